Source: an optimization exercise on an open RTL-to-GDS flow (aim: small area). Production flows keep margins and buffers that such runs may drop. Function was checked by simulation only, so behaviour that the tests miss may differ from the original. The runs stand in the order in which they began. Some may have run side by side, so a run need not build on the results above it, and the first need not be the original design. Not every run is shown, and edits may drop behaviour that the tests do not exercise. No activity file was given, so power comes from the tool's default toggle rates.

==> flow/design.v <==
module dff (q, d, wen, clk, rst);
    output         q;  
    input          d;  
    input 	   wen;  
    input          clk;  
    input          rst;  
    reg            state;
    assign q = state;
    always @(posedge clk) begin
      state <= rst ? 0 : (wen ? d : state);
    end
endmodule
module pipeline_reg #(parameter WIDTH = 16)(
    input clk,
    input rst_n,
    input [WIDTH-1:0] d,
    input clr,
    input wren,
    output [WIDTH-1:0] q
);
   dff ff [WIDTH-1:0](
      .q(q),
      .d(clr ? {WIDTH{1'b0}} : d),   
      .wen(wren),                   
      .clk(clk),                    
      .rst(~rst_n)                   
   );
endmodule
module pc_reg (
    input clk,                
    input rst_n,              
	input wen,
    input [15:0] pc_next,     
    output [15:0] pc      
);
	dff iDFF0(.d(pc_next[0]), .q(pc[0]), .wen(wen), .clk(clk), .rst(rst_n));
	dff iDFF1(.d(pc_next[1]), .q(pc[1]), .wen(wen), .clk(clk), .rst(rst_n));
	dff iDFF2(.d(pc_next[2]), .q(pc[2]), .wen(wen), .clk(clk), .rst(rst_n));
	dff iDFF3(.d(pc_next[3]), .q(pc[3]), .wen(wen), .clk(clk), .rst(rst_n));
	dff iDFF4(.d(pc_next[4]), .q(pc[4]), .wen(wen), .clk(clk), .rst(rst_n));
	dff iDFF5(.d(pc_next[5]), .q(pc[5]), .wen(wen), .clk(clk), .rst(rst_n));
	dff iDFF6(.d(pc_next[6]), .q(pc[6]), .wen(wen), .clk(clk), .rst(rst_n));
	dff iDFF7(.d(pc_next[7]), .q(pc[7]), .wen(wen), .clk(clk), .rst(rst_n));
	dff iDFF8(.d(pc_next[8]), .q(pc[8]), .wen(wen), .clk(clk), .rst(rst_n));
	dff iDFF9(.d(pc_next[9]), .q(pc[9]), .wen(wen), .clk(clk), .rst(rst_n));
	dff iDFF10(.d(pc_next[10]), .q(pc[10]), .wen(wen), .clk(clk), .rst(rst_n));
	dff iDFF11(.d(pc_next[11]), .q(pc[11]), .wen(wen), .clk(clk), .rst(rst_n));
	dff iDFF12(.d(pc_next[12]), .q(pc[12]), .wen(wen), .clk(clk), .rst(rst_n));
	dff iDFF13(.d(pc_next[13]), .q(pc[13]), .wen(wen), .clk(clk), .rst(rst_n));
	dff iDFF14(.d(pc_next[14]), .q(pc[14]), .wen(wen), .clk(clk), .rst(rst_n));
	dff iDFF15(.d(pc_next[15]), .q(pc[15]), .wen(wen), .clk(clk), .rst(rst_n));
endmodule
module full_adder_1bit(A, B, Cin, Sum, Cout);
	input A, B;			 
	input Cin;			 
	output Sum, Cout;		 
	wire A_xor_B;
	wire Cout_in0, Cout_in1;
	xor iXOR0(A_xor_B, A, B);
	xor iXOR1(Sum, A_xor_B, Cin);
	and iAND0(Cout_in0, A_xor_B, Cin);
	and iAND1(Cout_in1, A, B);
	or iOR0(Cout, Cout_in0, Cout_in1);
endmodule
module CLA(
	input [3:0] A,
	input [3:0] B,
	input Cin,
	output Cout,
	output [3:0] Sum,
	output Gg,
	output Pg);
	wire [3:0] carry;
	wire [3:0] g;
	wire [3:0] p;
	assign g[0] = A[0] & B[0];
	assign g[1] = A[1] & B[1];
	assign g[2] = A[2] & B[2];
	assign g[3] = A[3] & B[3];
	assign p[0] = A[0] | B[0];
	assign p[1] = A[1] | B[1];
	assign p[2] = A[2] | B[2];
	assign p[3] = A[3] | B[3];
	assign Pg = p[3] & p[2] & p[1] & p[0];
	assign Gg = g[3] | (p[3] & g[2]) | (p[3] & p[2] & g[1]) | (p[3] & p[2] & p[1] & g[0]);
	assign carry[0] = Cin;
	assign carry[1] = g[0] | (p[0] & carry[0]);
	assign carry[2] = g[1] | (p[1] & carry[1]);
	assign carry[3] = g[2] | (p[2] & carry[2]);
	assign Cout = g[3] | (p[3] & carry[3]);
	full_adder_1bit iFA0(.A(A[0]), .B(B[0]), .Cin(carry[0]), .Sum(Sum[0]), .Cout());
	full_adder_1bit iFA1(.A(A[1]), .B(B[1]), .Cin(carry[1]), .Sum(Sum[1]), .Cout());
	full_adder_1bit iFA2(.A(A[2]), .B(B[2]), .Cin(carry[2]), .Sum(Sum[2]), .Cout());
	full_adder_1bit iFA3(.A(A[3]), .B(B[3]), .Cin(carry[3]), .Sum(Sum[3]), .Cout());
endmodule
module CLA_5bit(
    input  [4:0] A,
    input  [4:0] B,
    input        Cin,
    output [4:0] Sum,
    output       Cout
);
    wire [3:0] sum_lower;
    wire       carry_lower;
    CLA cla4_inst(
        .A(A[3:0]),
        .B(B[3:0]),
        .Cin(Cin),
        .Cout(carry_lower),
        .Sum(sum_lower),
        .Gg(),  
        .Pg()   
    );
    wire carry_upper;
    full_adder_1bit fa_upper(
        .A(A[4]),
        .B(B[4]),
        .Cin(carry_lower),
        .Sum(Sum[4]),
        .Cout(carry_upper)
    );
    assign Sum[3:0] = sum_lower;
    assign Cout     = carry_upper;
endmodule
module CLA_6bit(
    input  [5:0] A,
    input  [5:0] B,
    input        Cin,
    output [5:0] Sum,
    output       Cout
);
    wire [3:0] sum_lower;
    wire       carry_lower;
    CLA cla4_inst(
        .A(A[3:0]),
        .B(B[3:0]),
        .Cin(Cin),
        .Cout(carry_lower),
        .Sum(sum_lower),
        .Gg(),  
        .Pg()   
    );
    wire sum_bit4, carry_bit4;
    full_adder_1bit fa4(
        .A(A[4]),
        .B(B[4]),
        .Cin(carry_lower),
        .Sum(sum_bit4),
        .Cout(carry_bit4)
    );
    wire sum_bit5, carry_bit5;
    full_adder_1bit fa5(
        .A(A[5]),
        .B(B[5]),
        .Cin(carry_bit4),
        .Sum(sum_bit5),
        .Cout(carry_bit5)
    );
    assign Sum = {sum_bit5, sum_bit4, sum_lower};
    assign Cout = carry_bit5;
endmodule
module CLA_7bit(
    input  [6:0] A,
    input  [6:0] B,
    input        Cin,
    output [6:0] Sum,
    output       Cout
);
    wire [3:0] sum_lower;
    wire       carry_lower;
    CLA cla4_inst(
        .A(A[3:0]),
        .B(B[3:0]),
        .Cin(Cin),
        .Cout(carry_lower),
        .Sum(sum_lower),
        .Gg(),
        .Pg()
    );
    wire sum_bit4, carry_bit4;
    full_adder_1bit fa4(
        .A(A[4]),
        .B(B[4]),
        .Cin(carry_lower),
        .Sum(sum_bit4),
        .Cout(carry_bit4)
    );
    wire sum_bit5, carry_bit5;
    full_adder_1bit fa5(
        .A(A[5]),
        .B(B[5]),
        .Cin(carry_bit4),
        .Sum(sum_bit5),
        .Cout(carry_bit5)
    );
    wire sum_bit6, carry_bit6;
    full_adder_1bit fa6(
        .A(A[6]),
        .B(B[6]),
        .Cin(carry_bit5),
        .Sum(sum_bit6),
        .Cout(carry_bit6)
    );
    assign Sum = {sum_bit6, sum_bit5, sum_bit4, sum_lower};
    assign Cout = carry_bit6;
endmodule
module adder(
	input [15:0] A,
	input [15:0] B,
	input Sub,
	output [15:0] Sum,
	output Ovfl);
	wire [15:0] B_in;		 
	wire [4:0] C;			 
	wire [15:0] Unsat_Sum;		 
	wire [3:0] Pg;			 
	wire [3:0] Gg;			 
	assign B_in = Sub ? (~B) : B;
	assign C[0] = Sub;
	assign C[1] = Gg[0] | (Pg[0] & C[0]);
	assign C[2] = Gg[1] | (Pg[1] & C[1]);
	assign C[3] = Gg[2] | (Pg[2] & C[2]);
	assign C[4] = Gg[3] | (Pg[3] & C[3]);
	CLA iCLA0(.A(A[3:0]), .B(B_in[3:0]), .Cin(C[0]), .Cout(), .Sum(Unsat_Sum[3:0]), .Gg(Gg[0]), .Pg(Pg[0]));
	CLA iCLA1(.A(A[7:4]), .B(B_in[7:4]), .Cin(C[1]), .Cout(), .Sum(Unsat_Sum[7:4]), .Gg(Gg[1]), .Pg(Pg[1]));
	CLA iCLA2(.A(A[11:8]), .B(B_in[11:8]), .Cin(C[2]), .Cout(), .Sum(Unsat_Sum[11:8]), .Gg(Gg[2]), .Pg(Pg[2]));
	CLA iCLA3(.A(A[15:12]), .B(B_in[15:12]), .Cin(C[3]), .Cout(), .Sum(Unsat_Sum[15:12]), .Gg(Gg[3]), .Pg(Pg[3]));
	assign Ovfl = (~A[15] & ~B_in[15] & Unsat_Sum[15]) | (A[15] & B_in[15] & ~Unsat_Sum[15]);
	assign Sum = Ovfl ? 
             ((~A[15] & ~B_in[15]) ? 16'h7FFF : 
             ((A[15] & B_in[15]) ? 16'h8000 : Unsat_Sum)) 
             : Unsat_Sum;
endmodule
module adder_16bit(
	input [15:0] A,
	input [15:0] B,
	input Sub,
	output [15:0] Sum
);
	wire [15:0] B_in;		 
	wire [4:0] C;			 
	wire [3:0] Pg;			 
	wire [3:0] Gg;			 
	assign B_in = Sub ? (~B) : B;
	assign C[0] = Sub;
	assign C[1] = Gg[0] | (Pg[0] & C[0]);
	assign C[2] = Gg[1] | (Pg[1] & C[1]);
	assign C[3] = Gg[2] | (Pg[2] & C[2]);
	assign C[4] = Gg[3] | (Pg[3] & C[3]);
	CLA iCLA0(.A(A[3:0]), .B(B_in[3:0]), .Cin(C[0]), .Cout(), .Sum(Sum[3:0]), .Gg(Gg[0]), .Pg(Pg[0]));
	CLA iCLA1(.A(A[7:4]), .B(B_in[7:4]), .Cin(C[1]), .Cout(), .Sum(Sum[7:4]), .Gg(Gg[1]), .Pg(Pg[1]));
	CLA iCLA2(.A(A[11:8]), .B(B_in[11:8]), .Cin(C[2]), .Cout(), .Sum(Sum[11:8]), .Gg(Gg[2]), .Pg(Pg[2]));
	CLA iCLA3(.A(A[15:12]), .B(B_in[15:12]), .Cin(C[3]), .Cout(), .Sum(Sum[15:12]), .Gg(Gg[3]), .Pg(Pg[3]));
endmodule
module addsub_4bit (Sum, Ovfl, A, B, sub);
	input [3:0] A, B;  
	input sub;  
	output [3:0] Sum;  
	output Ovfl;  
	wire Cin_bit0;
	wire Cout_bit0, Cout_bit1, Cout_bit2, Cout_bit3;
	wire [3:0] B_operand;
	assign Cin_bit0 = sub ? 1 : 0;
	assign B_operand = sub ? ~B : B;
	full_adder_1bit FA0(.A(A[0]), .B(B_operand[0]), .Cin(Cin_bit0), .Sum(Sum[0]), .Cout(Cout_bit0));
	full_adder_1bit FA1(.A(A[1]), .B(B_operand[1]), .Cin(Cout_bit0), .Sum(Sum[1]), .Cout(Cout_bit1));
	full_adder_1bit FA2(.A(A[2]), .B(B_operand[2]), .Cin(Cout_bit1), .Sum(Sum[2]), .Cout(Cout_bit2));
	full_adder_1bit FA3(.A(A[3]), .B(B_operand[3]), .Cin(Cout_bit2), .Sum(Sum[3]), .Cout(Cout_bit3));
	assign Ovfl = (~A[3] & ~B_operand[3] & Sum[3]) | (A[3] & B_operand[3] & ~Sum[3]);
endmodule
module PADDSB (Sum, A, B);
	input [15:0] A, B;  
	output [15:0] Sum;  
	wire Ovfl0, Ovfl1, Ovfl2, Ovfl3;
	wire sub;
	assign sub = 0;
	wire [15:0] result;
	addsub_4bit iAS0(.A(A[3:0]), .B(B[3:0]), .Sum(result[3:0]), .Ovfl(Ovfl0), .sub(sub));
	addsub_4bit iAS1(.A(A[7:4]), .B(B[7:4]), .Sum(result[7:4]), .Ovfl(Ovfl1), .sub(sub));
	addsub_4bit iAS2(.A(A[11:8]), .B(B[11:8]), .Sum(result[11:8]), .Ovfl(Ovfl2), .sub(sub));
	addsub_4bit iAS3(.A(A[15:12]), .B(B[15:12]), .Sum(result[15:12]), .Ovfl(Ovfl3), .sub(sub));
	assign Sum[3:0] = Ovfl0 ? ((A[3] == B[3]) ? (A[3] ? 4'b1000 : 4'b0111) : result[3:0]) : result[3:0];
	assign Sum[7:4] = Ovfl1 ? ((A[7] == B[7]) ? (A[7] ? 4'b1000 : 4'b0111) : result[7:4]) : result[7:4];
	assign Sum[11:8] = Ovfl2 ? ((A[11] == B[11]) ? (A[11] ? 4'b1000 : 4'b0111) : result[11:8]) : result[11:8];
	assign Sum[15:12] = Ovfl3 ? ((A[15] == B[15]) ? (A[15] ? 4'b1000 : 4'b0111) : result[15:12]) : result[15:12];
endmodule
module RED(
    input  [15:0] A,
    input  [15:0] B,
    output [15:0] R
);
    wire signed [4:0] a0, a1, a2, a3;
    wire signed [4:0] b0, b1, b2, b3;
    assign a0 = {A[3],   A[3:0]};
    assign a1 = {A[7],   A[7:4]};
    assign a2 = {A[11],  A[11:8]};
    assign a3 = {A[15],  A[15:12]};
    assign b0 = {B[3],   B[3:0]};
    assign b1 = {B[7],   B[7:4]};
    assign b2 = {B[11],  B[11:8]};
    assign b3 = {B[15],  B[15:12]};
    wire [4:0] sum0, sum1, sum2, sum3;
    CLA_5bit cla5_0(.A(a0), .B(b0), .Cin(1'b0), .Sum(sum0), .Cout());
    CLA_5bit cla5_1(.A(a1), .B(b1), .Cin(1'b0), .Sum(sum1), .Cout());
    CLA_5bit cla5_2(.A(a2), .B(b2), .Cin(1'b0), .Sum(sum2), .Cout());
    CLA_5bit cla5_3(.A(a3), .B(b3), .Cin(1'b0), .Sum(sum3), .Cout());
    wire signed [5:0] s0, s1, s2, s3;
    assign s0 = {sum0[4], sum0};
    assign s1 = {sum1[4], sum1};
    assign s2 = {sum2[4], sum2};
    assign s3 = {sum3[4], sum3};
    wire [5:0] partial0, partial1;
    CLA_6bit cla6_0(.A(s0), .B(s1), .Cin(1'b0), .Sum(partial0), .Cout());
    CLA_6bit cla6_1(.A(s2), .B(s3), .Cin(1'b0), .Sum(partial1), .Cout());
    wire signed [6:0] p0, p1;
    assign p0 = {partial0[5], partial0};
    assign p1 = {partial1[5], partial1};
    wire [6:0] final_sum;
    CLA_7bit cla7_0(.A(p0), .B(p1), .Cin(1'b0), .Sum(final_sum), .Cout());
    assign R = {{9{final_sum[6]}}, final_sum};
endmodule
module Shifter (Shift_Out, Shift_In, Shift_Val, Mode);
	input [15:0] Shift_In;  
	input [3:0] Shift_Val;  
	input Mode;  
	output [15:0] Shift_Out;  
	wire [15:0] SRA_Stage1, SRA_Stage2, SRA_Stage3, SRA_Stage4;
	wire [15:0] SLL_Stage1, SLL_Stage2, SLL_Stage3, SLL_Stage4;
	wire [15:0] Stage1_Result, Stage2_Result, Stage3_Result; 
	assign SRA_Stage1 = Shift_Val[0] ? {Shift_In[15], Shift_In[15:1]} : Shift_In;
	assign SLL_Stage1 = Shift_Val[0] ? {Shift_In[14:0], 1'b0} : Shift_In;
	assign Stage1_Result = Mode ? SRA_Stage1 : SLL_Stage1;
	assign SRA_Stage2 = Shift_Val[1] ? {{2{Stage1_Result[15]}}, Stage1_Result[15:2]} : Stage1_Result;
	assign SLL_Stage2 = Shift_Val[1] ? {Stage1_Result[13:0], 2'b00} : Stage1_Result;
	assign Stage2_Result = Mode ? SRA_Stage2 : SLL_Stage2;
	assign SRA_Stage3 = Shift_Val[2] ? {{4{Stage2_Result[15]}}, Stage2_Result[15:4]} : Stage2_Result;
	assign SLL_Stage3 = Shift_Val[2] ? {Stage2_Result[11:0], 4'b0000} : Stage2_Result;
	assign Stage3_Result = Mode ? SRA_Stage3 : SLL_Stage3;
	assign SRA_Stage4 = Shift_Val[3] ? {{8{Stage3_Result[15]}}, Stage3_Result[15:8]} : Stage3_Result;
	assign SLL_Stage4 = Shift_Val[3] ? {Stage3_Result[7:0], 8'b00000000} : Stage3_Result;
	assign Shift_Out = Mode ? SRA_Stage4 : SLL_Stage4;
endmodule
module rotate_right(ROR_In, ROR_Val, ROR_Out);
	input [15:0] ROR_In;
	input [3:0] ROR_Val;
	output [15:0] ROR_Out;
	wire [15:0] ror_stage1, ror_stage2, ror_stage3;
	assign ror_stage1 = ROR_Val[0] ? {ROR_In[0], ROR_In[15:1]} : ROR_In;
	assign ror_stage2 = ROR_Val[1] ? {ror_stage1[1:0], ror_stage1[15:2]} : ror_stage1;
	assign ror_stage3 = ROR_Val[2] ? {ror_stage2[3:0], ror_stage2[15:4]} : ror_stage2;
	assign ROR_Out = ROR_Val[3] ? {ror_stage3[7:0], ror_stage3[15:8]} : ror_stage3;
endmodule
module alu(
	input [15:0] a,
	input [15:0] b,
	input [3:0] op,
	output [15:0] result,
	output [2:0] flags
	);
	wire sub;
	wire shift_mode;
	wire [15:0] sum;
	wire [15:0] xor_result;
	wire [15:0] red_result;
	wire [15:0] shift_result;
	wire [15:0] ror_result;
	wire [15:0] paddsb_result;
	wire [15:0] add_sub, xor_red, adder_xorred, shift_rorpaddsb;
	wire [15:0] level3_mux1, level3_mux2;
	wire [15:0] llb_result, lhb_result, lb_result;
	wire [15:0] addr_result;
	wire V, Z_flag_op;
	assign sub = op[0];
	adder iadd_sub(.A(a), .B(b), .Sub(sub), .Sum(sum), .Ovfl(V));
	adder iLWSW(.A({a & 16'hFFFE}), .B(b), .Sub(1'b0), .Sum(addr_result), .Ovfl());
	assign xor_result = a ^ b;
	RED iRED(.A(a), .B(b), .R(red_result));
	assign shift_mode = op[0];
	Shifter iShift(.Shift_In(a), .Shift_Val(b[3:0]), .Shift_Out(shift_result), .Mode(shift_mode));
	rotate_right iROR(.ROR_In(a), .ROR_Val(b[3:0]), .ROR_Out(ror_result));
	PADDSB ipaddsb(.A(a), .B(b), .Sum(paddsb_result));
	assign flags[0] = V & (op == 4'b0000 | op == 4'b0001);
	assign Z_flag_op = ((op == 4'b0000) | (op == 4'b0001) | (op == 4'b0010) | (op == 4'b0100) | (op == 4'b0101) | (op == 4'b0110));
	assign flags[1] = (result == 16'h0000) & (Z_flag_op);
	assign flags[2] = (sum[15] == 1'b1) & (op == 4'b0000 | op == 4'b0001);
	assign llb_result = {a[15:8], b[7:0]};
	assign lhb_result = {b[7:0], a[7:0]};
	assign lb_result = op[0] ? lhb_result : llb_result;
	reg [15:0] final_result;
	always @* begin
		case(op)
			4'b0000: final_result = sum;                
			4'b0001: final_result = sum;                
			4'b0010: final_result = xor_result;         
			4'b0011: final_result = red_result;         
			4'b0100: final_result = shift_result;       
			4'b0101: final_result = shift_result;       
			4'b0110: final_result = ror_result;         
			4'b0111: final_result = paddsb_result;      
			4'b1000: final_result = addr_result;        
			4'b1001: final_result = addr_result;        
			4'b1010: final_result = llb_result;         
			4'b1011: final_result = lhb_result;         
			4'b1110: final_result = a;				    
			default: final_result = 16'h0000;           
		endcase
	end
	assign result = final_result;
endmodule
module BitCell( input clk, input rst, input D, input WriteEnable, input ReadEnable1, input
	ReadEnable2, output Bitline1, output Bitline2);
	wire Q_Out;
	dff iDFF0 (.clk(clk), .rst(rst), .d(D), .wen(WriteEnable), .q(Q_Out));
	assign Bitline1 = (ReadEnable1) ? Q_Out : 1'b0;
	assign Bitline2 = (ReadEnable2) ? Q_Out : 1'b0;
endmodule
module Register( input clk, input rst, input [15:0] D, input WriteReg, input ReadEnable1, input
	ReadEnable2, output [15:0] Bitline1, output [15:0] Bitline2);
	BitCell iBC0(.clk(clk), .rst(rst), .D(D[0]), .WriteEnable(WriteReg), .ReadEnable1(ReadEnable1), .ReadEnable2(ReadEnable2), .Bitline1(Bitline1[0]), .Bitline2(Bitline2[0]));
	BitCell iBC1(.clk(clk), .rst(rst), .D(D[1]), .WriteEnable(WriteReg), .ReadEnable1(ReadEnable1), .ReadEnable2(ReadEnable2), .Bitline1(Bitline1[1]), .Bitline2(Bitline2[1]));
	BitCell iBC2(.clk(clk), .rst(rst), .D(D[2]), .WriteEnable(WriteReg), .ReadEnable1(ReadEnable1), .ReadEnable2(ReadEnable2), .Bitline1(Bitline1[2]), .Bitline2(Bitline2[2]));
	BitCell iBC3(.clk(clk), .rst(rst), .D(D[3]), .WriteEnable(WriteReg), .ReadEnable1(ReadEnable1), .ReadEnable2(ReadEnable2), .Bitline1(Bitline1[3]), .Bitline2(Bitline2[3]));
	BitCell iBC4(.clk(clk), .rst(rst), .D(D[4]), .WriteEnable(WriteReg), .ReadEnable1(ReadEnable1), .ReadEnable2(ReadEnable2), .Bitline1(Bitline1[4]), .Bitline2(Bitline2[4]));
	BitCell iBC5(.clk(clk), .rst(rst), .D(D[5]), .WriteEnable(WriteReg), .ReadEnable1(ReadEnable1), .ReadEnable2(ReadEnable2), .Bitline1(Bitline1[5]), .Bitline2(Bitline2[5]));
	BitCell iBC6(.clk(clk), .rst(rst), .D(D[6]), .WriteEnable(WriteReg), .ReadEnable1(ReadEnable1), .ReadEnable2(ReadEnable2), .Bitline1(Bitline1[6]), .Bitline2(Bitline2[6]));
	BitCell iBC7(.clk(clk), .rst(rst), .D(D[7]), .WriteEnable(WriteReg), .ReadEnable1(ReadEnable1), .ReadEnable2(ReadEnable2), .Bitline1(Bitline1[7]), .Bitline2(Bitline2[7]));
	BitCell iBC8(.clk(clk), .rst(rst), .D(D[8]), .WriteEnable(WriteReg), .ReadEnable1(ReadEnable1), .ReadEnable2(ReadEnable2), .Bitline1(Bitline1[8]), .Bitline2(Bitline2[8]));
	BitCell iBC9(.clk(clk), .rst(rst), .D(D[9]), .WriteEnable(WriteReg), .ReadEnable1(ReadEnable1), .ReadEnable2(ReadEnable2), .Bitline1(Bitline1[9]), .Bitline2(Bitline2[9]));
	BitCell iBC10(.clk(clk), .rst(rst), .D(D[10]), .WriteEnable(WriteReg), .ReadEnable1(ReadEnable1), .ReadEnable2(ReadEnable2), .Bitline1(Bitline1[10]), .Bitline2(Bitline2[10]));
	BitCell iBC11(.clk(clk), .rst(rst), .D(D[11]), .WriteEnable(WriteReg), .ReadEnable1(ReadEnable1), .ReadEnable2(ReadEnable2), .Bitline1(Bitline1[11]), .Bitline2(Bitline2[11]));
	BitCell iBC12(.clk(clk), .rst(rst), .D(D[12]), .WriteEnable(WriteReg), .ReadEnable1(ReadEnable1), .ReadEnable2(ReadEnable2), .Bitline1(Bitline1[12]), .Bitline2(Bitline2[12]));
	BitCell iBC13(.clk(clk), .rst(rst), .D(D[13]), .WriteEnable(WriteReg), .ReadEnable1(ReadEnable1), .ReadEnable2(ReadEnable2), .Bitline1(Bitline1[13]), .Bitline2(Bitline2[13]));
	BitCell iBC14(.clk(clk), .rst(rst), .D(D[14]), .WriteEnable(WriteReg), .ReadEnable1(ReadEnable1), .ReadEnable2(ReadEnable2), .Bitline1(Bitline1[14]), .Bitline2(Bitline2[14]));
	BitCell iBC15(.clk(clk), .rst(rst), .D(D[15]), .WriteEnable(WriteReg), .ReadEnable1(ReadEnable1), .ReadEnable2(ReadEnable2), .Bitline1(Bitline1[15]), .Bitline2(Bitline2[15]));
endmodule	
module ReadDecoder_4_16(input [3:0] RegId, output [15:0] Wordline);
	assign Wordline[0] = (RegId == 4'b0000) ? 1 : 0;
	assign Wordline[1] = (RegId == 4'b0001) ? 1 : 0;
	assign Wordline[2] = (RegId == 4'b0010) ? 1 : 0;
	assign Wordline[3] = (RegId == 4'b0011) ? 1 : 0;
	assign Wordline[4] = (RegId == 4'b0100) ? 1 : 0;
	assign Wordline[5] = (RegId == 4'b0101) ? 1 : 0;
	assign Wordline[6] = (RegId == 4'b0110) ? 1 : 0;
	assign Wordline[7] = (RegId == 4'b0111) ? 1 : 0;
	assign Wordline[8] = (RegId == 4'b1000) ? 1 : 0;
	assign Wordline[9] = (RegId == 4'b1001) ? 1 : 0;
	assign Wordline[10] = (RegId == 4'b1010) ? 1 : 0;
	assign Wordline[11] = (RegId == 4'b1011) ? 1 : 0;
	assign Wordline[12] = (RegId == 4'b1100) ? 1 : 0;
	assign Wordline[13] = (RegId == 4'b1101) ? 1 : 0;
	assign Wordline[14] = (RegId == 4'b1110) ? 1 : 0;
	assign Wordline[15] = (RegId == 4'b1111) ? 1 : 0;
endmodule
module WriteDecoder_4_16(input [3:0] RegId, input WriteReg, output [15:0] Wordline);
	assign Wordline[0] = 1'b0;
	assign Wordline[1] = ((RegId == 4'b0001) & WriteReg) ? 1 : 0;
	assign Wordline[2] = ((RegId == 4'b0010) & WriteReg) ? 1 : 0;
	assign Wordline[3] = ((RegId == 4'b0011) & WriteReg) ? 1 : 0;
	assign Wordline[4] = ((RegId == 4'b0100) & WriteReg) ? 1 : 0;
	assign Wordline[5] = ((RegId == 4'b0101) & WriteReg) ? 1 : 0;
	assign Wordline[6] = ((RegId == 4'b0110) & WriteReg) ? 1 : 0;
	assign Wordline[7] = ((RegId == 4'b0111) & WriteReg) ? 1 : 0;
	assign Wordline[8] = ((RegId == 4'b1000) & WriteReg) ? 1 : 0;
	assign Wordline[9] = ((RegId == 4'b1001) & WriteReg) ? 1 : 0;
	assign Wordline[10] = ((RegId == 4'b1010) & WriteReg) ? 1 : 0;
	assign Wordline[11] = ((RegId == 4'b1011) & WriteReg) ? 1 : 0;
	assign Wordline[12] = ((RegId == 4'b1100) & WriteReg) ? 1 : 0;
	assign Wordline[13] = ((RegId == 4'b1101) & WriteReg) ? 1 : 0;
	assign Wordline[14] = ((RegId == 4'b1110) & WriteReg) ? 1 : 0;
	assign Wordline[15] = ((RegId == 4'b1111) & WriteReg) ? 1 : 0;
endmodule
module RegisterFile(input clk, input rst, input [3:0] SrcReg1, input [3:0] SrcReg2, input [3:0]
	DstReg, input WriteReg, input [15:0] DstData, output [15:0] SrcData1, output [15:0] SrcData2);
	wire [15:0] SrcReg1_Sel, SrcReg2_Sel;
	wire [15:0] WriteEn;
	wire [15:0] Data_Out1, Data_Out2;
	wire [15:0] Rd1 [0:15];
	wire [15:0] Rd2 [0:15];
	ReadDecoder_4_16 iRD0 (.RegId(SrcReg1), .Wordline(SrcReg1_Sel));
	ReadDecoder_4_16 iRD1 (.RegId(SrcReg2), .Wordline(SrcReg2_Sel));
	WriteDecoder_4_16 iWD0 (.RegId(DstReg), .WriteReg(WriteReg), .Wordline(WriteEn));
	Register iReg0(.clk(clk), .rst(rst), .D(DstData), .WriteReg(WriteEn[0]), .ReadEnable1(SrcReg1_Sel[0]), .ReadEnable2(SrcReg2_Sel[0]), .Bitline1(Rd1[0]), .Bitline2(Rd2[0]));
	Register iReg1(.clk(clk), .rst(rst), .D(DstData), .WriteReg(WriteEn[1]), .ReadEnable1(SrcReg1_Sel[1]), .ReadEnable2(SrcReg2_Sel[1]), .Bitline1(Rd1[1]), .Bitline2(Rd2[1]));
	Register iReg2(.clk(clk), .rst(rst), .D(DstData), .WriteReg(WriteEn[2]), .ReadEnable1(SrcReg1_Sel[2]), .ReadEnable2(SrcReg2_Sel[2]), .Bitline1(Rd1[2]), .Bitline2(Rd2[2]));
	Register iReg3(.clk(clk), .rst(rst), .D(DstData), .WriteReg(WriteEn[3]), .ReadEnable1(SrcReg1_Sel[3]), .ReadEnable2(SrcReg2_Sel[3]), .Bitline1(Rd1[3]), .Bitline2(Rd2[3]));
	Register iReg4(.clk(clk), .rst(rst), .D(DstData), .WriteReg(WriteEn[4]), .ReadEnable1(SrcReg1_Sel[4]), .ReadEnable2(SrcReg2_Sel[4]), .Bitline1(Rd1[4]), .Bitline2(Rd2[4]));
	Register iReg5(.clk(clk), .rst(rst), .D(DstData), .WriteReg(WriteEn[5]), .ReadEnable1(SrcReg1_Sel[5]), .ReadEnable2(SrcReg2_Sel[5]), .Bitline1(Rd1[5]), .Bitline2(Rd2[5]));
	Register iReg6(.clk(clk), .rst(rst), .D(DstData), .WriteReg(WriteEn[6]), .ReadEnable1(SrcReg1_Sel[6]), .ReadEnable2(SrcReg2_Sel[6]), .Bitline1(Rd1[6]), .Bitline2(Rd2[6]));
	Register iReg7(.clk(clk), .rst(rst), .D(DstData), .WriteReg(WriteEn[7]), .ReadEnable1(SrcReg1_Sel[7]), .ReadEnable2(SrcReg2_Sel[7]), .Bitline1(Rd1[7]), .Bitline2(Rd2[7]));
	Register iReg8(.clk(clk), .rst(rst), .D(DstData), .WriteReg(WriteEn[8]), .ReadEnable1(SrcReg1_Sel[8]), .ReadEnable2(SrcReg2_Sel[8]), .Bitline1(Rd1[8]), .Bitline2(Rd2[8]));
	Register iReg9(.clk(clk), .rst(rst), .D(DstData), .WriteReg(WriteEn[9]), .ReadEnable1(SrcReg1_Sel[9]), .ReadEnable2(SrcReg2_Sel[9]), .Bitline1(Rd1[9]), .Bitline2(Rd2[9]));
	Register iReg10(.clk(clk), .rst(rst), .D(DstData), .WriteReg(WriteEn[10]), .ReadEnable1(SrcReg1_Sel[10]), .ReadEnable2(SrcReg2_Sel[10]), .Bitline1(Rd1[10]), .Bitline2(Rd2[10]));
	Register iReg11(.clk(clk), .rst(rst), .D(DstData), .WriteReg(WriteEn[11]), .ReadEnable1(SrcReg1_Sel[11]), .ReadEnable2(SrcReg2_Sel[11]), .Bitline1(Rd1[11]), .Bitline2(Rd2[11]));
	Register iReg12(.clk(clk), .rst(rst), .D(DstData), .WriteReg(WriteEn[12]), .ReadEnable1(SrcReg1_Sel[12]), .ReadEnable2(SrcReg2_Sel[12]), .Bitline1(Rd1[12]), .Bitline2(Rd2[12]));
	Register iReg13(.clk(clk), .rst(rst), .D(DstData), .WriteReg(WriteEn[13]), .ReadEnable1(SrcReg1_Sel[13]), .ReadEnable2(SrcReg2_Sel[13]), .Bitline1(Rd1[13]), .Bitline2(Rd2[13]));
	Register iReg14(.clk(clk), .rst(rst), .D(DstData), .WriteReg(WriteEn[14]), .ReadEnable1(SrcReg1_Sel[14]), .ReadEnable2(SrcReg2_Sel[14]), .Bitline1(Rd1[14]), .Bitline2(Rd2[14]));
	Register iReg15(.clk(clk), .rst(rst), .D(DstData), .WriteReg(WriteEn[15]), .ReadEnable1(SrcReg1_Sel[15]), .ReadEnable2(SrcReg2_Sel[15]), .Bitline1(Rd1[15]), .Bitline2(Rd2[15]));
	assign Data_Out1 = Rd1[0] | Rd1[1] | Rd1[2] | Rd1[3] | Rd1[4] | Rd1[5] | Rd1[6] | Rd1[7] |
	                   Rd1[8] | Rd1[9] | Rd1[10] | Rd1[11] | Rd1[12] | Rd1[13] | Rd1[14] | Rd1[15];
	assign Data_Out2 = Rd2[0] | Rd2[1] | Rd2[2] | Rd2[3] | Rd2[4] | Rd2[5] | Rd2[6] | Rd2[7] |
	                   Rd2[8] | Rd2[9] | Rd2[10] | Rd2[11] | Rd2[12] | Rd2[13] | Rd2[14] | Rd2[15];
	assign SrcData1 = (WriteReg && (SrcReg1 == DstReg)) ? DstData : Data_Out1;
	assign SrcData2 = (WriteReg && (SrcReg2 == DstReg)) ? DstData : Data_Out2;
endmodule
module control (
    input [15:0] instruction,
    output RR1Mux,
    output RR2Mux,
    output [1:0] ImmMux,
    output ALUSrcMux,
    output MemtoRegMux,
    output PCSMux,
    output HaltMux,
    output BranchRegMux,
    output BranchMux,
    output RegWrite,
    output MemWrite,
    output MemRead,
    output Flag_Enable,
    output [3:0] ALUop
);
    wire [3:0] op;
    assign op = instruction[15:12];
    assign ALUop = op;
    assign MemWrite = (op == 4'b1001);  
    assign MemRead = (op == 4'b1000);
    assign RR1Mux = (op[3] & ~op[2] & op[1]);
    assign RR2Mux = MemWrite;
    assign ImmMux[1] = op[3] & ~op[2] & op[1];  
    assign ImmMux[0] = op[3] & ~op[2] & ~op[1];  
    assign ALUSrcMux = (~op[3] & op[2] & ~(op[1] & op[0])) |  
                   (op[3] & (~op[2] | ~op[1]));          
    assign MemtoRegMux = MemRead;
    assign PCSMux = (op == 4'b1110);
    assign HaltMux = (op == 4'b1111); 
    assign BranchMux = (op == 4'b1100);
    assign BranchRegMux = (op == 4'b1101);
    assign RegWrite = ~op[3] |                 
                     (op == 4'b1000) |         
                     (op == 4'b1010) |         
                     (op == 4'b1011) |         
                     (op == 4'b1110);          
    assign Flag_Enable = ((op == 4'b0000) | 
        (op == 4'b0001) | (op == 4'b0010) | (op == 4'b0100) | (op == 4'b0101) | (op == 4'b0110));
endmodule
module branch_unit(
    input         clk,               
    input         rst_n,             
    input         Flag_Enable_D,     
    input  [2:0]  branch_condition,  
    input  [15:0] a,                 
    input  [15:0] b,                 
    input  [3:0]  op,                
    output        branch_taken       
);
    wire sub;
    wire [15:0] sum;
    wire overflow;
    wire computed_V, computed_Z, computed_N;
    wire Z_flag_op;
    wire N, Z, V;
    assign sub = op[0];
    adder iadd_sub(
        .A(a),
        .B(b),
        .Sub(sub),
        .Sum(sum),
        .Ovfl(overflow)
    );
    assign computed_V = overflow & ((op == 4'b0000) | (op == 4'b0001));
    assign Z_flag_op = (op == 4'b0000) | (op == 4'b0001) |
                       (op == 4'b0010) | (op == 4'b0100) |
                       (op == 4'b0101) | (op == 4'b0110);
    assign computed_Z = (sum == 16'h0000) & Z_flag_op;
    assign computed_N = (sum[15] == 1'b1) & ((op == 4'b0000) | (op == 4'b0001));
    dff idff0(.d(computed_N), .q(N), .wen(Flag_Enable_D), .clk(clk), .rst(~rst_n));  
    dff idff1(.d(computed_Z), .q(Z), .wen(Flag_Enable_D), .clk(clk), .rst(~rst_n));  
    dff idff2(.d(computed_V), .q(V), .wen(Flag_Enable_D), .clk(clk), .rst(~rst_n));  
    reg Branch;
    always @(*) begin
        case (branch_condition)
            3'b000: Branch = ~Z;           
            3'b001: Branch = Z;            
            3'b010: Branch = ~Z & ~N;      
            3'b011: Branch = N;            
            3'b100: Branch = Z | (~Z & ~N);  
            3'b101: Branch = N | Z;        
            3'b110: Branch = V;            
            3'b111: Branch = 1'b1;         
            default: Branch = 1'b0;
        endcase
    end
    assign branch_taken = Branch;
endmodule
module hazard_forward(
    input         ALUSrcMux,
    input         reg_wr_enX,       
    input         reg_wr_enM,       
    input         reg_wr_enW,       
    input  [3:0]  write_regX,       
    input  [3:0]  write_regM,       
    input  [3:0]  write_regW,       
    input  [3:0]  rr1_reg_D,        
    input  [3:0]  rr2_reg_D,        
    input  [3:0]  rr1_reg_X,        
    input  [3:0]  rr2_reg_X,        
    input MemWriteD,
    input         mem_to_regX,      
    input         mem_to_regM,      
    output        stallFD,          
    output [1:0]  forwardD,         
    output [1:0]  forward_A_selX,   
    output [1:0]  forward_B_selX,    
    output forward_M_selM
);
    assign forwardD =
          (reg_wr_enX & (rr1_reg_D == write_regX)) ? 2'b01 :
          (reg_wr_enM & (rr1_reg_D == write_regM)) ? 2'b10 :
          (reg_wr_enW & (rr1_reg_D == write_regW)) ? 2'b11 : 2'b00;
    wire fwdA_ex_mem, fwdB_ex_mem;
    assign fwdA_ex_mem = reg_wr_enM & (write_regM != 4'b0000) & (write_regM == rr1_reg_X);
    assign fwdB_ex_mem = reg_wr_enM & (write_regM != 4'b0000) & (write_regM == rr2_reg_X);  
    wire fwdA_mem_wb, fwdB_mem_wb;
    assign fwdA_mem_wb = reg_wr_enW & (write_regW != 4'b0000) & (write_regW == rr1_reg_X);
    assign fwdB_mem_wb = reg_wr_enW & (write_regW != 4'b0000) & (write_regW == rr2_reg_X);  
    assign forward_A_selX = fwdA_ex_mem ? 2'b01 : (fwdA_mem_wb ? 2'b10 : 2'b00);
    assign forward_B_selX = fwdB_ex_mem ? 2'b01 : (fwdB_mem_wb ? 2'b10 : 2'b00);
    wire fwd_mem_to_mem;
    assign fwd_mem_to_mem = (write_regM != 4'b0000) & (write_regM == write_regW);
    assign forward_M_selM = fwd_mem_to_mem;
    wire load_hazard;
    assign load_hazard = mem_to_regX & (write_regX != 4'b0000) &
                     ((write_regX == rr1_reg_D) |
                       ( (write_regX == rr2_reg_D) & (~MemWriteD) ) );
    assign stallFD = load_hazard;
endmodule
module fetch(
    input clk,                     
    input rst_n,                   
    input stall,                   
    input flush,                   
    input [15:0] branch_target,    
    input [15:0] instruction,      
    output [15:0] pc,              
    output [31:0] F_out    
);
    wire [15:0] pc_next;           
    wire [15:0] pc_plus_2;         
    wire halt_PC;
    wire pc_en;
    assign pc_en = ~(stall);
    assign pc_next = (halt_PC & !flush)? pc :      
                 flush ? branch_target :         
                 pc_plus_2;                       
    pc_reg PC(
        .clk(clk),
        .rst_n(~rst_n),
        .wen(pc_en),
        .pc_next(pc_next),
        .pc(pc)
    );
    adder_16bit pc_incrementer(
        .A(pc),
        .B(16'h0002),
        .Sub(1'b0),
        .Sum(pc_plus_2)
    );
    assign halt_PC = &instruction[15:12];
    assign F_out = {pc_plus_2, instruction};
endmodule
module decode (
    input clk,
    input rst_n,
    input [31:0] D_in,
    input [15:0] write_data_W,
    input [3:0] wr_reg_W,
    input RegWrite_W,
    input [15:0] branch_fwrd,
    input [1:0] forwardD,
    output flush,
    output [15:0] branch_target,
    output [70:0] D_out
);
    wire [15:0] pc_plus_2_F;
    wire [15:0] instruction_F;
    wire [3:0] rr1_reg_D;                
    wire [3:0] rr2_reg_D;                
    wire [3:0] wr_reg_D;                 
    wire [15:0] rr1_data_D;              
    wire [15:0] rr2_data_D;              
    wire [15:0] imm_value_D;             
    wire RR1Mux_D;                       
    wire RR2Mux_D;                       
    wire [1:0] ImmMux_D;                 
    wire ALUSrcMux_D;                    
    wire MemtoRegMux_D;                  
    wire PCSMux_D;                       
    wire HaltMux_D;                      
    wire BranchRegMux_D;                 
    wire BranchMux_D;                    
    wire RegWrite_D;                     
    wire MemWrite_D;                     
    wire MemRead_D;                      
    wire Flag_Enable_D;                  
    wire [3:0] ALUop_D;                  
    assign pc_plus_2_F = D_in[31:16];     
    assign instruction_F = D_in[15:0];    
    control ctrl_unit(
        .instruction(instruction_F),
        .RR1Mux(RR1Mux_D),
        .RR2Mux(RR2Mux_D),
        .ImmMux(ImmMux_D),
        .ALUSrcMux(ALUSrcMux_D),
        .MemtoRegMux(MemtoRegMux_D),
        .PCSMux(PCSMux_D),
        .HaltMux(HaltMux_D),  
        .BranchRegMux(BranchRegMux_D),
        .BranchMux(BranchMux_D),
        .RegWrite(RegWrite_D),
        .MemWrite(MemWrite_D),
        .MemRead(MemRead_D),
        .Flag_Enable(Flag_Enable_D),
        .ALUop(ALUop_D)
    );
    assign rr1_reg_D = RR1Mux_D ? instruction_F[11:8] : instruction_F[7:4];     
    assign rr2_reg_D = (MemWrite_D | MemRead_D) ? instruction_F[11:8] : instruction_F[3:0];  
    assign wr_reg_D = instruction_F[11:8];  
    RegisterFile RF(
        .clk(clk),
        .rst(~rst_n),                   
        .SrcReg1(rr1_reg_D),
        .SrcReg2(rr2_reg_D),
        .DstReg(wr_reg_W),           
        .WriteReg(RegWrite_W),       
        .DstData(write_data_W),      
        .SrcData1(rr1_data_D), 
        .SrcData2(rr2_data_D)
    );
    assign imm_value_D = (ImmMux_D == 2'b00) ? {{12{1'b0}}, instruction_F[3:0]} :              
                       (ImmMux_D == 2'b01) ? {{11{instruction_F[3]}}, instruction_F[3:0], 1'b0} :  
                       {{8{1'b0}}, instruction_F[7:0]};                                      
    wire branch_taken;
    branch_unit branch_inst(
        .clk(clk),
        .rst_n(rst_n),
        .Flag_Enable_D(Flag_Enable_D),
        .branch_condition(instruction_F[11:9]),
        .a(rr1_data_D),         
        .b(rr2_data_D),         
        .op(ALUop_D),
        .branch_taken(branch_taken)
    );
    wire [15:0] extended_imm;
    wire [15:0] branch_imm;
    assign extended_imm = {{6{instruction_F[8]}}, instruction_F[8:0], 1'b0};  
    adder_16bit branch_adder(
        .A(pc_plus_2_F),
        .B(extended_imm),
        .Sub(1'b0),
        .Sum(branch_imm)
    );
    assign D_out = {
        PCSMux_D ? pc_plus_2_F : rr1_data_D,      
        rr2_data_D,      
        imm_value_D,     
        rr1_reg_D,       
        rr2_reg_D,       
        wr_reg_D,        
        ALUop_D,         
        ALUSrcMux_D,     
        MemtoRegMux_D,   
        RegWrite_D,      
        MemWrite_D,      
        MemRead_D,       
        Flag_Enable_D,   
        HaltMux_D        
    };
    assign flush = (branch_taken && (BranchMux_D || BranchRegMux_D));
    wire internal_data_select;
    assign internal_data_select = (forwardD == 2'b00);
    assign branch_target = internal_data_select ? ((flush) ? (BranchMux_D ? branch_imm : rr1_data_D) : 16'h0000) : branch_fwrd;
endmodule
module execute(
    input clk,
    input rst_n,
    input [70:0] X_in,
    input [1:0] fwdMuxSel_A,
    input [1:0] fwdMuxSel_B,
    input [15:0] fwd_dataMux_A,
    input [15:0] fwd_dataMux_B,
    output [48:0] X_out       
);
    wire [3:0] wr_reg_X;         
    wire [3:0] rr2_reg_X;        
    wire [3:0] rr1_reg_X;        
    wire [15:0] imm_value_X;     
    wire [15:0] rr2_data_X;      
    wire [15:0] rr1_data_X;      
    wire HaltMux_X;              
    wire Flag_Enable_X;          
    wire MemRead_X;              
    wire MemWrite_X;             
    wire RegWrite_X;             
    wire MemtoRegMux_X;          
    wire ALUSrcMux_X;            
    wire [3:0] ALUop_X;          
    assign {
        rr1_data_X,       
        rr2_data_X,       
        imm_value_X,      
        rr1_reg_X,        
        rr2_reg_X,        
        wr_reg_X,         
        ALUop_X,          
        ALUSrcMux_X,      
        MemtoRegMux_X,    
        RegWrite_X,       
        MemWrite_X,       
        MemRead_X,        
        Flag_Enable_X,    
        HaltMux_X         
    } = X_in;
    wire [15:0] alu_input_a;
    wire [15:0] alu_input_b;
    wire internal_a, internal_b;
    assign internal_a = (fwdMuxSel_A == 2'b00) || (fwdMuxSel_A == 2'b11);
    assign internal_b = (fwdMuxSel_B == 2'b00) || (fwdMuxSel_B == 2'b11);
    assign alu_input_a = internal_a ? rr1_data_X : fwd_dataMux_A;
    assign alu_input_b = ALUSrcMux_X ? imm_value_X : (internal_b ? rr2_data_X : fwd_dataMux_B);
    wire [15:0] alu_result_X;
    wire [2:0] flags;
    alu ALU(
        .a(alu_input_a),
        .b(alu_input_b),
        .op(ALUop_X),             
        .result(alu_result_X),
        .flags(flags)             
    );
    assign X_out = {
    rr1_reg_X,            
    rr2_reg_X,            
    alu_result_X,       
    rr2_data_X,       
    wr_reg_X,         
    MemWrite_X,       
    MemtoRegMux_X,    
    RegWrite_X,       
    HaltMux_X,        
    MemRead_X         
};
endmodule
module memory(
    input clk,
    input rst_n,
    input [48:0] M_in,
    input fwdMuxSel_M,
    input [15:0] fwdDataWB,
    output [38:0] M_out,
    output [15:0] mem_addr,
    output [15:0] mem_wdata,
    output mem_we,
    output mem_re,
    input [15:0] mem_rdata
);
    wire [3:0] wr_reg_M;         
    wire [15:0] alu_result_M;
    wire [15:0] rr2_data_M, MemDataIn;      
    wire [3:0] rr1_reg_M, rr2_reg_M;  
    wire MemRead_M;              
    wire MemWrite_M;             
    wire RegWrite_M;             
    wire MemtoRegMux_M;          
    wire HaltMux_M;              
assign {
    rr1_reg_M,            
    rr2_reg_M,            
    alu_result_M,       
    rr2_data_M,       
    wr_reg_M,         
    MemWrite_M,       
    MemtoRegMux_M,    
    RegWrite_M,       
    HaltMux_M,        
    MemRead_M         
} = M_in;
    assign MemDataIn = fwdMuxSel_M ? fwdDataWB : rr2_data_M;
    wire [15:0] mem_data_out;
    assign mem_addr = alu_result_M;          
    assign mem_wdata = MemDataIn;            
    assign mem_we = MemWrite_M;              
    assign mem_re = MemRead_M;               
    assign mem_data_out = mem_rdata;         
    assign M_out = {
        alu_result_M,        
        mem_data_out,      
        wr_reg_M,          
        HaltMux_M,         
        RegWrite_M,        
        MemtoRegMux_M      
    };
endmodule
module writeback(
    input [38:0] W_in,
    output HaltMux_W,    
    output RegWrite_W,  
    output [15:0] write_data_W,
    output [3:0] wr_reg_W
);
    wire [15:0] alu_result;
    wire [15:0] mem_data_out;
    wire MemtoRegMux_W;
    assign {
        alu_result,        
        mem_data_out,      
        wr_reg_W,          
        HaltMux_W,         
        RegWrite_W,        
        MemtoRegMux_W      
    } = W_in;
    assign write_data_W = MemtoRegMux_W ? mem_data_out : alu_result;
endmodule
module cpu(
    input clk,
    input rst_n,
    output hlt,
    output [15:0] pc,
    input [15:0] imem_data,
    output [15:0] dmem_addr,
    output [15:0] dmem_wdata,
    output dmem_we,
    output dmem_re,
    input [15:0] dmem_rdata
);
    wire flush;
    wire stallFD;       
    wire fwdMuxSel_M;   
    wire [15:0] branch_target;
    wire [15:0] write_data_W;
    wire [3:0] wr_reg_W;
    wire RegWrite_W;
    wire [31:0] FD_pipe_in, FD_pipe_out;
    wire [70:0] DX_pipe_in, DX_pipe_out;
    wire [48:0] XM_pipe_in, XM_pipe_out;
    wire [38:0] MW_pipe_in, MW_pipe_out;
    wire [1:0] fwdMuxSel_A, fwdMuxSel_B;
    wire [1:0] forwardD;
    wire forward_M_selM;
     hazard_forward hazard (
         .ALUSrcMux(DX_pipe_in[6]),
         .reg_wr_enX(XM_pipe_in[4]),        
         .reg_wr_enM(MW_pipe_in[1]),        
         .reg_wr_enW(RegWrite_W),      
         .write_regX(XM_pipe_in[8:5]),      
         .write_regM(MW_pipe_in[6:3]),      
         .write_regW(wr_reg_W),        
         .rr1_reg_D(DX_pipe_in[22:19]),        
         .rr2_reg_D(DX_pipe_in[18:15]),        
         .MemWriteD(DX_pipe_in[3]),
         .rr1_reg_X(XM_pipe_in[48:45]),        
         .rr2_reg_X(XM_pipe_in[44:41]),        
         .mem_to_regX(XM_pipe_in[3]),
         .mem_to_regM(MW_pipe_in[0]),
         .stallFD(stallFD),              
         .forwardD(forwardD),            
         .forward_A_selX(fwdMuxSel_A),   
         .forward_B_selX(fwdMuxSel_B),    
         .forward_M_selM(fwdMuxSel_M)
    );
    fetch fetch(
        .clk(clk),
        .rst_n(rst_n),
        .stall(stallFD),                
        .flush(flush),                   
        .branch_target(branch_target),   
        .pc(pc),                         
        .instruction(imem_data),         
        .F_out(FD_pipe_in)             
    );
    pipeline_reg #(.WIDTH(32)) ID_pipeline(
        .clk(clk),
        .rst_n(rst_n),
        .d(FD_pipe_in),
        .clr(flush),         
        .wren(~stallFD),     
        .q(FD_pipe_out)
    );
    wire [15:0] branch_fwrd, alu_result_X, alu_result_M;
    assign alu_result_X = XM_pipe_in[40:25];
    assign alu_result_M = MW_pipe_in[38:23];
    assign branch_fwrd =
                     forwardD == 2'b11 ? write_data_W :  
                     forwardD == 2'b01 ? alu_result_X :  
                     forwardD == 2'b10 ? alu_result_M :  
                     16'h0000;                           
    decode decode(
    .clk(clk),
    .rst_n(rst_n),
    .D_in(FD_pipe_out),
    .flush(flush),           
    .branch_target(branch_target),
    .D_out(DX_pipe_in),
    .write_data_W(write_data_W),
    .wr_reg_W(wr_reg_W),
    .RegWrite_W(RegWrite_W),
    .forwardD(forwardD),      
    .branch_fwrd(branch_fwrd)    
    );  
    pipeline_reg #(.WIDTH(71)) DX_pipeline(
        .clk(clk),
        .rst_n(rst_n),
        .d(DX_pipe_in),
        .clr(1'b0),        
        .wren(1'b1),       
        .q(DX_pipe_out)
    );
    wire [15:0] fwd_dataMux_A, fwd_dataMux_B;
    assign fwd_dataMux_A = 
                fwdMuxSel_A == 2'b10 ? write_data_W :  
                fwdMuxSel_A == 2'b01 ? alu_result_M :   
                16'h0000;
    assign fwd_dataMux_B = 
                fwdMuxSel_B == 2'b10 ? write_data_W :  
                fwdMuxSel_B == 2'b01 ? alu_result_M :   
                16'h0000;
    execute execute(
        .clk(clk),
        .rst_n(rst_n),
        .X_in(DX_pipe_out),
        .X_out(XM_pipe_in),
        .fwdMuxSel_A(fwdMuxSel_A),
        .fwdMuxSel_B(fwdMuxSel_B),
        .fwd_dataMux_A(fwd_dataMux_A),
        .fwd_dataMux_B(fwd_dataMux_B)
    );
    pipeline_reg #(.WIDTH(49)) XM_pipeline(
        .clk(clk),
        .rst_n(rst_n),
        .d(XM_pipe_in),
        .clr(1'b0),     
        .wren(1'b1),    
        .q(XM_pipe_out)
    );
    memory memory(
        .clk(clk),
        .rst_n(rst_n),
        .M_in(XM_pipe_out),
        .M_out(MW_pipe_in),
        .fwdDataWB(write_data_W),
        .fwdMuxSel_M(fwdMuxSel_M),
        .mem_addr(dmem_addr),
        .mem_wdata(dmem_wdata),
        .mem_we(dmem_we),
        .mem_re(dmem_re),
        .mem_rdata(dmem_rdata)
    );
    pipeline_reg #(.WIDTH(39)) MW_pipeline(
        .clk(clk),
        .rst_n(rst_n),
        .d(MW_pipe_in),
        .clr(1'b0),       
        .wren(1'b1),     
        .q(MW_pipe_out)
    );
    writeback writeback(
        .W_in(MW_pipe_out),
        .HaltMux_W(hlt),    
        .write_data_W(write_data_W),
        .wr_reg_W(wr_reg_W),
        .RegWrite_W(RegWrite_W)
    );
endmodule
==> flow/run.sh <==
#!/bin/bash
# synth_recipe.tcl (not shown) runs the flow's synth.tcl, then flattens the netlist and writes it again
# the make line also repeats each setting of config.mk as NAME=value (left out here)
make -C /OpenROAD-flow-scripts/flow DESIGN_CONFIG=/design/flow/config.mk WORK_HOME=/design/flow/orfs CLKGATE_MAP_FILE= SYNTH_SCRIPT=/design/flow/synth_recipe.tcl finish
==> flow/config.mk <==
export PLATFORM = sky130hd
export DESIGN_NAME = cpu
export DESIGN_NICKNAME = cpu
export VERILOG_FILES = /design/flow/design.v
export SDC_FILE = /design/flow/constraint.sdc
export NUM_CORES = 4
export LEC_CHECK = 0
export CAP_MARGIN = 20
export CORE_MARGIN = 2
export CORE_UTILIZATION = 40
export SLEW_MARGIN = 20
==> flow/constraint.sdc <==
create_clock -name core_clock -period 9.0 [get_ports {clk}]
set_input_delay 1.8000 -clock core_clock [delete_from_list [all_inputs] [get_ports {clk}]]
set_output_delay 1.8000 -clock core_clock [all_outputs]
set_load 0.01 [all_outputs]
==> results of run 1 <==
[kinds of logic (layout without fill, tap and decap cells)]
kind of cell / after synthesis / in the layout / synth area share, %
buffers and inverters: 491 / 484 / 7.44
AND/OR/NAND/NOR: 1090 / 1090 / 17.5
XOR/XNOR: 87 / 87 / 2.71
adder cells (fa/ha/maj): 199 / 199 / 11.0
flip-flops: 432 / 432 / 30.8
multiplexers: 110 / 110 / 4.13
AO/OA/AOI/OAI: 1065 / 1065 / 26.3
other: 0 / 1 / 0
[per-layer routing]
| layer | global-route usage, % | routed length (um) | vias to the layer above |
|---|---|---|---|
| met5 | 0.270 | 0 | - |
| met4 | 15.1 | 6460 | 0 |
| met3 | 6.16 | 12900 | 401 |
| met2 | 49.1 | 51700 | 1820 |
| met1 | 45.6 | 50600 | 13211 |
| li1 | - | - | 12333 |
[timing repair]
action                     CTS  global route
setup buffers                0             0
hold buffers                 0             0
setup endpoints to repair    0             2
resized for setup            0             1
[where the power goes]
part	internal, uW	switching (uW)
logic	288	580
clock network	1180	855
registers	1950	70.1
total	3420	1510
[area by class of cell]
cell class | instances | share of cell area, %
Sequential cell | 432 | 27.3
Antenna cell | 1 | 0.00791
Inverter | 166 | 2.04
Multi-Input combinational cell | 2551 | 55.6
Timing Repair Buffer | 237 | 6.26
Clock inverter | 23 | 0.972
Tap cell | 940 | 3.72
Clock buffer | 58 | 4.03
[per-stage QoR]
stage / hold slack [ns] / setup slack [ns] / util [%]
floorplan: 0.412 / 1.63 / -
global placement: 0.427 / 0.899 / 43.0
detailed placement: 0.437 / 0.807 / 43.1
CTS: 0.451 / 0.763 / 45.3
global route: 0.481 / 0.0448 / 45.4
finish: 0.444 / 0.574 / 45.4
[registers in the layout, indices dropped and copies added (netlist names), 32 cells and up]
signal	count
XM_pipeline.ff.state	40
ID_pipeline.ff.state	32
DX_pipeline.ff.state	62
MW_pipeline.ff.state	39
[how the worst min path moves through the flow]
stage | from | end | slack, ns | cells after the start
after global placement | XM_pipeline.ff[1].state$_SDFF_PN0_ | MW_pipeline.ff[2].state$_SDFF_PN0_ | 0.43 | 1
final | XM_pipeline.ff[1].state$_SDFF_PN0_ | MW_pipeline.ff[2].state$_SDFF_PN0_ | 0.44 | 1
after CTS | XM_pipeline.ff[1].state$_SDFF_PN0_ | MW_pipeline.ff[2].state$_SDFF_PN0_ | 0.45 | 1
after global routing | XM_pipeline.ff[1].state$_SDFF_PN0_ | MW_pipeline.ff[2].state$_SDFF_PN0_ | 0.48 | 1
after floorplan | XM_pipeline.ff[1].state$_SDFF_PN0_ | MW_pipeline.ff[2].state$_SDFF_PN0_ | 0.41 | 1
after detailed placement | XM_pipeline.ff[1].state$_SDFF_PN0_ | MW_pipeline.ff[2].state$_SDFF_PN0_ | 0.44 | 1
[layout by cell type (no fill, tap or decap), drive strengths merged, types with 7 or more instances in the layout]
| cell | n |
|---|---|
| nor2 | 497 |
| dfxtp | 432 |
| a211oi | 257 |
| nand2 | 211 |
| o21ai | 186 |
| a21oi | 182 |
| inv | 166 |
| a22oi | 162 |
| buf | 154 |
| ha | 116 |
| nand3 | 103 |
| mux2i | 88 |
| and2 | 84 |
| clkdlybuf4s50 | 83 |
| fa | 82 |
| xnor2 | 62 |
| clkbuf | 58 |
| and3 | 37 |
| nor3 | 36 |
| o211ai | 30 |
| a221oi | 29 |
| nor2b | 28 |
| a222oi | 27 |
| nor4 | 26 |
| xor2 | 25 |
| nand4 | 24 |
| a22o | 23 |
| a31oi | 21 |
| o31ai | 21 |
| o2111ai | 20 |
| mux2 | 20 |
| o21bai | 17 |
| nand2b | 14 |
| clkinv | 12 |
| a32oi | 10 |
| or3 | 9 |
| o22ai | 8 |
| a2111oi | 8 |
| o221ai | 7 |
==> impl_metrics.ini, run 1 <==
[status]
status = finished clean

[placed_design]
placed_area_um2 = 30000
port_buffers = 84
place.gp.congestion = 1.02
dp_hpwl_um = 86000
placedCellCount = 4325

[detailed_routing]
vias = 27765
routedWlPerCell_um = 27.6
drtIter0Drc = 4067
routed_wl_um = 122000
dr.pass1.iters = 7
ant_nets = 0
drc = 0
vias_per_cell = 6.30

[clock_network]
numCtsBuffers = 45
cts_max_path_buffers = 3
cts_root_buf = clkbuf_16
clock_latency_ns = 0.61
h-tree-depth = 2
cts_tree = yes
clk_transition_reported_paths_ns = 0.07
cts.sinks = 432

[run]
max_cap_violations = 0

[final_layout]
multi_input_area_um2 = 17600
stdcell_area_um2 = 31700
drive_above_1_share_pct = 10.0
finalNetCount = 3665
seq_area_um2 = 8650
area_delta_synth_final_pct = 12.7
fillers = 6953
fin_cells = 4408

[synthesis]
yosys.area.top_type = dfxtp_1
yosysSeqAreaShare_pct = 30.8
yosysMostFrequentCell = nor2_1
syn_inst = 3474
synth_ff_type = dfxtp_1
synth.top_cell.area_share_pct = 30.8
synth_edf_count = 0
post_synth_most_frequent_cells = nor2_1, dfxtp_1, a211oi_1, clkbuf_1, nand2_1
netlist_area_um2 = 28100
synth_seq_cells = 432
yosys-top-cells-area = dfxtp_1, a211oi_1, nor2_1
netlist-cell-type-count = 89
yosys_warnings = 4
avgSynthCellArea_um2 = 8.08
synthArstFlopShare_pct = 0

[critical_path]
cp-end-kind = flip-flop
worstSetupPathDepth = 24
crit_family = adder cells
cp.arrival_ns = 8.91
r2r_setup_slack_ns = 0.57
crit_fanout = 22
rr_startpoint = MW_pipeline.ff[4].state$_SDFF_PN0_
worstPathCellList = xor2_1 -> nor2_1 -> nand2_1 -> a21oi_1 -> o21ai_0 -> o21ai_0 -> inv_1 -> ha_1 -> fa_1 -> fa_1 -> inv_1 -> fa_1 -> fa_1 -> fa_1 -> fa_1 -> inv_1 -> fa_1 -> nor2_1 -> a2111oi_0 -> o21ai_0 -> a221oi_1 -> o21ai_0 -> nor4_1 -> nor2_1
crit_buf_inv = 3
setup.worst_path.start = MW_pipeline.ff[4].state$_SDFF_PN0_
endpoint = fetch.PC.iDFF15.state$_SDFFE_PN0P_
required_ns = 9.49
slowest_delay_ns = 0.73
crit_path_top_delay_cell = dfxtp_1
crit_path_frequent_cell = fa_1
critical_path_class = reg -> reg
startpoint_type = flip-flop
r2r-end = fetch.PC.iDFF15.state$_SDFFE_PN0P_
worst-r2r-cell-count = 24

[global_routing]
grt_usage_pct = 32.8
gr-total-overflow = 0
grt_max_degree = 129
antenna_found_initial = 4
grt_pass1_vias = 25568
grt_first_pass_wirelength_um = 176000

[die]
coreArea_um2 = 69800
dieWidth_um = 269
die_area_um2 = 72300
start_util_pct = 40.2
ios = 85
die_height_um = 269
fp-row-count = 97

[power]
peakVddDrop_mv = 0.136
total_power_uw = 4920
pwr_density_cell_nw_per_um2 = 156
cellLeakagePower_uw = 0.0117

[timing]
worst_pin_slew_ns = 1.14
relSlewSlack_pct = 23.2
fin_skew_ns = 0.0279
period_needed_ns = 8.43
fin_setup_tns_ns = 0
fin_crit_sh_pct = 93.6
rsz0062_at_grt = false
fmax_mhz = 119
setup_viol = 0
hold_viol = 0
slew_viol_final = 0

[worst_hold_path]
hp-class = reg -> reg
==> inputs of run 2 (changes only) <==
==> flow/design.v (replaced) <==
module cpu(
    input clk,
    input rst_n,
    output hlt,
    output [15:0] pc,
    input [15:0] imem_data,
    output [15:0] dmem_addr,
    output [15:0] dmem_wdata,
    output dmem_we,
    output dmem_re,
    input [15:0] dmem_rdata
);
    wire rst = ~rst_n;
    reg  [15:0] pc_q;                  
    reg  [15:0] fd_i;                  
    reg  [15:0] dx_a, dx_b, dx_i;      
    reg         fl_n, fl_z, fl_v;      
    reg  [15:0] xm_alu, xm_b;          
    reg  [3:0]  xm_wr;
    reg         xm_sw, xm_lw, xm_rw, xm_hlt;
    reg  [15:0] mw_wd;                 
    reg  [3:0]  mw_wr;
    reg         mw_rw, mw_hlt;
    assign pc  = pc_q;
    assign hlt = mw_hlt;
    wire [15:0] rf_wd = mw_wd & {16{rst_n}};
    wire [15:0] rf_q [0:15];
    assign rf_q[0] = 16'h0000;
    genvar g;
    generate
        for (g = 1; g < 16; g = g + 1) begin : R
            reg [15:0] q;
            wire we = rst | (mw_rw & (mw_wr == g));
            always @(posedge clk)
                if (we) q <= rf_wd;
            assign rf_q[g] = q;
        end
    endgenerate
    wire [3:0] op_d  = fd_i[15:12];
    wire       d_lb  = op_d[3] & ~op_d[2] & op_d[1];        
    wire       d_mem = op_d[3] & ~op_d[2] & ~op_d[1];       
    wire       d_sw  = d_mem & op_d[0];
    wire [3:0] rr1_d = d_lb  ? fd_i[11:8] : fd_i[7:4];
    wire [3:0] rr2_d = d_mem ? fd_i[11:8] : fd_i[3:0];
    wire byp1 = mw_rw & (rr1_d == mw_wr);
    wire byp2 = mw_rw & (rr2_d == mw_wr);
    reg [15:0] rd1, rd2;
    integer k;
    always @* begin
        rd1 = {16{byp1}} & mw_wd;
        rd2 = {16{byp2}} & mw_wd;
        for (k = 1; k < 16; k = k + 1) begin
            rd1 = rd1 | ({16{~byp1 & (rr1_d == k)}} & rf_q[k]);
            rd2 = rd2 | ({16{~byp2 & (rr2_d == k)}} & rf_q[k]);
        end
    end
    wire        f_sub = op_d[0];
    wire [15:0] f_b   = f_sub ? ~rd2 : rd2;
    wire [15:0] f_s;
    wire [16:0] f_c;
    assign f_c[0] = f_sub;
    generate
        for (g = 0; g < 16; g = g + 1) begin : FA
            assign f_s[g]   = rd1[g] ^ f_b[g] ^ f_c[g];
            assign f_c[g+1] = (rd1[g] & f_b[g]) | (f_c[g] & (rd1[g] ^ f_b[g]));
        end
    endgenerate
    wire f_ovf  = (rd1[15] == f_b[15]) & (f_s[15] != rd1[15]);
    wire f_as   = ~op_d[3] & ~op_d[2] & ~op_d[1];           
    wire f_en   = ~op_d[3] & ~(op_d[1] & op_d[0]);
    wire f_n    = f_as & (f_ovf ? rd1[15] : f_s[15]);
    wire f_z    = ~f_ovf & ~|f_s;
    wire f_v    = f_as & f_ovf;
    reg taken;
    always @* begin
        case (fd_i[11:9])
            3'b000: taken = ~fl_z;
            3'b001: taken = fl_z;
            3'b010: taken = ~fl_z & ~fl_n;
            3'b011: taken = fl_n;
            3'b100: taken = fl_z | ~fl_n;
            3'b101: taken = fl_n | fl_z;
            3'b110: taken = fl_v;
            default: taken = 1'b1;
        endcase
    end
    wire flush = taken & op_d[3] & op_d[2] & ~op_d[1];      
    wire [3:0] op_x  = dx_i[15:12];
    wire       x_lb  = op_x[3] & ~op_x[2] & op_x[1];
    wire       x_mem = op_x[3] & ~op_x[2] & ~op_x[1];
    wire       x_sw  = x_mem & op_x[0];
    wire       x_lw  = x_mem & ~op_x[0];
    wire [3:0] wr_x  = dx_i[11:8];
    wire [3:0] rr1_x = x_lb  ? dx_i[11:8] : dx_i[7:4];
    wire [3:0] rr2_x = x_mem ? dx_i[11:8] : dx_i[3:0];
    wire       x_rw  = ~op_x[3] | x_lw | x_lb | (op_x == 4'b1110);
    wire m_fw  = xm_rw & (xm_wr != 4'd0);
    wire w_fw  = mw_rw & (mw_wr != 4'd0);
    wire fam   = m_fw & (xm_wr == rr1_x);
    wire faw   = w_fw & (mw_wr == rr1_x) & ~fam;
    wire fbm   = m_fw & (xm_wr == rr2_x);
    wire fbw   = w_fw & (mw_wr == rr2_x) & ~fbm;
    wire [15:0] a  = ({16{fam}} & xm_alu) | ({16{faw}} & mw_wd) | ({16{~fam & ~faw}} & dx_a);
    wire [15:0] br = ({16{fbm}} & xm_alu) | ({16{fbw}} & mw_wd) | ({16{~fbm & ~fbw}} & dx_b);
    wire        x_sub  = (op_x == 4'b0001);
    wire        x_nib  = ~op_x[3] & op_x[1] & op_x[0];      
    wire [15:0] ad_a   = {a[15:1], a[0] & ~op_x[3]};
    wire [15:0] ad_b0  = op_x[3] ? {{11{dx_i[3]}}, dx_i[3:0], 1'b0} : br;
    wire [15:0] ad_b   = x_sub ? ~ad_b0 : ad_b0;
    wire [15:0] ad_p   = ad_a ^ ad_b;
    wire [15:0] ad_s;
    wire [16:0] ad_c;
    wire [3:0]  nib_co;
    assign ad_c[0] = x_sub;
    generate
        for (g = 0; g < 16; g = g + 1) begin : AD
            wire co = (ad_a[g] & ad_b[g]) | (ad_c[g] & ad_p[g]);
            assign ad_s[g] = ad_p[g] ^ ad_c[g];
            if (g % 4 == 3) begin : NB
                assign nib_co[g/4] = co;
                assign ad_c[g+1] = co & ~x_nib;
            end else begin : NN
                assign ad_c[g+1] = co;
            end
        end
    endgenerate
    wire        ad_ovf = (ad_a[15] == ad_b[15]) & (ad_s[15] != ad_a[15]);
    wire [15:0] r_add  = ad_ovf ? {ad_a[15], {15{~ad_a[15]}}} : ad_s;
    wire [15:0] r_pad;
    wire [4:0]  nsum [0:3];
    generate
        for (g = 0; g < 4; g = g + 1) begin : PD
            wire ov = (ad_a[4*g+3] == ad_b[4*g+3]) & (ad_s[4*g+3] != ad_a[4*g+3]);
            assign r_pad[4*g+3:4*g] = ov ? {ad_a[4*g+3], {3{~ad_a[4*g+3]}}} : ad_s[4*g+3:4*g];
            assign nsum[g] = {ad_p[4*g+3] ^ nib_co[g], ad_s[4*g+3:4*g]};
        end
    endgenerate
    wire [5:0]  red0 = {nsum[0][4], nsum[0]} + {nsum[1][4], nsum[1]};
    wire [5:0]  red1 = {nsum[2][4], nsum[2]} + {nsum[3][4], nsum[3]};
    wire [6:0]  red  = {red0[5], red0} + {red1[5], red1};
    wire [15:0] r_red = {{9{red[6]}}, red};
    wire [3:0]  sh_n   = dx_i[3:0];
    wire        x_sll  = (op_x == 4'b0100);
    wire        x_sra  = (op_x == 4'b0101);
    wire [3:0]  rot_n  = x_sll ? (4'd0 - sh_n) : sh_n;
    wire [15:0] rot1   = rot_n[0] ? {a[0],      a[15:1]}     : a;
    wire [15:0] rot2   = rot_n[1] ? {rot1[1:0], rot1[15:2]}  : rot1;
    wire [15:0] rot4   = rot_n[2] ? {rot2[3:0], rot2[15:4]}  : rot2;
    wire [15:0] rot8   = rot_n[3] ? {rot4[7:0], rot4[15:8]}  : rot4;
    wire [15:0] therm;                        
    wire [15:0] r_sh;
    generate
        for (g = 0; g < 16; g = g + 1) begin : SH
            assign therm[g] = (sh_n <= g);
            wire keep = x_sll ? therm[g] : (x_sra ? therm[15-g] : 1'b1);
            assign r_sh[g] = keep ? rot8[g] : (x_sra & a[15]);
        end
    endgenerate
    wire s_add = (~op_x[3] & ~op_x[2] & ~op_x[1]) | x_mem;
    wire s_xor = (op_x == 4'b0010);
    wire s_red = (op_x == 4'b0011);
    wire s_sh  = ~op_x[3] & op_x[2] & ~(op_x[1] & op_x[0]);
    wire s_pad = (op_x == 4'b0111);
    wire s_llb = (op_x == 4'b1010);
    wire s_lhb = (op_x == 4'b1011);
    wire s_pcs = (op_x == 4'b1110);
    wire [15:0] alu_x =
          ({16{s_add}} & r_add)
        | ({16{s_xor}} & (a ^ br))
        | ({16{s_red}} & r_red)
        | ({16{s_sh}}  & r_sh)
        | ({16{s_pad}} & r_pad)
        | ({16{s_llb}} & {a[15:8], dx_i[7:0]})
        | ({16{s_lhb}} & {dx_i[7:0], a[7:0]})
        | ({16{s_pcs}} & a);
    wire stall = x_lw & (wr_x != 4'd0) &
                 ((wr_x == rr1_d) | ((wr_x == rr2_d) & ~d_sw));
    wire fdx = x_sw  & (fd_i[7:4] == wr_x);
    wire fdm = xm_rw & (fd_i[7:4] == xm_wr);
    wire fdw = mw_rw & (fd_i[7:4] == mw_wr);
    wire [15:0] b_tgt  = pc_q + {{6{fd_i[8]}}, fd_i[8:0], 1'b0};
    wire [15:0] tgt    = fdx ? alu_x : fdm ? xm_alu : fdw ? mw_wd :
                         (op_d[0] ? rd1 : b_tgt);
    wire        halt_f = &imem_data[15:12];
    wire [15:0] pc_p2  = {pc_q[15:1] + 15'd1, pc_q[0]};
    wire [15:0] pc_nx  = flush ? tgt : (halt_f ? pc_q : pc_p2);
    assign dmem_addr  = xm_alu;
    assign dmem_we    = xm_sw;
    assign dmem_re    = xm_lw;
    assign dmem_wdata = ((xm_wr != 4'd0) & (xm_wr == mw_wr)) ? mw_wd : xm_b;
    always @(posedge clk) begin
        if (rst) begin
            pc_q <= 16'h0000;
            fd_i <= 16'h0000;
        end else if (~stall) begin
            pc_q <= pc_nx;
            fd_i <= flush ? 16'h0000 : imem_data;
        end
    end
    always @(posedge clk) begin
        if (rst) begin
            fl_n <= 1'b0; fl_z <= 1'b0; fl_v <= 1'b0;
        end else if (f_en) begin
            fl_n <= f_n; fl_z <= f_z; fl_v <= f_v;
        end
    end
    always @(posedge clk) begin
        if (rst) begin
            dx_a <= 16'h0000; dx_b <= 16'h0000;
            dx_i <= 16'hC000;    
            xm_alu <= 16'h0000; xm_b <= 16'h0000; xm_wr <= 4'd0;
            xm_sw <= 1'b0; xm_lw <= 1'b0; xm_rw <= 1'b0; xm_hlt <= 1'b0;
            mw_wd <= 16'h0000; mw_wr <= 4'd0; mw_rw <= 1'b0; mw_hlt <= 1'b0;
        end else begin
            dx_a <= (op_d == 4'b1110) ? pc_q : rd1;
            dx_b <= rd2;
            dx_i <= fd_i;
            xm_alu <= alu_x; xm_b <= dx_b; xm_wr <= wr_x;
            xm_sw <= x_sw; xm_lw <= x_lw; xm_rw <= x_rw; xm_hlt <= (op_x == 4'b1111);
            mw_wd <= xm_lw ? dmem_rdata : xm_alu;
            mw_wr <= xm_wr; mw_rw <= xm_rw; mw_hlt <= xm_hlt;
        end
    end
endmodule
--- a/flow/config.mk
+++ b/flow/config.mk
@@ -5,7 +5,8 @@
 export SDC_FILE = /design/flow/constraint.sdc
 export NUM_CORES = 4
 export LEC_CHECK = 0
+export ABC_AREA = 1
 export CAP_MARGIN = 20
 export CORE_MARGIN = 2
-export CORE_UTILIZATION = 40
+export CORE_UTILIZATION = 60
 export SLEW_MARGIN = 20
==> run 2 against run 1 <==
  * The layout now fails its checks (negative setup slack)
  * Clock skew increased by 0.0096 ns
  * Global-route usage grew 20 points
  * Sequential power rose by 8%
  * Maximum frequency fell by 9.1%
  * Largest power group is now combinational cells
  * Clock power fell by 7%
  * Count of clock-buffer cells in the layout shrank 3
  * Non-clock buffer count up 176
  * Register-to-register slack got worse by 0.84 ns
  * Sequential cell count decreased by 47
  * Final area down 7.7%
==> impl_metrics.ini, run 2 <==
[critical_path]
crit_path_top_delay_cell = fa_1
r2r_setup_slack_ns = -0.27
cp.arrival_ns = 9.74
required_ns = 9.47
rr_startpoint = dx_i[15]$_SDFF_PN1_
crit_path_frequent_cell = fa_2
r2r-end = pc_q[13]$_SDFFE_PN0P_
startpoint_type = flip-flop
worst-r2r-cell-count = 49
critical_path_class = reg -> reg
cp-end-kind = flip-flop
crit_fanout = 8
slowest_delay_ns = 0.53
setup.worst_path.start = dx_i[15]$_SDFF_PN1_

[global_routing]
grt_pass1_vias = 24950
antenna_found_initial = 5
grt_usage_pct = 52.5
grt_max_degree = 84
gr-total-overflow = 0
grt_first_pass_wirelength_um = 157000

[detailed_routing]
routed_wl_um = 109000
routedWlPerCell_um = 27.9
dr.pass1.iters = 9
vias = 26374
drc = 0
vias_per_cell = 6.74
ant_nets = 0
drtIter0Drc = 4683

[timing]
hold_viol = 0
fin_setup_tns_ns = -3.48
fin_crit_sh_pct = 103
fin_skew_ns = 0.0375
fin_ws_ns = -0.266
rsz0062_at_grt = true
relSlewSlack_pct = 20.1
setup_viol = 23
period_needed_ns = 9.27
worst_pin_slew_ns = 1.20
fmax_mhz = 108
slew_viol_final = 0

[synthesis]
synth_ff_type = edfxtp_1
synthArstFlopShare_pct = 0
avgSynthCellArea_um2 = 7.82
yosys_warnings = 1
yosys-top-cells-area = edfxtp_1, dfxtp_1, nand2_1
post_synth_most_frequent_cells = nand2_1, inv_1, nand3_1, nor2_1, edfxtp_1
yosysSeqAreaShare_pct = 42.8
synth_seq_cells = 385
yosysMostFrequentCell = nand2_1
netlist-cell-type-count = 53
synth.top_cell.area_share_pct = 30.5
syn_inst = 3019
netlist_area_um2 = 23600
synth_edf_count = 240
yosys.area.top_type = edfxtp_1

[final_layout]
largest_register_ffs = 240
multi_input_area_um2 = 11900
finalNetCount = 3464
area_delta_synth_final_pct = 23.8
layout_common_cells = nand2_1, inv_1, buf_4
fin_cells = 3912
drive_above_1_share_pct = 18.3
regMostFlops = R.q
seq_area_um2 = 10100
fillers = 2877
final_common_cell = nand2_1

[placed_design]
place.gp.congestion = 1.17
port_buffers = 84
placedCellCount = 3802
dp_hpwl_um = 78300

[clock_network]
holdBufCountCts = 0
cts.sinks = 385
cts_tree = yes
h-tree-depth = 2
cts_root_buf = clkbuf_16
clk_transition_reported_paths_ns = 0.07
cts_max_path_buffers = 3
clock_latency_ns = 0.61
numCtsBuffers = 42

[power]
peakVddDrop_mv = 0.224
pwr_density_cell_nw_per_um2 = 216
seqPwrFrac_pct = 34.5
power.share.clock_pct = 29.9
pwr-share-comb_pct = 35.6
p_sw_uw = 2320
intPower_uw = 3990
cellLeakagePower_uw = 0.0126
p_sw_share_pct = 36.8

[run]
max_cap_violations = 0

[worst_hold_path]
hp-start = dx_b[15]$_SDFF_PN0_
hp-class = reg -> reg
holdPathEnd = xm_b[15]$_SDFF_PN0_
whs_path_depth = 2

[die]
start_util_pct = 60.9
ios = 85
die_height_um = 202
coreArea_um2 = 38700
dieWidth_um = 202
die_area_um2 = 41000
fp-row-count = 72

[status]
status = finished with violations
check.faults = negative setup slack
## run 2: changes by cell type after synthesis, sizes merged, moves of 229 or more
cell,previous run,this run
dfxtp,432,145
a211oi,257,28
nand2,211,607
inv,162,444
edfxtp,0,240
nor2,497,255
## run 2: worst max path at each step
stage | to | cells past startpoint
final | pc_q[13]$_SDFFE_PN0P_ | 49
after detailed placement | pc_q[13]$_SDFFE_PN0P_ | 53
after global placement | pc_q[13]$_SDFFE_PN0P_ | 53
after global routing | pc_q[8]$_SDFFE_PN0P_ | 54
after CTS | pc_q[12]$_SDFFE_PN0P_ | 54
after floorplan | pc_q[8]$_SDFFE_PN0P_ | 56
## run 2: repair_timing
| item | 4_1_cts | 5_1_grt |
|---|---|---|
| setup buffers | 22 | 8 |
| setup endpoints to repair | 25 | 27 |
| gates cloned | 3 | 0 |
| pin swaps | 43 | 60 |
| resized for setup | 59 | 73 |
## run 2: critical path, delay by kind of cell (launching register included)
kind	cells	cell delay, ns
fa+ha+maj	17	5.32
simple gates	20	2.35
buf+inv	9	0.81
flops	1	0.38
compound gates	3	0.28
## run 2: logic make-up (layout without fill, tap and decap cells)
family | Yosys count | in the layout | share of synthesized area, %
xor+xnor | 62 | 62 | 2.30
compound gates | 668 | 668 | 16.8
other cells | 0 | 3 | 0
buf+inv | 570 | 940 | 9.50
fa+ha+maj | 71 | 71 | 5.16
flops | 385 | 385 | 42.8
simple gates | 1263 | 1265 | 23.4
## run 2: cell type report
type                            instances  share of cell area [%]
Clock inverter                         21                    1.12
Inverter                              451                    5.84
Clock buffer                           55                    3.94
Sequential cell                       385                    34.7
Timing Repair Buffer                  413                    11.6
Tap cell                              518                    2.22
Antenna cell                            3                  0.0257
Multi-Input combinational cell       2066                    40.6
## run 2: stage by stage
step / hold WS [ns] / cell area [um^2] / total power [uW] / utilization [%] / setup slack, ns
final: 0.419 / 29200 / 6320 / 75.4 / -0.266
after global routing: 0.432 / 29200 / 6490 / 75.4 / -0.608
after CTS: 0.426 / 28900 / 6060 / 74.6 / -0.117
after detailed placement: 0.421 / 27100 / 4110 / 69.9 / -0.471
after global placement: 0.413 / 27000 / 4040 / 69.8 / -0.327
after floorplan: 0.390 / 23800 / 3260 / - / 0.0191
## run 2: metal layers
| metal | wire [um] | part of all wire [%] | up-vias | GRT usage, % |
|---|---|---|---|---|
| met2 | 44200 | 40 | 2627 | 76.3 |
| met3 | 18200 | 17 | 849 | 20.5 |
| met4 | 12100 | 11 | 4 | 41.9 |
| met5 | 26 | 0.024 | - | 0 |
| li1 | - | - | 10983 | - |
| met1 | 34700 | 32 | 11911 | 61.8 |
## run 2: power by group through the flow
stage	sequential, uW	clock [uW]	combinational, uW
after detailed placement	2190	0	1910
after global placement	2190	0	1850
after floorplan	2140	0	1120
after CTS	2160	1870	2030
after global routing	2180	1930	2370
final	2180	1890	2250
==> inputs of run 3 (changes only) <==
==> flow/design.v (replaced) <==
module cpu(
    input clk,
    input rst_n,
    output hlt,
    output [15:0] pc,
    input [15:0] imem_data,
    output [15:0] dmem_addr,
    output [15:0] dmem_wdata,
    output dmem_we,
    output dmem_re,
    input [15:0] dmem_rdata
);
    wire rst = ~rst_n;
    genvar g;
    reg  [15:0] pc_q;                  
    reg  [15:0] fd_i;                  
    reg  [15:0] dx_a, dx_b, dx_i;      
    reg         dx_bub;                
    reg         dx_fam, dx_faw;        
    reg         dx_fbm, dx_fbw;        
    reg         fl_n, fl_z, fl_v;      
    reg  [15:0] xm_alu, xm_b;          
    reg  [3:0]  xm_wr;
    reg         xm_sw, xm_lw, xm_rw, xm_hlt;
    reg  [15:0] mw_wd;                 
    reg  [3:0]  mw_wr;
    reg         mw_rw, mw_hlt;
    assign pc  = pc_q;
    assign hlt = mw_hlt;
    wire [15:0] rf_wd;
    wire [15:0] rf_q [0:15];
    assign rf_q[0] = mw_wd;            
    wire [15:1] rf_we;
    wdec u_wdec(.wr(mw_wr), .rw(mw_rw), .rst(rst), .we(rf_we));
    generate
        for (g = 0; g < 16; g = g + 1) begin : WD
            g_and2 u(.a(mw_wd[g]), .b(rst_n), .y(rf_wd[g]));
        end
        for (g = 1; g < 16; g = g + 1) begin : R
            reg [15:0] q;
            always @(posedge clk)
                if (rf_we[g]) q <= rf_wd;
            assign rf_q[g] = q;
        end
    endgenerate
    wire [3:0] op_d  = fd_i[15:12];
    wire       d_lb  = op_d[3] & ~op_d[2] & op_d[1];        
    wire       d_mem = op_d[3] & ~op_d[2] & ~op_d[1];       
    wire       d_sw  = d_mem & op_d[0];
    wire       d_pcs = (op_d == 4'b1110);
    wire [3:0] rr1_d = d_lb  ? fd_i[11:8] : fd_i[7:4];
    wire [3:0] rr2_d = d_mem ? fd_i[11:8] : fd_i[3:0];
    wire [3:0] op_x  = dx_i[15:12];
    wire [3:0] wr_x  = dx_i[11:8];
    wire       x_lb  = op_x[3] & ~op_x[2] & op_x[1];
    wire       x_mem = op_x[3] & ~op_x[2] & ~op_x[1];
    wire       x_sw  = ~dx_bub & x_mem & op_x[0];
    wire       x_lw  = ~dx_bub & x_mem & ~op_x[0];
    wire       x_rw  = ~dx_bub & (~op_x[3] | (x_mem & ~op_x[0]) | x_lb | (op_x == 4'b1110));
    wire       x_hlt = ~dx_bub & (op_x == 4'b1111);
    wire       x_nz  = (wr_x != 4'd0);
    wire       m_fw  = xm_rw & (xm_wr != 4'd0);
    wire e1x, e2x, e1m, e2m, e1w, e2w;
    eq4 u_e1x(.a(rr1_d), .b(wr_x),  .y(e1x));
    eq4 u_e2x(.a(rr2_d), .b(wr_x),  .y(e2x));
    eq4 u_e1m(.a(rr1_d), .b(xm_wr), .y(e1m));
    eq4 u_e2m(.a(rr2_d), .b(xm_wr), .y(e2m));
    eq4 u_e1w(.a(rr1_d), .b(mw_wr), .y(e1w));
    eq4 u_e2w(.a(rr2_d), .b(mw_wr), .y(e2w));
    wire byp1 = mw_rw & e1w;
    wire byp2 = mw_rw & e2w;
    wire [16:0] s1, s2;
    rdsel u_s1(.rr(rr1_d), .byp(byp1), .pcs(d_pcs), .sel(s1));
    rdsel u_s2(.rr(rr2_d), .byp(byp2), .pcs(1'b0),  .sel(s2));
    wire [15:0] rd1, rd2;              
    generate
        for (g = 0; g < 16; g = g + 1) begin : B
            wire [16:0] col;
            genvar h;
            for (h = 0; h < 16; h = h + 1) begin : C
                assign col[h] = rf_q[h][g];
            end
            assign col[16] = pc_q[g];
            ao17 u_r1(.s(s1), .d(col), .y(rd1[g]));
            ao16 u_r2(.s(s2[15:0]), .d(col[15:0]), .y(rd2[g]));
        end
    endgenerate
    wire f_n, f_z, f_v;
    flagcalc u_fl(.a(rd1), .b(rd2), .sub(op_d[0]), .n(f_n), .z(f_z), .v(f_v));
    wire f_as = ~op_d[3] & ~op_d[2] & ~op_d[1];             
    wire f_en = ~op_d[3] & ~(op_d[1] & op_d[0]);
    reg taken;
    always @* begin
        case (fd_i[11:9])
            3'b000: taken = ~fl_z;
            3'b001: taken = fl_z;
            3'b010: taken = ~fl_z & ~fl_n;
            3'b011: taken = fl_n;
            3'b100: taken = fl_z | ~fl_n;
            3'b101: taken = fl_n | fl_z;
            3'b110: taken = fl_v;
            default: taken = 1'b1;
        endcase
    end
    wire flush = taken & op_d[3] & op_d[2] & ~op_d[1];      
    wire stall = x_lw & x_nz & (e1x | (e2x & ~d_sw));
    wire [15:0] alu_x;
    alu u_alu(.op(op_x), .imm(dx_i[7:0]), .dx_a(dx_a), .dx_b(dx_b),
              .m_val(xm_alu), .w_val(mw_wd),
              .fam(dx_fam), .faw(dx_faw), .fbm(dx_fbm), .fbw(dx_fbw),
              .y(alu_x));
    wire fdx = x_sw & e1x;
    wire fdm = xm_rw & e1m;
    wire go  = rst_n & ~stall;
    wire halt_f = &imem_data[15:12];
    wire sel_x  = go & flush & fdx;
    wire sel_m  = go & flush & ~fdx & fdm;
    wire sel_r  = go & flush & ~fdx & ~fdm & (byp1 | op_d[0]);
    wire sel_ad = go & (flush ? (~fdx & ~fdm & ~byp1 & ~op_d[0]) : ~halt_f);
    wire sel_pc = rst_n & (stall | (~flush & halt_f));
    wire [15:0] pc_add;
    pcadd u_pca(.pc(pc_q), .off(fd_i[8:0]), .br(flush), .y(pc_add));
    wire [15:0] pc_nx;
    generate
        for (g = 0; g < 16; g = g + 1) begin : P
            ao5 u_p(.s({sel_pc, sel_ad, sel_r, sel_m, sel_x}),
                    .d({pc_q[g], pc_add[g], rd1[g], xm_alu[g], alu_x[g]}),
                    .y(pc_nx[g]));
        end
    endgenerate
    wire sfw_eq;
    eq4 u_sfw(.a(xm_wr), .b(mw_wr), .y(sfw_eq));
    wire sfw = sfw_eq & (xm_wr != 4'd0);       
    wire [15:0] wd_nx, fd_nx;
    wire fd_hold = rst_n & stall;
    wire fd_take = go & ~flush;
    generate
        for (g = 0; g < 16; g = g + 1) begin : MX
            g_mux2 u_sd(.a0(xm_b[g]), .a1(mw_wd[g]), .s(sfw), .y(dmem_wdata[g]));
            g_mux2 u_wd(.a0(xm_alu[g]), .a1(dmem_rdata[g]), .s(xm_lw), .y(wd_nx[g]));
            g_ao22 u_fd(.a(fd_i[g]), .b(fd_hold), .c(imem_data[g]), .d(fd_take), .y(fd_nx[g]));
        end
    endgenerate
    assign dmem_addr = xm_alu;
    assign dmem_we   = xm_sw;
    assign dmem_re   = xm_lw;
    always @(posedge clk) begin
        pc_q <= pc_nx;
        fd_i <= fd_nx;
    end
    always @(posedge clk) begin
        if (rst) begin
            fl_n <= 1'b0; fl_z <= 1'b0; fl_v <= 1'b0;
        end else if (f_en) begin
            fl_n <= f_as & f_n; fl_z <= f_z; fl_v <= f_as & f_v;
        end
    end
    always @(posedge clk) begin
        dx_a   <= rd1;
        dx_b   <= rd2;
        dx_i   <= fd_i;
        dx_fam <= e1x & x_rw & x_nz;
        dx_faw <= e1m & m_fw;
        dx_fbm <= e2x & x_rw & x_nz;
        dx_fbw <= e2m & m_fw;
        xm_alu <= alu_x;
        xm_b   <= dx_b;
        mw_wd  <= wd_nx;
    end
    always @(posedge clk) begin
        dx_bub <= rst;
        if (rst) begin
            xm_wr <= 4'd0;
            xm_sw <= 1'b0; xm_lw <= 1'b0; xm_rw <= 1'b0; xm_hlt <= 1'b0;
            mw_wr <= 4'd0; mw_rw <= 1'b0; mw_hlt <= 1'b0;
        end else begin
            xm_wr <= dx_bub ? 4'd0 : wr_x;
            xm_sw <= x_sw; xm_lw <= x_lw; xm_rw <= x_rw; xm_hlt <= x_hlt;
            mw_wr <= xm_wr; mw_rw <= xm_rw; mw_hlt <= xm_hlt;
        end
    end
endmodule
module wdec(input [3:0] wr, input rw, input rst, output [15:1] we);
    genvar g;
    generate
        for (g = 1; g < 16; g = g + 1) begin : W
            assign we[g] = rst | (rw & (wr == g));
        end
    endgenerate
endmodule
module eq4(input [3:0] a, input [3:0] b, output y);
    assign y = (a == b);
endmodule
module rdsel(input [3:0] rr, input byp, input pcs, output [16:0] sel);
    wire en = ~pcs & ~byp;
    genvar g;
    generate
        for (g = 1; g < 16; g = g + 1) begin : S
            assign sel[g] = en & (rr == g);
        end
    endgenerate
    assign sel[0]  = ~pcs & byp;
    assign sel[16] = pcs;
endmodule
module ao17(input [16:0] s, input [16:0] d, output y);
    wire [5:0] n;
    g_aoi222 u0(.a(s[0]),  .b(d[0]),  .c(s[1]),  .d(d[1]),  .e(s[2]),  .f(d[2]),  .y(n[0]));
    g_aoi222 u1(.a(s[3]),  .b(d[3]),  .c(s[4]),  .d(d[4]),  .e(s[5]),  .f(d[5]),  .y(n[1]));
    g_aoi222 u2(.a(s[6]),  .b(d[6]),  .c(s[7]),  .d(d[7]),  .e(s[8]),  .f(d[8]),  .y(n[2]));
    g_aoi222 u3(.a(s[9]),  .b(d[9]),  .c(s[10]), .d(d[10]), .e(s[11]), .f(d[11]), .y(n[3]));
    g_aoi222 u4(.a(s[12]), .b(d[12]), .c(s[13]), .d(d[13]), .e(s[14]), .f(d[14]), .y(n[4]));
    g_aoi22  u5(.a(s[15]), .b(d[15]), .c(s[16]), .d(d[16]), .y(n[5]));
    wire m;
    g_and3  u6(.a(n[0]), .b(n[1]), .c(n[2]), .y(m));
    g_nand4 u7(.a(m), .b(n[3]), .c(n[4]), .d(n[5]), .y(y));
endmodule
module ao16(input [15:0] s, input [15:0] d, output y);
    wire [5:0] n;
    g_aoi222 u0(.a(s[0]),  .b(d[0]),  .c(s[1]),  .d(d[1]),  .e(s[2]),  .f(d[2]),  .y(n[0]));
    g_aoi222 u1(.a(s[3]),  .b(d[3]),  .c(s[4]),  .d(d[4]),  .e(s[5]),  .f(d[5]),  .y(n[1]));
    g_aoi222 u2(.a(s[6]),  .b(d[6]),  .c(s[7]),  .d(d[7]),  .e(s[8]),  .f(d[8]),  .y(n[2]));
    g_aoi222 u3(.a(s[9]),  .b(d[9]),  .c(s[10]), .d(d[10]), .e(s[11]), .f(d[11]), .y(n[3]));
    g_aoi222 u4(.a(s[12]), .b(d[12]), .c(s[13]), .d(d[13]), .e(s[14]), .f(d[14]), .y(n[4]));
    g_nand2  u5(.a(s[15]), .b(d[15]), .y(n[5]));
    wire m;
    g_and3  u6(.a(n[0]), .b(n[1]), .c(n[2]), .y(m));
    g_nand4 u7(.a(m), .b(n[3]), .c(n[4]), .d(n[5]), .y(y));
endmodule
module ao5(input [4:0] s, input [4:0] d, output y);
    wire n0, n1;
    g_aoi222 u0(.a(s[0]), .b(d[0]), .c(s[1]), .d(d[1]), .e(s[2]), .f(d[2]), .y(n0));
    g_aoi22  u1(.a(s[3]), .b(d[3]), .c(s[4]), .d(d[4]), .y(n1));
    g_nand2  u2(.a(n0), .b(n1), .y(y));
endmodule
module ao3(input [2:0] s, input [2:0] d, output y);
    wire n;
    g_aoi222 u0(.a(s[0]), .b(d[0]), .c(s[1]), .d(d[1]), .e(s[2]), .f(d[2]), .y(n));
    g_inv    u1(.a(n), .y(y));
endmodule
module nadd16(input [15:0] a, input [15:0] b, input cin, input kill,
              output [15:0] bs, output [3:0] nco, output [15:0] s);
    genvar g;
    wire [16:0] rc;
    generate
        for (g = 0; g < 16; g = g + 1) begin : F
            wire ci = (g == 0) ? cin : ((g % 4 == 0) ? 1'b0 : rc[g]);
            g_fa u(.a(a[g]), .b(b[g]), .c(ci), .s(bs[g]), .co(rc[g+1]));
        end
    endgenerate
    assign nco = {rc[16], rc[12], rc[8], rc[4]};
    wire [3:0] allp;                   
    wire [3:1] c;                      
    generate
        for (g = 1; g < 4; g = g + 1) begin : N
            wire p01, p012;
            g_and2 u0(.a(bs[4*g]),   .b(bs[4*g+1]), .y(p01));
            g_and2 u1(.a(p01),       .b(bs[4*g+2]), .y(p012));
            g_and2 u2(.a(p012),      .b(bs[4*g+3]), .y(allp[g]));
            wire cj;
            if (g == 1) begin : C1
                assign cj = nco[0];
            end else begin : CN
                g_ao21 u3(.a(allp[g-1]), .b(c[g-1]), .c(nco[g-1]), .y(cj));
            end
            g_andn u4(.a(cj), .b(kill), .y(c[g]));
            wire t1, t2, t3;
            g_and2 u5(.a(c[g]), .b(bs[4*g]),   .y(t1));
            g_and2 u6(.a(c[g]), .b(p01),       .y(t2));
            g_and2 u7(.a(c[g]), .b(p012),      .y(t3));
            g_xor2 x0(.a(bs[4*g]),   .b(c[g]), .y(s[4*g]));
            g_xor2 x1(.a(bs[4*g+1]), .b(t1),   .y(s[4*g+1]));
            g_xor2 x2(.a(bs[4*g+2]), .b(t2),   .y(s[4*g+2]));
            g_xor2 x3(.a(bs[4*g+3]), .b(t3),   .y(s[4*g+3]));
        end
    endgenerate
    assign allp[0] = 1'b0;
    assign s[3:0] = bs[3:0];
endmodule
module flagcalc(input [15:0] a, input [15:0] b, input sub, output n, output z, output v);
    wire [15:0] bb, bs, s;
    wire [3:0]  nco;
    genvar g;
    generate
        for (g = 0; g < 16; g = g + 1) begin : X
            g_xor2 u(.a(b[g]), .b(sub), .y(bb[g]));
        end
    endgenerate
    nadd16 u_add(.a(a), .b(bb), .cin(sub), .kill(1'b0), .bs(bs), .nco(nco), .s(s));
    wire ovf = (a[15] == bb[15]) & (s[15] != a[15]);
    assign n = ovf ? a[15] : s[15];
    assign z = ~ovf & ~|s;
    assign v = ovf;
endmodule
module pcadd(input [15:0] pc, input [8:0] off, input br, output [15:0] y);
    wire [15:1] ad;
    assign ad[1] = br ? off[0] : 1'b1;
    genvar g;
    generate
        for (g = 2; g < 16; g = g + 1) begin : A
            assign ad[g] = br & off[(g < 10) ? g - 1 : 8];
        end
    endgenerate
    wire [16:1] c;
    assign c[1] = 1'b0;
    generate
        for (g = 1; g < 16; g = g + 1) begin : F
            g_fa u(.a(pc[g]), .b(ad[g]), .c(c[g]), .s(y[g]), .co(c[g+1]));
        end
    endgenerate
    assign y[0] = pc[0];
endmodule
module alu(
    input  [3:0]  op,
    input  [7:0]  imm,             
    input  [15:0] dx_a, dx_b, m_val, w_val,
    input         fam, faw, fbm, fbw,
    output [15:0] y
);
    wire x_lb  = op[3] & ~op[2] & op[1];
    wire x_mem = op[3] & ~op[2] & ~op[1];
    wire isrc  = (~op[3] & op[2] & ~(op[1] & op[0])) | (op[3] & ~(op[2] & op[1]));
    wire sub   = (op == 4'b0001);
    wire nib   = ~op[3] & op[1] & op[0];                     
    wire sa_m = fam, sa_w = ~fam & faw, sa_r = ~fam & ~faw;
    wire sb_m = ~isrc & fbm, sb_w = ~isrc & ~fbm & fbw, sb_r = ~isrc & ~fbm & ~fbw;
    wire [15:0] ib = x_lb  ? {8'h00, imm} :
                     x_mem ? {{11{imm[3]}}, imm[3:0], 1'b0} : {12'h000, imm[3:0]};
    wire [15:0] ibs = ib & {16{isrc}};
    wire [15:0] a, aa, b, p;
    genvar g;
    generate
        for (g = 0; g < 16; g = g + 1) begin : BIT
            ao3 u_a(.s({sa_r, sa_w, sa_m}), .d({dx_a[g], w_val[g], m_val[g]}), .y(a[g]));
            opb u_b(.s({sb_r, sb_w, sb_m}), .d({dx_b[g], w_val[g], m_val[g]}), .i(ibs[g]), .inv(sub), .y(b[g]));
            g_xor2 u_p(.a(aa[g]), .b(b[g]), .y(p[g]));
        end
    endgenerate
    assign aa = {a[15:1], a[0] & ~op[3]};              
    wire [15:0] bs, s;
    wire [3:0]  nco;
    nadd16 u_add(.a(aa), .b(b), .cin(sub), .kill(nib), .bs(bs), .nco(nco), .s(s));
    wire [4:0] x0 = {p[3]  ^ nco[0], bs[3:0]};
    wire [4:0] x1 = {p[7]  ^ nco[1], bs[7:4]};
    wire [4:0] x2 = {p[11] ^ nco[2], bs[11:8]};
    wire [4:0] x3 = {p[15] ^ nco[3], bs[15:12]};
    wire [5:0] u, v;
    wire [6:0] red;
    sadd5 u_u(.a(x0), .b(x1), .y(u));
    sadd5 u_v(.a(x2), .b(x3), .y(v));
    sadd6 u_r(.a(u), .b(v), .y(red));
    wire [3:0]  sh_n = imm[3:0];
    wire        sll  = (op == 4'b0100);
    wire [3:0]  rn   = sll ? (4'd0 - sh_n) : sh_n;
    wire [15:0] rot;
    rotr u_rot(.a(a), .n(rn), .y(rot));
    wire [3:0]  a3 = {aa[15], aa[11], aa[7], aa[3]};
    wire [3:0]  b3 = {b[15], b[11], b[7], b[3]};
    wire [3:0]  s3 = {s[15], s[11], s[7], s[3]};
    wire [15:0] thr;
    wire [3:0]  gs;
    wire [7:0]  cn;
    wire        c_sll, c_sra, c_ror, c_fill, s_xor, s_red, sa_lo, sa_hi, s_llb, s_lhb;
    aluctl u_ctl(.op(op), .n(sh_n), .a3(a3), .b3(b3), .s3(s3), .red6(red[6]),
                 .thr(thr), .gs(gs), .cn(cn),
                 .sll(c_sll), .sra(c_sra), .ror(c_ror), .fill(c_fill),
                 .s_xor(s_xor), .s_red(s_red), .sa_lo(sa_lo), .sa_hi(sa_hi),
                 .s_llb(s_llb), .s_lhb(s_lhb));
    generate
        for (g = 0; g < 16; g = g + 1) begin : RS
            wire kk, nk;
            shmask u_m(.tl(thr[g]), .tr(thr[15-g]), .sll(c_sll), .sra(c_sra), .ror(c_ror),
                       .fill(c_fill), .c(cn[2*(g/4) + ((g % 4 == 3) ? 1 : 0)]), .kk(kk), .nk(nk));
            if (g < 7) begin : LO
                rbit6 u_r(.s(s[g]), .gs(gs[g/4]), .p(p[g]), .sx(s_xor), .rot(rot[g]), .kk(kk),
                          .r(red[g]), .sr(s_red), .a(a[g]), .sa(sa_lo), .b(b[g]), .sb(s_llb),
                          .nk(nk), .y(y[g]));
            end else if (g < 8) begin : L7
                rbit5 u_r(.s(s[g]), .gs(gs[g/4]), .p(p[g]), .sx(s_xor), .rot(rot[g]), .kk(kk),
                          .a(a[g]), .sa(sa_lo), .b(b[g]), .sb(s_llb), .nk(nk), .y(y[g]));
            end else begin : HI
                rbit5 u_r(.s(s[g]), .gs(gs[g/4]), .p(p[g]), .sx(s_xor), .rot(rot[g]), .kk(kk),
                          .a(a[g]), .sa(sa_hi), .b(b[g-8]), .sb(s_lhb), .nk(nk), .y(y[g]));
            end
        end
    endgenerate
endmodule
module opb(input [2:0] s, input [2:0] d, input i, input inv, output y);
    wire o = (s[0] & d[0]) | (s[1] & d[1]) | (s[2] & d[2]) | i;
    assign y = o ^ inv;
endmodule
module shmask(input tl, input tr, input sll, input sra, input ror, input fill,
              input c, output kk, output nk);
    assign kk = ror | (sll & tl) | (sra & tr);
    assign nk = ~(c | (fill & ~tr));
endmodule
module rbit6(input s, gs, p, sx, rot, kk, r, sr, a, sa, b, sb, nk, output y);
    wire n0, n1;
    g_aoi222 u0(.a(s), .b(gs), .c(p), .d(sx), .e(rot), .f(kk), .y(n0));
    g_aoi222 u1(.a(r), .b(sr), .c(a), .d(sa), .e(b), .f(sb), .y(n1));
    g_nand3  u2(.a(n0), .b(n1), .c(nk), .y(y));
endmodule
module rbit5(input s, gs, p, sx, rot, kk, a, sa, b, sb, nk, output y);
    wire n0, n1;
    g_aoi222 u0(.a(s), .b(gs), .c(p), .d(sx), .e(rot), .f(kk), .y(n0));
    g_aoi22  u1(.a(a), .b(sa), .c(b), .d(sb), .y(n1));
    g_nand3  u2(.a(n0), .b(n1), .c(nk), .y(y));
endmodule
module sadd5(input [4:0] a, input [4:0] b, output [5:0] y);
    wire [5:0] c;
    g_ha u0(.a(a[0]), .b(b[0]), .s(y[0]), .co(c[1]));
    g_fa u1(.a(a[1]), .b(b[1]), .c(c[1]), .s(y[1]), .co(c[2]));
    g_fa u2(.a(a[2]), .b(b[2]), .c(c[2]), .s(y[2]), .co(c[3]));
    g_fa u3(.a(a[3]), .b(b[3]), .c(c[3]), .s(y[3]), .co(c[4]));
    g_fa u4(.a(a[4]), .b(b[4]), .c(c[4]), .s(y[4]), .co(c[5]));
    assign y[5] = a[4] ^ b[4] ^ c[5];
endmodule
module sadd6(input [5:0] a, input [5:0] b, output [6:0] y);
    wire [6:0] c;
    g_ha u0(.a(a[0]), .b(b[0]), .s(y[0]), .co(c[1]));
    g_fa u1(.a(a[1]), .b(b[1]), .c(c[1]), .s(y[1]), .co(c[2]));
    g_fa u2(.a(a[2]), .b(b[2]), .c(c[2]), .s(y[2]), .co(c[3]));
    g_fa u3(.a(a[3]), .b(b[3]), .c(c[3]), .s(y[3]), .co(c[4]));
    g_fa u4(.a(a[4]), .b(b[4]), .c(c[4]), .s(y[4]), .co(c[5]));
    g_fa u5(.a(a[5]), .b(b[5]), .c(c[5]), .s(y[5]), .co(c[6]));
    assign y[6] = a[5] ^ b[5] ^ c[6];
endmodule
module rotr(input [15:0] a, input [3:0] n, output [15:0] y);
    wire [15:0] r1, r2, r4, r8;
    genvar g;
    generate
        for (g = 0; g < 16; g = g + 1) begin : M
            g_mux2i m1(.a0(a[g]),  .a1(a[(g+1)%16]),  .s(n[0]), .y(r1[g]));
            g_mux2i m2(.a0(r1[g]), .a1(r1[(g+2)%16]), .s(n[1]), .y(r2[g]));
            g_mux2i m4(.a0(r2[g]), .a1(r2[(g+4)%16]), .s(n[2]), .y(r4[g]));
            g_mux2i m8(.a0(r4[g]), .a1(r4[(g+8)%16]), .s(n[3]), .y(r8[g]));
        end
    endgenerate
    assign y = r8;
endmodule
module aluctl(
    input [3:0] op, input [3:0] n,
    input [3:0] a3, input [3:0] b3, input [3:0] s3,    
    input red6,
    output [15:0] thr, output [3:0] gs, output [7:0] cn,
    output sll, output sra, output ror, output fill,
    output s_xor, output s_red, output sa_lo, output sa_hi, output s_llb, output s_lhb
);
    wire x_mem = op[3] & ~op[2] & ~op[1];
    wire s_add = (~op[3] & ~op[2] & ~op[1]) | x_mem;
    wire s_pad = (op == 4'b0111);
    wire s_pcs = (op == 4'b1110);
    assign sll   = (op == 4'b0100);
    assign sra   = (op == 4'b0101);
    assign ror   = (op == 4'b0110);
    assign fill  = sra & a3[3];
    assign s_xor = (op == 4'b0010);
    assign s_red = (op == 4'b0011);
    assign s_llb = (op == 4'b1010);
    assign s_lhb = (op == 4'b1011);
    assign sa_lo = s_pcs | s_lhb;
    assign sa_hi = s_pcs | s_llb;
    genvar g;
    generate
        for (g = 0; g < 16; g = g + 1) begin : T
            assign thr[g] = (n <= g);
        end
    endgenerate
    wire [3:0] ov;
    generate
        for (g = 0; g < 4; g = g + 1) begin : O
            assign ov[g] = (a3[g] == b3[g]) & (s3[g] != a3[g]);
            assign gs[g] = (s_add & ~ov[3]) | (s_pad & ~ov[g]);
            wire sat_add = s_add & ov[3];
            wire sat_pad = s_pad & ov[g];
            wire rs = s_red & red6;
            assign cn[2*g]   = (sat_add & ~a3[3]) | (sat_pad & ~a3[g]) | ((g >= 2) ? rs : 1'b0);
            assign cn[2*g+1] = (sat_add & ((g == 3) ? a3[3] : ~a3[3])) | (sat_pad & a3[g]) |
                               ((g >= 1) ? rs : 1'b0);
        end
    endgenerate
endmodule
module g_aoi222(input a, b, c, d, e, f, output y);
    assign y = ~((a & b) | (c & d) | (e & f));
endmodule
module g_aoi22(input a, b, c, d, output y);
    assign y = ~((a & b) | (c & d));
endmodule
module g_ao22(input a, b, c, d, output y);
    assign y = (a & b) | (c & d);
endmodule
module g_ao21(input a, b, c, output y);
    assign y = (a & b) | c;
endmodule
module g_nand2(input a, b, output y);
    assign y = ~(a & b);
endmodule
module g_and2(input a, b, output y);
    assign y = a & b;
endmodule
module g_andn(input a, b, output y);
    assign y = a & ~b;
endmodule
module g_and3(input a, b, c, output y);
    assign y = a & b & c;
endmodule
module g_nand3(input a, b, c, output y);
    assign y = ~(a & b & c);
endmodule
module g_nand4(input a, b, c, d, output y);
    assign y = ~(a & b & c & d);
endmodule
module g_inv(input a, output y);
    assign y = ~a;
endmodule
module g_xor2(input a, b, output y);
    assign y = a ^ b;
endmodule
module g_mux2(input a0, a1, s, output y);
    assign y = s ? a1 : a0;
endmodule
module g_mux2i(input a0, a1, s, output y);
    assign y = ~(s ? a1 : a0);
endmodule
module g_fa(input a, b, c, output s, co);
    assign s  = a ^ b ^ c;
    assign co = (a & b) | (c & (a ^ b));
endmodule
module g_ha(input a, b, output s, co);
    assign s  = a ^ b;
    assign co = a & b;
endmodule
--- a/flow/config.mk
+++ b/flow/config.mk
@@ -5,8 +5,8 @@
 export SDC_FILE = /design/flow/constraint.sdc
 export NUM_CORES = 4
 export LEC_CHECK = 0
-export ABC_AREA = 1
 export CAP_MARGIN = 20
 export CORE_MARGIN = 2
 export CORE_UTILIZATION = 60
 export SLEW_MARGIN = 20
+export SYNTH_HIERARCHICAL = 1
==> run 3 against run 2 <==
  * Final area decreased by 19%
  * Critical path type unchanged
  * The run now finishes clean
  * Setup slack improved by 1.4 ns
  * Area after synthesis down 14%
  * Non-clock buffer count decreased by 257
==> impl_metrics.ini, run 3 <==
[final_layout]
drive_above_1_share_pct = 16.4
area_delta_synth_final_pct = 16.1
fin_cells = 2203
fillers = 2329
regMostFlops = R.q
final_common_cell = edfxtp_1
largest_register_ffs = 240
layout_common_cells = edfxtp_1, a222oi_1, dfxtp_1
finalNetCount = 1818

[placed_design]
placedCellCount = 2123
port_buffers = 84
pre_cts_ws_ns = 1.31
dp_hpwl_um = 47700
place.gp.congestion = 1.01

[detailed_routing]
vias_per_cell = 7.27
drc = 0
routedWlPerCell_um = 29.9
ant_nets = 0
drtIter0Drc = 2550
dr.pass1.iters = 14
vias = 16026
routed_wl_um = 65900

[global_routing]
grt_first_pass_wirelength_um = 97800
grt_max_degree = 30
grt_usage_pct = 37.2
antenna_found_initial = 0
grt_pass1_vias = 15780
gr-total-overflow = 0

[critical_path]
rr_startpoint = dx_i[14]$_DFF_P_
crit_fanout = 21
setup.worst_path.start = dx_i[14]$_DFF_P_
cp.arrival_ns = 8.31
worstPathCellList = nor2b_4 -> nor4_2 -> a22oi_1 -> nand2_1 -> xor2_1 -> fa_1 -> fa_1 -> fa_1 -> fa_1 -> fa_1 -> fa_1 -> fa_1 -> fa_1 -> xor3_1 -> a22oi_2 -> nand2_1 -> a21oi_1 -> nand3_1 -> a222oi_1 -> nand2_1
critical_path_class = reg -> reg
crit_path_top_delay_cell = nor4_2
crit_path_frequent_cell = fa_1
crit_family = adder cells
slowest_delay_ns = 0.94
cp-end-kind = flip-flop
crit_buf_inv = 0
required_ns = 9.45
startpoint_type = flip-flop

[clock_network]
cts_max_path_buffers = 3
numCtsBuffers = 43
cts.sinks = 390
cts_tree = yes
cts_resized = 0
cts_root_buf = clkbuf_16
h-tree-depth = 2
post_cts_buffers = 0
clk_transition_reported_paths_ns = 0.06
holdBufCountCts = 0
clock_latency_ns = 0.58

[die]
die_area_um2 = 35300
dieWidth_um = 188
die_height_um = 188
start_util_pct = 60.7
ios = 85
coreArea_um2 = 33400
fp-row-count = 67

[synthesis]
syn_inst = 1547
yosys_warnings = 7
avgSynthCellArea_um2 = 13.1
netlist_area_um2 = 20300

[timing]
fin_skew_ns = 0.0249
fin_setup_tns_ns = 0
fin_ws_ns = 1.15
worst_pin_slew_ns = 1.12
period_needed_ns = 7.85
relSlewSlack_pct = 24.9
setup_viol = 0
slew_viol_final = 0
rsz0062_at_grt = false
fmax_mhz = 127
fin_crit_sh_pct = 87.3
hold_viol = 0

[run]
max_cap_violations = 0

[power]
cellLeakagePower_uw = 0.00917
pwr_density_cell_nw_per_um2 = 283
peakVddDrop_mv = 0.263

[worst_hold_path]
hp-start = dx_b[15]$_DFF_P_
hp-class = reg -> reg

[status]
status = finished clean
[run 3: cell count changes in the layout (fill, tap and decap cells not counted), sizes merged, moves of 63 or more]
cell / change
and2: +75
buf: -258
o22ai: -119
mux2i: +66
nand3: -279
nand2: -531
a222oi: +215
a21oi: -128
o21ai: -215
a22oi: +63
nor2: -207
inv: -398
[run 3: stage by stage]
stage                     util, %  power [uW]  hold slack (ns)  area, um^2
after detailed placement     66.1        4760            0.350       22100
after global routing         70.5        6890            0.368       23600
after floorplan                 -        3910            0.331       20300
after CTS                    70.5        6590            0.355       23600
after global placement       66.0        4730            0.337       22100
final                        70.5        6670            0.352       23600
[run 3: area by class of cell]
| cell class | instances | area [um^2] | share of cell area [%] |
|---|---|---|---|
| flip-flops and latches | 390 | 10200 | 43.3 |
| multi-input cells | 1087 | 9790 | 41.5 |
| repair buffers | 156 | 1380 | 5.86 |
| clock buffers | 48 | 1110 | 4.73 |
| well taps | 448 | 561 | 2.38 |
| clock inverters | 31 | 360 | 1.53 |
| inverters | 42 | 160 | 0.679 |
| diodes | 1 | 2.50 | 0.0106 |
[run 3: path summary, 6_finish.rpt]
path / endpoint / slack, ns / depth (start not counted)
setup / recovery: pc_q[8]$_DFF_P_ / 1.15 / 20
setup reg to reg: pc_q[8]$_DFF_P_ / 1.15 / 20
hold / removal: xm_b[15]$_DFF_P_ / 0.35 / 0
hold reg to reg: xm_b[15]$_DFF_P_ / 0.35 / 0
[run 3: report_power, final]
part	total [uW]	switching [uW]	internal [uW]
sequential	2630	340	2290
clock	1840	741	1100
combinational	2200	1260	941
total	6670	2340	4330
[run 3: metal layers]
metal / share of wire, % / track usage, % / up-vias
li1: - / - / 6737
met3: 10 / 6.12 / 229
met1: 38 / 49.1 / 7901
met2: 47 / 59.8 / 1159
met5: 0 / 0 / -
met4: 5.2 / 18.6 / 0
==> inputs of run 4 (changes only) <==
--- a/flow/config.mk
+++ b/flow/config.mk
@@ -8,5 +8,7 @@
 export CAP_MARGIN = 20
 export CORE_MARGIN = 2
 export CORE_UTILIZATION = 60
+export CTS_CLUSTER_DIAMETER = 100
+export CTS_CLUSTER_SIZE = 25
 export SLEW_MARGIN = 20
 export SYNTH_HIERARCHICAL = 1
==> run 4 against run 3 <==
  * Wire length is 1.5% lower
  * Sequential power is essentially flat
  * Final cell count down 2.2%
  * Critical path type unchanged
  * Largest power group unchanged
==> impl_metrics.ini, run 4 <==
[status]
status = finished clean

[timing]
hold_viol = 0
period_needed_ns = 7.91
slew_viol_final = 0
rsz0062_at_grt = false
fin_crit_sh_pct = 87.9
worst_pin_slew_ns = 1.17
fin_setup_tns_ns = 0
fin_skew_ns = 0.0350
setup_viol = 0
fmax_mhz = 126
relSlewSlack_pct = 21.6

[clock_network]
cts_resized = 0
h-tree-depth = 1
holdBufCountCts = 0
cts_max_path_buffers = 3
cts.sinks = 390
cts_root_buf = clkbuf_16
clk_transition_reported_paths_ns = 0.10
clock_latency_ns = 0.54
numCtsBuffers = 19
post_cts_buffers = 0
cts_tree = yes

[critical_path]
cp-end-kind = flip-flop
startpoint_type = flip-flop
crit_fanout = 21
r2r_setup_slack_ns = 1.09
required_ns = 9.42
critical_path_class = reg -> reg
cp.arrival_ns = 8.33

[final_layout]
area_delta_synth_final_pct = 11.5
regMostFlops = R.q
drive_above_1_share_pct = 14.1
seq_area_um2 = 10200
largest_register_ffs = 240
antenna_cells = 0
final_common_cell = edfxtp_1
layout_common_cells = edfxtp_1, a222oi_1, dfxtp_1
finalNetCount = 1794
fillers = 2423
multi_input_area_um2 = 9790

[synthesis]
avgSynthCellArea_um2 = 13.1
netlist_area_um2 = 20300
yosys_warnings = 7
syn_inst = 1547

[global_routing]
grt_first_pass_wirelength_um = 96000
grt_pass1_vias = 15461
grt_usage_pct = 36.2
antenna_found_initial = 0
gr-total-overflow = 0
grt_max_degree = 30

[detailed_routing]
vias_per_cell = 7.31
drc = 0
ant_nets = 0
vias = 15760
dr.pass1.iters = 10
routed_wl_um = 64900
routedWlPerCell_um = 30.1
drtIter0Drc = 2505

[placed_design]
place.gp.congestion = 1.01
dp_hpwl_um = 47700
port_buffers = 84

[power]
pwr_density_cell_nw_per_um2 = 255
cellLeakagePower_uw = 0.00870
peakVddDrop_mv = 0.258
total_power_uw = 5770

[die]
ios = 85
die_height_um = 188
dieWidth_um = 188
coreArea_um2 = 33400
fp-row-count = 67
die_area_um2 = 35300
start_util_pct = 60.7

[worst_hold_path]
hp-class = reg -> reg

[run]
max_cap_violations = 0
## run 4: layout make-up
class	instances	share of cell area, %
clock inverter	3	0.0995
tap	448	2.48
sequential	390	45.1
inverter	42	0.708
timing repair buffer	156	6.10
clock buffer	29	2.27
multi-input combinational	1087	43.2
## run 4: worst paths after layout
check / from / end / cells after the start
worst max-delay path: dx_i[14]$_DFF_P_ / pc_q[8]$_DFF_P_ / 20
worst min-delay path: dx_b[15]$_DFF_P_ / xm_b[15]$_DFF_P_ / 0
worst max register to register: dx_i[14]$_DFF_P_ / pc_q[8]$_DFF_P_ / 20
worst min register to register: dx_b[15]$_DFF_P_ / xm_b[15]$_DFF_P_ / 0
## run 4: critical path: stages, from the launching register on
cell      delay, ns
dfxtp_1        0.92
nor2b_4        0.14
nor4_2         0.98
a22oi_1        0.21
nand2_1        0.12
xor2_1         0.61
fa_1           0.32
fa_1           0.49
fa_1           0.45
fa_1           0.47
fa_1           0.46
fa_1           0.39
fa_1           0.38
fa_1           0.38
xor3_1         0.27
a22oi_2        0.26
nand2_1        0.13
a21oi_1        0.13
nand3_1        0.13
a222oi_1       0.42
nand2_1        0.09
## run 4: power by group
| group | internal (uW) | total [uW] | switching [uW] |
|---|---|---|---|
| logic | 939 | 2180 | 1240 |
| clock network | 403 | 960 | 557 |
| registers | 2290 | 2620 | 337 |
| total | 3630 | 5770 | 2140 |
## run 4: metal layers
layer | part of all wire, % | global-route usage (%)
met5 | 0 | 0
met4 | 4.2 | 14.1
met3 | 9.6 | 5.35
met2 | 48 | 59.7
met1 | 38 | 48.7
## run 4: per-stage QoR
| stage | worst slack [ns] | hold slack (ns) | cells | utilization, % | area (um^2) |
|---|---|---|---|---|---|
| floorplan | 0.518 | 0.331 | 1557 | - | 20300 |
| global placement | 1.50 | 0.337 | 2122 | 66.0 | 22100 |
| detailed placement | 1.31 | 0.350 | 2123 | 66.1 | 22100 |
| CTS | 1.24 | 0.337 | 2155 | 67.7 | 22600 |
| global route | 0.749 | 0.364 | 2155 | 67.7 | 22600 |
| finish | 1.09 | 0.345 | 2155 | 67.7 | 22600 |
==> inputs of run 5 (changes only) <==
==> flow/flow/run.sh (new file) <==
#!/bin/bash
# Layout flow: the standard ORFS flow (standard.sh), with the port
# buffers made of the smallest buffer cell and the clock tree built with
# larger sink clusters and without dummy loads.
set -euo pipefail
export BUFFER_PORTS_ARGS="-buffer_cell sky130_fd_sc_hd__buf_1"
export CTS_ARGS="-sink_clustering_enable -repair_clock_nets -sink_clustering_size 25 -sink_clustering_max_diameter 100 -dont_use_dummy_load"
bash standard.sh > orfs_make.log 2>&1
==> flow/standard.sh (new file) <==
#!/bin/bash
# synth_recipe.tcl (not shown) runs the flow's synth.tcl, then flattens the netlist and writes it again
# the make line also repeats each setting of config.mk as NAME=value (left out here)
make -C /OpenROAD-flow-scripts/flow DESIGN_CONFIG=/design/flow/config.mk WORK_HOME=/design/flow/orfs CLKGATE_MAP_FILE= SYNTH_SCRIPT=/design/flow/synth_recipe.tcl "${@:-finish}"
--- a/flow/config.mk
+++ b/flow/config.mk
@@ -8,7 +8,5 @@
 export CAP_MARGIN = 20
 export CORE_MARGIN = 2
 export CORE_UTILIZATION = 60
-export CTS_CLUSTER_DIAMETER = 100
-export CTS_CLUSTER_SIZE = 25
 export SLEW_MARGIN = 20
 export SYNTH_HIERARCHICAL = 1
removed: flow/run.sh
==> run 5 against run 4 <==
  * Still clean
  * Maximum frequency increased by 2.0%
  * Synthesized cell count stayed put
  * Setup slack better by 0.15 ns
  * Critical path depth stayed put
  * First-iteration DRC count rose by 6.7%
  * Clock power is 2.2% lower
  * Count of clock-buffer cells in the layout down 9
  * Die area stayed put
  * Hold slack improved by 0.027 ns
==> impl_metrics.ini, run 5 <==
[status]
status = finished clean

[timing]
period_needed_ns = 7.76
hold_viol = 0
slew_viol_final = 0
fin_crit_sh_pct = 86.2
fin_skew_ns = 0.0943
worst_pin_slew_ns = 1.11
rsz0062_at_grt = false
fmax_mhz = 129
relSlewSlack_pct = 25.5
setup_viol = 0
fin_setup_tns_ns = 0

[clock_network]
cts.sinks = 390
post_cts_buffers = 0
cts_root_buf = clkbuf_16
clock_latency_ns = 0.56
cts_resized = 0
clk_transition_reported_paths_ns = 0.10
cts_tree = yes
holdBufCountCts = 0
cts_max_path_buffers = 3
h-tree-depth = 1
numCtsBuffers = 20

[final_layout]
final_common_cell = edfxtp_1
antenna_cells = 0
drive_above_1_share_pct = 13.7
largest_register_ffs = 240
area_delta_synth_final_pct = 8.62
finalNetCount = 1789
regMostFlops = R.q
stdcell_area_um2 = 22100
layout_common_cells = edfxtp_1, a222oi_1, dfxtp_1
final_core_util_pct = 65.9

[power]
peakVddDrop_mv = 0.235
p_sw_share_pct = 37.5
pwr-share-comb_pct = 37.4
p_sw_uw = 2130
seqPwrFrac_pct = 46.1
pwr_density_cell_nw_per_um2 = 258
cellLeakagePower_uw = 0.00845
power.share.clock_pct = 16.5
intPower_uw = 3560

[synthesis]
avgSynthCellArea_um2 = 13.1
yosys_warnings = 7
netlist_area_um2 = 20300
syn_inst = 1547

[placed_design]
port_buffers = 84
placed_area_um2 = 21500
dp_hpwl_um = 47900
place.gp.congestion = 0.982

[die]
die_area_um2 = 35300
die_height_um = 188
dieWidth_um = 188
start_util_pct = 60.7
fp-row-count = 67
coreArea_um2 = 33400
ios = 85

[run]
max_cap_violations = 0

[critical_path]
cp.arrival_ns = 8.19
critical_path_class = reg -> reg
r2r_setup_slack_ns = 1.24
startpoint_type = flip-flop
cp-end-kind = flip-flop
crit_fanout = 21
required_ns = 9.43

[global_routing]
gr-total-overflow = 0
grt_first_pass_wirelength_um = 96000
grt_usage_pct = 36.3
grt_max_degree = 30
grt_pass1_vias = 15019
antenna_found_initial = 0

[detailed_routing]
routedWlPerCell_um = 30.3
drtIter0Drc = 2672
drc = 0
routed_wl_um = 64700
vias = 15530
ant_nets = 0
dr.pass1.iters = 10
vias_per_cell = 7.27

[worst_hold_path]
hp-class = reg -> reg
[run 5: cell count changes in the layout (fill, tap and decap cells not counted), sizes merged]
cell	previous run	this run
buf	72	150
clkbuf	29	20
clkdlybuf4s50	84	0
clkinvlp	1	0
inv	44	42
[run 5: per-stage QoR]
stage / setup slack [ns] / total power (uW) / instances / hold WS (ns)
2_1_floorplan: 0.518 / 3910 / 1557 / 0.331
3_3_place_gp: 1.52 / 4710 / 2116 / 0.353
3_5_place_dp: 1.33 / 4700 / 2116 / 0.358
4_1_cts: 1.32 / 5620 / 2136 / 0.375
5_1_grt: 0.884 / 5910 / 2137 / 0.379
6_report: 1.24 / 5690 / 2137 / 0.372
[run 5: cell type report]
cell class | instances | area (um^2)
multi-input cells | 1087 | 9810
inverters | 42 | 160
clock buffers | 20 | 500
fillers | 2484 | 11400
well taps | 448 | 561
flip-flops and latches | 390 | 10200
repair buffers | 150 | 811
[run 5: power groups by stage]
| stage | clock network [uW] | registers [uW] | logic (uW) |
|---|---|---|---|
| 2_1_floorplan | 0 | 2510 | 1410 |
| 3_3_place_gp | 0 | 2630 | 2080 |
| 3_5_place_dp | 0 | 2640 | 2050 |
| 4_1_cts | 943 | 2600 | 2080 |
| 5_1_grt | 995 | 2650 | 2270 |
| 6_report | 939 | 2620 | 2130 |
[run 5: metal layers]
metal,global-route usage [%],wire [um],vias to the layer above
met5,0,0,-
met4,14.6,2860,0
met3,5.48,6570,176
met2,58.5,30000,1112
met1,49.8,25300,7606
li1,-,-,6636
[run 5: final timing paths]
path,start,end,cells past startpoint
worst max-delay path,dx_i[14]$_DFF_P_,pc_q[7]$_DFF_P_,20
worst min-delay path,dx_b[10]$_DFF_P_,xm_b[10]$_DFF_P_,0
worst max register to register,dx_i[14]$_DFF_P_,pc_q[7]$_DFF_P_,20
worst min register to register,dx_b[10]$_DFF_P_,xm_b[10]$_DFF_P_,0
[run 5: worst max-delay path, cell delays in order, from the launching register on]
cell	delay, ns
dfxtp_1	0.92
nor2b_4	0.15
nor4b_2	0.87
a22oi_1	0.17
nand2_1	0.13
xor2_1	0.62
fa_1	0.32
fa_1	0.47
fa_1	0.43
fa_1	0.39
fa_1	0.40
fa_1	0.48
fa_1	0.46
fa_1	0.40
xor3_1	0.26
a22oi_2	0.23
o31ai_1	0.12
a21oi_1	0.16
nand3_1	0.22
a222oi_1	0.37
nand2_1	0.08
==> inputs of run 6 (changes only) <==
--- a/flow/design.v
+++ b/flow/design.v
@@ -277,18 +277,35 @@
     assign s[3:0] = bs[3:0];
 endmodule
 module flagcalc(input [15:0] a, input [15:0] b, input sub, output n, output z, output v);
-    wire [15:0] bb, bs, s;
-    wire [3:0]  nco;
+    wire [15:0] bb, bs;
+    wire [16:0] rc;
     genvar g;
     generate
-        for (g = 0; g < 16; g = g + 1) begin : X
-            g_xor2 u(.a(b[g]), .b(sub), .y(bb[g]));
+        for (g = 0; g < 16; g = g + 1) begin : F
+            g_xor2 u_x(.a(b[g]), .b(sub), .y(bb[g]));
+            wire ci = (g == 0) ? sub : ((g % 4 == 0) ? 1'b0 : rc[g]);
+            g_fa u(.a(a[g]), .b(bb[g]), .c(ci), .s(bs[g]), .co(rc[g+1]));
         end
     endgenerate
-    nadd16 u_add(.a(a), .b(bb), .cin(sub), .kill(1'b0), .bs(bs), .nco(nco), .s(s));
-    wire ovf = (a[15] == bb[15]) & (s[15] != a[15]);
-    assign n = ovf ? a[15] : s[15];
-    assign z = ~ovf & ~|s;
+    wire [3:0] allp, allz, nz;
+    wire [3:1] c;
+    generate
+        for (g = 0; g < 4; g = g + 1) begin : N
+            assign allp[g] = &bs[4*g+3:4*g];
+            assign allz[g] = ~|bs[4*g+3:4*g];
+        end
+    endgenerate
+    assign c[1] = rc[4];
+    assign c[2] = rc[8]  | (allp[1] & c[1]);
+    assign c[3] = rc[12] | (allp[2] & c[2]);
+    assign nz[0] = allz[0];
+    assign nz[1] = c[1] ? allp[1] : allz[1];
+    assign nz[2] = c[2] ? allp[2] : allz[2];
+    assign nz[3] = c[3] ? allp[3] : allz[3];
+    wire s15 = bs[15] ^ (c[3] & bs[12] & bs[13] & bs[14]);
+    wire ovf = (a[15] == bb[15]) & (s15 != a[15]);
+    assign n = ovf ? a[15] : s15;
+    assign z = ~ovf & (&nz);
     assign v = ovf;
 endmodule
 module pcadd(input [15:0] pc, input [8:0] off, input br, output [15:0] y);
==> run 6 against run 5 <==
  * Maximum frequency grew 1.8%
  * Largest cell class unchanged
  * Power is 0.64% lower
  * Die area is 0.85% lower
  * Highest routed layer unchanged
  * Register-to-register slack improved by 0.14 ns
  * Sequential power about the same
==> impl_metrics.ini, run 6 <==
[synthesis]
netlist_area_um2 = 20100
avgSynthCellArea_um2 = 13.2
yosys_warnings = 7
syn_inst = 1522

[status]
status = finished clean

[global_routing]
grt_first_pass_wirelength_um = 95200
antenna_found_initial = 0
grt_pass1_vias = 14639
grt_max_degree = 30
grt_usage_pct = 36.6
gr-total-overflow = 0

[critical_path]
startpoint_type = flip-flop
worst-r2r-cell-count = 22
crit_path_frequent_cell = fa_1
slowest_delay_ns = 0.49
rr_startpoint = fd_i[9]$_DFF_P_
r2r-end = pc_q[15]$_DFF_P_
crit_path_top_delay_cell = dfxtp_1
r2r_setup_slack_ns = 1.38
crit_fanout = 12
setup.worst_path.start = fd_i[9]$_DFF_P_
critical_path_class = reg -> reg
required_ns = 9.46
endpoint = pc_q[15]$_DFF_P_
worstPathCellList = nor4bb_1 -> and4bb_1 -> nand3_4 -> inv_4 -> nand2b_1 -> fa_1 -> fa_1 -> fa_1 -> fa_1 -> fa_1 -> fa_1 -> fa_1 -> fa_1 -> fa_1 -> fa_1 -> fa_1 -> fa_1 -> fa_1 -> fa_1 -> fa_1 -> a22oi_2 -> nand2_1
cp-end-kind = flip-flop
cp.arrival_ns = 8.08

[final_layout]
drive_above_1_share_pct = 14.5
final_core_util_pct = 65.9
area_delta_synth_final_pct = 9.02
final_common_cell = edfxtp_1
regMostFlops = R.q
layout_common_cells = edfxtp_1, a222oi_1, dfxtp_1
stdcell_area_um2 = 21900
fillers = 2553
largest_register_ffs = 240
finalNetCount = 1773
fin_cells = 2121
antenna_cells = 0

[timing]
relSlewSlack_pct = 25.4
fin_crit_sh_pct = 84.7
hold_viol = 0
worst_pin_slew_ns = 1.12
fmax_mhz = 131
setup_viol = 0
fin_setup_tns_ns = 0
period_needed_ns = 7.62
fin_skew_ns = 0.118
timing.hold.ws_ns = 0.356
rsz0062_at_grt = false
slew_viol_final = 0

[power]
p_sw_uw = 2110
power.share.clock_pct = 16.6
p_sw_share_pct = 37.3
pwr_density_cell_nw_per_um2 = 258
intPower_uw = 3540
seqPwrFrac_pct = 46.1
pwr-share-comb_pct = 37.3
peakVddDrop_mv = 0.229
cellLeakagePower_uw = 0.00836

[die]
dieWidth_um = 187
die_height_um = 187
coreArea_um2 = 33300
ios = 85
start_util_pct = 60.5
fp-row-count = 67
die_area_um2 = 35000

[clock_network]
clock_latency_ns = 0.57
holdBufCountCts = 0
numCtsBuffers = 20
cts_resized = 0
h-tree-depth = 1
cts_tree = yes
cts_root_buf = clkbuf_16
cts_max_path_buffers = 3
post_cts_buffers = 0
clk_transition_reported_paths_ns = 0.10
cts.sinks = 390

[placed_design]
placedCellCount = 2101
dp_hpwl_um = 47000
port_buffers = 84
place.gp.congestion = 0.981
placed_area_um2 = 21400

[worst_hold_path]
hp-class = reg -> reg

[detailed_routing]
routed_wl_um = 65200
routedWlPerCell_um = 30.7
drtIter0Drc = 3377
ant_nets = 0
drc = 0
dr.pass1.iters = 14
vias_per_cell = 7.33
vias = 15541

[run]
max_cap_violations = 0
## run 6: stage by stage
stage | power [uW] | setup slack, ns
floorplan | 3880 | 0.518
global placement | 4630 | 1.47
detailed placement | 4660 | 1.35
CTS | 5580 | 1.40
global route | 5880 | 1.15
finish | 5650 | 1.38
## run 6: area by class of cell
cell class	count	area [um^2]	share of cell area [%]
inverter	43	164	0.747
multi-input combinational	1063	9640	43.9
sequential	390	10200	46.5
timing repair buffer	157	863	3.94
clock buffer	20	500	2.28
tap	448	561	2.56
## run 6: how the worst min path moves through the flow
| stage | start | endpoint | slack, ns | cells after the start |
|---|---|---|---|---|
| floorplan | dx_b[0]$_DFF_P_ | xm_b[0]$_DFF_P_ | 0.33 | 0 |
| global placement | dx_b[15]$_DFF_P_ | xm_b[15]$_DFF_P_ | 0.34 | 0 |
| detailed placement | dx_b[15]$_DFF_P_ | xm_b[15]$_DFF_P_ | 0.34 | 0 |
| CTS | dx_b[15]$_DFF_P_ | xm_b[15]$_DFF_P_ | 0.36 | 0 |
| global route | dx_b[12]$_DFF_P_ | xm_b[12]$_DFF_P_ | 0.37 | 0 |
| finish | dx_b[15]$_DFF_P_ | xm_b[15]$_DFF_P_ | 0.36 | 0 |
## run 6: power by group through the flow
stage | Combinational (uW) | Clock, uW | Sequential (uW)
5_1_grt | 2250 | 1000 | 2630
3_5_place_dp | 2020 | 0 | 2630
4_1_cts | 2050 | 938 | 2590
6_report | 2110 | 937 | 2610
3_3_place_gp | 2010 | 0 | 2620
2_1_floorplan | 1370 | 0 | 2510
## run 6: worst max-delay path, delay by kind of cell (launching register included)
family,cells,cell delay (ns)
AOI/OAI and AO/OA,1,0.16
adders and majority gates,15,6.08
buffers and inverters,1,0.14
DFF,1,0.49
and+or+nand+nor,5,0.69
## run 6: metal layers
layer | track usage [%] | vias to the layer above | routed length [um] | share of wire, %
met5 | 0 | - | 0 | 0
met4 | 10.9 | 0 | 2170 | 3.3
met3 | 6.15 | 131 | 8500 | 13
met2 | 55.4 | 1170 | 28800 | 44
met1 | 54.3 | 7642 | 25700 | 39
li1 | - | 6598 | - | -
==> inputs of run 7 (changes only) <==
==> flow/flow/run.sh (replaced) <==
#!/bin/bash
# Layout flow: the standard ORFS flow (standard.sh) in two parts.
#  1. standard synthesis, unchanged;
#  2. every combinational cell that synthesis sized above drive strength 1
#     is set back to drive strength 1 (flow/downsize.tcl); placement and
#     timing repair size cells up again where the layout needs it;
#  3. the rest of the standard flow, with the port buffers made of the
#     smallest buffer cell and the clock tree built with larger sink
#     clusters and without dummy loads.
# Each tool's output goes to a log file of its own in this folder (and ORFS
# keeps its per-step logs under orfs/logs).
set -euo pipefail
export BUFFER_PORTS_ARGS="-buffer_cell sky130_fd_sc_hd__buf_1"
export CTS_ARGS="-sink_clustering_enable -repair_clock_nets -sink_clustering_size 25 -sink_clustering_max_diameter 100 -dont_use_dummy_load"
bash standard.sh synth > synth_make.log 2>&1
RESULTS_DIR="$PWD/orfs/results/$FLOW_PLATFORM/cpu/base" \
    openroad -no_init -exit flow/downsize.tcl > downsize.log 2>&1
bash standard.sh > layout_make.log 2>&1
==> flow/flow/downsize.tcl (new file) <==
# Set every combinational cell that synthesis gave a drive strength above 1
# back to drive strength 1; placement and timing repair size up where needed.
read_db $::env(RESULTS_DIR)/1_synth.odb
set db [ord::get_db]
set block [[$db getChip] getBlock]
set n 0
foreach inst [$block getInsts] {
  set name [[$inst getMaster] getName]
  if {![regexp {^(sky130_fd_sc_hd__[a-z0-9]+)_([0-9]+)$} $name -> base drive]} { continue }
  if {$drive == 1} { continue }
  if {[regexp {__(df|edf|sdf|dl|sdl|conb|clk|tap|fill|decap|diode|lpflow)} $base]} { continue }
  set m [$db findMaster ${base}_1]
  if {$m == "NULL"} { continue }
  $inst swapMaster $m
  incr n
}
puts "downsize: $n instances set to drive strength 1"
write_db $::env(RESULTS_DIR)/1_synth.odb
==> run 7 against run 6 <==
  * Final area decreased by 3.2%
  * Combinational power increased by 4%
  * Critical path type unchanged
  * Power increased by 0.92%
  * Maximum frequency shrank 3.3%
  * Still clean on timing, DRC and antenna
  * Sequential share of layout area increased by 1.5 points
  * Global-route usage is 0.97 points higher
  * Highest routed layer unchanged
==> impl_metrics.ini, run 7 <==
[synthesis]
avgSynthCellArea_um2 = 12.7
netlist_area_um2 = 19400
yosys_warnings = 7
syn_inst = 1522

[final_layout]
finalNetCount = 1765
regMostFlops = R.q
drive_above_1_share_pct = 6.73
fillers = 2386
final_core_util_pct = 66.9
area_delta_synth_final_pct = 9.46
largest_register_ffs = 240
layout_common_cells = edfxtp_1, a222oi_1, dfxtp_1
final_common_cell = edfxtp_1

[detailed_routing]
routed_wl_um = 63800
vias_per_cell = 7.57
vias = 15662
drtIter0Drc = 2753
routedWlPerCell_um = 30.8
drc = 0
ant_nets = 0
dr.pass1.iters = 10

[timing]
hold_viol = 0
fin_skew_ns = 0.0470
rsz0062_at_grt = false
fin_setup_tns_ns = 0
slew_viol_final = 0
period_needed_ns = 7.88
relSlewSlack_pct = 26.0
fmax_mhz = 127
setup_viol = 0
fin_crit_sh_pct = 87.6
worst_pin_slew_ns = 1.11

[clock_network]
cts_root_buf = clkbuf_16
cts_resized = 0
h-tree-depth = 1
clk_transition_reported_paths_ns = 0.10
post_cts_buffers = 0
clock_latency_ns = 0.55
cts_tree = yes
cts.sinks = 390
holdBufCountCts = 0
numCtsBuffers = 19
cts_max_path_buffers = 3

[power]
cellLeakagePower_uw = 0.00818
peakVddDrop_mv = 0.410
pwr_density_cell_nw_per_um2 = 269

[critical_path]
endpoint = pc_q[15]$_DFF_P_
worst-r2r-cell-count = 22
cp.arrival_ns = 8.32
startpoint_type = flip-flop
required_ns = 9.44
r2r_setup_slack_ns = 1.12
crit_fanout = 12
r2r-end = pc_q[15]$_DFF_P_
setup.worst_path.start = fd_i[9]$_DFF_P_
rr_startpoint = fd_i[9]$_DFF_P_
cp-end-kind = flip-flop
critical_path_class = reg -> reg

[die]
die_height_um = 184
fp-row-count = 65
dieWidth_um = 184
start_util_pct = 61.2
coreArea_um2 = 31700
ios = 85
die_area_um2 = 33800

[global_routing]
grt_pass1_vias = 15209
grt_max_degree = 30
grt_usage_pct = 37.5
antenna_found_initial = 1
grt_first_pass_wirelength_um = 94100
gr-total-overflow = 0

[run]
max_cap_violations = 0

[status]
status = finished clean

[placed_design]
dp_hpwl_um = 46200
port_buffers = 84
place.gp.congestion = 0.988

[worst_hold_path]
hp-class = reg -> reg
[run 7: worst max-delay path: stages, from the launching register on]
cell and delay [ns]:
dfxtp_1 0.50, nor4bb_1 0.09, and4bb_1 0.30, nand3_1 0.20, inv_1 0.34, nand2b_1 0.13
fa_1 0.42, fa_1 0.39, fa_1 0.40, fa_1 0.40, fa_1 0.39, fa_1 0.42
fa_1 0.43, fa_1 0.39, fa_1 0.39, fa_1 0.38, fa_1 0.39, fa_1 0.40
fa_1 0.39, fa_1 0.38, fa_1 0.44, a22oi_1 0.17, nand2_1 0.06
[run 7: worst min path at each step]
stage,slack (ns),depth (start not counted),startpoint,endpoint
after floorplan,0.33,0,dx_b[0]$_DFF_P_,xm_b[0]$_DFF_P_
after global placement,0.34,0,dx_b[15]$_DFF_P_,xm_b[15]$_DFF_P_
after detailed placement,0.35,0,dx_b[15]$_DFF_P_,xm_b[15]$_DFF_P_
after CTS,0.36,0,dx_b[3]$_DFF_P_,xm_b[3]$_DFF_P_
after global routing,0.37,0,dx_b[3]$_DFF_P_,xm_b[3]$_DFF_P_
final,0.37,0,dx_b[3]$_DFF_P_,xm_b[3]$_DFF_P_
[run 7: power breakdown]
group          internal [uW]  leakage [uW]  switching, uW  total, uW
combinational            833       0.00425           1360       2190
sequential              2290       0.00370            317       2600
clock                    380      0.000234            532        912
[run 7: final cells by class]
class	instances	area [um^2]	share of cell area [%]
Tap cell	402	503	2.37
Sequential cell	390	10200	48.1
Timing Repair Buffer	150	811	3.82
Antenna cell	1	2.50	0.0118
Clock buffer	19	475	2.24
Inverter	43	161	0.760
Multi-Input combinational cell	1063	9070	42.7
[run 7: per-layer routing]
metal	up-vias	track usage, %	share of wire, %
li1	6587	-	-
met4	0	17.1	4.5
met2	1240	60.9	47
met5	-	0	0
met1	7652	49.2	36
met3	183	7.25	12
[run 7: metrics by stage]
step / setup slack [ns] / power, uW / instances / hold WS, ns / area (um^2)
after floorplan: 0.575 / 3770 / 1530 / 0.331 / 19400
after global placement: 1.25 / 4720 / 2048 / 0.339 / 20700
after detailed placement: 1.23 / 4760 / 2048 / 0.348 / 20700
after CTS: 1.22 / 5660 / 2067 / 0.364 / 21200
after global routing: 0.810 / 5890 / 2067 / 0.370 / 21200
final: 1.12 / 5700 / 2068 / 0.365 / 21200
==> inputs of run 8 (changes only) <==
--- a/flow/design.v
+++ b/flow/design.v
@@ -27,19 +27,15 @@
     reg         mw_rw, mw_hlt;
     assign pc  = pc_q;
     assign hlt = mw_hlt;
-    wire [15:0] rf_wd;
     wire [15:0] rf_q [0:15];
     assign rf_q[0] = mw_wd;            
     wire [15:1] rf_we;
-    wdec u_wdec(.wr(mw_wr), .rw(mw_rw), .rst(rst), .we(rf_we));
+    wdec u_wdec(.wr(mw_wr), .rw(mw_rw), .rst(dx_bub), .we(rf_we));
     generate
-        for (g = 0; g < 16; g = g + 1) begin : WD
-            g_and2 u(.a(mw_wd[g]), .b(rst_n), .y(rf_wd[g]));
-        end
         for (g = 1; g < 16; g = g + 1) begin : R
             reg [15:0] q;
             always @(posedge clk)
-                if (rf_we[g]) q <= rf_wd;
+                if (rf_we[g]) q <= mw_wd;
             assign rf_q[g] = q;
         end
     endgenerate
@@ -133,11 +129,13 @@
     wire sfw = sfw_eq & (xm_wr != 4'd0);       
     wire [15:0] wd_nx, fd_nx;
     wire fd_hold = rst_n & stall;
+    wire wd_ld = rst_n & xm_lw;                
+    wire wd_al = rst_n & ~xm_lw;               
     wire fd_take = go & ~flush;
     generate
         for (g = 0; g < 16; g = g + 1) begin : MX
             g_mux2 u_sd(.a0(xm_b[g]), .a1(mw_wd[g]), .s(sfw), .y(dmem_wdata[g]));
-            g_mux2 u_wd(.a0(xm_alu[g]), .a1(dmem_rdata[g]), .s(xm_lw), .y(wd_nx[g]));
+            g_ao22 u_wd(.a(xm_alu[g]), .b(wd_al), .c(dmem_rdata[g]), .d(wd_ld), .y(wd_nx[g]));
             g_ao22 u_fd(.a(fd_i[g]), .b(fd_hold), .c(imem_data[g]), .d(fd_take), .y(fd_nx[g]));
         end
     endgenerate
@@ -149,9 +147,7 @@
         fd_i <= fd_nx;
     end
     always @(posedge clk) begin
-        if (rst) begin
-            fl_n <= 1'b0; fl_z <= 1'b0; fl_v <= 1'b0;
-        end else if (f_en) begin
+        if (f_en) begin
             fl_n <= f_as & f_n; fl_z <= f_z; fl_v <= f_as & f_v;
         end
     end
@@ -169,14 +165,15 @@
     end
     always @(posedge clk) begin
         dx_bub <= rst;
+        xm_wr  <= dx_bub ? 4'd0 : wr_x;
+        mw_wr  <= xm_wr;
+        mw_rw  <= xm_rw;
         if (rst) begin
-            xm_wr <= 4'd0;
             xm_sw <= 1'b0; xm_lw <= 1'b0; xm_rw <= 1'b0; xm_hlt <= 1'b0;
-            mw_wr <= 4'd0; mw_rw <= 1'b0; mw_hlt <= 1'b0;
+            mw_hlt <= 1'b0;
         end else begin
-            xm_wr <= dx_bub ? 4'd0 : wr_x;
             xm_sw <= x_sw; xm_lw <= x_lw; xm_rw <= x_rw; xm_hlt <= x_hlt;
-            mw_wr <= xm_wr; mw_rw <= xm_rw; mw_hlt <= xm_hlt;
+            mw_hlt <= xm_hlt;
         end
     end
 endmodule
@@ -342,13 +339,13 @@
     wire sb_m = ~isrc & fbm, sb_w = ~isrc & ~fbm & fbw, sb_r = ~isrc & ~fbm & ~fbw;
     wire [15:0] ib = x_lb  ? {8'h00, imm} :
                      x_mem ? {{11{imm[3]}}, imm[3:0], 1'b0} : {12'h000, imm[3:0]};
-    wire [15:0] ibs = ib & {16{isrc}};
+    wire [15:0] nibs = ~(ib & {16{isrc}});
     wire [15:0] a, aa, b, p;
     genvar g;
     generate
         for (g = 0; g < 16; g = g + 1) begin : BIT
             ao3 u_a(.s({sa_r, sa_w, sa_m}), .d({dx_a[g], w_val[g], m_val[g]}), .y(a[g]));
-            opb u_b(.s({sb_r, sb_w, sb_m}), .d({dx_b[g], w_val[g], m_val[g]}), .i(ibs[g]), .inv(sub), .y(b[g]));
+            opb u_b(.s({sb_r, sb_w, sb_m}), .d({dx_b[g], w_val[g], m_val[g]}), .ni(nibs[g]), .inv(sub), .y(b[g]));
             g_xor2 u_p(.a(aa[g]), .b(b[g]), .y(p[g]));
         end
     endgenerate
@@ -401,9 +398,11 @@
         end
     endgenerate
 endmodule
-module opb(input [2:0] s, input [2:0] d, input i, input inv, output y);
-    wire o = (s[0] & d[0]) | (s[1] & d[1]) | (s[2] & d[2]) | i;
-    assign y = o ^ inv;
+module opb(input [2:0] s, input [2:0] d, input ni, input inv, output y);
+    wire n, o;
+    g_aoi222 u0(.a(s[0]), .b(d[0]), .c(s[1]), .d(d[1]), .e(s[2]), .f(d[2]), .y(n));
+    g_nand2  u1(.a(n), .b(ni), .y(o));
+    g_xor2   u2(.a(o), .b(inv), .y(y));
 endmodule
 module shmask(input tl, input tr, input sll, input sra, input ror, input fill,
               input c, output kk, output nk);
==> run 8 against run 7 <==
  * Still clean on timing, DRC and antenna
  * First-iteration DRC count is 1.2% lower
  * Die area is 1.1% lower
  * Utilization is 0.17 points lower
  * Non-clock buffer count is 6 higher
  * Largest power group unchanged
==> impl_metrics.ini, run 8 <==
[status]
status = finished clean

[critical_path]
worst-r2r-cell-count = 23
crit_fanout = 10
r2r_setup_slack_ns = 0.74
cp.arrival_ns = 8.68
required_ns = 9.42
critical_path_class = reg -> reg
cp-end-kind = flip-flop
r2r-end = pc_q[15]$_DFF_P_
setup.worst_path.start = fd_i[11]$_DFF_P_
startpoint_type = flip-flop
endpoint = pc_q[15]$_DFF_P_
rr_startpoint = fd_i[11]$_DFF_P_

[die]
die_height_um = 183
ios = 85
die_area_um2 = 33400
start_util_pct = 60.8
coreArea_um2 = 31600
dieWidth_um = 183
fp-row-count = 65

[clock_network]
cts_resized = 0
holdBufCountCts = 0
cts_tree = yes
numCtsBuffers = 19
clk_transition_reported_paths_ns = 0.10
h-tree-depth = 1
post_cts_buffers = 0
cts_max_path_buffers = 3
cts_root_buf = clkbuf_16
clock_latency_ns = 0.53
cts.sinks = 390

[power]
pwr_density_cell_nw_per_um2 = 262
intPower_uw = 3470
p_sw_uw = 2060
power.share.clock_pct = 16.5
cellLeakagePower_uw = 0.00814
seqPwrFrac_pct = 46.9
pwr-share-comb_pct = 36.6
peakVddDrop_mv = 0.243
p_sw_share_pct = 37.2

[timing]
worst_pin_slew_ns = 1.16
relSlewSlack_pct = 22.3
fin_crit_sh_pct = 91.8
fin_setup_tns_ns = 0
rsz0062_at_grt = false
period_needed_ns = 8.26
slew_viol_final = 0
fmax_mhz = 121
fin_ws_ns = 0.735
setup_viol = 0
fin_skew_ns = 0.0289
timing.hold.ws_ns = 0.370
hold_viol = 0

[global_routing]
grt_first_pass_wirelength_um = 91300
gr-total-overflow = 0
grt_pass1_vias = 14560
antenna_found_initial = 0
grt_max_degree = 26
grt_usage_pct = 36.5

[worst_hold_path]
hp-class = reg -> reg

[final_layout]
fillers = 2363
final_common_cell = edfxtp_1
finalNetCount = 1736
largest_register_ffs = 240
seq_area_um2 = 10200
antenna_cells = 0
area_delta_synth_final_pct = 9.80
regMostFlops = R.q
layout_common_cells = edfxtp_1, a222oi_1, dfxtp_1
multi_input_area_um2 = 8830
drive_above_1_share_pct = 7.03

[detailed_routing]
vias_per_cell = 7.53
ant_nets = 0
drtIter0Drc = 2721
dr.pass1.iters = 9
routed_wl_um = 61700
routedWlPerCell_um = 30.3
drc = 0
vias = 15338

[placed_design]
port_buffers = 84
dp_hpwl_um = 45000
pre_cts_ws_ns = 0.829
place.gp.congestion = 1.04

[synthesis]
syn_inst = 1486
avgSynthCellArea_um2 = 12.9
netlist_area_um2 = 19200
yosys_warnings = 7

[run]
max_cap_violations = 0
-- run 8: power groups by stage --
stage | sequential [uW] | clock (uW) | combinational, uW
2_1_floorplan | 2520 | 0 | 1230
3_3_place_gp | 2590 | 0 | 1950
3_5_place_dp | 2610 | 0 | 1960
4_1_cts | 2570 | 908 | 1980
5_1_grt | 2620 | 971 | 2140
6_report | 2590 | 911 | 2020
-- run 8: how the worst min path moves through the flow --
stage               cells past startpoint                to              from  slack (ns)
floorplan                               0   xm_b[0]$_DFF_P_   dx_b[0]$_DFF_P_        0.33
detailed placement                      0  xm_b[11]$_DFF_P_  dx_b[11]$_DFF_P_        0.35
CTS                                     0  xm_b[11]$_DFF_P_  dx_b[11]$_DFF_P_        0.37
global route                            0  xm_b[11]$_DFF_P_  dx_b[11]$_DFF_P_        0.37
global placement                        0   xm_b[1]$_DFF_P_   dx_b[1]$_DFF_P_        0.34
finish                                  0   xm_b[6]$_DFF_P_   dx_b[6]$_DFF_P_        0.37
-- run 8: through the flow --
| stage | power (uW) | utilization (%) | cell area, um^2 | std cells |
|---|---|---|---|---|
| finish | 5520 | 66.8 | 21100 | 2038 |
| global route | 5730 | 66.8 | 21100 | 2038 |
| CTS | 5460 | 66.7 | 21000 | 2038 |
| detailed placement | 4570 | 65.2 | 20600 | 2019 |
| global placement | 4540 | 65.2 | 20600 | 2019 |
| floorplan | 3750 | - | 19200 | 1494 |
-- run 8: per-layer routing --
| metal | wire (um) | vias to the layer above | global-route usage [%] |
|---|---|---|---|
| met1 | 23100 | 7463 | 49.2 |
| met2 | 29500 | 1178 | 60.2 |
| met3 | 5960 | 195 | 4.23 |
| met5 | 0 | - | 0 |
| li1 | - | 6502 | - |
| met4 | 3130 | 0 | 16.0 |
-- run 8: final cells by class --
class                      instances  area share [%]
multi-input combinational       1027            41.9
timing repair buffer             156            4.06
inverter                          44           0.784
tap                              402            2.39
clock buffer                      19            2.26
sequential                       390            48.6
-- run 8: worst max-delay path, stage by stage (launching register included) --
cell	delay, ns
dfxtp_1	0.50
nor2b_1	0.08
a311oi_1	0.25
a22oi_1	0.13
or3_1	0.50
inv_1	0.24
nand2b_1	0.11
fa_1	0.43
fa_1	0.39
fa_1	0.39
fa_1	0.39
fa_1	0.39
fa_1	0.39
fa_1	0.48
fa_1	0.42
fa_1	0.41
fa_1	0.41
fa_1	0.39
fa_1	0.39
fa_1	0.38
fa_1	0.39
fa_1	0.43
a22oi_1	0.19
nand2_1	0.07
==> inputs of run 9 (changes only) <==
--- a/flow/design.v
+++ b/flow/design.v
@@ -43,7 +43,8 @@
     wire       d_lb  = op_d[3] & ~op_d[2] & op_d[1];        
     wire       d_mem = op_d[3] & ~op_d[2] & ~op_d[1];       
     wire       d_sw  = d_mem & op_d[0];
-    wire       d_pcs = (op_d == 4'b1110);
+    wire       d_pcs;                                    
+    g_and2 u_pcs(.a(op_d[3] & op_d[2]), .b(op_d[1] & ~op_d[0]), .y(d_pcs));
     wire [3:0] rr1_d = d_lb  ? fd_i[11:8] : fd_i[7:4];
     wire [3:0] rr2_d = d_mem ? fd_i[11:8] : fd_i[3:0];
     wire [3:0] op_x  = dx_i[15:12];
@@ -98,7 +99,8 @@
             default: taken = 1'b1;
         endcase
     end
-    wire flush = taken & op_d[3] & op_d[2] & ~op_d[1];      
+    wire flush;                                              
+    g_and2 u_fl2(.a(taken), .b(op_d[3] & op_d[2] & ~op_d[1]), .y(flush));
     wire stall = x_lw & x_nz & (e1x | (e2x & ~d_sw));
     wire [15:0] alu_x;
     alu u_alu(.op(op_x), .imm(dx_i[7:0]), .dx_a(dx_a), .dx_b(dx_b),
@@ -109,11 +111,13 @@
     wire fdm = xm_rw & e1m;
     wire go  = rst_n & ~stall;
     wire halt_f = &imem_data[15:12];
-    wire sel_x  = go & flush & fdx;
-    wire sel_m  = go & flush & ~fdx & fdm;
-    wire sel_r  = go & flush & ~fdx & ~fdm & (byp1 | op_d[0]);
-    wire sel_ad = go & (flush ? (~fdx & ~fdm & ~byp1 & ~op_d[0]) : ~halt_f);
-    wire sel_pc = rst_n & (stall | (~flush & halt_f));
+    wire gf = go & flush;
+    wire sel_x, sel_m, sel_r, sel_ad, sel_pc;
+    g_and2 u_sx(.a(gf), .b(fdx), .y(sel_x));
+    g_and2 u_sm(.a(gf), .b(~fdx & fdm), .y(sel_m));
+    g_and2 u_sr(.a(gf), .b(~fdx & ~fdm & (byp1 | op_d[0])), .y(sel_r));
+    g_and2 u_sa(.a(go), .b(flush ? (~fdx & ~fdm & ~byp1 & ~op_d[0]) : ~halt_f), .y(sel_ad));
+    g_and2 u_sp(.a(rst_n), .b(stall | (~flush & halt_f)), .y(sel_pc));
     wire [15:0] pc_add;
     pcadd u_pca(.pc(pc_q), .off(fd_i[8:0]), .br(flush), .y(pc_add));
     wire [15:0] pc_nx;
@@ -126,12 +130,14 @@
     endgenerate
     wire sfw_eq;
     eq4 u_sfw(.a(xm_wr), .b(mw_wr), .y(sfw_eq));
-    wire sfw = sfw_eq & (xm_wr != 4'd0);       
+    wire sfw;                                  
+    g_and2 u_sfw2(.a(sfw_eq), .b(xm_wr != 4'd0), .y(sfw));
     wire [15:0] wd_nx, fd_nx;
-    wire fd_hold = rst_n & stall;
-    wire wd_ld = rst_n & xm_lw;                
-    wire wd_al = rst_n & ~xm_lw;               
-    wire fd_take = go & ~flush;
+    wire fd_hold, fd_take, wd_ld, wd_al;
+    g_and2 u_fh(.a(rst_n), .b(stall),   .y(fd_hold));
+    g_and2 u_ft(.a(go),    .b(~flush),  .y(fd_take));
+    g_and2 u_wl(.a(rst_n), .b(xm_lw),   .y(wd_ld));     
+    g_and2 u_wa(.a(rst_n), .b(~xm_lw),  .y(wd_al));     
     generate
         for (g = 0; g < 16; g = g + 1) begin : MX
             g_mux2 u_sd(.a0(xm_b[g]), .a1(mw_wd[g]), .s(sfw), .y(dmem_wdata[g]));
@@ -178,10 +184,15 @@
     end
 endmodule
 module wdec(input [3:0] wr, input rw, input rst, output [15:1] we);
+    wire [3:0] hi, lo;
     genvar g;
     generate
+        for (g = 0; g < 4; g = g + 1) begin : D
+            assign hi[g] = rw & (wr[3:2] == g);
+            assign lo[g] = (wr[1:0] == g);
+        end
         for (g = 1; g < 16; g = g + 1) begin : W
-            assign we[g] = rst | (rw & (wr == g));
+            g_ao21 u(.a(hi[g/4]), .b(lo[g%4]), .c(rst), .y(we[g]));
         end
     endgenerate
 endmodule
@@ -190,13 +201,18 @@
 endmodule
 module rdsel(input [3:0] rr, input byp, input pcs, output [16:0] sel);
     wire en = ~pcs & ~byp;
+    wire [3:0] hi, lo;
     genvar g;
     generate
+        for (g = 0; g < 4; g = g + 1) begin : D
+            assign hi[g] = en & (rr[3:2] == g);
+            assign lo[g] = (rr[1:0] == g);
+        end
         for (g = 1; g < 16; g = g + 1) begin : S
-            assign sel[g] = en & (rr == g);
+            g_and2 u(.a(hi[g/4]), .b(lo[g%4]), .y(sel[g]));
         end
     endgenerate
-    assign sel[0]  = ~pcs & byp;
+    g_and2 u0(.a(byp), .b(~pcs), .y(sel[0]));
     assign sel[16] = pcs;
 endmodule
 module ao17(input [16:0] s, input [16:0] d, output y);
@@ -333,10 +349,16 @@
     wire x_lb  = op[3] & ~op[2] & op[1];
     wire x_mem = op[3] & ~op[2] & ~op[1];
     wire isrc  = (~op[3] & op[2] & ~(op[1] & op[0])) | (op[3] & ~(op[2] & op[1]));
-    wire sub   = (op == 4'b0001);
+    wire sub;
+    g_and2 u_sub(.a(~op[3] & ~op[2] & ~op[1]), .b(op[0]), .y(sub));
     wire nib   = ~op[3] & op[1] & op[0];                     
-    wire sa_m = fam, sa_w = ~fam & faw, sa_r = ~fam & ~faw;
-    wire sb_m = ~isrc & fbm, sb_w = ~isrc & ~fbm & fbw, sb_r = ~isrc & ~fbm & ~fbw;
+    wire sa_m = fam, sa_w, sa_r;
+    g_and2 u_saw(.a(~fam), .b(faw),  .y(sa_w));
+    g_and2 u_sar(.a(~fam), .b(~faw), .y(sa_r));
+    wire sb_m, sb_w, sb_r;
+    g_and2 u_sbm(.a(~isrc), .b(fbm), .y(sb_m));
+    g_and2 u_sbw(.a(~isrc & ~fbm), .b(fbw),  .y(sb_w));
+    g_and2 u_sbr(.a(~isrc & ~fbm), .b(~fbw), .y(sb_r));
     wire [15:0] ib = x_lb  ? {8'h00, imm} :
                      x_mem ? {{11{imm[3]}}, imm[3:0], 1'b0} : {12'h000, imm[3:0]};
     wire [15:0] nibs = ~(ib & {16{isrc}});
@@ -364,7 +386,12 @@
     sadd6 u_r(.a(u), .b(v), .y(red));
     wire [3:0]  sh_n = imm[3:0];
     wire        sll  = (op == 4'b0100);
-    wire [3:0]  rn   = sll ? (4'd0 - sh_n) : sh_n;
+    wire [3:0]  ng   = 4'd0 - sh_n;
+    wire [3:0]  rn;
+    assign rn[0] = sh_n[0];
+    g_mux2 u_rn1(.a0(sh_n[1]), .a1(ng[1]), .s(sll), .y(rn[1]));
+    g_mux2 u_rn2(.a0(sh_n[2]), .a1(ng[2]), .s(sll), .y(rn[2]));
+    g_mux2 u_rn3(.a0(sh_n[3]), .a1(ng[3]), .s(sll), .y(rn[3]));
     wire [15:0] rot;
     rotr u_rot(.a(a), .n(rn), .y(rot));
     wire [3:0]  a3 = {aa[15], aa[11], aa[7], aa[3]};
@@ -465,16 +492,19 @@
     wire s_add = (~op[3] & ~op[2] & ~op[1]) | x_mem;
     wire s_pad = (op == 4'b0111);
     wire s_pcs = (op == 4'b1110);
-    assign sll   = (op == 4'b0100);
-    assign sra   = (op == 4'b0101);
-    assign ror   = (op == 4'b0110);
-    assign fill  = sra & a3[3];
-    assign s_xor = (op == 4'b0010);
-    assign s_red = (op == 4'b0011);
-    assign s_llb = (op == 4'b1010);
-    assign s_lhb = (op == 4'b1011);
-    assign sa_lo = s_pcs | s_lhb;
-    assign sa_hi = s_pcs | s_llb;
+    wire s_rd  = (op == 4'b0011);
+    wire [3:0] oh = {op[3] & op[2], op[3] & ~op[2], ~op[3] & op[2], ~op[3] & ~op[2]};
+    wire [3:0] ol = {op[1] & op[0], op[1] & ~op[0], ~op[1] & op[0], ~op[1] & ~op[0]};
+    g_and2 u_sll(.a(oh[1]), .b(ol[0]), .y(sll));
+    g_and2 u_sra(.a(oh[1]), .b(ol[1]), .y(sra));
+    g_and2 u_ror(.a(oh[1]), .b(ol[2]), .y(ror));
+    g_and2 u_fil(.a(op == 4'b0101), .b(a3[3]), .y(fill));
+    g_and2 u_xor(.a(oh[0]), .b(ol[2]), .y(s_xor));
+    g_and2 u_red(.a(oh[0]), .b(ol[3]), .y(s_red));
+    g_and2 u_llb(.a(oh[2]), .b(ol[2]), .y(s_llb));
+    g_and2 u_lhb(.a(oh[2]), .b(ol[3]), .y(s_lhb));
+    g_or2  u_slo(.a(s_pcs), .b(op == 4'b1011), .y(sa_lo));
+    g_or2  u_shi(.a(s_pcs), .b(op == 4'b1010), .y(sa_hi));
     genvar g;
     generate
         for (g = 0; g < 16; g = g + 1) begin : T
@@ -488,7 +518,7 @@
             assign gs[g] = (s_add & ~ov[3]) | (s_pad & ~ov[g]);
             wire sat_add = s_add & ov[3];
             wire sat_pad = s_pad & ov[g];
-            wire rs = s_red & red6;
+            wire rs = s_rd & red6;
             assign cn[2*g]   = (sat_add & ~a3[3]) | (sat_pad & ~a3[g]) | ((g >= 2) ? rs : 1'b0);
             assign cn[2*g+1] = (sat_add & ((g == 3) ? a3[3] : ~a3[3])) | (sat_pad & a3[g]) |
                                ((g >= 1) ? rs : 1'b0);
@@ -545,3 +575,6 @@
     assign s  = a ^ b;
     assign co = a & b;
 endmodule
+module g_or2(input a, b, output y);
+    assign y = a | b;
+endmodule
==> flow/flow/run.sh (replaced) <==
#!/bin/bash
# Layout flow: the standard ORFS flow (standard.sh) in two parts.
#  1. standard synthesis, unchanged;
#  2. every combinational cell that synthesis sized above drive strength 1
#     is set back to drive strength 1 (flow/downsize.tcl); placement and
#     timing repair size cells up again where the layout needs it;
#  3. the rest of the standard flow, with
#     - the port buffers made of the smallest buffer cell,
#     - timing-driven global placement that keeps none of its trial
#       buffering (GPL_KEEP_OVERFLOW 0); the resizer step after placement
#       repairs what needs it,
#     - the clock tree built with larger sink clusters and no dummy loads.
# Each tool's output goes to a log file of its own in this folder (and ORFS
# keeps its per-step logs under orfs/logs).
set -euo pipefail
export BUFFER_PORTS_ARGS="-buffer_cell sky130_fd_sc_hd__buf_1"
export GPL_KEEP_OVERFLOW=0
export CTS_ARGS="-sink_clustering_enable -repair_clock_nets -sink_clustering_size 25 -sink_clustering_max_diameter 100 -dont_use_dummy_load"
bash standard.sh synth > synth_make.log 2>&1
RESULTS_DIR="$PWD/orfs/results/$FLOW_PLATFORM/cpu/base" \
    openroad -no_init -exit flow/downsize.tcl > downsize.log 2>&1
bash standard.sh > layout_make.log 2>&1
==> run 9 against run 8 <==
  * Global-route usage up 0.33 points
  * Still clean
  * Sequential cell count unchanged
  * Critical endpoint is now pc_q[5]$_DFF_P_
  * Wire length up 1.7%
  * Count of clock-buffer cells in the layout up 1
  * First-iteration DRC count up 9.0%
  * Non-clock buffer count down 72
  * Critical path depth up 2
==> impl_metrics.ini, run 9 <==
[status]
status = finished clean

[critical_path]
cp-end-kind = flip-flop
crit_buf_inv = 0
required_ns = 9.40
critical_path_class = reg -> reg
crit_path_top_delay_cell = dfxtp_1
slowest_delay_ns = 0.74
crit_fanout = 17
crit_family = simple AND/OR/NAND/NOR gates
cp.arrival_ns = 8.67
startpoint_type = flip-flop

[clock_network]
cts_resized = 0
h-tree-depth = 1
clock_latency_ns = 0.57
holdBufCountCts = 0
cts.sinks = 390
cts_tree = yes
cts_root_buf = clkbuf_16
post_cts_buffers = 0
cts_max_path_buffers = 3
numCtsBuffers = 20
clk_transition_reported_paths_ns = 0.11

[final_layout]
final_common_cell = edfxtp_1
final_core_util_pct = 65.1
largest_register_ffs = 240
regMostFlops = R.q
fin_cells = 1983
fillers = 2428
layout_common_cells = edfxtp_1, a222oi_1, dfxtp_1
finalNetCount = 1681
seq_area_um2 = 10200
antenna_cells = 0
drive_above_1_share_pct = 1.39
multi_input_area_um2 = 8860
area_delta_synth_final_pct = 6.42

[global_routing]
grt_max_degree = 26
grt_first_pass_wirelength_um = 92500
antenna_found_initial = 0
grt_pass1_vias = 14682
grt_usage_pct = 36.8
gr-total-overflow = 0

[timing]
relSlewSlack_pct = 18.0
period_needed_ns = 8.27
setup_viol = 0
fin_setup_tns_ns = 0
fin_skew_ns = 0.101
rsz0062_at_grt = false
hold_viol = 0
slew_viol_final = 0
fmax_mhz = 121
worst_pin_slew_ns = 1.23
fin_crit_sh_pct = 91.9
timing.hold.ws_ns = 0.368

[synthesis]
syn_inst = 1498
netlist_area_um2 = 19400
avgSynthCellArea_um2 = 12.9
yosys_warnings = 7

[power]
peakVddDrop_mv = 0.221
pwr_density_cell_nw_per_um2 = 264
cellLeakagePower_uw = 0.00794

[detailed_routing]
vias = 15353
routedWlPerCell_um = 31.6
ant_nets = 0
routed_wl_um = 62700
drtIter0Drc = 2967
drc = 0
vias_per_cell = 7.74
dr.pass1.iters = 14

[placed_design]
port_buffers = 84
dp_hpwl_um = 44100
place.gp.congestion = 1.05
placedCellCount = 1963

[die]
dieWidth_um = 184
start_util_pct = 61.2
die_height_um = 184
fp-row-count = 65
die_area_um2 = 33700
ios = 85
coreArea_um2 = 31600

[worst_hold_path]
hp-class = reg -> reg

[run]
max_cap_violations = 0
## run 9: cell types whose count changed in the layout (fill, tap and decap cells not counted), sizes merged, moves of 4 or more
cell,before,now
and2b,2,8
a22oi,47,42
inv,44,49
nor3,14,7
buf,156,84
and2,44,105
nand2b,13,3
a21oi,24,28
nor2,50,24
a21o,4,18
o21ai,22,13
o31ai,12,7
nand2,74,69
## run 9: layer usage
layer	vias up	part of all wire, %	routed length (um)	track usage (%)
met1	7630	37	23400	49.3
li1	6376	-	-	-
met2	1168	47	29700	60.6
met3	179	11	6720	4.71
met4	0	4.6	2880	16.1
met5	-	0	0	0
## run 9: metrics by stage
step | setup WS [ns] | total power, uW | area [um^2]
finish | 0.730 | 5440 | 20600
global route | 0.338 | 5650 | 20600
CTS | 0.959 | 5380 | 20600
detailed placement | 0.940 | 4460 | 20100
global placement | 1.06 | 4430 | 20100
floorplan | 1.62 | 3730 | 19400
## run 9: worst paths after layout
kind / start / to / slack, ns / cells past startpoint
worst max-delay path: dx_i[15]$_DFF_P_ / pc_q[5]$_DFF_P_ / 0.73 / 25
worst min-delay path: dx_b[15]$_DFF_P_ / xm_b[15]$_DFF_P_ / 0.37 / 0
worst min register to register: dx_b[15]$_DFF_P_ / xm_b[15]$_DFF_P_ / 0.37 / 0
worst max register to register: dx_i[15]$_DFF_P_ / pc_q[5]$_DFF_P_ / 0.73 / 25
## run 9: cell type report
class                      instances  area share [%]
multi-input combinational       1038            43.0
sequential                       390            49.7
tap                              402            2.44
clock buffer                      20            2.43
inverter                          49           0.893
timing repair buffer              84            1.53
## run 9: worst reg2reg max path, stage by stage, from the launching register on
cell and delay (ns):
dfxtp_1 0.74, nor2b_1 0.51, a21oi_1 0.10, nor2b_1 0.17, and2_1 0.36, a222oi_1 0.41, nand2_1 0.12, xor2_1 0.25
fa_1 0.54, fa_1 0.40, fa_1 0.41, fa_1 0.58, and2_1 0.15, a21o_1 0.13, nor2b_1 0.33, a21o_1 0.16
nor2b_1 0.28, and2_1 0.20, xor2_1 0.30, or3b_1 0.43, nand3_1 0.20, o31ai_1 0.18, a222oi_1 0.45, nand3_1 0.28
a222oi_1 0.39, nand2_1 0.09
## run 9: power by group
| part | switching (uW) | internal, uW |
|---|---|---|
| Combinational | 1110 | 765 |
| Sequential | 340 | 2280 |
| Clock | 548 | 398 |
==> inputs of run 10 (changes only) <==
--- a/flow/design.v
+++ b/flow/design.v
@@ -65,10 +65,12 @@
     eq4 u_e1w(.a(rr1_d), .b(mw_wr), .y(e1w));
     eq4 u_e2w(.a(rr2_d), .b(mw_wr), .y(e2w));
     wire byp1 = mw_rw & e1w;
-    wire byp2 = mw_rw & e2w;
+    wire byp2;                                  
+    g_and2 u_byp2(.a(mw_rw), .b(e2w), .y(byp2));
     wire [16:0] s1, s2;
     rdsel u_s1(.rr(rr1_d), .byp(byp1), .pcs(d_pcs), .sel(s1));
-    rdsel u_s2(.rr(rr2_d), .byp(byp2), .pcs(1'b0),  .sel(s2));
+    rdsel2 u_s2(.rr(rr2_d), .byp(byp2), .sel(s2[15:0]));
+    assign s2[16] = 1'b0;
     wire [15:0] rd1, rd2;              
     generate
         for (g = 0; g < 16; g = g + 1) begin : B
@@ -215,6 +217,21 @@
     g_and2 u0(.a(byp), .b(~pcs), .y(sel[0]));
     assign sel[16] = pcs;
 endmodule
+module rdsel2(input [3:0] rr, input byp, output [15:0] sel);
+    wire en = ~byp;
+    wire [3:0] hi, lo;
+    genvar g;
+    generate
+        for (g = 0; g < 4; g = g + 1) begin : D
+            assign hi[g] = en & (rr[3:2] == g);
+            assign lo[g] = (rr[1:0] == g);
+        end
+        for (g = 1; g < 16; g = g + 1) begin : S
+            g_and2 u(.a(hi[g/4]), .b(lo[g%4]), .y(sel[g]));
+        end
+    endgenerate
+    assign sel[0] = byp;
+endmodule
 module ao17(input [16:0] s, input [16:0] d, output y);
     wire [5:0] n;
     g_aoi222 u0(.a(s[0]),  .b(d[0]),  .c(s[1]),  .d(d[1]),  .e(s[2]),  .f(d[2]),  .y(n[0]));
@@ -256,8 +273,11 @@
     wire [16:0] rc;
     generate
         for (g = 0; g < 16; g = g + 1) begin : F
-            wire ci = (g == 0) ? cin : ((g % 4 == 0) ? 1'b0 : rc[g]);
-            g_fa u(.a(a[g]), .b(b[g]), .c(ci), .s(bs[g]), .co(rc[g+1]));
+            if (g % 4 == 0 && g > 0) begin : H
+                g_ha u(.a(a[g]), .b(b[g]), .s(bs[g]), .co(rc[g+1]));
+            end else begin : A
+                g_fa u(.a(a[g]), .b(b[g]), .c((g == 0) ? cin : rc[g]), .s(bs[g]), .co(rc[g+1]));
+            end
         end
     endgenerate
     assign nco = {rc[16], rc[12], rc[8], rc[4]};
@@ -296,8 +316,11 @@
     generate
         for (g = 0; g < 16; g = g + 1) begin : F
             g_xor2 u_x(.a(b[g]), .b(sub), .y(bb[g]));
-            wire ci = (g == 0) ? sub : ((g % 4 == 0) ? 1'b0 : rc[g]);
-            g_fa u(.a(a[g]), .b(bb[g]), .c(ci), .s(bs[g]), .co(rc[g+1]));
+            if (g % 4 == 0 && g > 0) begin : H
+                g_ha u(.a(a[g]), .b(bb[g]), .s(bs[g]), .co(rc[g+1]));
+            end else begin : A
+                g_fa u(.a(a[g]), .b(bb[g]), .c((g == 0) ? sub : rc[g]), .s(bs[g]), .co(rc[g+1]));
+            end
         end
     endgenerate
     wire [3:0] allp, allz, nz;
@@ -330,10 +353,10 @@
             assign ad[g] = br & off[(g < 10) ? g - 1 : 8];
         end
     endgenerate
-    wire [16:1] c;
-    assign c[1] = 1'b0;
+    wire [16:2] c;
+    g_ha u1(.a(pc[1]), .b(ad[1]), .s(y[1]), .co(c[2]));
     generate
-        for (g = 1; g < 16; g = g + 1) begin : F
+        for (g = 2; g < 16; g = g + 1) begin : F
             g_fa u(.a(pc[g]), .b(ad[g]), .c(c[g]), .s(y[g]), .co(c[g+1]));
         end
     endgenerate
@@ -352,7 +375,8 @@
     wire sub;
     g_and2 u_sub(.a(~op[3] & ~op[2] & ~op[1]), .b(op[0]), .y(sub));
     wire nib   = ~op[3] & op[1] & op[0];                     
-    wire sa_m = fam, sa_w, sa_r;
+    wire sa_m = fam;
+    wire sa_w, sa_r;
     g_and2 u_saw(.a(~fam), .b(faw),  .y(sa_w));
     g_and2 u_sar(.a(~fam), .b(~faw), .y(sa_r));
     wire sb_m, sb_w, sb_r;
@@ -399,18 +423,18 @@
     wire [3:0]  s3 = {s[15], s[11], s[7], s[3]};
     wire [15:0] thr;
     wire [3:0]  gs;
-    wire [7:0]  cn;
-    wire        c_sll, c_sra, c_ror, c_fill, s_xor, s_red, sa_lo, sa_hi, s_llb, s_lhb;
+    wire [7:0]  ncn;
+    wire        c_sll, c_sra, c_ror, c_nfill, s_xor, s_red, sa_lo, sa_hi, s_llb, s_lhb;
     aluctl u_ctl(.op(op), .n(sh_n), .a3(a3), .b3(b3), .s3(s3), .red6(red[6]),
-                 .thr(thr), .gs(gs), .cn(cn),
-                 .sll(c_sll), .sra(c_sra), .ror(c_ror), .fill(c_fill),
+                 .thr(thr), .gs(gs), .ncn(ncn),
+                 .sll(c_sll), .sra(c_sra), .ror(c_ror), .nfill(c_nfill),
                  .s_xor(s_xor), .s_red(s_red), .sa_lo(sa_lo), .sa_hi(sa_hi),
                  .s_llb(s_llb), .s_lhb(s_lhb));
     generate
         for (g = 0; g < 16; g = g + 1) begin : RS
             wire kk, nk;
             shmask u_m(.tl(thr[g]), .tr(thr[15-g]), .sll(c_sll), .sra(c_sra), .ror(c_ror),
-                       .fill(c_fill), .c(cn[2*(g/4) + ((g % 4 == 3) ? 1 : 0)]), .kk(kk), .nk(nk));
+                       .nfill(c_nfill), .nc(ncn[2*(g/4) + ((g % 4 == 3) ? 1 : 0)]), .kk(kk), .nk(nk));
             if (g < 7) begin : LO
                 rbit6 u_r(.s(s[g]), .gs(gs[g/4]), .p(p[g]), .sx(s_xor), .rot(rot[g]), .kk(kk),
                           .r(red[g]), .sr(s_red), .a(a[g]), .sa(sa_lo), .b(b[g]), .sb(s_llb),
@@ -431,10 +455,10 @@
     g_nand2  u1(.a(n), .b(ni), .y(o));
     g_xor2   u2(.a(o), .b(inv), .y(y));
 endmodule
-module shmask(input tl, input tr, input sll, input sra, input ror, input fill,
-              input c, output kk, output nk);
+module shmask(input tl, input tr, input sll, input sra, input ror, input nfill,
+              input nc, output kk, output nk);
     assign kk = ror | (sll & tl) | (sra & tr);
-    assign nk = ~(c | (fill & ~tr));
+    assign nk = nc & (nfill | tr);
 endmodule
 module rbit6(input s, gs, p, sx, rot, kk, r, sr, a, sa, b, sb, nk, output y);
     wire n0, n1;
@@ -484,8 +508,8 @@
     input [3:0] op, input [3:0] n,
     input [3:0] a3, input [3:0] b3, input [3:0] s3,    
     input red6,
-    output [15:0] thr, output [3:0] gs, output [7:0] cn,
-    output sll, output sra, output ror, output fill,
+    output [15:0] thr, output [3:0] gs, output [7:0] ncn,
+    output sll, output sra, output ror, output nfill,
     output s_xor, output s_red, output sa_lo, output sa_hi, output s_llb, output s_lhb
 );
     wire x_mem = op[3] & ~op[2] & ~op[1];
@@ -498,7 +522,7 @@
     g_and2 u_sll(.a(oh[1]), .b(ol[0]), .y(sll));
     g_and2 u_sra(.a(oh[1]), .b(ol[1]), .y(sra));
     g_and2 u_ror(.a(oh[1]), .b(ol[2]), .y(ror));
-    g_and2 u_fil(.a(op == 4'b0101), .b(a3[3]), .y(fill));
+    assign nfill = ~((op == 4'b0101) & a3[3]);
     g_and2 u_xor(.a(oh[0]), .b(ol[2]), .y(s_xor));
     g_and2 u_red(.a(oh[0]), .b(ol[3]), .y(s_red));
     g_and2 u_llb(.a(oh[2]), .b(ol[2]), .y(s_llb));
@@ -519,9 +543,9 @@
             wire sat_add = s_add & ov[3];
             wire sat_pad = s_pad & ov[g];
             wire rs = s_rd & red6;
-            assign cn[2*g]   = (sat_add & ~a3[3]) | (sat_pad & ~a3[g]) | ((g >= 2) ? rs : 1'b0);
-            assign cn[2*g+1] = (sat_add & ((g == 3) ? a3[3] : ~a3[3])) | (sat_pad & a3[g]) |
-                               ((g >= 1) ? rs : 1'b0);
+            assign ncn[2*g]   = ~((sat_add & ~a3[3]) | (sat_pad & ~a3[g]) | ((g >= 2) ? rs : 1'b0));
+            assign ncn[2*g+1] = ~((sat_add & ((g == 3) ? a3[3] : ~a3[3])) | (sat_pad & a3[g]) |
+                                ((g >= 1) ? rs : 1'b0));
         end
     endgenerate
 endmodule
==> run 10 against run 9 <==
  * Final area fell by 0.72%
  * First-iteration DRC count rose by 12%
  * Maximum frequency fell by 2.7%
  * Still clean on timing, DRC and antenna
  * Clock skew fell by 0.023 ns
  * Hold slack improved by 0.0044 ns
  * Critical path type unchanged
  * Register-to-register slack got worse by 0.23 ns
  * Highest routed layer unchanged
  * Power rose by 3.7%
  * Global-route usage rose by 1.4 points
  * Sequential share of layout area rose by 0.36 points
  * Sequential power rose by 2%
==> impl_metrics.ini, run 10 <==
[status]
status = finished clean

[timing]
fin_crit_sh_pct = 94.4
slew_viol_final = 0
hold_viol = 0
fin_setup_tns_ns = 0
setup_viol = 0
period_needed_ns = 8.50
fmax_mhz = 118
fin_skew_ns = 0.0787
rsz0062_at_grt = false
worst_pin_slew_ns = 1.08
relSlewSlack_pct = 27.8

[final_layout]
fillers = 2369
final_common_cell = edfxtp_1
largest_register_ffs = 240
stdcell_area_um2 = 20500
layout_common_cells = edfxtp_1, a222oi_1, dfxtp_1
fin_cells = 1948
drive_above_1_share_pct = 1.49
finalNetCount = 1645
area_delta_synth_final_pct = 6.22
regMostFlops = R.q

[die]
die_height_um = 183
start_util_pct = 61.0
ios = 85
coreArea_um2 = 31600
dieWidth_um = 183
die_area_um2 = 33500
fp-row-count = 65

[detailed_routing]
dr.pass1.iters = 14
drc = 0
drtIter0Drc = 3327
routedWlPerCell_um = 33.8
vias_per_cell = 7.86
routed_wl_um = 65800
ant_nets = 0
vias = 15312

[placed_design]
dp_hpwl_um = 46400
place.gp.congestion = 1.14
placedCellCount = 1927
placed_area_um2 = 20000
port_buffers = 84

[worst_hold_path]
hp-class = reg -> reg

[clock_network]
holdBufCountCts = 0
post_cts_buffers = 0
numCtsBuffers = 20
cts.sinks = 390
cts_tree = yes
clock_latency_ns = 0.55
cts_resized = 0
cts_root_buf = clkbuf_16
clk_transition_reported_paths_ns = 0.10
cts_max_path_buffers = 3
h-tree-depth = 1

[synthesis]
avgSynthCellArea_um2 = 13.1
yosys_warnings = 7
netlist_area_um2 = 19300
syn_inst = 1475

[critical_path]
required_ns = 9.21
worstPathCellList = nor3b_1 -> mux2_1 -> xor2_1 -> nor4_1 -> and2_1 -> nor3b_1 -> and2_1 -> a222oi_1 -> and3_1 -> nand4_1 -> xor2_1 -> fa_1 -> fa_1 -> fa_1 -> fa_1 -> or4_1 -> nor2_1 -> o211ai_1 -> a2111oi_1
slowest_delay_ns = 0.94
critical_path_class = reg -> reg
cp-end-kind = flip-flop
cp.arrival_ns = 8.71
crit_fanout = 20
crit_path_top_delay_cell = a2111oi_1
crit_path_frequent_cell = fa_1
startpoint_type = flip-flop

[run]
max_cap_violations = 0

[global_routing]
antenna_found_initial = 1
grt_max_degree = 26
gr-total-overflow = 0
grt_usage_pct = 38.2
grt_pass1_vias = 14117
grt_first_pass_wirelength_um = 93700

[power]
pwr_density_cell_nw_per_um2 = 276
peakVddDrop_mv = 0.224
cellLeakagePower_uw = 0.00776
run 10: routing by layer:
metal / vias up / wire length (um) / GRT usage [%]
li1: 6324 / - / -
met1: 7478 / 23800 / 50.8
met2: 1280 / 30200 / 61.4
met3: 230 / 7470 / 5.74
met4: 0 / 4410 / 19.7
met5: - / 0 / 0
run 10: critical path, delay by kind of cell, from the launching register on:
| kind | cells | cell delay (ns) |
|---|---|---|
| compound gates | 3 | 1.54 |
| xor+xnor | 2 | 0.41 |
| fa+ha+maj | 4 | 1.70 |
| flops | 1 | 0.45 |
| mux | 1 | 0.55 |
| simple gates | 9 | 3.48 |
run 10: stage by stage:
step	util, %	setup WS, ns	total power (uW)	hold slack (ns)
after floorplan	-	1.87	3840	0.330
after global routing	64.8	0.381	5830	0.375
after global placement	63.2	0.897	4640	0.357
after detailed placement	63.2	0.867	4650	0.358
after CTS	64.8	0.772	5570	0.373
final	64.8	0.500	5640	0.372
run 10: area by class of cell:
cell class              instances  area, um^2  share of cell area, %
flip-flops and latches        390       10200                   50.1
clock buffers                  20         500                   2.45
inverters                      32         120                  0.587
diodes                          1        2.50                 0.0122
repair buffers                 84         315                   1.54
multi-input cells            1019        8770                   42.9
well taps                     402         503                   2.46
run 10: report_power, final:
part | internal, uW | switching [uW] | total [uW]
clock network | 398 | 539 | 938
logic | 830 | 1220 | 2050
registers | 2290 | 366 | 2660
total | 3520 | 2120 | 5640
run 10: worst paths after layout:
check,startpoint,to,slack (ns),cells past startpoint
setup / recovery,fd_i[15]$_DFF_P_,fl_z$_DFFE_PP_,0.50,19
hold reg to reg,dx_b[9]$_DFF_P_,xm_b[9]$_DFF_P_,0.37,0
setup reg to reg,fd_i[15]$_DFF_P_,fl_z$_DFFE_PP_,0.50,19
hold / removal,dx_b[9]$_DFF_P_,xm_b[9]$_DFF_P_,0.37,0
==> inputs of run 11 (changes only) <==
--- a/flow/design.v
+++ b/flow/design.v
@@ -69,8 +69,7 @@
     g_and2 u_byp2(.a(mw_rw), .b(e2w), .y(byp2));
     wire [16:0] s1, s2;
     rdsel u_s1(.rr(rr1_d), .byp(byp1), .pcs(d_pcs), .sel(s1));
-    rdsel2 u_s2(.rr(rr2_d), .byp(byp2), .sel(s2[15:0]));
-    assign s2[16] = 1'b0;
+    rdsel2 u_s2(.rr(rr2_d), .byp(byp2), .lb(d_lb), .sel(s2));
     wire [15:0] rd1, rd2;              
     generate
         for (g = 0; g < 16; g = g + 1) begin : B
@@ -81,7 +80,11 @@
             end
             assign col[16] = pc_q[g];
             ao17 u_r1(.s(s1), .d(col), .y(rd1[g]));
-            ao16 u_r2(.s(s2[15:0]), .d(col[15:0]), .y(rd2[g]));
+            if (g < 8) begin : LB
+                ao17 u_r2(.s(s2), .d({fd_i[g], col[15:0]}), .y(rd2[g]));
+            end else begin : NL
+                ao16 u_r2(.s(s2[15:0]), .d(col[15:0]), .y(rd2[g]));
+            end
         end
     endgenerate
     wire f_n, f_z, f_v;
@@ -105,7 +108,7 @@
     g_and2 u_fl2(.a(taken), .b(op_d[3] & op_d[2] & ~op_d[1]), .y(flush));
     wire stall = x_lw & x_nz & (e1x | (e2x & ~d_sw));
     wire [15:0] alu_x;
-    alu u_alu(.op(op_x), .imm(dx_i[7:0]), .dx_a(dx_a), .dx_b(dx_b),
+    alu u_alu(.op(op_x), .imm(dx_i[3:0]), .dx_a(dx_a), .dx_b(dx_b),
               .m_val(xm_alu), .w_val(mw_wd),
               .fam(dx_fam), .faw(dx_faw), .fbm(dx_fbm), .fbw(dx_fbw),
               .y(alu_x));
@@ -165,8 +168,8 @@
         dx_i   <= fd_i;
         dx_fam <= e1x & x_rw & x_nz;
         dx_faw <= e1m & m_fw;
-        dx_fbm <= e2x & x_rw & x_nz;
-        dx_fbw <= e2m & m_fw;
+        dx_fbm <= e2x & x_rw & x_nz & ~d_lb;
+        dx_fbw <= e2m & m_fw & ~d_lb;
         xm_alu <= alu_x;
         xm_b   <= dx_b;
         mw_wd  <= wd_nx;
@@ -217,8 +220,8 @@
     g_and2 u0(.a(byp), .b(~pcs), .y(sel[0]));
     assign sel[16] = pcs;
 endmodule
-module rdsel2(input [3:0] rr, input byp, output [15:0] sel);
-    wire en = ~byp;
+module rdsel2(input [3:0] rr, input byp, input lb, output [16:0] sel);
+    wire en = ~byp & ~lb;
     wire [3:0] hi, lo;
     genvar g;
     generate
@@ -230,7 +233,8 @@
             g_and2 u(.a(hi[g/4]), .b(lo[g%4]), .y(sel[g]));
         end
     endgenerate
-    assign sel[0] = byp;
+    g_and2 u0(.a(byp), .b(~lb), .y(sel[0]));
+    assign sel[16] = lb;
 endmodule
 module ao17(input [16:0] s, input [16:0] d, output y);
     wire [5:0] n;
@@ -364,14 +368,14 @@
 endmodule
 module alu(
     input  [3:0]  op,
-    input  [7:0]  imm,             
+    input  [3:0]  imm,             
     input  [15:0] dx_a, dx_b, m_val, w_val,
     input         fam, faw, fbm, fbw,
     output [15:0] y
 );
     wire x_lb  = op[3] & ~op[2] & op[1];
     wire x_mem = op[3] & ~op[2] & ~op[1];
-    wire isrc  = (~op[3] & op[2] & ~(op[1] & op[0])) | (op[3] & ~(op[2] & op[1]));
+    wire isrc  = (~op[3] & op[2] & ~(op[1] & op[0])) | (op[3] & ~op[1]);
     wire sub;
     g_and2 u_sub(.a(~op[3] & ~op[2] & ~op[1]), .b(op[0]), .y(sub));
     wire nib   = ~op[3] & op[1] & op[0];                     
@@ -383,8 +387,7 @@
     g_and2 u_sbm(.a(~isrc), .b(fbm), .y(sb_m));
     g_and2 u_sbw(.a(~isrc & ~fbm), .b(fbw),  .y(sb_w));
     g_and2 u_sbr(.a(~isrc & ~fbm), .b(~fbw), .y(sb_r));
-    wire [15:0] ib = x_lb  ? {8'h00, imm} :
-                     x_mem ? {{11{imm[3]}}, imm[3:0], 1'b0} : {12'h000, imm[3:0]};
+    wire [15:0] ib = x_mem ? {{11{imm[3]}}, imm[3:0], 1'b0} : {12'h000, imm[3:0]};
     wire [15:0] nibs = ~(ib & {16{isrc}});
     wire [15:0] a, aa, b, p;
     genvar g;
--- a/flow/flow/run.sh
+++ b/flow/flow/run.sh
@@ -15,7 +15,7 @@
 set -euo pipefail
 export BUFFER_PORTS_ARGS="-buffer_cell sky130_fd_sc_hd__buf_1"
 export GPL_KEEP_OVERFLOW=0
-export CTS_ARGS="-sink_clustering_enable -repair_clock_nets -sink_clustering_size 25 -sink_clustering_max_diameter 100 -dont_use_dummy_load"
+export CTS_ARGS="-sink_clustering_enable -repair_clock_nets -sink_clustering_size 30 -sink_clustering_max_diameter 100 -dont_use_dummy_load"
 bash standard.sh synth > synth_make.log 2>&1
 RESULTS_DIR="$PWD/orfs/results/$FLOW_PLATFORM/cpu/base" \
     openroad -no_init -exit flow/downsize.tcl > downsize.log 2>&1
==> run 11 against run 10 <==
  * Sequential power is 2% lower
  * Power is 3.1% lower
  * Global-route usage down 1.9 points
  * Still clean on timing, DRC and antenna
  * Setup slack improved by 0.72 ns
  * Final area shrank 0.65%
  * Utilization is 0.42 points lower
  * Register-to-register slack better by 0.72 ns
  * Hold slack better by 0.0023 ns
  * Clock power is 8.1% lower
  * Combinational power fell by 3%
  * Die area fell by 0.39%
==> impl_metrics.ini, run 11 <==
[status]
status = finished clean

[die]
dieWidth_um = 183
start_util_pct = 60.8
fp-row-count = 65
die_height_um = 183
die_area_um2 = 33400
coreArea_um2 = 31600
ios = 85

[critical_path]
cp.arrival_ns = 8.20
cp-end-kind = flip-flop
startpoint_type = flip-flop
required_ns = 9.42
crit_fanout = 12
rr_startpoint = fd_i[11]$_DFF_P_
critical_path_class = reg -> reg
setup.worst_path.start = fd_i[11]$_DFF_P_

[final_layout]
finalNetCount = 1635
area_delta_synth_final_pct = 5.94
multi_input_area_um2 = 8780
layout_common_cells = edfxtp_1, a222oi_1, dfxtp_1
antenna_cells = 0
largest_register_ffs = 240
drive_above_1_share_pct = 1.37
regMostFlops = R.q
seq_area_um2 = 10200
fillers = 2429
final_common_cell = edfxtp_1
final_core_util_pct = 64.4

[detailed_routing]
dr.pass1.iters = 10
routed_wl_um = 61200
drc = 0
routedWlPerCell_um = 31.6
vias = 15015
ant_nets = 0
drtIter0Drc = 2533
vias_per_cell = 7.75

[timing]
period_needed_ns = 7.78
fin_setup_tns_ns = 0
fin_skew_ns = 0.0539
fin_crit_sh_pct = 86.4
setup_viol = 0
worst_pin_slew_ns = 1.08
rsz0062_at_grt = false
hold_viol = 0
relSlewSlack_pct = 27.9
slew_viol_final = 0
fmax_mhz = 129

[worst_hold_path]
hp-start = dx_b[8]$_DFF_P_
hp-class = reg -> reg

[clock_network]
clock_latency_ns = 0.54
cts_max_path_buffers = 3
holdBufCountCts = 0
cts_tree = yes
numCtsBuffers = 17
h-tree-depth = 1
cts_resized = 0
cts_root_buf = clkbuf_16
post_cts_buffers = 0
cts.sinks = 386
clk_transition_reported_paths_ns = 0.12

[synthesis]
avgSynthCellArea_um2 = 13.1
yosys_warnings = 7
netlist_area_um2 = 19200
syn_inst = 1467

[global_routing]
gr-total-overflow = 0
grt_usage_pct = 36.3
antenna_found_initial = 1
grt_max_degree = 31
grt_first_pass_wirelength_um = 90600
grt_pass1_vias = 14183

[placed_design]
dp_hpwl_um = 45200
place.gp.congestion = 1.08
port_buffers = 84

[power]
cellLeakagePower_uw = 0.00768
peakVddDrop_mv = 0.317
pwr_density_cell_nw_per_um2 = 269

[run]
max_cap_violations = 0
[run 11: per-layer routing]
layer / global-route usage [%] / vias to the layer above / wire (um)
li1: - / 6310 / -
met3: 4.45 / 198 / 5710
met2: 59.8 / 1047 / 28900
met1: 47.8 / 7460 / 23100
met4: 18.2 / 0 / 3470
met5: 0 / - / 0
[run 11: critical path, stage by stage (launching register included)]
cell and delay, ns:
dfxtp_1 0.52, nand2b_1 0.15, a21oi_1 0.06, o41ai_1 0.32, and2_1 0.37, nand2b_1 0.10, ha_1 0.21, fa_1 0.38
fa_1 0.41, fa_1 0.41, fa_1 0.40, fa_1 0.42, fa_1 0.41, fa_1 0.39, fa_1 0.39, fa_1 0.42
fa_1 0.41, fa_1 0.40, fa_1 0.40, fa_1 0.40, fa_1 0.44, a22oi_1 0.18, nand2_1 0.08
[run 11: metrics by stage]
step,hold WS (ns),total power (uW),area (um^2),setup WS [ns],instances
floorplan,0.330,3800,19200,1.87,1467
global placement,0.354,4530,19900,1.48,1919
detailed placement,0.361,4550,19900,1.35,1919
CTS,0.376,5390,20300,1.30,1936
global route,0.384,5670,20300,0.894,1937
finish,0.374,5470,20300,1.22,1937
[run 11: final timing paths]
path                      end  slack (ns)  cells past startpoint
max          pc_q[15]$_DFF_P_        1.22                     22
min           xm_b[8]$_DFF_P_        0.37                      0
max reg2reg  pc_q[15]$_DFF_P_        1.22                     22
min reg2reg   xm_b[8]$_DFF_P_        0.37                      0
[run 11: layout make-up]
cell class | instances | area share, %
sequential | 386 | 50.0
timing repair buffer | 85 | 1.63
clock buffer | 17 | 2.09
multi-input combinational | 1014 | 43.2
inverter | 33 | 0.609
tap | 402 | 2.47
[run 11: power breakdown]
group / switching, uW / internal, uW / total [uW] / leakage, uW
clock: 519 / 343 / 862 / 0.000209
combinational: 1170 / 813 / 1980 / 0.00379
sequential: 350 / 2270 / 2620 / 0.00368
==> inputs of run 12 (changes only) <==
--- a/flow/design.v
+++ b/flow/design.v
@@ -135,8 +135,9 @@
     endgenerate
     wire sfw_eq;
     eq4 u_sfw(.a(xm_wr), .b(mw_wr), .y(sfw_eq));
-    wire sfw;                                  
+    wire sfw, nsfw;                            
     g_and2 u_sfw2(.a(sfw_eq), .b(xm_wr != 4'd0), .y(sfw));
+    g_or2  u_sfw3(.a(~sfw_eq), .b(xm_wr == 4'd0), .y(nsfw));
     wire [15:0] wd_nx, fd_nx;
     wire fd_hold, fd_take, wd_ld, wd_al;
     g_and2 u_fh(.a(rst_n), .b(stall),   .y(fd_hold));
@@ -145,7 +146,7 @@
     g_and2 u_wa(.a(rst_n), .b(~xm_lw),  .y(wd_al));     
     generate
         for (g = 0; g < 16; g = g + 1) begin : MX
-            g_mux2 u_sd(.a0(xm_b[g]), .a1(mw_wd[g]), .s(sfw), .y(dmem_wdata[g]));
+            g_ao22 u_sd(.a(xm_b[g]), .b(nsfw), .c(mw_wd[g]), .d(sfw), .y(dmem_wdata[g]));
             g_ao22 u_wd(.a(xm_alu[g]), .b(wd_al), .c(dmem_rdata[g]), .d(wd_ld), .y(wd_nx[g]));
             g_ao22 u_fd(.a(fd_i[g]), .b(fd_hold), .c(imem_data[g]), .d(fd_take), .y(fd_nx[g]));
         end
@@ -375,7 +376,7 @@
 );
     wire x_lb  = op[3] & ~op[2] & op[1];
     wire x_mem = op[3] & ~op[2] & ~op[1];
-    wire isrc  = (~op[3] & op[2] & ~(op[1] & op[0])) | (op[3] & ~op[1]);
+    wire isrc  = x_mem;
     wire sub;
     g_and2 u_sub(.a(~op[3] & ~op[2] & ~op[1]), .b(op[0]), .y(sub));
     wire nib   = ~op[3] & op[1] & op[0];                     
@@ -387,14 +388,18 @@
     g_and2 u_sbm(.a(~isrc), .b(fbm), .y(sb_m));
     g_and2 u_sbw(.a(~isrc & ~fbm), .b(fbw),  .y(sb_w));
     g_and2 u_sbr(.a(~isrc & ~fbm), .b(~fbw), .y(sb_r));
-    wire [15:0] ib = x_mem ? {{11{imm[3]}}, imm[3:0], 1'b0} : {12'h000, imm[3:0]};
+    wire [15:0] ib = {{11{imm[3]}}, imm[3:0], 1'b0};
     wire [15:0] nibs = ~(ib & {16{isrc}});
     wire [15:0] a, aa, b, p;
     genvar g;
     generate
         for (g = 0; g < 16; g = g + 1) begin : BIT
             ao3 u_a(.s({sa_r, sa_w, sa_m}), .d({dx_a[g], w_val[g], m_val[g]}), .y(a[g]));
-            opb u_b(.s({sb_r, sb_w, sb_m}), .d({dx_b[g], w_val[g], m_val[g]}), .ni(nibs[g]), .inv(sub), .y(b[g]));
+            if (g == 0) begin : B0           
+                opb0 u_b(.s({sb_r, sb_w, sb_m}), .d({dx_b[g], w_val[g], m_val[g]}), .inv(sub), .y(b[g]));
+            end else begin : BN
+                opb u_b(.s({sb_r, sb_w, sb_m}), .d({dx_b[g], w_val[g], m_val[g]}), .ni(nibs[g]), .inv(sub), .y(b[g]));
+            end
             g_xor2 u_p(.a(aa[g]), .b(b[g]), .y(p[g]));
         end
     endgenerate
@@ -475,6 +480,11 @@
     g_aoi22  u1(.a(a), .b(sa), .c(b), .d(sb), .y(n1));
     g_nand3  u2(.a(n0), .b(n1), .c(nk), .y(y));
 endmodule
+module opb0(input [2:0] s, input [2:0] d, input inv, output y);
+    wire n;
+    g_aoi222 u0(.a(s[0]), .b(d[0]), .c(s[1]), .d(d[1]), .e(s[2]), .f(d[2]), .y(n));
+    g_xnor2  u2(.a(n), .b(inv), .y(y));
+endmodule
 module sadd5(input [4:0] a, input [4:0] b, output [5:0] y);
     wire [5:0] c;
     g_ha u0(.a(a[0]), .b(b[0]), .s(y[0]), .co(c[1]));
@@ -482,7 +492,7 @@
     g_fa u2(.a(a[2]), .b(b[2]), .c(c[2]), .s(y[2]), .co(c[3]));
     g_fa u3(.a(a[3]), .b(b[3]), .c(c[3]), .s(y[3]), .co(c[4]));
     g_fa u4(.a(a[4]), .b(b[4]), .c(c[4]), .s(y[4]), .co(c[5]));
-    assign y[5] = a[4] ^ b[4] ^ c[5];
+    g_fa u5(.a(a[4]), .b(b[4]), .c(c[5]), .s(y[5]), .co());
 endmodule
 module sadd6(input [5:0] a, input [5:0] b, output [6:0] y);
     wire [6:0] c;
@@ -492,7 +502,7 @@
     g_fa u3(.a(a[3]), .b(b[3]), .c(c[3]), .s(y[3]), .co(c[4]));
     g_fa u4(.a(a[4]), .b(b[4]), .c(c[4]), .s(y[4]), .co(c[5]));
     g_fa u5(.a(a[5]), .b(b[5]), .c(c[5]), .s(y[5]), .co(c[6]));
-    assign y[6] = a[5] ^ b[5] ^ c[6];
+    g_fa u6(.a(a[5]), .b(b[5]), .c(c[6]), .s(y[6]), .co());
 endmodule
 module rotr(input [15:0] a, input [3:0] n, output [15:0] y);
     wire [15:0] r1, r2, r4, r8;
@@ -605,3 +615,6 @@
 module g_or2(input a, b, output y);
     assign y = a | b;
 endmodule
+module g_xnor2(input a, b, output y);
+    assign y = ~(a ^ b);
+endmodule
==> run 12 against run 11 <==
  * Critical path type unchanged
  * Final area down 0.46%
  * Hold slack better by 0.0045 ns
  * Die area is 0.45% lower
  * First-iteration DRC count up 18%
  * Power grew 1.9%
  * Largest cell class unchanged
  * Still clean on timing, DRC and antenna
  * Clock power about the same
  * Maximum frequency is 5.4% lower
  * Highest routed layer unchanged
  * Via count about the same
  * Critical path depth is 1 lower
  * Final cell count is 0.15% lower
  * Clock skew increased by 0.032 ns
  * Sequential share of layout area grew 0.23 points
==> impl_metrics.ini, run 12 <==
[status]
status = finished clean

[timing]
fmax_mhz = 122
fin_ws_ns = 0.773
hold_viol = 0
slew_viol_final = 0
fin_skew_ns = 0.0855
setup_viol = 0
fin_setup_tns_ns = 0
rsz0062_at_grt = false
fin_crit_sh_pct = 91.4
timing.hold.ws_ns = 0.379
period_needed_ns = 8.23
worst_pin_slew_ns = 1.13
relSlewSlack_pct = 24.6

[synthesis]
syn_inst = 1463
netlist_area_um2 = 19100
yosys_warnings = 7
avgSynthCellArea_um2 = 13.1

[power]
cellLeakagePower_uw = 0.00759
peakVddDrop_mv = 0.198
pwr-share-comb_pct = 37.1
p_sw_share_pct = 38.2
intPower_uw = 3440
pwr_density_cell_nw_per_um2 = 275
power.share.clock_pct = 15.5
total_power_uw = 5570
seqPwrFrac_pct = 47.4
p_sw_uw = 2130

[final_layout]
fillers = 2375
seq_area_um2 = 10200
layout_common_cells = edfxtp_1, a222oi_1, dfxtp_1
regMostFlops = R.q
multi_input_area_um2 = 8690
final_common_cell = edfxtp_1
largest_register_ffs = 240
drive_above_1_share_pct = 1.37
area_delta_synth_final_pct = 5.95
stdcell_area_um2 = 20200
finalNetCount = 1634

[clock_network]
numCtsBuffers = 17
clock_latency_ns = 0.56
holdBufCountCts = 0
post_cts_buffers = 0
cts_max_path_buffers = 3
cts_tree = yes
cts.sinks = 386
h-tree-depth = 1
cts_resized = 0
clk_transition_reported_paths_ns = 0.12
cts_root_buf = clkbuf_16

[die]
coreArea_um2 = 31500
die_height_um = 182
start_util_pct = 60.7
fp-row-count = 65
ios = 85
dieWidth_um = 182
die_area_um2 = 33300

[detailed_routing]
dr.pass1.iters = 10
wl_met3_um = 6560
vias = 15009
ant_nets = 0
top_layer_used = met4
drtIter0Drc = 2980
drc = 0
routedWlPerCell_um = 32.4
vias_per_cell = 7.76
routed_wl_um = 62800
wl_met2_um = 29800
wl_met1_um = 23200

[global_routing]
grt_max_degree = 31
grt_usage_pct = 37.2
gr-total-overflow = 0
antenna_found_initial = 1
grt_first_pass_wirelength_um = 92200
grt_pass1_vias = 14631

[placed_design]
port_buffers = 84
pre_cts_ws_ns = 0.896
place.gp.congestion = 1.01
placed_area_um2 = 19800
dp_hpwl_um = 45500

[critical_path]
startpoint_type = flip-flop
cp-end-kind = flip-flop
critical_path_class = reg -> reg
crit_fanout = 17
worst-r2r-cell-count = 21
cp.arrival_ns = 8.64
required_ns = 9.42

[run]
max_cap_violations = 0

[worst_hold_path]
whs_path_depth = 0
hp-class = reg -> reg
## run 12: final timing paths
check / start / endpoint / slack [ns]
hold reg to reg: dx_b[15]$_DFF_P_ / xm_b[15]$_DFF_P_ / 0.38
setup / recovery: dx_i[15]$_DFF_P_ / pc_q[10]$_DFF_P_ / 0.77
setup reg to reg: dx_i[15]$_DFF_P_ / pc_q[10]$_DFF_P_ / 0.77
hold / removal: dx_b[15]$_DFF_P_ / xm_b[15]$_DFF_P_ / 0.38
## run 12: final cells by class
type | instances | area share (%)
Timing Repair Buffer | 84 | 1.56
Sequential cell | 386 | 50.2
Clock buffer | 17 | 2.10
Multi-Input combinational cell | 1009 | 43.0
Antenna cell | 1 | 0.0124
Tap cell | 402 | 2.49
Inverter | 35 | 0.649
## run 12: power groups by stage
| stage | registers (uW) | clock network, uW | logic, uW |
|---|---|---|---|
| 2_1_floorplan | 2520 | 0 | 1350 |
| 3_5_place_dp | 2660 | 0 | 2010 |
| 4_1_cts | 2620 | 865 | 2030 |
| 6_report | 2640 | 864 | 2070 |
| 3_3_place_gp | 2640 | 0 | 2070 |
| 5_1_grt | 2670 | 916 | 2240 |
## run 12: worst max-delay path, cell delays in order, from the launching register on
cell,delay [ns]
dfxtp_1,0.71
nor3b_1,0.59
nor2_1,0.10
and2_1,0.39
a222oi_1,0.46
xnor2_1,0.26
fa_1,0.53
fa_1,0.40
fa_1,0.39
fa_1,0.54
fa_1,0.47
fa_1,0.39
fa_1,0.53
fa_1,0.46
fa_1,0.46
nor3b_1,0.18
a22o_1,0.25
a21oi_1,0.25
o21a_1,0.17
nand3_1,0.10
a222oi_1,0.36
nand2_1,0.09
## run 12: layer usage
| layer | global-route usage (%) | vias up |
|---|---|---|
| met2 | 62.1 | 1153 |
| met3 | 5.31 | 184 |
| li1 | - | 6293 |
| met4 | 17.5 | 0 |
| met1 | 48.5 | 7379 |
| met5 | 0 | - |
## run 12: metrics by stage
step                      std cells  util (%)
after floorplan                1463         -
after global placement         1916      62.9
after detailed placement       1916      62.9
after CTS                      1933      64.3
after global routing           1933      64.3
final                          1934      64.3
==> inputs of run 13 (changes only) <==
--- a/flow/flow/run.sh
+++ b/flow/flow/run.sh
@@ -15,7 +15,7 @@
 set -euo pipefail
 export BUFFER_PORTS_ARGS="-buffer_cell sky130_fd_sc_hd__buf_1"
 export GPL_KEEP_OVERFLOW=0
-export CTS_ARGS="-sink_clustering_enable -repair_clock_nets -sink_clustering_size 30 -sink_clustering_max_diameter 100 -dont_use_dummy_load"
+export CTS_ARGS="-sink_clustering_enable -repair_clock_nets -sink_clustering_size 25 -sink_clustering_max_diameter 100 -dont_use_dummy_load"
 bash standard.sh synth > synth_make.log 2>&1
 RESULTS_DIR="$PWD/orfs/results/$FLOW_PLATFORM/cpu/base" \
     openroad -no_init -exit flow/downsize.tcl > downsize.log 2>&1
==> run 13 against run 12 <==
  * Still clean on timing, DRC and antenna
  * Combinational power is essentially flat
  * Critical path depth is the same
  * Hold slack is essentially flat
  * Wire length grew 0.86%
  * Final cell count grew 0.16%
  * Die area is the same
  * Maximum frequency shrank 0.45%
  * Global-route usage grew 0.24 points
  * Critical path type unchanged
  * Largest power group unchanged
  * Highest routed layer unchanged
==> impl_metrics.ini, run 13 <==
[clock_network]
numCtsBuffers = 19
h-tree-depth = 1
cts_max_path_buffers = 3
cts_resized = 0
holdBufCountCts = 0
post_cts_buffers = 0
cts.sinks = 386
clk_transition_reported_paths_ns = 0.10
cts_tree = yes
clock_latency_ns = 0.56
cts_root_buf = clkbuf_16

[timing]
rsz0062_at_grt = false
fmax_mhz = 121
fin_crit_sh_pct = 91.8
fin_setup_tns_ns = 0
fin_skew_ns = 0.0593
worst_pin_slew_ns = 1.15
setup_viol = 0
fin_ws_ns = 0.736
period_needed_ns = 8.26
relSlewSlack_pct = 23.2
hold_viol = 0
slew_viol_final = 0

[final_layout]
final_core_util_pct = 64.4
fillers = 2360
finalNetCount = 1636
final_common_cell = edfxtp_1
layout_common_cells = edfxtp_1, a222oi_1, dfxtp_1
largest_register_ffs = 240
area_delta_synth_final_pct = 6.23
drive_above_1_share_pct = 1.50
regMostFlops = R.q

[detailed_routing]
routed_wl_um = 63300
drtIter0Drc = 3039
drc = 0
dr.pass1.iters = 11
vias = 15152
vias_per_cell = 7.82
ant_nets = 0
routedWlPerCell_um = 32.7

[power]
cellLeakagePower_uw = 0.00761
pwr_density_cell_nw_per_um2 = 278
peakVddDrop_mv = 0.236

[critical_path]
required_ns = 9.39
crit_family = adder cells
crit_fanout = 17
cp.arrival_ns = 8.66
critical_path_class = reg -> reg
crit_path_frequent_cell = fa_1
worstPathCellList = nor3b_1 -> inv_1 -> and2_1 -> a222oi_1 -> xnor2_1 -> fa_1 -> fa_1 -> fa_1 -> fa_1 -> fa_1 -> fa_1 -> fa_1 -> fa_1 -> fa_1 -> nor3b_1 -> a22o_1 -> a21oi_1 -> o21a_1 -> nand3_1 -> a222oi_1 -> nand2_1
crit_buf_inv = 1
slowest_delay_ns = 0.72
cp-end-kind = flip-flop
startpoint_type = flip-flop
crit_path_top_delay_cell = dfxtp_1

[global_routing]
antenna_found_initial = 2
grt_first_pass_wirelength_um = 92700
grt_usage_pct = 37.5
grt_pass1_vias = 14567
grt_max_degree = 26
gr-total-overflow = 0

[status]
status = finished clean

[synthesis]
yosys_warnings = 7
netlist_area_um2 = 19100
syn_inst = 1463
avgSynthCellArea_um2 = 13.1

[die]
fp-row-count = 65
start_util_pct = 60.7
dieWidth_um = 182
ios = 85
die_height_um = 182
die_area_um2 = 33300
coreArea_um2 = 31500

[run]
max_cap_violations = 0

[worst_hold_path]
hp-class = reg -> reg

[placed_design]
port_buffers = 84
place.gp.congestion = 1.01
dp_hpwl_um = 45500
pre_cts_ws_ns = 0.896
[run 13: layer usage]
| metal | global-route usage (%) | part of all wire [%] | up-vias |
|---|---|---|---|
| met1 | 48.3 | 37 | 7461 |
| li1 | - | - | 6298 |
| met3 | 6.71 | 11 | 219 |
| met4 | 17.2 | 5.4 | 0 |
| met2 | 62.2 | 47 | 1174 |
| met5 | 0 | 0 | - |
[run 13: where the power goes]
part	internal [uW]	switching, uW
logic	825	1250
registers	2280	361
clock network	380	545
[run 13: layout make-up]
class / instances / area [um^2] / share of cell area (%)
Antenna cell: 2 / 5.00 / 0.0247
Clock buffer: 19 / 475 / 2.34
Inverter: 35 / 131 / 0.648
Multi-Input combinational cell: 1009 / 8690 / 42.8
Sequential cell: 386 / 10200 / 50.1
Tap cell: 402 / 503 / 2.48
Timing Repair Buffer: 84 / 315 / 1.55
[run 13: path summary, 6_finish.rpt]
| kind | start | depth (start not counted) | to | slack (ns) |
|---|---|---|---|---|
| worst max register to register | dx_i[15]$_DFF_P_ | 21 | pc_q[8]$_DFF_P_ | 0.74 |
| worst max-delay path | dx_i[15]$_DFF_P_ | 21 | pc_q[8]$_DFF_P_ | 0.74 |
| worst min-delay path | dx_b[15]$_DFF_P_ | 0 | xm_b[15]$_DFF_P_ | 0.38 |
| worst min register to register | dx_b[15]$_DFF_P_ | 0 | xm_b[15]$_DFF_P_ | 0.38 |
[run 13: through the flow]
step	power, uW	hold slack (ns)	cell area (um^2)	std cells
final	5640	0.378	20300	1937
after global routing	5880	0.383	20300	1935
after CTS	5570	0.375	20300	1935
after detailed placement	4670	0.360	19800	1916
after global placement	4710	0.360	19800	1916
after floorplan	3870	0.330	19100	1463
==> inputs of run 14 (changes only) <==
--- a/flow/design.v
+++ b/flow/design.v
@@ -45,8 +45,13 @@
     wire       d_sw  = d_mem & op_d[0];
     wire       d_pcs;                                    
     g_and2 u_pcs(.a(op_d[3] & op_d[2]), .b(op_d[1] & ~op_d[0]), .y(d_pcs));
-    wire [3:0] rr1_d = d_lb  ? fd_i[11:8] : fd_i[7:4];
-    wire [3:0] rr2_d = d_mem ? fd_i[11:8] : fd_i[3:0];
+    wire [3:0] rr1_d, rr2_d;
+    generate
+        for (g = 0; g < 4; g = g + 1) begin : RR
+            g_ao22 u1(.a(fd_i[8+g]), .b(d_lb),  .c(fd_i[4+g]), .d(~d_lb),  .y(rr1_d[g]));
+            g_ao22 u2(.a(fd_i[8+g]), .b(d_mem), .c(fd_i[g]),   .d(~d_mem), .y(rr2_d[g]));
+        end
+    endgenerate
     wire [3:0] op_x  = dx_i[15:12];
     wire [3:0] wr_x  = dx_i[11:8];
     wire       x_lb  = op_x[3] & ~op_x[2] & op_x[1];
@@ -272,7 +277,7 @@
     g_aoi222 u0(.a(s[0]), .b(d[0]), .c(s[1]), .d(d[1]), .e(s[2]), .f(d[2]), .y(n));
     g_inv    u1(.a(n), .y(y));
 endmodule
-module nadd16(input [15:0] a, input [15:0] b, input cin, input kill,
+module nadd16(input [15:0] a, input [15:0] b, input cin, input kill, input kx,
               output [15:0] bs, output [3:0] nco, output [15:0] s);
     genvar g;
     wire [16:0] rc;
@@ -280,8 +285,12 @@
         for (g = 0; g < 16; g = g + 1) begin : F
             if (g % 4 == 0 && g > 0) begin : H
                 g_ha u(.a(a[g]), .b(b[g]), .s(bs[g]), .co(rc[g+1]));
+            end else if (g == 0) begin : A0
+                g_fa u(.a(a[g]), .b(b[g]), .c(cin), .s(bs[g]), .co(rc[g+1]));
             end else begin : A
-                g_fa u(.a(a[g]), .b(b[g]), .c((g == 0) ? cin : rc[g]), .s(bs[g]), .co(rc[g+1]));
+                wire ci;
+                g_andn k(.a(rc[g]), .b(kx), .y(ci));
+                g_fa u(.a(a[g]), .b(b[g]), .c(ci), .s(bs[g]), .co(rc[g+1]));
             end
         end
     endgenerate
@@ -380,6 +389,7 @@
     wire sub;
     g_and2 u_sub(.a(~op[3] & ~op[2] & ~op[1]), .b(op[0]), .y(sub));
     wire nib   = ~op[3] & op[1] & op[0];                     
+    wire x_xor = (op == 4'b0010);                            
     wire sa_m = fam;
     wire sa_w, sa_r;
     g_and2 u_saw(.a(~fam), .b(faw),  .y(sa_w));
@@ -390,7 +400,8 @@
     g_and2 u_sbr(.a(~isrc & ~fbm), .b(~fbw), .y(sb_r));
     wire [15:0] ib = {{11{imm[3]}}, imm[3:0], 1'b0};
     wire [15:0] nibs = ~(ib & {16{isrc}});
-    wire [15:0] a, aa, b, p;
+    wire [15:0] a, aa, b;
+    wire [3:0]  p;                     
     genvar g;
     generate
         for (g = 0; g < 16; g = g + 1) begin : BIT
@@ -400,17 +411,19 @@
             end else begin : BN
                 opb u_b(.s({sb_r, sb_w, sb_m}), .d({dx_b[g], w_val[g], m_val[g]}), .ni(nibs[g]), .inv(sub), .y(b[g]));
             end
-            g_xor2 u_p(.a(aa[g]), .b(b[g]), .y(p[g]));
+            if (g % 4 == 3) begin : P
+                g_xor2 u_p(.a(aa[g]), .b(b[g]), .y(p[g/4]));
+            end
         end
     endgenerate
     assign aa = {a[15:1], a[0] & ~op[3]};              
     wire [15:0] bs, s;
     wire [3:0]  nco;
-    nadd16 u_add(.a(aa), .b(b), .cin(sub), .kill(nib), .bs(bs), .nco(nco), .s(s));
-    wire [4:0] x0 = {p[3]  ^ nco[0], bs[3:0]};
-    wire [4:0] x1 = {p[7]  ^ nco[1], bs[7:4]};
-    wire [4:0] x2 = {p[11] ^ nco[2], bs[11:8]};
-    wire [4:0] x3 = {p[15] ^ nco[3], bs[15:12]};
+    nadd16 u_add(.a(aa), .b(b), .cin(sub), .kill(nib | x_xor), .kx(x_xor), .bs(bs), .nco(nco), .s(s));
+    wire [4:0] x0 = {p[0] ^ nco[0], bs[3:0]};
+    wire [4:0] x1 = {p[1] ^ nco[1], bs[7:4]};
+    wire [4:0] x2 = {p[2] ^ nco[2], bs[11:8]};
+    wire [4:0] x3 = {p[3] ^ nco[3], bs[15:12]};
     wire [5:0] u, v;
     wire [6:0] red;
     sadd5 u_u(.a(x0), .b(x1), .y(u));
@@ -432,11 +445,11 @@
     wire [15:0] thr;
     wire [3:0]  gs;
     wire [7:0]  ncn;
-    wire        c_sll, c_sra, c_ror, c_nfill, s_xor, s_red, sa_lo, sa_hi, s_llb, s_lhb;
+    wire        c_sll, c_sra, c_ror, c_nfill, s_red, sa_lo, sa_hi, s_llb, s_lhb;
     aluctl u_ctl(.op(op), .n(sh_n), .a3(a3), .b3(b3), .s3(s3), .red6(red[6]),
                  .thr(thr), .gs(gs), .ncn(ncn),
                  .sll(c_sll), .sra(c_sra), .ror(c_ror), .nfill(c_nfill),
-                 .s_xor(s_xor), .s_red(s_red), .sa_lo(sa_lo), .sa_hi(sa_hi),
+                 .s_red(s_red), .sa_lo(sa_lo), .sa_hi(sa_hi),
                  .s_llb(s_llb), .s_lhb(s_lhb));
     generate
         for (g = 0; g < 16; g = g + 1) begin : RS
@@ -444,14 +457,14 @@
             shmask u_m(.tl(thr[g]), .tr(thr[15-g]), .sll(c_sll), .sra(c_sra), .ror(c_ror),
                        .nfill(c_nfill), .nc(ncn[2*(g/4) + ((g % 4 == 3) ? 1 : 0)]), .kk(kk), .nk(nk));
             if (g < 7) begin : LO
-                rbit6 u_r(.s(s[g]), .gs(gs[g/4]), .p(p[g]), .sx(s_xor), .rot(rot[g]), .kk(kk),
+                rbit6 u_r(.s(s[g]), .gs(gs[g/4]), .rot(rot[g]), .kk(kk),
                           .r(red[g]), .sr(s_red), .a(a[g]), .sa(sa_lo), .b(b[g]), .sb(s_llb),
                           .nk(nk), .y(y[g]));
             end else if (g < 8) begin : L7
-                rbit5 u_r(.s(s[g]), .gs(gs[g/4]), .p(p[g]), .sx(s_xor), .rot(rot[g]), .kk(kk),
+                rbit5 u_r(.s(s[g]), .gs(gs[g/4]), .rot(rot[g]), .kk(kk),
                           .a(a[g]), .sa(sa_lo), .b(b[g]), .sb(s_llb), .nk(nk), .y(y[g]));
             end else begin : HI
-                rbit5 u_r(.s(s[g]), .gs(gs[g/4]), .p(p[g]), .sx(s_xor), .rot(rot[g]), .kk(kk),
+                rbit5 u_r(.s(s[g]), .gs(gs[g/4]), .rot(rot[g]), .kk(kk),
                           .a(a[g]), .sa(sa_hi), .b(b[g-8]), .sb(s_lhb), .nk(nk), .y(y[g]));
             end
         end
@@ -468,15 +481,15 @@
     assign kk = ror | (sll & tl) | (sra & tr);
     assign nk = nc & (nfill | tr);
 endmodule
-module rbit6(input s, gs, p, sx, rot, kk, r, sr, a, sa, b, sb, nk, output y);
+module rbit6(input s, gs, rot, kk, r, sr, a, sa, b, sb, nk, output y);
     wire n0, n1;
-    g_aoi222 u0(.a(s), .b(gs), .c(p), .d(sx), .e(rot), .f(kk), .y(n0));
+    g_aoi22  u0(.a(s), .b(gs), .c(rot), .d(kk), .y(n0));
     g_aoi222 u1(.a(r), .b(sr), .c(a), .d(sa), .e(b), .f(sb), .y(n1));
     g_nand3  u2(.a(n0), .b(n1), .c(nk), .y(y));
 endmodule
-module rbit5(input s, gs, p, sx, rot, kk, a, sa, b, sb, nk, output y);
+module rbit5(input s, gs, rot, kk, a, sa, b, sb, nk, output y);
     wire n0, n1;
-    g_aoi222 u0(.a(s), .b(gs), .c(p), .d(sx), .e(rot), .f(kk), .y(n0));
+    g_aoi22  u0(.a(s), .b(gs), .c(rot), .d(kk), .y(n0));
     g_aoi22  u1(.a(a), .b(sa), .c(b), .d(sb), .y(n1));
     g_nand3  u2(.a(n0), .b(n1), .c(nk), .y(y));
 endmodule
@@ -523,7 +536,7 @@
     input red6,
     output [15:0] thr, output [3:0] gs, output [7:0] ncn,
     output sll, output sra, output ror, output nfill,
-    output s_xor, output s_red, output sa_lo, output sa_hi, output s_llb, output s_lhb
+    output s_red, output sa_lo, output sa_hi, output s_llb, output s_lhb
 );
     wire x_mem = op[3] & ~op[2] & ~op[1];
     wire s_add = (~op[3] & ~op[2] & ~op[1]) | x_mem;
@@ -536,7 +549,6 @@
     g_and2 u_sra(.a(oh[1]), .b(ol[1]), .y(sra));
     g_and2 u_ror(.a(oh[1]), .b(ol[2]), .y(ror));
     assign nfill = ~((op == 4'b0101) & a3[3]);
-    g_and2 u_xor(.a(oh[0]), .b(ol[2]), .y(s_xor));
     g_and2 u_red(.a(oh[0]), .b(ol[3]), .y(s_red));
     g_and2 u_llb(.a(oh[2]), .b(ol[2]), .y(s_llb));
     g_and2 u_lhb(.a(oh[2]), .b(ol[3]), .y(s_lhb));
@@ -552,7 +564,7 @@
     generate
         for (g = 0; g < 4; g = g + 1) begin : O
             assign ov[g] = (a3[g] == b3[g]) & (s3[g] != a3[g]);
-            assign gs[g] = (s_add & ~ov[3]) | (s_pad & ~ov[g]);
+            assign gs[g] = (s_add & ~ov[3]) | (s_pad & ~ov[g]) | (op == 4'b0010);
             wire sat_add = s_add & ov[3];
             wire sat_pad = s_pad & ov[g];
             wire rs = s_rd & red6;
--- a/flow/flow/run.sh
+++ b/flow/flow/run.sh
@@ -15,7 +15,7 @@
 set -euo pipefail
 export BUFFER_PORTS_ARGS="-buffer_cell sky130_fd_sc_hd__buf_1"
 export GPL_KEEP_OVERFLOW=0
-export CTS_ARGS="-sink_clustering_enable -repair_clock_nets -sink_clustering_size 25 -sink_clustering_max_diameter 100 -dont_use_dummy_load"
+export CTS_ARGS="-sink_clustering_enable -repair_clock_nets -sink_clustering_size 30 -sink_clustering_max_diameter 100 -dont_use_dummy_load"
 bash standard.sh synth > synth_make.log 2>&1
 RESULTS_DIR="$PWD/orfs/results/$FLOW_PLATFORM/cpu/base" \
     openroad -no_init -exit flow/downsize.tcl > downsize.log 2>&1
==> run 14 against run 13 <==
  * Still clean on timing, DRC and antenna
  * Die area fell by 0.50%
  * Maximum frequency fell by 1.0%
  * Clock skew rose by 0.0066 ns
  * Hold slack got worse by 0.016 ns
  * Critical path depth rose by 3
  * Wire length fell by 1.8%
  * Critical path type unchanged
==> impl_metrics.ini, run 14 <==
[critical_path]
worstPathCellList = nor3b_2 -> nor2_1 -> and2_1 -> a222oi_1 -> xnor2_1 -> fa_1 -> nor2b_1 -> fa_1 -> nor2b_1 -> fa_1 -> nor2b_1 -> fa_1 -> fa_1 -> fa_1 -> fa_1 -> fa_1 -> fa_1 -> and3_1 -> a2bb2o_1 -> a21oi_1 -> o21a_1 -> nand3_1 -> a222oi_1 -> nand2_1
required_ns = 9.40
r2r_setup_slack_ns = 0.65
crit_path_top_delay_cell = dfxtp_1
slowest_delay_ns = 0.62
startpoint_type = flip-flop
crit_fanout = 16
cp.arrival_ns = 8.75
critical_path_class = reg -> reg
crit_family = adder cells
cp-end-kind = flip-flop
crit_path_frequent_cell = fa_1
crit_buf_inv = 0

[timing]
period_needed_ns = 8.35
fin_skew_ns = 0.0659
fmax_mhz = 120
slew_viol_final = 0
fin_crit_sh_pct = 92.8
worst_pin_slew_ns = 1.02
hold_viol = 0
fin_ws_ns = 0.652
relSlewSlack_pct = 31.8
rsz0062_at_grt = false
fin_setup_tns_ns = 0
setup_viol = 0

[global_routing]
gr-total-overflow = 0
grt_first_pass_wirelength_um = 92100
antenna_found_initial = 1
grt_pass1_vias = 14138
grt_max_degree = 31
grt_usage_pct = 37.2

[final_layout]
final_common_cell = edfxtp_1
regMostFlops = R.q
largest_register_ffs = 240
drive_above_1_share_pct = 1.50
stdcell_area_um2 = 20200
finalNetCount = 1635
layout_common_cells = edfxtp_1, a222oi_1, dfxtp_1
fin_cells = 1934
antenna_cells = 0
area_delta_synth_final_pct = 6.07
fillers = 2384

[clock_network]
h-tree-depth = 1
clock_latency_ns = 0.55
cts_tree = yes
numCtsBuffers = 17
clk_transition_reported_paths_ns = 0.12
cts_root_buf = clkbuf_16
cts.sinks = 386
holdBufCountCts = 0
cts_max_path_buffers = 3
cts_resized = 0
post_cts_buffers = 0

[placed_design]
placedCellCount = 1917
dp_hpwl_um = 46000
placed_area_um2 = 19700
pre_cts_ws_ns = 0.697
port_buffers = 84
place.gp.congestion = 1.02

[power]
pwr_density_cell_nw_per_um2 = 273
cellLeakagePower_uw = 0.00758
peakVddDrop_mv = 0.283
total_power_uw = 5500

[status]
status = finished clean

[die]
die_height_um = 182
fp-row-count = 65
dieWidth_um = 182
die_area_um2 = 33100
ios = 85
coreArea_um2 = 31400
start_util_pct = 60.5

[synthesis]
netlist_area_um2 = 19000
yosys_warnings = 7
syn_inst = 1461
avgSynthCellArea_um2 = 13.0

[worst_hold_path]
hp-class = reg -> reg

[detailed_routing]
drc = 0
vias_per_cell = 7.67
drtIter0Drc = 2759
vias = 14843
dr.pass1.iters = 10
routedWlPerCell_um = 32.1
ant_nets = 0
routed_wl_um = 62100

[run]
max_cap_violations = 0
## run 14: cell types whose count changed in the layout (fill, tap and decap cells not counted), sizes merged, moves of 3 or more
cell	before	now
a222oi	231	215
a22oi	49	65
nor2b	16	28
xor2	91	79
a22o	49	56
mux2	11	4
and3	34	37
## run 14: final timing paths
kind / start / to / cells past startpoint
hold reg to reg: dx_b[9]$_DFF_P_ / xm_b[9]$_DFF_P_ / 0
setup / recovery: dx_i[15]$_DFF_P_ / pc_q[10]$_DFF_P_ / 24
hold / removal: dx_b[9]$_DFF_P_ / xm_b[9]$_DFF_P_ / 0
setup reg to reg: dx_i[15]$_DFF_P_ / pc_q[10]$_DFF_P_ / 24
## run 14: metal layers
layer / global-route usage (%) / vias up / part of all wire (%)
met1: 49.0 / 7334 / 38
met3: 4.77 / 169 / 9.2
li1: - / 6257 / -
met4: 14.4 / 2 / 4.7
met5: 0 / - / 0.023
met2: 63.3 / 1081 / 48
## run 14: where the power goes
part / switching (uW) / internal, uW
logic: 1220 / 784
clock network: 529 / 343
registers: 349 / 2270
## run 14: cell type report
class                   instances  area (um^2)  area share (%)
well taps                     402          503            2.50
multi-input cells            1007         8600            42.7
repair buffers                 85          323            1.60
clock buffers                  17          425            2.11
inverters                      37          139           0.689
flip-flops and latches        386        10200            50.4
## run 14: per-stage QoR
stage	util [%]	hold WS [ns]
after floorplan	-	0.330
after global placement	62.8	0.353
after detailed placement	62.8	0.345
after CTS	64.2	0.361
after global routing	64.2	0.374
final	64.2	0.363
==> inputs of run 15 (changes only) <==
--- a/flow/flow/run.sh
+++ b/flow/flow/run.sh
@@ -15,7 +15,7 @@
 set -euo pipefail
 export BUFFER_PORTS_ARGS="-buffer_cell sky130_fd_sc_hd__buf_1"
 export GPL_KEEP_OVERFLOW=0
-export CTS_ARGS="-sink_clustering_enable -repair_clock_nets -sink_clustering_size 30 -sink_clustering_max_diameter 100 -dont_use_dummy_load"
+export CTS_ARGS="-sink_clustering_enable -repair_clock_nets -sink_clustering_size 25 -sink_clustering_max_diameter 100 -dont_use_dummy_load"
 bash standard.sh synth > synth_make.log 2>&1
 RESULTS_DIR="$PWD/orfs/results/$FLOW_PLATFORM/cpu/base" \
     openroad -no_init -exit flow/downsize.tcl > downsize.log 2>&1
==> run 15 against run 14 <==
  * Still clean on timing, DRC and antenna
  * Sequential cell count unchanged
  * Global-route usage increased by 0.079 points
  * Sequential share of layout area fell by 0.11 points
  * Setup slack worse by 0.15 ns
  * Combinational power is essentially flat
  * Count of clock-buffer cells in the layout grew 2
  * Non-clock buffer count unchanged
  * Via count is 0.23% higher
  * Register-to-register slack worse by 0.15 ns
  * Critical endpoint unchanged
==> impl_metrics.ini, run 15 <==
[status]
status = finished clean

[final_layout]
drive_above_1_share_pct = 1.56
largest_register_ffs = 240
seq_area_um2 = 10200
layout_common_cells = edfxtp_1, a222oi_1, dfxtp_1
stdcell_area_um2 = 20200
fillers = 2377
finalNetCount = 1637
final_common_cell = edfxtp_1
area_delta_synth_final_pct = 6.31
regMostFlops = R.q
multi_input_area_um2 = 8590
antenna_cells = 0

[timing]
slew_viol_final = 0
fmax_mhz = 118
timing.hold.ws_ns = 0.362
fin_skew_ns = 0.0557
fin_setup_tns_ns = 0
relSlewSlack_pct = 31.5
worst_pin_slew_ns = 1.03
fin_crit_sh_pct = 94.4
setup_viol = 0
rsz0062_at_grt = false
fin_ws_ns = 0.505
hold_viol = 0
period_needed_ns = 8.50

[clock_network]
cts.sinks = 386
h-tree-depth = 1
clock_latency_ns = 0.56
cts_root_buf = clkbuf_16
cts_resized = 0
clk_transition_reported_paths_ns = 0.10
cts_tree = yes
post_cts_buffers = 0
holdBufCountCts = 0
numCtsBuffers = 19
cts_max_path_buffers = 3

[power]
p_sw_share_pct = 38.0
intPower_uw = 3440
cellLeakagePower_uw = 0.00760
power.share.clock_pct = 16.6
pwr_density_cell_nw_per_um2 = 274
seqPwrFrac_pct = 47.3
pwr-share-comb_pct = 36.1
peakVddDrop_mv = 0.284
p_sw_uw = 2100

[die]
coreArea_um2 = 31400
die_height_um = 182
ios = 85
fp-row-count = 65
die_area_um2 = 33100
dieWidth_um = 182
start_util_pct = 60.5

[global_routing]
gr-total-overflow = 0
grt_first_pass_wirelength_um = 92400
antenna_found_initial = 3
grt_pass1_vias = 14150
grt_usage_pct = 37.3
grt_max_degree = 26

[synthesis]
netlist_area_um2 = 19000
syn_inst = 1461
avgSynthCellArea_um2 = 13.0
yosys_warnings = 7

[placed_design]
port_buffers = 84
placed_area_um2 = 19700
dp_hpwl_um = 46000
pre_cts_ws_ns = 0.697
place.gp.congestion = 1.02

[critical_path]
startpoint_type = flip-flop
crit_fanout = 16
cp-end-kind = flip-flop
critical_path_class = reg -> reg
required_ns = 9.40
setup.worst_path.start = dx_i[15]$_DFF_P_
cp.arrival_ns = 8.89
rr_startpoint = dx_i[15]$_DFF_P_

[detailed_routing]
routedWlPerCell_um = 32.0
vias_per_cell = 7.68
vias = 14877
routed_wl_um = 62000
ant_nets = 0
drc = 0
drtIter0Drc = 2788
dr.pass1.iters = 15

[worst_hold_path]
hp-class = reg -> reg
hp-start = dx_b[9]$_DFF_P_

[run]
max_cap_violations = 0
## run 15: final timing paths
path | endpoint | slack (ns) | cells after the start
worst max-delay path | pc_q[10]$_DFF_P_ | 0.50 | 24
worst min-delay path | xm_b[9]$_DFF_P_ | 0.36 | 0
worst max register to register | pc_q[10]$_DFF_P_ | 0.50 | 24
worst min register to register | xm_b[9]$_DFF_P_ | 0.36 | 0
## run 15: through the flow
stage | util (%) | power (uW) | cells
after detailed placement | 62.8 | 4590 | 1917
after global placement | 62.8 | 4600 | 1916
after global routing | 64.3 | 5760 | 1936
after CTS | 64.3 | 5490 | 1936
after floorplan | - | 3750 | 1461
final | 64.3 | 5540 | 1936
## run 15: cell type report
type	count	area share (%)
multi-input combinational	1007	42.6
tap	402	2.49
inverter	37	0.688
timing repair buffer	85	1.60
clock buffer	19	2.35
sequential	386	50.3
## run 15: critical path: stages (launching register included)
cell	delay, ns
dfxtp_1	0.62
nor3b_1	0.53
nor2_1	0.12
and2_1	0.39
a222oi_1	0.46
xnor2_1	0.20
fa_1	0.45
nor2b_1	0.16
fa_1	0.38
nor2b_1	0.15
fa_1	0.37
nor2b_1	0.15
fa_1	0.57
fa_1	0.46
fa_1	0.38
fa_1	0.52
fa_1	0.46
fa_1	0.48
and3_1	0.22
a2bb2o_1	0.31
a21oi_1	0.21
o21a_1	0.17
nand3_1	0.10
a222oi_1	0.39
nand2_1	0.12
## run 15: metal layers
layer  vias up  part of all wire, %  wire length, um  track usage, %
li1       6263                    -                -               -
met1      7252                   37            22900            48.9
met2      1168                   48            29800            62.9
met3       190                   10             6280            5.27
met4         4                  5.0             3080            15.2
met5         -                0.045               28               0
## run 15: power by group through the flow
stage / combinational [uW] / clock [uW] / sequential [uW]
final: 2000 / 918 / 2620
after global routing: 2130 / 971 / 2660
after CTS: 1970 / 915 / 2600
after global placement: 1980 / 0 / 2620
after floorplan: 1240 / 0 / 2510
after detailed placement: 1950 / 0 / 2640

## what the ideal ports hide
The flow's constraints put no driver on any port. The routed layouts listed below were extracted and timed again, unchanged, in two steps.
Step 1 assumes that a clkbuf_16 drives the clock port and a buf_2 every other input.
Step 2 adds t to the input delays and takes it off the output delays; t is the mean of the earliest and latest rising clock arrival at the registers after step 1. Input paths then give back, and output paths get back, about the clock's delay inside the block.
Three values: no drivers, after step 1, after step 2; two values: the first two.
run | t (ns) | slack for setup (ns) | worst hold slack (ns)
run 1 | 0.653 | 0.574 / 0.574 / 0.574 | 0.444 / 0.444 / 0.444
run 2 | 0.651 | -0.266 / -0.266 / -0.266 | 0.419 / 0.419 / 0.419
run 3 | 0.628 | 1.146 / 1.146 / 1.146 | 0.352 / 0.352 / 0.352
run 4 | 0.581 | 1.090 / 1.090 / 1.090 | 0.345 / 0.345 / 0.345
run 5 | 0.573 | 1.242 / 1.242 / 1.242 | 0.372 / 0.372 / 0.372
run 6 | 0.562 | 1.380 / 1.380 / 1.380 | 0.356 / 0.356 / 0.356
run 7 | 0.578 | 1.117 / 1.117 / 1.117 | 0.365 / 0.365 / 0.365
run 8 | 0.575 | 0.735 / 0.735 / 0.735 | 0.370 / 0.370 / 0.370
run 9 | 0.572 | 0.730 / 0.730 / 0.730 | 0.368 / 0.368 / 0.368
run 10 | 0.570 | 0.500 / 0.500 / 0.500 | 0.372 / 0.372 / 0.372
run 11 | 0.567 | 1.220 / 1.220 / 1.220 | 0.374 / 0.374 / 0.374
run 12 | 0.568 | 0.773 / 0.773 / 0.773 | 0.379 / 0.379 / 0.379
run 13 | 0.587 | 0.736 / 0.736 / 0.736 | 0.378 / 0.378 / 0.378
run 14 | 0.574 | 0.652 / 0.652 / 0.652 | 0.363 / 0.363 / 0.363
run 15 | 0.582 | 0.505 / 0.505 / 0.505 | 0.362 / 0.362 / 0.362
